What follows belongs to an exercise in optimizing a design on an open flow for small area, a short achievable clock period and few clock cycles per item; a production flow would make more cautious choices.
RTL that was checked went through simulation tests only; none was proved equivalent to the original.
Order is by start time. A run may have started before the one above it ended, and the first run may already hold edits.
Some runs may be left out. An edit can pass the tests and still lose a function that they never use.
Function not checked in runs 2 to 4: the RTL went through the layout flow alone.
Power and IR drop assume default switching activity.

==> design.v <==
module multiplier(opA, opB, op_en, clk, rst, res, add, sub, done);
    input [31:0] opA, opB;
    input op_en, clk, rst;
    output reg [63:0] res;
    output reg [4:0] add, sub;
    output reg done;
    reg [5:0] index;
    reg signed [63:0] A;
    reg signed [64:0] B;
    always @(posedge clk) begin
        if(rst == 1'b1) begin
            done <= 1'b1;
            index <= 6'd0;
            sub <= 5'd0;
            add <= 5'd0;
            res <= 64'd0;
            A <= 64'd0;
            B <= 65'd0;
        end
        else if(op_en == 1) begin
            done <= 1'b0;
            index <= 6'd1;
            add <= 5'd0;
            sub <= 5'd0;
            res <= 64'd0;
            A <= $signed(opA);
            B[64:1] <= $signed(opB);
            B[0] <= 1'b0;
        end
        else if(done == 1'b0) begin
            if(B[index] != B[index-1]) begin
                if(B[index] == 1'b1) begin
                    res <= res - (A << (index-1));
                    sub <= sub + 5'd1;
                end
                else begin
                    res <= res + (A << (index-1));
                    add <= add + 5'd1;
                end
            end
            if (index == 6'd32 || (B >>> (index)) == 65'sd0 || ~(B >>> (index)) == 65'sd0) begin
                done <= 1'b1;
            end
            index <= index + 5'd1;
        end
    end
endmodule
==> run.sh <==
#!/bin/bash
# synth_recipe.tcl (not shown) runs the flow's synth.tcl, then flattens the netlist and writes it again
# the make line also repeats each setting of config.mk as NAME=value (left out here)
make -C /OpenROAD-flow-scripts/flow DESIGN_CONFIG=/design/flow/config.mk WORK_HOME=/design/flow/orfs CLKGATE_MAP_FILE= SYNTH_SCRIPT=/design/flow/synth_recipe.tcl finish
==> config.mk <==
export PLATFORM = sky130hd
export DESIGN_NAME = multiplier
export DESIGN_NICKNAME = multiplier
export VERILOG_FILES = /design/flow/design.v
export SDC_FILE = /design/flow/constraint.sdc
export NUM_CORES = 4
export LEC_CHECK = 0
export CAP_MARGIN = 20
export CORE_MARGIN = 2
export CORE_UTILIZATION = 40
export PLACE_DENSITY = 0.6
export SLEW_MARGIN = 20
==> constraint.sdc <==
create_clock -name core_clock -period 8.0 [get_ports {clk}]
set_input_delay 1.6000 -clock core_clock [delete_from_list [all_inputs] [get_ports {clk}]]
set_output_delay 1.6000 -clock core_clock [all_outputs]
set_load 0.01 [all_outputs]
==> run_results.csv, run 1 <==
group,metric,value,unit
sta,fin_ws,516,ps
logic_synthesis,synth_fp_nets,2211,
sta,final-hold-violation-count,0,
floorplan,die_h,203,um
floorplan,start_util,40.7,%
routing,finalWirelength,59300,um
sta,grt_setup_unrepaired,"no",
global_route,grt_antenna_before_repair,1,
cells_and_area,final_common_cell,"nand2_1",
critical_path,crit_type,"reg2reg",
floorplan,coreArea,38900,um2
logic_synthesis,ys.flop_type,"dfxtp_1",
power_and_ir_drop,p_total,3.47,mW
cells_and_area,syn_to_final_growth,18.0,%
routing,firstDrtPassIters,6,
cts,root_buffer,"clkbuf_16",
flow_run,drv_cap,0,
floorplan,dieArea,41200,um2
cells_and_area,finish.utilization,48.1,%
cts,cts.sink_count,145,
power_and_ir_drop,vdd_drop_max,0.000153,V
cts,cts_buffer_depth,2,
routing,drtIter0Drc,1573,
cells_and_area,layout-drive-gt1-share,11.5,%
global_route,overflow,0,
logic_synthesis,synth_seq_cells,145,
cells_and_area,insertedDiodeCount,0,
global_route,grt_pass1_wl,91400,um
cts,htreeDepth,4,
logic_synthesis,async_flop_share,0,%
cts,clk_transition_reported_paths,70,ps
global_route,grt_max_degree,69,
sta,drv_slew,0,
placed_design,routabilityCongestion,0.997,
routing,vias_per_cell,6.17,
logic_synthesis,syn_area_per_cell,7.64,um2
global_route,grt_pass1_vias,15400,
routing,drc,0,
cts,cts_tree,"built",
logic_synthesis,synth_edf_count,0,
logic_synthesis,yosysSeqAreaShare,18.3,%
placed_design,pre_cts_ws,397,ps
placed_design,dp_cells,2676,
power_and_ir_drop,leakage,7.30,nW
hold_path,hold_path_class,"reg2reg",
placed_design,hpwlAfterDp,46700,um
floorplan,io-pin-count,142,
floorplan,core.rowCount,72,
sta,relSlewSlack,38.2,%
cts,clk_latency,460,ps
cells_and_area,stdcell_count,2709,
critical_path,rrSetupSlack,520,ps
outcome,status,"finished clean",
critical_path,cp_data_required_time,8390,ps
sta,setup_viol,0,
critical_path,crit_fanout,16,
sta,final.setup_skew,14.8,ps
logic_synthesis,synth_cells,2074,
critical_path,crit_arrival,7870,ps
sta,fin_setup_tns,0,ps
logic_synthesis,yosysWarnings,1,
sta,fin_crit,7480,ps
global_route,track_usage,28.3,%
cts,numCtsBuffers,17,
placed_design,port_buffers,141,
routing,ant_nets,0,
critical_path,cp-start-kind,"flop",
power_and_ir_drop,p_per_area,185,nW/um2
cells_and_area,final_cell_mix,"nand2_1 (271), nor2_1 (221), a21oi_1 (190)",
sta,worst_slew_pin_slew,917,ps
critical_path,cp-end-kind,"flop",
routing,post_drt_wl_per_cell,21.9,um
sta,timing.fmax,134,MHz
cts,cts_setup_buffers,0,
routing,vias,16700,
sta,finalCritPeriodShare,93.6,%
logic_synthesis,yosysUniqueCellTypes,92,
cells_and_area,nets,2315,
logic_synthesis,synth_area,15800,um2
floorplan,dieWidth,203,um
-- power by group --
part           total (mW)  internal (mW)  switching, mW
logic                1.80          0.725           1.07
clock network       0.880          0.481          0.400
registers           0.791          0.749         0.0414
-- cells in the mapped netlist, types with 25 or more instances --
cell type | n | share of area (%)
o21ai_0 | 105 | 3.3
nand2_1 | 271 | 6.4
nand3_1 | 60 | 1.9
xnor2_1 | 78 | 4.3
a211oi_1 | 25 | 1.2
mux4_2 | 62 | 8.8
ha_1 | 69 | 5.4
a31oi_1 | 28 | 1.1
dfxtp_1 | 145 | 18
nor3_1 | 35 | 1.1
a21oi_1 | 190 | 6.0
mux2i_1 | 118 | 7.5
xor2_1 | 44 | 2.4
clkbuf_1 | 92 | 2.2
nor2_1 | 222 | 5.3
a21o_1 | 54 | 2.6
-- layer usage --
metal / track usage (%) / part of all wire (%)
met1: 41.0 / 47
met2: 41.6 / 42
met3: 5.01 / 7.7
met4: 10.8 / 3.3
met5: 0 / 0
-- cell type report --
class,instances,area [um2]
Clock inverter,15,209
Timing Repair Buffer,224,2040
Multi-Input combinational cell,1766,12400
Sequential cell,145,2910
Tap cell,518,648
Fill cell,3870,20200
Clock buffer,17,425
Inverter,24,90.1
-- worst max-delay path, stage by stage, from the launching register on --
cell	delay, ps
dfxtp_1	850
o31a_1	740
nor2_4	220
mux2i_1	340
o22a_1	360
o22ai_1	190
or4_1	480
or4_4	580
nor2_1	170
inv_1	70
o21ai_0	200
xor2_1	110
ha_1	370
and3_1	200
buf_4	120
nand3_1	100
a311oi_1	380
nor3_1	120
buf_4	180
o31ai_1	220
buf_4	180
a21oi_1	130
a211o_1	280
a21oi_1	170
a31oi_1	80
or4_1	400
a21oi_1	140
-- path summary, 6_finish.rpt --
check	from	endpoint	cells past startpoint
worst max-delay path	index[2]$_SDFFE_PP0N_	res[63]$_SDFFE_PP0P_	26
worst min-delay path	res[43]$_SDFFE_PP0P_	res[43]$_SDFFE_PP0P_	2
worst max register to register	index[2]$_SDFFE_PP0N_	res[63]$_SDFFE_PP0P_	26
worst min register to register	res[43]$_SDFFE_PP0P_	res[43]$_SDFFE_PP0P_	2
-- logic make-up (layout without fill, tap and decap cells) --
logic type / after synthesis / count (layout) / share of synthesized area (%)
AND/OR/NAND/NOR: 756 / 756 / 22.0
AO/OA/AOI/OAI: 619 / 619 / 25.4
multiplexers: 199 / 199 / 17.6
buffers and inverters: 163 / 280 / 4.33
flip-flops: 145 / 145 / 18.3
XOR/XNOR: 122 / 122 / 6.74
adder cells (fa/ha/maj): 70 / 70 / 5.57
-- timing repair --
item	CTS	global route
resized for setup	0	7
endpoints found under the setup margin	0	6
hold buffers	0	0
-- sequential cells by signal, summed over array words and instances (netlist names) --
register / flops
add: 5
B: 32
sub: 5
done: 1
res: 64
A: 32
index: 6
-- through the flow --
| stage | cell area [um2] | hold slack (ps) |
|---|---|---|
| 3_3_place_gp | 18000 | 465 |
| 6_report | 18700 | 479 |
| 4_1_cts | 18600 | 482 |
| 2_1_floorplan | 15800 | 479 |
| 3_5_place_dp | 18000 | 473 |
| 5_1_grt | 18700 | 496 |
Testbench counts, summed over its fixed seeds: cycles 30,544, ops 1,600.
==> run 2, diff against run 1 <==
==> design.v (replaced) <==
module multiplier(opA, opB, op_en, clk, rst, res, add, sub, done);
    input [31:0] opA, opB;
    input op_en, clk, rst;
    output reg [63:0] res;
    output reg [4:0] add, sub;
    output reg done;
    localparam K  = 4;                
    localparam R  = K / 2;            
    localparam NG = (32 + K - 1) / K;  
    localparam CW = (NG > 1) ? $clog2(NG) : 1;
    reg [31:0] A, B;
    reg [CW-1:0] cnt;
    reg [R-1:0] neg, one, two;        
    function [NG*K:0] ext;
        input [31:0] x;
        integer i;
        begin
            for (i = 0; i <= NG*K; i = i + 1)
                ext[i] = (i == 0) ? 1'b0 : (i - 1 < 32) ? x[i-1] : x[31];
        end
    endfunction
    function [3*R-1:0] enc;
        input [NG*K:0] e;
        input integer g;
        integer r;
        reg b0, b1, b2;
        begin
            for (r = 0; r < R; r = r + 1) begin
                b0 = e[g*K + 2*r];
                b1 = e[g*K + 2*r + 1];
                b2 = e[g*K + 2*r + 2];
                enc[r]       = b2 & ~(b1 & b0);            
                enc[R + r]   = b1 ^ b0;                    
                enc[2*R + r] = (b2 & ~b1 & ~b0) | (~b2 & b1 & b0);  
            end
        end
    endfunction
    wire [NG*K:0] eB = ext(opB);
    reg  [NG:1] fits;                 
    reg  [CW-1:0] start;
    reg  [3*R-1:0] ctl0;
    integer i;
    always @(*) begin
        for (i = 1; i <= NG; i = i + 1)
            fits[i] = (K*i - 1 >= 31) ? 1'b1 :
                      (&($signed(opB) >>> (K*i - 1))) | ~(|($signed(opB) >>> (K*i - 1)));
        start = {CW{1'b0}};
        ctl0 = enc(eB, 0);
        for (i = 1; i < NG; i = i + 1)
            if (!fits[i]) begin
                start = i;
                ctl0 = enc(eB, i);
            end
    end
    wire [NG*K:0] eBr = ext(B);
    reg [3*R-1:0] ctln;
    integer g;
    always @(*) begin
        ctln = enc(eBr, 0);
        for (g = 0; g < NG; g = g + 1)
            if (cnt == g + 1) ctln = enc(eBr, g);
    end
    reg signed [63:0] acc;
    reg [33:0] mag, pp;
    integer r;
    always @(*) begin
        acc = res << K;
        for (r = 0; r < R; r = r + 1) begin
            mag = two[r] ? {A[31], A, 1'b0} : one[r] ? {{2{A[31]}}, A} : 34'd0;
            pp = neg[r] ? ~mag : mag;
            acc = acc + ({{30{pp[33]}}, pp} << (2*r)) + (neg[r] << (2*r));
        end
    end
    wire [31:0] tr = B ^ {B[30:0], 1'b0};
    reg [5:0] nt;
    integer t;
    always @(*) begin
        nt = 6'd0;
        for (t = 0; t < 32; t = t + 1)
            nt = nt + tr[t];
    end
    always @(posedge clk) begin
        add <= nt[5:1];
        sub <= nt[5:1] + nt[0];
        if (rst) begin
            done <= 1'b1;
        end else if (op_en) begin
            done <= 1'b0;
            A <= opA;
            B <= opB;
            cnt <= start;
            {two, one, neg} <= ctl0;
            res <= 64'd0;
        end else if (!done) begin
            res <= acc;
            {two, one, neg} <= ctln;
            cnt <= cnt - 1'b1;
            if (cnt == 0) done <= 1'b1;
        end
    end
endmodule
--- a/config.mk
+++ b/config.mk
@@ -5,8 +5,10 @@
 export SDC_FILE = /design/flow/constraint.sdc
 export NUM_CORES = 4
 export LEC_CHECK = 0
+export ABC_CLOCK_PERIOD_IN_PS = 2500
 export CAP_MARGIN = 20
 export CORE_MARGIN = 2
 export CORE_UTILIZATION = 40
 export PLACE_DENSITY = 0.6
+export SETUP_SLACK_MARGIN = 5
 export SLEW_MARGIN = 20
==> run 2 against run 1 <==
  * Clock skew increased by 3.7 ps
  * Still clean on timing, DRC and antenna
  * Largest cell class unchanged
  * Fmax increased by 42%
  * Critical path type unchanged
  * Area after synthesis decreased by 6.6%
  * Worst hold slack improved by 220 ps
  * Via count decreased by 19%
  * Register-to-register slack improved by 2200 ps
  * Critical endpoint is now sub[4]$_DFF_P_
  * Setup slack improved by 2200 ps
  * Utilization increased by 15 points
  * Sequential share of layout area increased by 3.4 points
  * Non-clock buffer count increased by 193
==> run_results.csv, run 2 <==
group,metric,value,unit
placed_design,hpwlAfterDp,31600,um
critical_path,crit_fanout,3,
logic_synthesis,yosysUniqueCellTypes,87,
critical_path,crit_arrival,5610,ps
hold_path,hold_start,"cnt[0]$_DFFE_PP_",
cts,numCtsBuffers,17,
cts,cts_buffer_depth,2,
critical_path,cp-end-kind,"flop",
cts,root_buffer,"clkbuf_16",
sta,relSlewSlack,34.9,%
logic_synthesis,synth_edf_count,137,
critical_path,reg2regPathDepth,18,
logic_synthesis,synth_cells,1577,
cts,htreeDepth,4,
logic_synthesis,synth-compound-area-share,18.2,%
floorplan,core.rowCount,70,
sta,setup_viol,0,
logic_synthesis,synth-xor-area-share,7.80,%
sta,timing.fmax,190,MHz
routing,vias,13600,
hold_path,hold_depth,1,
floorplan,dieWidth,196,um
cells_and_area,fill_cells,2814,
cells_and_area,syn_to_final_growth,54.3,%
cells_and_area,insertedDiodeCount,0,
critical_path,reg2reg_to,"sub[4]$_DFF_P_",
cts,cts_hold_buffers,0,
hold_path,min_to,"cnt[0]$_DFFE_PP_",
logic_synthesis,syn_area_per_cell,9.39,um2
critical_path,rrSetupSlack,2740,ps
sta,grt_setup_unrepaired,"yes",
logic_synthesis,yosysSeqAreaShare,29.3,%
global_route,overflow,0,
logic_synthesis,yosysMostFrequentCell,"inv_1",
cells_and_area,reg_top3,"res: 64 flops, A: 32 flops, B: 32 flops",
cells_and_area,largest_register_ffs,64,
cells_and_area,multiInputGateArea,12200,um2
floorplan,dieArea,38600,um2
floorplan,coreArea,36500,um2
sta,drv_slew,0,
critical_path,cp-start-kind,"flop",
floorplan,start_util,40.5,%
logic_synthesis,synth.area.mux_share,2.22,%
hold_path,hold_path_class,"reg2reg",
logic_synthesis,yosysWarnings,1,
sta,fin_crit,5260,ps
floorplan,die_h,196,um
cells_and_area,final_cell_mix,"buf_4 (168), inv_1 (160), edfxtp_1 (137)",
routing,ant_nets,0,
global_route,grt_pass1_vias,13400,
routing,drtIter0Drc,918,
cells_and_area,nets,2241,
logic_synthesis,synth_seq_cells,148,
cells_and_area,seq_area,4340,um2
logic_synthesis,synth_top_family_by_area,"adder cells",
logic_synthesis,yosysTopAreaCell,"edfxtp_1",
critical_path,r2r-start,"B[17]$_DFFE_PP_",
global_route,grt_max_degree,66,
logic_synthesis,ys_top_cells_by_area,"edfxtp_1 (28%), ha_1 (12%), fa_1 (11%)",
cts,cts.sink_count,148,
outcome,status,"finished clean",
critical_path,cp_data_required_time,8350,ps
placed_design,routabilityCongestion,0.911,
critical_path,crit_type,"reg2reg",
cts,clk_latency,460,ps
cells_and_area,layout-drive-gt1-share,37.1,%
placed_design,port_buffers,141,
global_route,grt_antenna_before_repair,0,
logic_synthesis,yosys.area_share.simple,12.1,%
routing,post_drt_wl_per_cell,20.7,um
sta,worst_slew_pin_slew,973,ps
logic_synthesis,async_flop_share,0,%
logic_synthesis,netlist_top_cells_count,"inv_1 (201), ha_1 (147), edfxtp_1 (137)",
sta,fin_setup_tns,0,ps
routing,firstDrtPassIters,5,
logic_synthesis,synth_fp_nets,1873,
cts,cts_tree,"built",
logic_synthesis,ys.flop_type,"edfxtp_1",
flow_run,drv_cap,0,
routing,finalWirelength,50100,um
global_route,track_usage,24.7,%
global_route,grt_pass1_wl,74000,um
routing,vias_per_cell,5.59,
sta,final.setup_skew,18.5,ps
logic_synthesis,synth_area,14800,um2
cells_and_area,final_common_cell,"buf_4",
logic_synthesis,synth_fa_ha_area_share,23.5,%
floorplan,io-pin-count,142,
cts,clk_transition_reported_paths,70,ps
logic_synthesis,netlist.area_leader.share,27.8,%
routing,drc,0,
sta,finalCritPeriodShare,65.7,%
cells_and_area,top_register,"res",
sta,final-hold-violation-count,0,
run 2: changes by cell type after synthesis, moves of 80 or more:
| cell | before | now |
|---|---|---|
| inv_1 | 23 | 201 |
| a21oi_1 | 190 | 110 |
| fa_1 | 1 | 82 |
| nor2_1 | 222 | 115 |
| mux2i_1 | 118 | 13 |
| dfxtp_1 | 145 | 11 |
| edfxtp_1 | 0 | 137 |
| nand2_1 | 271 | 99 |
run 2: worst max-delay path: stages (launching register included):
cell and delay (ps):
edfxtp_1 440, ha_4 300, inv_2 30, fa_1 550, inv_2 40, fa_1 520, inv_1 50, fa_2 530
fa_1 410, inv_1 80, fa_1 420, fa_1 490, inv_1 40, ha_2 190, fa_2 370, a21o_1 170
a21oi_2 170, xnor2_2 110, a31o_2 240
run 2: cell type report:
cell class	count	area share, %
clock buffer	17	1.86
sequential	148	19.0
multi-input combinational	1160	53.2
inverter	201	3.86
clock inverter	15	0.701
timing repair buffer	417	18.9
tap	468	2.56
run 2: kinds of logic (layout without fill, tap and decap cells):
| kind of cell | Yosys count | in the layout |
|---|---|---|
| xor+xnor | 131 | 131 |
| simple gates | 365 | 366 |
| flops | 148 | 148 |
| buf+inv | 270 | 650 |
| fa+ha+maj | 229 | 229 |
| mux | 28 | 28 |
| compound gates | 406 | 406 |
run 2: how the worst max path moves through the flow:
stage	startpoint	end	depth (start not counted)
finish	B[17]$_DFFE_PP_	sub[4]$_DFF_P_	18
global route	B[17]$_DFFE_PP_	sub[4]$_DFF_P_	18
CTS	B[17]$_DFFE_PP_	sub[4]$_DFF_P_	18
detailed placement	B[17]$_DFFE_PP_	sub[4]$_DFF_P_	18
global placement	B[17]$_DFFE_PP_	sub[4]$_DFF_P_	18
floorplan	B[17]$_DFFE_PP_	sub[4]$_DFF_P_	18
run 2: repair_timing:
item                       CTS  global route
pin swaps                  117           137
setup endpoints to repair  267           208
hold endpoints to repair     0             0
gates resized for setup    490           223
setup buffers              151           102
gates cloned                11             1
run 2: routing by layer:
layer | vias to the layer above | global-route usage [%] | wire (um)
li1 | 6289 | - | -
met3 | 110 | 3.08 | 2430
met4 | 0 | 8.56 | 1640
met1 | 6690 | 32.8 | 21400
met2 | 482 | 41.7 | 24700
met5 | - | 0 | 0
run 2: metrics by stage:
| step | hold WS, ps | util (%) | setup WS (ps) | std cells | cell area, um2 |
|---|---|---|---|---|---|
| after floorplan | 610 | - | 2870 | 1577 | 15800 |
| after global placement | 640 | 47.5 | 2730 | 2129 | 17400 |
| after detailed placement | 689 | 47.5 | 2650 | 2129 | 17400 |
| after CTS | 697 | 57.5 | 2760 | 2323 | 21000 |
| after global routing | 757 | 62.6 | 2600 | 2426 | 22900 |
| final | 694 | 62.6 | 2740 | 2426 | 22900 |
Power of run 2 is not shown: the default activity estimate is doubtful for this run.
==> run 3, diff against run 2 <==
==> design.v (replaced) <==
module multiplier(opA, opB, op_en, clk, rst, res, add, sub, done);
    input [31:0] opA, opB;
    input op_en, clk, rst;
    output reg [63:0] res;
    output reg [4:0] add, sub;
    output reg done;
    localparam K  = 4;                 
    localparam R  = K / 2;             
    localparam NG = (32 + K - 1) / K;  
    localparam CW = (NG > 1) ? $clog2(NG) : 1;
    localparam W  = 32 + K;            
    localparam [W-1:0] CLOW = (1 << W) - ((((1 << (2*R)) - 1) / 3) << 33);
    reg [31:0] A, B;
    reg swap;                          
    reg [CW-1:0] cnt;
    reg [R-1:0] neg, one, two;         
    function [K:0] win;
        input [31:0] x;
        input integer g;
        integer i, p;
        begin
            for (i = 0; i <= K; i = i + 1) begin
                p = K*g + i - 1;
                win[i] = (p < 0) ? 1'b0 : (p > 31) ? x[31] : x[p];
            end
        end
    endfunction
    function [3*R-1:0] enc;
        input [K:0] w;
        integer r;
        reg b0, b1, b2;
        begin
            for (r = 0; r < R; r = r + 1) begin
                b0 = w[2*r];
                b1 = w[2*r + 1];
                b2 = w[2*r + 2];
                enc[r]       = b2 & ~(b1 & b0);
                enc[R + r]   = b1 ^ b0;
                enc[2*R + r] = (b2 & ~b1 & ~b0) | (~b2 & b1 & b0);
            end
        end
    endfunction
    function [NG:1] fit;
        input [31:0] x;
        integer i;
        begin
            for (i = 1; i <= NG; i = i + 1)
                fit[i] = (K*i - 1 >= 31) ? 1'b1 :
                         (&($signed(x) >>> (K*i - 1))) | ~(|($signed(x) >>> (K*i - 1)));
        end
    endfunction
    wire [NG:1] fA = fit(opA), fB = fit(opB);
    wire sw = |(fA & ~fB);             
    wire [NG:1] fM = fA | fB;
    reg  [CW-1:0] start;
    reg  [K:0] wA, wB;
    integer i;
    always @(*) begin
        start = {CW{1'b0}};
        wA = win(opA, 0);
        wB = win(opB, 0);
        for (i = 1; i < NG; i = i + 1)
            if (!fM[i]) begin
                start = i;
                wA = win(opA, i);
                wB = win(opB, i);
            end
    end
    reg [K:0] nA, nB;
    integer g;
    always @(*) begin
        nA = win(A, 0);
        nB = win(B, 0);
        for (g = 1; g < NG - 1; g = g + 1)
            if (cnt == g + 1) begin
                nA = win(A, g);
                nB = win(B, g);
            end
    end
    wire [K:0] nY = swap ? nA : nB;
    wire [31:0] X = swap ? B : A;      
    reg [W+1:0] low;                   
    reg [33:0] mag, pp;
    integer r;
    always @(*) begin
        low = {res[31:0], {K{1'b0}}} + CLOW;
        for (r = 0; r < R; r = r + 1) begin
            mag = two[r] ? {X[31], X, 1'b0} : one[r] ? {{2{X[31]}}, X} : 34'd0;
            pp = neg[r] ? ~mag : mag;
            low = low + ({~pp[33], pp[32:0]} << (2*r)) + (neg[r] << (2*r));
        end
    end
    wire [63-W:0] hi  = res[63-K:32];
    wire [63-W:0] hin = (low[W+1:W] == 2'd0) ? hi - 1'b1 :
                        (low[W+1:W] == 2'd1) ? hi : hi + 1'b1;
    wire [31:0] tr = B ^ {B[30:0], 1'b0};
    reg [2:0] c4 [0:7];
    reg [5:0] nt;
    integer t;
    always @(*) begin
        for (t = 0; t < 8; t = t + 1)
            c4[t] = tr[4*t] + tr[4*t+1] + tr[4*t+2] + tr[4*t+3];
        nt = ((c4[0] + c4[1]) + (c4[2] + c4[3])) + ((c4[4] + c4[5]) + (c4[6] + c4[7]));
    end
    always @(posedge clk) begin
        add <= nt[5:1];
        sub <= nt[5:1] + nt[0];
        if (rst) begin
            done <= 1'b1;
        end else if (op_en) begin
            done <= 1'b0;
            A <= opA;
            B <= opB;
            swap <= sw;
            cnt <= start;
            {two, one, neg} <= enc(sw ? wA : wB);
            res <= 64'd0;
        end else if (!done) begin
            res <= {hin, low[W-1:0]};
            {two, one, neg} <= enc(nY);
            cnt <= cnt - 1'b1;
            if (cnt == 0) done <= 1'b1;
        end
    end
endmodule
==> run 3 against run 2 <==
  * Critical path depth did not move
  * Flip-flop and latch count rose by 1
  * Fmax is 0.34% higher
  * Die area decreased by 11%
  * Utilization decreased by 2.8 points
  * Worst hold slack got worse by 40 ps
  * Area after synthesis down 11%
  * Clock-buffer cell count is the same
  * Register-to-register slack improved by 20 ps
  * Non-clock buffer count down 66
  * Critical endpoint unchanged
==> run_results.csv, run 3 <==
group,metric,value,unit
cts,cts_hold_buffers,0,
critical_path,startpoint,"B[20]$_DFFE_PP_",
critical_path,cp-start-kind,"flop",
logic_synthesis,synth_fp_nets,1529,
sta,timing.fmax,191,MHz
routing,vias,11900,
floorplan,dieWidth,185,um
routing,drc,0,
floorplan,dieArea,34400,um2
logic_synthesis,synth_seq_cells,149,
sta,finalCritPeriodShare,65.5,%
sta,setup_viol,0,
cts,cts.sink_count,149,
sta,fin_crit,5240,ps
sta,final.setup_skew,11.9,ps
logic_synthesis,synth_edf_count,138,
logic_synthesis,synth_area,13200,um2
floorplan,die_h,185,um
hold_path,hold_path_class,"reg2reg",
logic_synthesis,ys_top_cells_by_area,"edfxtp_1 (31%), ha_1 (8.8%), fa_1 (8.2%)",
critical_path,reg2reg_to,"sub[4]$_DFF_P_",
critical_path,crit_type,"reg2reg",
logic_synthesis,ys.flop_type,"edfxtp_1",
global_route,overflow,0,
floorplan,start_util,40.6,%
cells_and_area,top_register,"res",
placed_design,hpwlAfterDp,29800,um
cells_and_area,seq_area,4360,um2
critical_path,reg2regPathDepth,18,
cts,cts_buffer_depth,2,
critical_path,cp-end-kind,"flop",
global_route,grt_pass1_vias,12000,
logic_synthesis,yosysSeqAreaShare,33.1,%
sta,drv_slew,0,
logic_synthesis,yosysTopAreaCell,"edfxtp_1",
routing,firstDrtPassIters,5,
logic_synthesis,netlist.area_leader.share,31.5,%
routing,drtIter0Drc,895,
placed_design,routabilityCongestion,0.926,
cells_and_area,reg_top3,"res: 64 flops, A: 32 flops, B: 32 flops",
placed_design,port_buffers,141,
sta,final-hold-violation-count,0,
critical_path,cp_data_required_time,8340,ps
critical_path,critPathMostFrequentCell,"fa_1",
logic_synthesis,yosysMostFrequentCell,"edfxtp_1",
critical_path,crit_path_top_delay_cell,"fa_1",
critical_path,critPathCapture,"sub[4]$_DFF_P_",
cells_and_area,layout-drive-gt1-share,35.5,%
sta,fin_setup_tns,0,ps
cts,root_buffer,"clkbuf_16",
global_route,track_usage,25.4,%
cts,clk_transition_reported_paths,70,ps
logic_synthesis,synth_cells,1315,
global_route,grt_antenna_before_repair,0,
logic_synthesis,yosysWarnings,2,
floorplan,io-pin-count,142,
critical_path,rrSetupSlack,2760,ps
sta,relSlewSlack,36.3,%
logic_synthesis,async_flop_share,0,%
flow_run,drv_cap,0,
global_route,grt_max_degree,76,
critical_path,crit_fanout,2,
cts,cts_tree,"built",
critical_path,r2r-start,"B[20]$_DFFE_PP_",
routing,finalWirelength,43300,um
floorplan,coreArea,32500,um2
hold_path,hold_start,"res[40]$_SDFFCE_PP0P_",
cells_and_area,final_cell_mix,"buf_4 (147), edfxtp_1 (138), nor2_1 (102)",
sta,grt_setup_unrepaired,"yes",
cts,clk_latency,460,ps
cts,htreeDepth,4,
floorplan,core.rowCount,66,
routing,vias_per_cell,5.73,
cells_and_area,final_common_cell,"buf_4",
cells_and_area,fill_cells,2690,
cells_and_area,nets,1833,
cts,numCtsBuffers,17,
critical_path,max_stage_delay,550,ps
global_route,grt_pass1_wl,66900,um
routing,ant_nets,0,
logic_synthesis,syn_area_per_cell,10.0,um2
outcome,status,"finished clean",
cells_and_area,insertedDiodeCount,0,
routing,post_drt_wl_per_cell,20.9,um
critical_path,crit_chain,"xor2_1 > fa_1 > inv_1 > fa_1 > fa_1 > inv_2 > fa_1 > inv_1 > fa_1 > fa_1 > inv_1 > ha_2 > inv_2 > fa_2 > inv_2 > ha_4 > ha_4 > a31o_2",
logic_synthesis,netlist_top_cells_count,"edfxtp_1 (138), xnor2_1 (119), nor2_1 (109)",
cells_and_area,syn_to_final_growth,47.3,%
critical_path,crit_arrival,5580,ps
sta,worst_slew_pin_slew,955,ps
logic_synthesis,yosysUniqueCellTypes,75,
cells_and_area,largest_register_ffs,64,
cells_and_area,multiInputGateArea,10300,um2
run 3: cell types whose count changed after synthesis, moves of 38 or more:
cell | previous run | this run
inv_1 | 201 | 67
xnor2_1 | 50 | 119
a21oi_1 | 110 | 55
ha_1 | 147 | 93
xor2_1 | 80 | 41
nand2_1 | 99 | 61
run 3: what timing repair did:
| item | 4_1_cts | 5_1_grt |
|---|---|---|
| pin swaps | 105 | 90 |
| buffers inserted | 156 | 39 |
| endpoints found under the setup margin | 277 | 158 |
| resized for setup | 345 | 118 |
| cloned | 4 | 1 |
run 3: worst min path at each step:
stage                                 end  cells after the start
floorplan           res[63]$_SDFFCE_PP0P_                      2
global route        res[63]$_SDFFCE_PP0P_                      2
finish              res[44]$_SDFFCE_PP0P_                      2
CTS                 res[63]$_SDFFCE_PP0P_                      2
detailed placement  res[63]$_SDFFCE_PP0P_                      2
global placement    res[63]$_SDFFCE_PP0P_                      2
run 3: area by class of cell:
class	count	share of cell area, %
clock buffers	17	2.19
well taps	442	2.85
multi-input cells	1032	53.3
inverters	68	1.34
clock inverters	15	0.871
flip-flops and latches	149	22.5
repair buffers	351	17.0
run 3: cells by family (layout without fill, tap and decap cells):
| kind of cell | Yosys count | after routing | synth area share (%) |
|---|---|---|---|
| and+or+nand+nor | 348 | 349 | 13.4 |
| xor gates and xnor gates | 160 | 160 | 10.6 |
| AOI/OAI and AO/OA | 311 | 311 | 16.2 |
| muxes | 64 | 65 | 5.58 |
| DFF | 149 | 149 | 33.1 |
| adders and majority gates | 147 | 147 | 17.0 |
| buffers and inverters | 136 | 451 | 4.02 |
run 3: routing by layer:
layer  vias to the layer above  share of wire (%)  wire (um)  track usage [%]
met1                      5861                 42      18300             32.9
met3                        79                5.9       2560             4.21
met5                         -                  0          0                0
li1                       5469                  -          -                -
met4                         0                2.8       1190             7.49
met2                       483                 49      21300             43.7
run 3: critical path: cells and delay by family (launching register included):
kind,cells,cell delay (ps)
XOR/XNOR,1,200
buffers and inverters,6,300
adder cells (fa/ha/maj),10,3990
flip-flops,1,470
AO/OA/AOI/OAI,1,190
run 3: through the flow:
step | area (um2) | cells | util [%] | hold slack, ps | worst slack (ps)
2_1_floorplan | 14100 | 1315 | - | 640 | 2980
3_3_place_gp | 15800 | 1841 | 48.7 | 618 | 1780
3_5_place_dp | 15800 | 1842 | 48.7 | 637 | 1680
4_1_cts | 18600 | 2034 | 57.2 | 661 | 2740
5_1_grt | 19400 | 2074 | 59.8 | 700 | 2590
6_report | 19400 | 2074 | 59.8 | 654 | 2760
Power of run 3 is not shown: the default activity estimate is doubtful for this run.
==> run 4, diff against run 3 <==
--- a/config.mk
+++ b/config.mk
@@ -10,5 +10,5 @@
 export CORE_MARGIN = 2
 export CORE_UTILIZATION = 40
 export PLACE_DENSITY = 0.6
-export SETUP_SLACK_MARGIN = 5
+export SETUP_SLACK_MARGIN = 3
 export SLEW_MARGIN = 20
==> run 4 against run 3 <==
  * Flip-flop and latch count did not move
  * Worst hold slack improved by 1.6 ps
  * Critical path depth rose by 4
  * Die area did not move
  * Cell count fell by 5.3%
  * Synthesized cell count did not move
  * Global-route usage fell by 1.5 points
  * Setup slack got worse by 4.2 ps
  * Non-clock buffer count fell by 110
  * Critical path type unchanged
  * Critical endpoint is now res[41]$_SDFFCE_PP0P_
  * Highest routed layer unchanged
==> run_results.csv, run 4 <==
group,metric,value,unit
logic_synthesis,netlist_top_cells_count,"edfxtp_1 (138), xnor2_1 (119), nor2_1 (109)",
logic_synthesis,synth-compound-area-share,16.2,%
logic_synthesis,ys_top_cells_by_area,"edfxtp_1 (31%), ha_1 (8.8%), fa_1 (8.2%)",
logic_synthesis,synth_edf_count,138,
outcome,status,"finished clean",
cells_and_area,reg_top3,"res: 64 flops, A: 32 flops, B: 32 flops",
cells_and_area,stdcell_count,1965,
sta,setup_viol,0,
sta,fin_setup_tns,0,ps
logic_synthesis,synth_seq_cells,149,
cts,clk_latency,440,ps
cells_and_area,fill_cells,2788,
critical_path,r2r-start,"swap$_DFFE_PP_",
routing,ant_nets,0,
critical_path,startpoint,"swap$_DFFE_PP_",
logic_synthesis,netlist.area_leader.share,31.5,%
cts,cts_hold_buffers,0,
routing,highest_layer,"met4",
global_route,grt_pass1_vias,11200,
global_route,overflow,0,
sta,final-hold-violation-count,0,
cts,htreeDepth,4,
global_route,grt_pass1_wl,63300,um
critical_path,crit_type,"reg2reg",
floorplan,start_util,40.6,%
logic_synthesis,async_flop_share,0,%
logic_synthesis,synth_fa_ha_area_share,17.0,%
hold_path,hold_path_class,"reg2reg",
cts,root_buffer,"clkbuf_16",
logic_synthesis,synth_top_family_by_area,"adder cells",
critical_path,cp_data_required_time,8160,ps
cells_and_area,seq_area,4360,um2
cells_and_area,multiInputGateArea,9730,um2
cts,numCtsBuffers,17,
critical_path,cp-end-kind,"flop",
floorplan,coreArea,32500,um2
sta,timing.fmax,191,MHz
logic_synthesis,synth_cells,1315,
logic_synthesis,syn_area_per_cell,10.0,um2
logic_synthesis,synth_area,13200,um2
routing,drc,0,
floorplan,core.rowCount,66,
logic_synthesis,synth-xor-area-share,10.6,%
logic_synthesis,yosys.area_share.simple,13.4,%
critical_path,max_stage_delay,460,ps
logic_synthesis,synth_fp_nets,1529,
logic_synthesis,yosysMostFrequentCell,"edfxtp_1",
logic_synthesis,yosysTopAreaCell,"edfxtp_1",
logic_synthesis,yosysSeqAreaShare,33.1,%
sta,finalCritPeriodShare,65.5,%
placed_design,port_buffers,141,
sta,worst_slew_pin_slew,941,ps
routing,drtIter0Drc,1161,
cts,clk_transition_reported_paths,70,ps
cells_and_area,insertedDiodeCount,0,
global_route,grt_antenna_before_repair,0,
routing,vias,11400,
cts,cts.sink_count,149,
critical_path,crit_chain,"buf_6 > buf_16 > buf_4 > mux2_2 > a22oi_2 > xnor2_1 > fa_1 > ha_1 > ha_4 > a21o_1 > a21oi_2 > o21bai_2 > a41oi_4 > a21oi_4 > a22o_4 > a21oi_4 > mux2i_4 > buf_6 > buf_4 > o22ai_2 > xnor2_1 > nor2_1",
placed_design,dp_cells,1839,
critical_path,crit_arrival,5400,ps
cells_and_area,largest_register_ffs,64,
floorplan,io-pin-count,142,
cells_and_area,syn_to_final_growth,35.5,%
routing,route.met2.wl,19900,um
critical_path,reg2regPathDepth,22,
sta,holdWs,656,ps
routing,vias_per_cell,5.81,
cells_and_area,final_cell_mix,"edfxtp_1 (138), clkdlybuf4s50_1 (119), nor2_1 (104)",
routing,finalWirelength,41000,um
cts,cts_buffer_depth,2,
critical_path,crit_path_top_delay_cell,"fa_1",
cts,cts_tree,"built",
sta,final.setup_skew,15.1,ps
cells_and_area,final_common_cell,"edfxtp_1",
floorplan,dieWidth,185,um
routing,firstDrtPassIters,5,
sta,fin_crit,5240,ps
hold_path,hold_start,"res[59]$_SDFFCE_PP0P_",
cells_and_area,nets,1724,
placed_design,routabilityCongestion,0.896,
routing,met3_length,2870,um
critical_path,cp-start-kind,"flop",
cells_and_area,layout-drive-gt1-share,24.2,%
logic_synthesis,ys.flop_type,"edfxtp_1",
floorplan,dieArea,34400,um2
global_route,grt_max_degree,67,
critical_path,crit_fanout,6,
routing,post_drt_wl_per_cell,20.9,um
placed_design,hpwlAfterDp,28500,um
logic_synthesis,yosysWarnings,2,
sta,relSlewSlack,37.1,%
routing,met1Wirelength,17500,um
sta,drv_slew,0,
floorplan,die_h,185,um
sta,grt_setup_unrepaired,"yes",
logic_synthesis,synth.area.mux_share,5.58,%
cells_and_area,top_register,"res",
hold_path,hold_depth,2,
cells_and_area,finish.utilization,55.0,%
flow_run,drv_cap,0,
global_route,track_usage,24.0,%
logic_synthesis,yosysUniqueCellTypes,75,
-- run 4: cell count changes in the layout (fill, tap and decap cells not counted), sizes merged, moves of 4 or more --
cell | previous run | this run
buf | 232 | 101
clkbuf | 24 | 18
clkdlybuf4s50 | 42 | 119
clkinv | 7 | 2
dlygate4sd2 | 57 | 5
dlymetal6s2s | 11 | 16
inv | 73 | 77
-- run 4: per-layer routing --
metal	global-route usage [%]	vias to the layer above
met1	32.6	5599
met3	3.09	55
met4	6.25	0
met2	40.2	508
met5	0	-
li1	-	5256
-- run 4: cells by family (layout without fill, tap and decap cells) --
kind of cell / count (synthesis) / after routing
AND/OR/NAND/NOR: 348 / 351
AO/OA/AOI/OAI: 311 / 311
XOR/XNOR: 160 / 160
flip-flops: 149 / 149
adder cells (fa/ha/maj): 147 / 147
buffers and inverters: 136 / 341
multiplexers: 64 / 64
-- run 4: cell type report --
type / count / area share, %
Multi-Input combinational cell: 1033 / 54.6
Sequential cell: 149 / 24.5
Timing Repair Buffer: 241 / 13.2
Tap cell: 442 / 3.10
Clock buffer: 18 / 2.41
Inverter: 68 / 1.43
Clock inverter: 14 / 0.863
-- run 4: what timing repair did --
item                       CTS  global route
pin swaps                   90            64
setup buffers               61            26
setup endpoints to repair   67            46
gates cloned                 7             0
resized for setup          182            84
-- run 4: per-stage QoR --
step / setup slack, ps / instance area [um2]
final: 2760 / 17800
after global routing: 2580 / 17800
after floorplan: 2970 / 13200
after CTS: 2760 / 17200
after global placement: 1510 / 15000
after detailed placement: 1380 / 15000
-- run 4: final timing paths --
path                           endpoint  slack [ps]
setup / recovery  res[41]$_SDFFCE_PP0P_        2760
hold / removal    res[63]$_SDFFCE_PP0P_         660
setup reg to reg  res[41]$_SDFFCE_PP0P_        2760
hold reg to reg   res[63]$_SDFFCE_PP0P_         660
-- run 4: critical path, delay by kind of cell, from the launching register on --
family	cells	cell delay (ps)
AOI/OAI and AO/OA	9	1560
xor gates and xnor gates	2	300
adders and majority gates	3	1070
buffers and inverters	5	770
DFF	1	450
muxes	2	740
and+or+nand+nor	1	50
Power of run 4 is not shown: the default activity estimate is doubtful for this run.
==> run 5, diff against run 4 <==
==> design.v (replaced) <==
module multiplier(opA, opB, op_en, clk, rst, res, add, sub, done);
    input [31:0] opA, opB;
    input op_en, clk, rst;
    output reg [63:0] res;
    output reg [4:0] add, sub;
    output reg done;
    reg [31:0] X, Y;                  
    reg swap;                         
    reg [2:0] cnt;                    
    reg [1:0] neg, one, two;          
    wire fA1 = (&opA[31:3] | ~|opA[31:3]);
    wire fA2 = (&opA[31:7] | ~|opA[31:7]);
    wire fA3 = (&opA[31:11] | ~|opA[31:11]);
    wire fA4 = (&opA[31:15] | ~|opA[31:15]);
    wire fA5 = (&opA[31:19] | ~|opA[31:19]);
    wire fA6 = (&opA[31:23] | ~|opA[31:23]);
    wire fA7 = (&opA[31:27] | ~|opA[31:27]);
    wire fB1 = (&opB[31:3] | ~|opB[31:3]);
    wire fB2 = (&opB[31:7] | ~|opB[31:7]);
    wire fB3 = (&opB[31:11] | ~|opB[31:11]);
    wire fB4 = (&opB[31:15] | ~|opB[31:15]);
    wire fB5 = (&opB[31:19] | ~|opB[31:19]);
    wire fB6 = (&opB[31:23] | ~|opB[31:23]);
    wire fB7 = (&opB[31:27] | ~|opB[31:27]);
    wire sw = (fA1 & ~fB1) | (fA2 & ~fB2) | (fA3 & ~fB3) | (fA4 & ~fB4) | (fA5 & ~fB5) | (fA6 & ~fB6) | (fA7 & ~fB7);
    wire fM1 = fA1 | fB1;
    wire fM2 = fA2 | fB2;
    wire fM3 = fA3 | fB3;
    wire fM4 = fA4 | fB4;
    wire fM5 = fA5 | fB5;
    wire fM6 = fA6 | fB6;
    wire fM7 = fA7 | fB7;
    reg [2:0] start;
    reg [4:0] wA, wB;
    reg [63:0] rinit;
    always @(*) begin
        start = 3'd0;
        rinit = 64'hffffffff60000000;
        wA = {opA[3], opA[2], opA[1], opA[0], 1'b0};
        wB = {opB[3], opB[2], opB[1], opB[0], 1'b0};
        if (!fM1) begin start = 3'd1; rinit = 64'hffffffff56000000; wA = {opA[7], opA[6], opA[5], opA[4], opA[3]}; wB = {opB[7], opB[6], opB[5], opB[4], opB[3]}; end
        if (!fM2) begin start = 3'd2; rinit = 64'hffffffff55600000; wA = {opA[11], opA[10], opA[9], opA[8], opA[7]}; wB = {opB[11], opB[10], opB[9], opB[8], opB[7]}; end
        if (!fM3) begin start = 3'd3; rinit = 64'hffffffff55560000; wA = {opA[15], opA[14], opA[13], opA[12], opA[11]}; wB = {opB[15], opB[14], opB[13], opB[12], opB[11]}; end
        if (!fM4) begin start = 3'd4; rinit = 64'hffffffff55556000; wA = {opA[19], opA[18], opA[17], opA[16], opA[15]}; wB = {opB[19], opB[18], opB[17], opB[16], opB[15]}; end
        if (!fM5) begin start = 3'd5; rinit = 64'hffffffff55555600; wA = {opA[23], opA[22], opA[21], opA[20], opA[19]}; wB = {opB[23], opB[22], opB[21], opB[20], opB[19]}; end
        if (!fM6) begin start = 3'd6; rinit = 64'hffffffff55555560; wA = {opA[27], opA[26], opA[25], opA[24], opA[23]}; wB = {opB[27], opB[26], opB[25], opB[24], opB[23]}; end
        if (!fM7) begin start = 3'd7; rinit = 64'hffffffff55555556; wA = {opA[31], opA[30], opA[29], opA[28], opA[27]}; wB = {opB[31], opB[30], opB[29], opB[28], opB[27]}; end
    end
    function [5:0] enc;
        input [4:0] w;
        integer r;
        reg b0, b1, b2;
        begin
            for (r = 0; r < 2; r = r + 1) begin
                b0 = w[2*r]; b1 = w[2*r+1]; b2 = w[2*r+2];
                enc[r]       = b2 & ~(b1 & b0);
                enc[2 + r]   = b1 ^ b0;
                enc[4 + r] = (b2 & ~b1 & ~b0) | (~b2 & b1 & b0);
            end
        end
    endfunction
    reg [4:0] wn;
    always @(*) begin
        wn = {Y[3], Y[2], Y[1], Y[0], 1'b0};
        case (cnt)
            3'd2: wn = {Y[7], Y[6], Y[5], Y[4], Y[3]};
            3'd3: wn = {Y[11], Y[10], Y[9], Y[8], Y[7]};
            3'd4: wn = {Y[15], Y[14], Y[13], Y[12], Y[11]};
            3'd5: wn = {Y[19], Y[18], Y[17], Y[16], Y[15]};
            3'd6: wn = {Y[23], Y[22], Y[21], Y[20], Y[19]};
            3'd7: wn = {Y[27], Y[26], Y[25], Y[24], Y[23]};
            default: ;
        endcase
    end
    wire [33:0] m0 = two[0] ? {X[31], X, 1'b0} : one[0] ? {{2{X[31]}}, X} : 34'd0;
    wire [33:0] q0 = m0 ^ {34{neg[0]}};
    wire [33:0] u0 = {~q0[33], q0[32:0]};
    wire [33:0] m1 = two[1] ? {X[31], X, 1'b0} : one[1] ? {{2{X[31]}}, X} : 34'd0;
    wire [33:0] q1 = m1 ^ {34{neg[1]}};
    wire [33:0] u1 = {~q1[33], q1[32:0]};
    wire ts1 = neg[1] ^ u0[2];
    wire tc2 = neg[1] & u0[2];
    wire ts3 = u0[3] ^ u1[1];
    wire tc4 = u0[3] & u1[1];
    wire ts5 = res[0] ^ u0[4] ^ u1[2];
    wire tc6 = (res[0] & u0[4]) | (res[0] & u1[2]) | (u0[4] & u1[2]);
    wire ts7 = res[1] ^ u0[5] ^ u1[3];
    wire tc8 = (res[1] & u0[5]) | (res[1] & u1[3]) | (u0[5] & u1[3]);
    wire ts9 = res[2] ^ u0[6] ^ u1[4];
    wire tc10 = (res[2] & u0[6]) | (res[2] & u1[4]) | (u0[6] & u1[4]);
    wire ts11 = res[3] ^ u0[7] ^ u1[5];
    wire tc12 = (res[3] & u0[7]) | (res[3] & u1[5]) | (u0[7] & u1[5]);
    wire ts13 = res[4] ^ u0[8] ^ u1[6];
    wire tc14 = (res[4] & u0[8]) | (res[4] & u1[6]) | (u0[8] & u1[6]);
    wire ts15 = res[5] ^ u0[9] ^ u1[7];
    wire tc16 = (res[5] & u0[9]) | (res[5] & u1[7]) | (u0[9] & u1[7]);
    wire ts17 = res[6] ^ u0[10] ^ u1[8];
    wire tc18 = (res[6] & u0[10]) | (res[6] & u1[8]) | (u0[10] & u1[8]);
    wire ts19 = res[7] ^ u0[11] ^ u1[9];
    wire tc20 = (res[7] & u0[11]) | (res[7] & u1[9]) | (u0[11] & u1[9]);
    wire ts21 = res[8] ^ u0[12] ^ u1[10];
    wire tc22 = (res[8] & u0[12]) | (res[8] & u1[10]) | (u0[12] & u1[10]);
    wire ts23 = res[9] ^ u0[13] ^ u1[11];
    wire tc24 = (res[9] & u0[13]) | (res[9] & u1[11]) | (u0[13] & u1[11]);
    wire ts25 = res[10] ^ u0[14] ^ u1[12];
    wire tc26 = (res[10] & u0[14]) | (res[10] & u1[12]) | (u0[14] & u1[12]);
    wire ts27 = res[11] ^ u0[15] ^ u1[13];
    wire tc28 = (res[11] & u0[15]) | (res[11] & u1[13]) | (u0[15] & u1[13]);
    wire ts29 = res[12] ^ u0[16] ^ u1[14];
    wire tc30 = (res[12] & u0[16]) | (res[12] & u1[14]) | (u0[16] & u1[14]);
    wire ts31 = res[13] ^ u0[17] ^ u1[15];
    wire tc32 = (res[13] & u0[17]) | (res[13] & u1[15]) | (u0[17] & u1[15]);
    wire ts33 = res[14] ^ u0[18] ^ u1[16];
    wire tc34 = (res[14] & u0[18]) | (res[14] & u1[16]) | (u0[18] & u1[16]);
    wire ts35 = res[15] ^ u0[19] ^ u1[17];
    wire tc36 = (res[15] & u0[19]) | (res[15] & u1[17]) | (u0[19] & u1[17]);
    wire ts37 = res[16] ^ u0[20] ^ u1[18];
    wire tc38 = (res[16] & u0[20]) | (res[16] & u1[18]) | (u0[20] & u1[18]);
    wire ts39 = res[17] ^ u0[21] ^ u1[19];
    wire tc40 = (res[17] & u0[21]) | (res[17] & u1[19]) | (u0[21] & u1[19]);
    wire ts41 = res[18] ^ u0[22] ^ u1[20];
    wire tc42 = (res[18] & u0[22]) | (res[18] & u1[20]) | (u0[22] & u1[20]);
    wire ts43 = res[19] ^ u0[23] ^ u1[21];
    wire tc44 = (res[19] & u0[23]) | (res[19] & u1[21]) | (u0[23] & u1[21]);
    wire ts45 = res[20] ^ u0[24] ^ u1[22];
    wire tc46 = (res[20] & u0[24]) | (res[20] & u1[22]) | (u0[24] & u1[22]);
    wire ts47 = res[21] ^ u0[25] ^ u1[23];
    wire tc48 = (res[21] & u0[25]) | (res[21] & u1[23]) | (u0[25] & u1[23]);
    wire ts49 = res[22] ^ u0[26] ^ u1[24];
    wire tc50 = (res[22] & u0[26]) | (res[22] & u1[24]) | (u0[26] & u1[24]);
    wire ts51 = res[23] ^ u0[27] ^ u1[25];
    wire tc52 = (res[23] & u0[27]) | (res[23] & u1[25]) | (u0[27] & u1[25]);
    wire ts53 = res[24] ^ u0[28] ^ u1[26];
    wire tc54 = (res[24] & u0[28]) | (res[24] & u1[26]) | (u0[28] & u1[26]);
    wire ts55 = res[25] ^ u0[29] ^ u1[27];
    wire tc56 = (res[25] & u0[29]) | (res[25] & u1[27]) | (u0[29] & u1[27]);
    wire ts57 = res[26] ^ u0[30] ^ u1[28];
    wire tc58 = (res[26] & u0[30]) | (res[26] & u1[28]) | (u0[30] & u1[28]);
    wire ts59 = res[27] ^ u0[31] ^ u1[29];
    wire tc60 = (res[27] & u0[31]) | (res[27] & u1[29]) | (u0[31] & u1[29]);
    wire ts61 = res[28] ^ u0[32] ^ u1[30];
    wire tc62 = (res[28] & u0[32]) | (res[28] & u1[30]) | (u0[32] & u1[30]);
    wire ts63 = res[29] ^ u0[33] ^ u1[31];
    wire tc64 = (res[29] & u0[33]) | (res[29] & u1[31]) | (u0[33] & u1[31]);
    wire ts65 = res[30] ^ u1[32];
    wire tc66 = res[30] & u1[32];
    wire ts67 = res[31] ^ u1[33];
    wire tc68 = res[31] & u1[33];
    wire [36:0] rs = {tc68, tc66, tc64, tc62, tc60, tc58, tc56, tc54, tc52, tc50, tc48, tc46, tc44, tc42, tc40, tc38, tc36, tc34, tc32, tc30, tc28, tc26, tc24, tc22, tc20, tc18, tc16, tc14, tc12, tc10, tc8, tc6, tc4, tc2, u1[0], u0[1], neg[0]};
    wire [36:0] rc = {1'b0, ts67, ts65, ts63, ts61, ts59, ts57, ts55, ts53, ts51, ts49, ts47, ts45, ts43, ts41, ts39, ts37, ts35, ts33, ts31, ts29, ts27, ts25, ts23, ts21, ts19, ts17, ts15, ts13, ts11, ts9, ts7, ts5, ts3, ts1, 1'b0, u0[0]};
    wire [36:0] low = rs + rc;
    wire [27:0] hi = res[59:32];
    wire [27:0] hin;
    assign hin[0] = hi[0] ^ low[36];
    assign hin[1] = hi[1] ^ (low[36] & (&hi[0:0]));
    assign hin[2] = hi[2] ^ (low[36] & (&hi[1:0]));
    assign hin[3] = hi[3] ^ (low[36] & (&hi[2:0]));
    assign hin[4] = hi[4] ^ (low[36] & (&hi[3:0]));
    assign hin[5] = hi[5] ^ (low[36] & (&hi[4:0]));
    assign hin[6] = hi[6] ^ (low[36] & (&hi[5:0]));
    assign hin[7] = hi[7] ^ (low[36] & (&hi[6:0]));
    assign hin[8] = hi[8] ^ (low[36] & (&hi[7:0]));
    assign hin[9] = hi[9] ^ (low[36] & (&hi[8:0]));
    assign hin[10] = hi[10] ^ (low[36] & (&hi[9:0]));
    assign hin[11] = hi[11] ^ (low[36] & (&hi[10:0]));
    assign hin[12] = hi[12] ^ (low[36] & (&hi[11:0]));
    assign hin[13] = hi[13] ^ (low[36] & (&hi[12:0]));
    assign hin[14] = hi[14] ^ (low[36] & (&hi[13:0]));
    assign hin[15] = hi[15] ^ (low[36] & (&hi[14:0]));
    assign hin[16] = hi[16] ^ (low[36] & (&hi[15:0]));
    assign hin[17] = hi[17] ^ (low[36] & (&hi[16:0]));
    assign hin[18] = hi[18] ^ (low[36] & (&hi[17:0]));
    assign hin[19] = hi[19] ^ (low[36] & (&hi[18:0]));
    assign hin[20] = hi[20] ^ (low[36] & (&hi[19:0]));
    assign hin[21] = hi[21] ^ (low[36] & (&hi[20:0]));
    assign hin[22] = hi[22] ^ (low[36] & (&hi[21:0]));
    assign hin[23] = hi[23] ^ (low[36] & (&hi[22:0]));
    assign hin[24] = hi[24] ^ (low[36] & (&hi[23:0]));
    assign hin[25] = hi[25] ^ (low[36] & (&hi[24:0]));
    assign hin[26] = hi[26] ^ (low[36] & (&hi[25:0]));
    assign hin[27] = hi[27] ^ (low[36] & (&hi[26:0]));
    wire [31:0] B = swap ? X : Y;
    wire [31:0] rise = B & ~{B[30:0], 1'b0};
    wire [15:0] pr;
    genvar j;
    generate for (j = 0; j < 16; j = j + 1) begin : pair
        assign pr[j] = rise[2*j] | rise[2*j+1];
    end endgenerate
    wire ps69 = pr[0] ^ pr[1] ^ pr[2];
    wire pc70 = (pr[0] & pr[1]) | (pr[0] & pr[2]) | (pr[1] & pr[2]);
    wire ps71 = pr[3] ^ pr[4];
    wire pc72 = pr[3] & pr[4];
    wire ps73 = pr[5] ^ pr[6] ^ pr[7];
    wire pc74 = (pr[5] & pr[6]) | (pr[5] & pr[7]) | (pr[6] & pr[7]);
    wire ps75 = pr[8] ^ pr[9] ^ pr[10];
    wire pc76 = (pr[8] & pr[9]) | (pr[8] & pr[10]) | (pr[9] & pr[10]);
    wire ps77 = pr[11] ^ pr[12] ^ pr[13];
    wire pc78 = (pr[11] & pr[12]) | (pr[11] & pr[13]) | (pr[12] & pr[13]);
    wire ps79 = pr[14] ^ pr[15];
    wire pc80 = pr[14] & pr[15];
    wire ps81 = ps69 ^ ps71 ^ ps73;
    wire pc82 = (ps69 & ps71) | (ps69 & ps73) | (ps71 & ps73);
    wire ps83 = pc70 ^ pc72 ^ pc74;
    wire pc84 = (pc70 & pc72) | (pc70 & pc74) | (pc72 & pc74);
    wire ps85 = pc76 ^ pc78;
    wire pc86 = pc76 & pc78;
    wire ps87 = ps75 ^ ps77;
    wire pc88 = ps75 & ps77;
    wire ps89 = pc80 ^ pc82 ^ ps83;
    wire pc90 = (pc80 & pc82) | (pc80 & ps83) | (pc82 & ps83);
    wire ps91 = ps79 ^ ps81;
    wire pc92 = ps79 & ps81;
    wire ps93 = ps85 ^ pc88 ^ ps89;
    wire pc94 = (ps85 & pc88) | (ps85 & ps89) | (pc88 & ps89);
    wire ps95 = pc84 ^ pc86 ^ pc90;
    wire pc96 = (pc84 & pc86) | (pc84 & pc90) | (pc86 & pc90);
    wire [4:0] ps = {1'b0, pc96, pc94, pc92, ps87};
    wire [4:0] pc = {1'b0, 1'b0, ps95, ps93, ps91};
    wire [4:0] m31 = {5{B[31]}};
    wire [4:0] as = ps ^ pc ^ m31;
    wire [4:0] ac = ((ps & pc) | (ps & m31) | (pc & m31)) << 1;
    always @(posedge clk) begin
        sub <= ps + pc;
        add <= as + ac;
        if (rst) begin
            done <= 1'b1;
        end else if (op_en) begin
            done <= 1'b0;
            X <= sw ? opB : opA;
            Y <= sw ? opA : opB;
            swap <= sw;
            cnt <= start;
            {two, one, neg} <= enc(sw ? wA : wB);
            res <= rinit;
        end else if (!done) begin
            res <= {hin, low[35:0]};
            {two, one, neg} <= enc(wn);
            cnt <= cnt - 1'b1;
            if (cnt == 0) done <= 1'b1;
        end
    end
endmodule
--- a/config.mk
+++ b/config.mk
@@ -5,7 +5,6 @@
 export SDC_FILE = /design/flow/constraint.sdc
 export NUM_CORES = 4
 export LEC_CHECK = 0
-export ABC_CLOCK_PERIOD_IN_PS = 2500
 export CAP_MARGIN = 20
 export CORE_MARGIN = 2
 export CORE_UTILIZATION = 40
==> run 5 against run 4 <==
  * Area after synthesis down 2.9%
  * Utilization decreased by 5.5 points
  * Wire length shrank 6.9%
  * Die area shrank 2.8%
  * Highest routed layer unchanged
  * Still clean on timing, DRC and antenna
  * Cell area fell by 13%
  * Sequential share of layout area increased by 3.5 points
  * Largest cell class unchanged
  * Flip-flop and latch count unchanged
  * Via count fell by 3.9%
  * Synthesized cell count increased by 1.4%
==> run_results.csv, run 5 <==
group,metric,value,unit
outcome,status,"finished clean",
critical_path,crit_type,"in2reg",
sta,grt_setup_unrepaired,"no",
power_and_ir_drop,switching_share,43.3,%
floorplan,die_h,183,um
floorplan,coreArea,31600,um2
critical_path,worst-path-buf-inv,3,
cts,cts.sink_count,149,
cells_and_area,final_common_cell,"edfxtp_1",
sta,fin_setup_tns,0,ps
routing,drtIter0Drc,1148,
logic_synthesis,synth_edf_count,138,
routing,drc,0,
routing,firstDrtPassIters,6,
cts,clk_latency,450,ps
sta,fin_crit,4900,ps
global_route,overflow,0,
placed_design,routabilityCongestion,0.976,
logic_synthesis,yosysTopAreaCell,"edfxtp_1",
critical_path,cp-end-kind,"flop",
sta,relSlewSlack,31.1,%
cells_and_area,reg_top3,"res: 64 flops, X: 32 flops, Y: 32 flops",
placed_design,port_buffers,141,
logic_synthesis,yosysSeqAreaShare,34.1,%
cts,clk_transition_reported_paths,60,ps
global_route,grt_max_degree,85,
logic_synthesis,async_flop_share,0,%
critical_path,cp_top_family,"simple AND/OR/NAND/NOR gates",
cts,numCtsBuffers,17,
logic_synthesis,synth_area,12800,um2
power_and_ir_drop,vdd_drop_max,0.000162,V
floorplan,dieArea,33400,um2
routing,finalWirelength,38200,um
logic_synthesis,synth_cells,1333,
logic_synthesis,ys_top_cells_by_area,"edfxtp_1 (32%), fa_1 (6.9%), ha_1 (6.1%)",
global_route,grt_pass1_wl,59200,um
critical_path,max_stage_delay,580,ps
routing,vias_per_cell,5.80,
floorplan,io-pin-count,142,
floorplan,dieWidth,183,um
cts,cts_hold_buffers,0,
critical_path,crit_chain,"clkdlybuf4s50_1 > nand4_1 > or4_1 > or3_4 > o22a_2 > nor2_4 > a2111o_2 > buf_4 > buf_4 > mux2_2",
sta,setup_viol,0,
critical_path,crit_arrival,5090,ps
cells_and_area,nets,1649,
power_and_ir_drop,power_frac_comb,60.6,%
global_route,grt_pass1_vias,10400,
cts,cts_tree,"built",
power_and_ir_drop,power_switching,2.18,mW
logic_synthesis,netlist_top_cells_count,"edfxtp_1 (138), inv_1 (128), nand2_1 (99)",
logic_synthesis,synth_fp_nets,1506,
routing,ant_nets,0,
cells_and_area,largest_register_ffs,64,
cells_and_area,layout-drive-gt1-share,12.0,%
cts,cts_buffer_depth,2,
power_and_ir_drop,p_total,5.03,mW
critical_path,cp-start-kind,"input port",
logic_synthesis,synth_seq_cells,149,
critical_path,cp_data_required_time,8180,ps
critical_path,crit_path_top_delay_cell,"clkdlybuf4s50_1",
logic_synthesis,yosysUniqueCellTypes,78,
floorplan,core.rowCount,65,
logic_synthesis,yosysMostFrequentCell,"edfxtp_1",
sta,final-hold-violation-count,0,
power_and_ir_drop,leakage,6.06,nW
cts,root_buffer,"clkbuf_16",
logic_synthesis,ys.flop_type,"edfxtp_1",
sta,drv_slew,0,
routing,vias,11000,
flow_run,drv_cap,0,
cts,htreeDepth,4,
sta,final.setup_skew,12.5,ps
global_route,grt_antenna_before_repair,0,
floorplan,start_util,40.5,%
cells_and_area,syn_to_final_growth,22.1,%
sta,finalCritPeriodShare,61.3,%
power_and_ir_drop,power.share.clock,16.1,%
cells_and_area,top_register,"res",
critical_path,crit_fanout,38,
placed_design,hpwlAfterDp,29100,um
power_and_ir_drop,seqPwrFrac,23.3,%
sta,worst_slew_pin_slew,1030,ps
cells_and_area,fill_cells,2941,
sta,timing.fmax,204,MHz
logic_synthesis,yosysWarnings,1,
routing,post_drt_wl_per_cell,20.2,um
power_and_ir_drop,p_per_area,323,nW/um2
hold_path,hold_path_class,"reg2reg",
power_and_ir_drop,p_int,2.85,mW
critical_path,critPathMostFrequentCell,"buf_4",
global_route,track_usage,22.8,%
cells_and_area,final_cell_mix,"edfxtp_1 (138), clkdlybuf4s50_1 (134), inv_1 (128)",
logic_synthesis,netlist.area_leader.share,32.4,%
logic_synthesis,syn_area_per_cell,9.59,um2
==> run 5: kinds of logic (layout without fill, tap and decap cells) <==
| group | count (synthesis) | after routing | share of synthesized area (%) |
|---|---|---|---|
| buf+inv | 194 | 348 | 5.90 |
| xor+xnor | 107 | 107 | 7.33 |
| mux | 86 | 86 | 7.37 |
| flops | 149 | 149 | 34.1 |
| compound gates | 346 | 348 | 18.4 |
| fa+ha+maj | 106 | 106 | 13.0 |
| simple gates | 345 | 345 | 13.9 |
| other cells | 0 | 1 | 0 |
==> run 5: metal layers <==
layer	share of wire, %	GRT usage (%)
met5	0	0
met4	2.9	8.22
met3	6.3	3.02
met2	43	33.0
met1	48	34.6
==> run 5: area by class of cell <==
cell class	instances	area, um2	share of cell area [%]
Sequential cell	149	4360	28.0
Timing Repair Buffer	186	1810	11.6
Tap cell	402	503	3.22
Multi-Input combinational cell	992	7860	50.4
Antenna cell	1	2.50	0.0160
Inverter	130	488	3.13
Clock inverter	13	136	0.874
Clock buffer	19	443	2.84
==> run 5: power groups by stage <==
stage          logic, mW  clock network, mW  registers [mW]
2_1_floorplan       2.05                  0            1.20
3_3_place_gp        2.88                  0            1.19
3_5_place_dp        2.91                  0            1.20
4_1_cts             2.98              0.817            1.18
5_1_grt             3.40              0.853            1.19
6_report            3.05              0.811            1.17
==> run 5: stage by stage <==
stage               utilization, %  area [um2]  hold WS, ps  worst slack, ps  std cells
floorplan                        -       12800          610             3010       1333
global placement              46.2       14600          616             1980       1829
detailed placement            46.2       14600          627             1890       1829
CTS                           48.7       15400          645             2990       1875
global route                  49.4       15600          674             3000       1891
finish                        49.5       15600          642             3100       1892
==> run 5: path summary, 6_finish.rpt <==
check                                      startpoint                     to  slack, ps  cells past startpoint
worst max-delay path                          opA[26]        X[12]$_DFFE_PP_       3100                     10
worst min-delay path            res[59]$_SDFFCE_PP1P_  res[63]$_SDFFCE_PP1P_        640                      2
worst max register to register       two[1]$_DFFE_PP_  res[53]$_SDFFCE_PP1P_       3170                     17
worst min register to register  res[59]$_SDFFCE_PP1P_  res[63]$_SDFFCE_PP1P_        640                      2
==> run 5: worst reg2reg max path: cells and delay by family (launching register included) <==
kind | cells | cell delay (ps)
xor+xnor | 1 | 210
compound gates | 2 | 410
fa+ha+maj | 2 | 810
simple gates | 10 | 2260
flops | 1 | 460
buf+inv | 2 | 530
==> run 5: repair_timing <==
item	in CTS	in global routing
setup buffers	12	14
gates resized for setup	16	27
setup endpoints to repair	76	51
pin swaps	7	9
cloned	2	2
Testbench counts for the RTL of run 5, summed over its fixed seeds: cycles 7,138, ops 1,600.
==> run 6, diff against run 5 <==
==> design.v (replaced) <==
module multiplier(opA, opB, op_en, clk, rst, res, add, sub, done);
    input [31:0] opA, opB;
    input op_en, clk, rst;
    output reg [63:0] res;
    output reg [4:0] add, sub;
    output reg done;
    reg [31:0] X, Y;                  
    reg swap;                         
    reg [1:0] cnt;                    
    reg [3:0] neg, one, two;          
    wire fA1 = (&opA[31:7] | ~|opA[31:7]);
    wire fA2 = (&opA[31:15] | ~|opA[31:15]);
    wire fA3 = (&opA[31:23] | ~|opA[31:23]);
    wire fB1 = (&opB[31:7] | ~|opB[31:7]);
    wire fB2 = (&opB[31:15] | ~|opB[31:15]);
    wire fB3 = (&opB[31:23] | ~|opB[31:23]);
    wire sw = (fA1 & ~fB1) | (fA2 & ~fB2) | (fA3 & ~fB3);
    wire fM1 = fA1 | fB1;
    wire fM2 = fA2 | fB2;
    wire fM3 = fA3 | fB3;
    reg [1:0] start;
    reg [8:0] wA, wB;
    reg [63:0] rinit;
    always @(*) begin
        start = 2'd0;
        rinit = 64'hffffffff56000000;
        wA = {opA[7], opA[6], opA[5], opA[4], opA[3], opA[2], opA[1], opA[0], 1'b0};
        wB = {opB[7], opB[6], opB[5], opB[4], opB[3], opB[2], opB[1], opB[0], 1'b0};
        if (!fM1) begin start = 2'd1; rinit = 64'hffffffff55560000; wA = {opA[15], opA[14], opA[13], opA[12], opA[11], opA[10], opA[9], opA[8], opA[7]}; wB = {opB[15], opB[14], opB[13], opB[12], opB[11], opB[10], opB[9], opB[8], opB[7]}; end
        if (!fM2) begin start = 2'd2; rinit = 64'hffffffff55555600; wA = {opA[23], opA[22], opA[21], opA[20], opA[19], opA[18], opA[17], opA[16], opA[15]}; wB = {opB[23], opB[22], opB[21], opB[20], opB[19], opB[18], opB[17], opB[16], opB[15]}; end
        if (!fM3) begin start = 2'd3; rinit = 64'hffffffff55555556; wA = {opA[31], opA[30], opA[29], opA[28], opA[27], opA[26], opA[25], opA[24], opA[23]}; wB = {opB[31], opB[30], opB[29], opB[28], opB[27], opB[26], opB[25], opB[24], opB[23]}; end
    end
    function [11:0] enc;
        input [8:0] w;
        integer r;
        reg b0, b1, b2;
        begin
            for (r = 0; r < 4; r = r + 1) begin
                b0 = w[2*r]; b1 = w[2*r+1]; b2 = w[2*r+2];
                enc[r]       = b2 & ~(b1 & b0);
                enc[4 + r]   = b1 ^ b0;
                enc[8 + r] = (b2 & ~b1 & ~b0) | (~b2 & b1 & b0);
            end
        end
    endfunction
    reg [8:0] wn;
    always @(*) begin
        wn = {Y[7], Y[6], Y[5], Y[4], Y[3], Y[2], Y[1], Y[0], 1'b0};
        case (cnt)
            2'd2: wn = {Y[15], Y[14], Y[13], Y[12], Y[11], Y[10], Y[9], Y[8], Y[7]};
            2'd3: wn = {Y[23], Y[22], Y[21], Y[20], Y[19], Y[18], Y[17], Y[16], Y[15]};
            default: ;
        endcase
    end
    wire [33:0] m0 = two[0] ? {X[31], X, 1'b0} : one[0] ? {{2{X[31]}}, X} : 34'd0;
    wire [33:0] q0 = m0 ^ {34{neg[0]}};
    wire [33:0] u0 = {~q0[33], q0[32:0]};
    wire [33:0] m1 = two[1] ? {X[31], X, 1'b0} : one[1] ? {{2{X[31]}}, X} : 34'd0;
    wire [33:0] q1 = m1 ^ {34{neg[1]}};
    wire [33:0] u1 = {~q1[33], q1[32:0]};
    wire [33:0] m2 = two[2] ? {X[31], X, 1'b0} : one[2] ? {{2{X[31]}}, X} : 34'd0;
    wire [33:0] q2 = m2 ^ {34{neg[2]}};
    wire [33:0] u2 = {~q2[33], q2[32:0]};
    wire [33:0] m3 = two[3] ? {X[31], X, 1'b0} : one[3] ? {{2{X[31]}}, X} : 34'd0;
    wire [33:0] q3 = m3 ^ {34{neg[3]}};
    wire [33:0] u3 = {~q3[33], q3[32:0]};
    wire ts1 = neg[3] ^ u0[6];
    wire tc2 = neg[3] & u0[6];
    wire ts3 = u0[7] ^ u1[5];
    wire tc4 = u0[7] & u1[5];
    wire ts5 = res[0] ^ u0[8] ^ u1[6];
    wire tc6 = (res[0] & u0[8]) | (res[0] & u1[6]) | (u0[8] & u1[6]);
    wire ts7 = res[1] ^ u0[9] ^ u1[7];
    wire tc8 = (res[1] & u0[9]) | (res[1] & u1[7]) | (u0[9] & u1[7]);
    wire ts9 = res[2] ^ u0[10] ^ u1[8];
    wire tc10 = (res[2] & u0[10]) | (res[2] & u1[8]) | (u0[10] & u1[8]);
    wire ts11 = res[3] ^ u0[11] ^ u1[9];
    wire tc12 = (res[3] & u0[11]) | (res[3] & u1[9]) | (u0[11] & u1[9]);
    wire ts13 = res[4] ^ u0[12] ^ u1[10];
    wire tc14 = (res[4] & u0[12]) | (res[4] & u1[10]) | (u0[12] & u1[10]);
    wire ts15 = res[5] ^ u0[13] ^ u1[11];
    wire tc16 = (res[5] & u0[13]) | (res[5] & u1[11]) | (u0[13] & u1[11]);
    wire ts17 = res[6] ^ u0[14] ^ u1[12];
    wire tc18 = (res[6] & u0[14]) | (res[6] & u1[12]) | (u0[14] & u1[12]);
    wire ts19 = res[7] ^ u0[15] ^ u1[13];
    wire tc20 = (res[7] & u0[15]) | (res[7] & u1[13]) | (u0[15] & u1[13]);
    wire ts21 = res[8] ^ u0[16] ^ u1[14];
    wire tc22 = (res[8] & u0[16]) | (res[8] & u1[14]) | (u0[16] & u1[14]);
    wire ts23 = res[9] ^ u0[17] ^ u1[15];
    wire tc24 = (res[9] & u0[17]) | (res[9] & u1[15]) | (u0[17] & u1[15]);
    wire ts25 = res[10] ^ u0[18] ^ u1[16];
    wire tc26 = (res[10] & u0[18]) | (res[10] & u1[16]) | (u0[18] & u1[16]);
    wire ts27 = res[11] ^ u0[19] ^ u1[17];
    wire tc28 = (res[11] & u0[19]) | (res[11] & u1[17]) | (u0[19] & u1[17]);
    wire ts29 = res[12] ^ u0[20] ^ u1[18];
    wire tc30 = (res[12] & u0[20]) | (res[12] & u1[18]) | (u0[20] & u1[18]);
    wire ts31 = res[13] ^ u0[21] ^ u1[19];
    wire tc32 = (res[13] & u0[21]) | (res[13] & u1[19]) | (u0[21] & u1[19]);
    wire ts33 = res[14] ^ u0[22] ^ u1[20];
    wire tc34 = (res[14] & u0[22]) | (res[14] & u1[20]) | (u0[22] & u1[20]);
    wire ts35 = res[15] ^ u0[23] ^ u1[21];
    wire tc36 = (res[15] & u0[23]) | (res[15] & u1[21]) | (u0[23] & u1[21]);
    wire ts37 = res[16] ^ u0[24] ^ u1[22];
    wire tc38 = (res[16] & u0[24]) | (res[16] & u1[22]) | (u0[24] & u1[22]);
    wire ts39 = res[17] ^ u0[25] ^ u1[23];
    wire tc40 = (res[17] & u0[25]) | (res[17] & u1[23]) | (u0[25] & u1[23]);
    wire ts41 = res[18] ^ u0[26] ^ u1[24];
    wire tc42 = (res[18] & u0[26]) | (res[18] & u1[24]) | (u0[26] & u1[24]);
    wire ts43 = res[19] ^ u0[27] ^ u1[25];
    wire tc44 = (res[19] & u0[27]) | (res[19] & u1[25]) | (u0[27] & u1[25]);
    wire ts45 = res[20] ^ u0[28] ^ u1[26];
    wire tc46 = (res[20] & u0[28]) | (res[20] & u1[26]) | (u0[28] & u1[26]);
    wire ts47 = res[21] ^ u0[29] ^ u1[27];
    wire tc48 = (res[21] & u0[29]) | (res[21] & u1[27]) | (u0[29] & u1[27]);
    wire ts49 = res[22] ^ u0[30] ^ u1[28];
    wire tc50 = (res[22] & u0[30]) | (res[22] & u1[28]) | (u0[30] & u1[28]);
    wire ts51 = res[23] ^ u0[31] ^ u1[29];
    wire tc52 = (res[23] & u0[31]) | (res[23] & u1[29]) | (u0[31] & u1[29]);
    wire ts53 = res[24] ^ u0[32] ^ u1[30];
    wire tc54 = (res[24] & u0[32]) | (res[24] & u1[30]) | (u0[32] & u1[30]);
    wire ts55 = res[25] ^ u0[33] ^ u1[31];
    wire tc56 = (res[25] & u0[33]) | (res[25] & u1[31]) | (u0[33] & u1[31]);
    wire ts57 = res[26] ^ u1[32];
    wire tc58 = res[26] & u1[32];
    wire ts59 = res[27] ^ u1[33];
    wire tc60 = res[27] & u1[33];
    wire ts61 = neg[2] ^ u0[4];
    wire tc62 = neg[2] & u0[4];
    wire ts63 = u0[5] ^ u1[3];
    wire tc64 = u0[5] & u1[3];
    wire ts65 = u1[4] ^ u2[2] ^ u3[0];
    wire tc66 = (u1[4] & u2[2]) | (u1[4] & u3[0]) | (u2[2] & u3[0]);
    wire ts67 = u2[3] ^ u3[1] ^ tc2;
    wire tc68 = (u2[3] & u3[1]) | (u2[3] & tc2) | (u3[1] & tc2);
    wire ts69 = u2[4] ^ u3[2] ^ tc4;
    wire tc70 = (u2[4] & u3[2]) | (u2[4] & tc4) | (u3[2] & tc4);
    wire ts71 = u2[5] ^ u3[3] ^ tc6;
    wire tc72 = (u2[5] & u3[3]) | (u2[5] & tc6) | (u3[3] & tc6);
    wire ts73 = u2[6] ^ u3[4] ^ tc8;
    wire tc74 = (u2[6] & u3[4]) | (u2[6] & tc8) | (u3[4] & tc8);
    wire ts75 = u2[7] ^ u3[5] ^ tc10;
    wire tc76 = (u2[7] & u3[5]) | (u2[7] & tc10) | (u3[5] & tc10);
    wire ts77 = u2[8] ^ u3[6] ^ tc12;
    wire tc78 = (u2[8] & u3[6]) | (u2[8] & tc12) | (u3[6] & tc12);
    wire ts79 = u2[9] ^ u3[7] ^ tc14;
    wire tc80 = (u2[9] & u3[7]) | (u2[9] & tc14) | (u3[7] & tc14);
    wire ts81 = u2[10] ^ u3[8] ^ tc16;
    wire tc82 = (u2[10] & u3[8]) | (u2[10] & tc16) | (u3[8] & tc16);
    wire ts83 = u2[11] ^ u3[9] ^ tc18;
    wire tc84 = (u2[11] & u3[9]) | (u2[11] & tc18) | (u3[9] & tc18);
    wire ts85 = u2[12] ^ u3[10] ^ tc20;
    wire tc86 = (u2[12] & u3[10]) | (u2[12] & tc20) | (u3[10] & tc20);
    wire ts87 = u2[13] ^ u3[11] ^ tc22;
    wire tc88 = (u2[13] & u3[11]) | (u2[13] & tc22) | (u3[11] & tc22);
    wire ts89 = u2[14] ^ u3[12] ^ tc24;
    wire tc90 = (u2[14] & u3[12]) | (u2[14] & tc24) | (u3[12] & tc24);
    wire ts91 = u2[15] ^ u3[13] ^ tc26;
    wire tc92 = (u2[15] & u3[13]) | (u2[15] & tc26) | (u3[13] & tc26);
    wire ts93 = u2[16] ^ u3[14] ^ tc28;
    wire tc94 = (u2[16] & u3[14]) | (u2[16] & tc28) | (u3[14] & tc28);
    wire ts95 = u2[17] ^ u3[15] ^ tc30;
    wire tc96 = (u2[17] & u3[15]) | (u2[17] & tc30) | (u3[15] & tc30);
    wire ts97 = u2[18] ^ u3[16] ^ tc32;
    wire tc98 = (u2[18] & u3[16]) | (u2[18] & tc32) | (u3[16] & tc32);
    wire ts99 = u2[19] ^ u3[17] ^ tc34;
    wire tc100 = (u2[19] & u3[17]) | (u2[19] & tc34) | (u3[17] & tc34);
    wire ts101 = u2[20] ^ u3[18] ^ tc36;
    wire tc102 = (u2[20] & u3[18]) | (u2[20] & tc36) | (u3[18] & tc36);
    wire ts103 = u2[21] ^ u3[19] ^ tc38;
    wire tc104 = (u2[21] & u3[19]) | (u2[21] & tc38) | (u3[19] & tc38);
    wire ts105 = u2[22] ^ u3[20] ^ tc40;
    wire tc106 = (u2[22] & u3[20]) | (u2[22] & tc40) | (u3[20] & tc40);
    wire ts107 = u2[23] ^ u3[21] ^ tc42;
    wire tc108 = (u2[23] & u3[21]) | (u2[23] & tc42) | (u3[21] & tc42);
    wire ts109 = u2[24] ^ u3[22] ^ tc44;
    wire tc110 = (u2[24] & u3[22]) | (u2[24] & tc44) | (u3[22] & tc44);
    wire ts111 = u2[25] ^ u3[23] ^ tc46;
    wire tc112 = (u2[25] & u3[23]) | (u2[25] & tc46) | (u3[23] & tc46);
    wire ts113 = u2[26] ^ u3[24] ^ tc48;
    wire tc114 = (u2[26] & u3[24]) | (u2[26] & tc48) | (u3[24] & tc48);
    wire ts115 = u2[27] ^ u3[25] ^ tc50;
    wire tc116 = (u2[27] & u3[25]) | (u2[27] & tc50) | (u3[25] & tc50);
    wire ts117 = u2[28] ^ u3[26] ^ tc52;
    wire tc118 = (u2[28] & u3[26]) | (u2[28] & tc52) | (u3[26] & tc52);
    wire ts119 = u2[29] ^ u3[27] ^ tc54;
    wire tc120 = (u2[29] & u3[27]) | (u2[29] & tc54) | (u3[27] & tc54);
    wire ts121 = u2[30] ^ u3[28] ^ tc56;
    wire tc122 = (u2[30] & u3[28]) | (u2[30] & tc56) | (u3[28] & tc56);
    wire ts123 = u2[31] ^ u3[29] ^ tc58;
    wire tc124 = (u2[31] & u3[29]) | (u2[31] & tc58) | (u3[29] & tc58);
    wire ts125 = res[28] ^ u2[32] ^ u3[30];
    wire tc126 = (res[28] & u2[32]) | (res[28] & u3[30]) | (u2[32] & u3[30]);
    wire ts127 = res[29] ^ u2[33];
    wire tc128 = res[29] & u2[33];
    wire ts129 = neg[1] ^ u0[2];
    wire tc130 = neg[1] & u0[2];
    wire ts131 = u0[3] ^ u1[1];
    wire tc132 = u0[3] & u1[1];
    wire ts133 = u1[2] ^ u2[0] ^ ts61;
    wire tc134 = (u1[2] & u2[0]) | (u1[2] & ts61) | (u2[0] & ts61);
    wire ts135 = u2[1] ^ tc62 ^ ts63;
    wire tc136 = (u2[1] & tc62) | (u2[1] & ts63) | (tc62 & ts63);
    wire ts137 = ts1 ^ tc64 ^ ts65;
    wire tc138 = (ts1 & tc64) | (ts1 & ts65) | (tc64 & ts65);
    wire ts139 = ts3 ^ tc66 ^ ts67;
    wire tc140 = (ts3 & tc66) | (ts3 & ts67) | (tc66 & ts67);
    wire ts141 = ts5 ^ tc68 ^ ts69;
    wire tc142 = (ts5 & tc68) | (ts5 & ts69) | (tc68 & ts69);
    wire ts143 = ts7 ^ tc70 ^ ts71;
    wire tc144 = (ts7 & tc70) | (ts7 & ts71) | (tc70 & ts71);
    wire ts145 = ts9 ^ tc72 ^ ts73;
    wire tc146 = (ts9 & tc72) | (ts9 & ts73) | (tc72 & ts73);
    wire ts147 = ts11 ^ tc74 ^ ts75;
    wire tc148 = (ts11 & tc74) | (ts11 & ts75) | (tc74 & ts75);
    wire ts149 = ts13 ^ tc76 ^ ts77;
    wire tc150 = (ts13 & tc76) | (ts13 & ts77) | (tc76 & ts77);
    wire ts151 = ts15 ^ tc78 ^ ts79;
    wire tc152 = (ts15 & tc78) | (ts15 & ts79) | (tc78 & ts79);
    wire ts153 = ts17 ^ tc80 ^ ts81;
    wire tc154 = (ts17 & tc80) | (ts17 & ts81) | (tc80 & ts81);
    wire ts155 = ts19 ^ tc82 ^ ts83;
    wire tc156 = (ts19 & tc82) | (ts19 & ts83) | (tc82 & ts83);
    wire ts157 = ts21 ^ tc84 ^ ts85;
    wire tc158 = (ts21 & tc84) | (ts21 & ts85) | (tc84 & ts85);
    wire ts159 = ts23 ^ tc86 ^ ts87;
    wire tc160 = (ts23 & tc86) | (ts23 & ts87) | (tc86 & ts87);
    wire ts161 = ts25 ^ tc88 ^ ts89;
    wire tc162 = (ts25 & tc88) | (ts25 & ts89) | (tc88 & ts89);
    wire ts163 = ts27 ^ tc90 ^ ts91;
    wire tc164 = (ts27 & tc90) | (ts27 & ts91) | (tc90 & ts91);
    wire ts165 = ts29 ^ tc92 ^ ts93;
    wire tc166 = (ts29 & tc92) | (ts29 & ts93) | (tc92 & ts93);
    wire ts167 = ts31 ^ tc94 ^ ts95;
    wire tc168 = (ts31 & tc94) | (ts31 & ts95) | (tc94 & ts95);
    wire ts169 = ts33 ^ tc96 ^ ts97;
    wire tc170 = (ts33 & tc96) | (ts33 & ts97) | (tc96 & ts97);
    wire ts171 = ts35 ^ tc98 ^ ts99;
    wire tc172 = (ts35 & tc98) | (ts35 & ts99) | (tc98 & ts99);
    wire ts173 = ts37 ^ tc100 ^ ts101;
    wire tc174 = (ts37 & tc100) | (ts37 & ts101) | (tc100 & ts101);
    wire ts175 = ts39 ^ tc102 ^ ts103;
    wire tc176 = (ts39 & tc102) | (ts39 & ts103) | (tc102 & ts103);
    wire ts177 = ts41 ^ tc104 ^ ts105;
    wire tc178 = (ts41 & tc104) | (ts41 & ts105) | (tc104 & ts105);
    wire ts179 = ts43 ^ tc106 ^ ts107;
    wire tc180 = (ts43 & tc106) | (ts43 & ts107) | (tc106 & ts107);
    wire ts181 = ts45 ^ tc108 ^ ts109;
    wire tc182 = (ts45 & tc108) | (ts45 & ts109) | (tc108 & ts109);
    wire ts183 = ts47 ^ tc110 ^ ts111;
    wire tc184 = (ts47 & tc110) | (ts47 & ts111) | (tc110 & ts111);
    wire ts185 = ts49 ^ tc112 ^ ts113;
    wire tc186 = (ts49 & tc112) | (ts49 & ts113) | (tc112 & ts113);
    wire ts187 = ts51 ^ tc114 ^ ts115;
    wire tc188 = (ts51 & tc114) | (ts51 & ts115) | (tc114 & ts115);
    wire ts189 = ts53 ^ tc116 ^ ts117;
    wire tc190 = (ts53 & tc116) | (ts53 & ts117) | (tc116 & ts117);
    wire ts191 = ts55 ^ tc118 ^ ts119;
    wire tc192 = (ts55 & tc118) | (ts55 & ts119) | (tc118 & ts119);
    wire ts193 = ts57 ^ tc120 ^ ts121;
    wire tc194 = (ts57 & tc120) | (ts57 & ts121) | (tc120 & ts121);
    wire ts195 = ts59 ^ tc122 ^ ts123;
    wire tc196 = (ts59 & tc122) | (ts59 & ts123) | (tc122 & ts123);
    wire ts197 = tc60 ^ tc124 ^ ts125;
    wire tc198 = (tc60 & tc124) | (tc60 & ts125) | (tc124 & ts125);
    wire ts199 = u3[31] ^ tc126 ^ ts127;
    wire tc200 = (u3[31] & tc126) | (u3[31] & ts127) | (tc126 & ts127);
    wire ts201 = res[30] ^ u3[32] ^ tc128;
    wire tc202 = (res[30] & u3[32]) | (res[30] & tc128) | (u3[32] & tc128);
    wire ts203 = res[31] ^ u3[33];
    wire tc204 = res[31] & u3[33];
    wire [40:0] rs = {tc204, tc202, tc200, tc198, tc196, tc194, tc192, tc190, tc188, tc186, tc184, tc182, tc180, tc178, tc176, tc174, tc172, tc170, tc168, tc166, tc164, tc162, tc160, tc158, tc156, tc154, tc152, tc150, tc148, tc146, tc144, tc142, tc140, tc138, tc136, tc134, tc132, tc130, u1[0], u0[1], neg[0]};
    wire [40:0] rc = {1'b0, ts203, ts201, ts199, ts197, ts195, ts193, ts191, ts189, ts187, ts185, ts183, ts181, ts179, ts177, ts175, ts173, ts171, ts169, ts167, ts165, ts163, ts161, ts159, ts157, ts155, ts153, ts151, ts149, ts147, ts145, ts143, ts141, ts139, ts137, ts135, ts133, ts131, ts129, 1'b0, u0[0]};
    wire [40:0] low = rs + rc;
    wire [23:0] hi = res[55:32];
    wire [23:0] hin;
    assign hin[0] = hi[0] ^ low[40];
    assign hin[1] = hi[1] ^ (low[40] & (&hi[0:0]));
    assign hin[2] = hi[2] ^ (low[40] & (&hi[1:0]));
    assign hin[3] = hi[3] ^ (low[40] & (&hi[2:0]));
    assign hin[4] = hi[4] ^ (low[40] & (&hi[3:0]));
    assign hin[5] = hi[5] ^ (low[40] & (&hi[4:0]));
    assign hin[6] = hi[6] ^ (low[40] & (&hi[5:0]));
    assign hin[7] = hi[7] ^ (low[40] & (&hi[6:0]));
    assign hin[8] = hi[8] ^ (low[40] & (&hi[7:0]));
    assign hin[9] = hi[9] ^ (low[40] & (&hi[8:0]));
    assign hin[10] = hi[10] ^ (low[40] & (&hi[9:0]));
    assign hin[11] = hi[11] ^ (low[40] & (&hi[10:0]));
    assign hin[12] = hi[12] ^ (low[40] & (&hi[11:0]));
    assign hin[13] = hi[13] ^ (low[40] & (&hi[12:0]));
    assign hin[14] = hi[14] ^ (low[40] & (&hi[13:0]));
    assign hin[15] = hi[15] ^ (low[40] & (&hi[14:0]));
    assign hin[16] = hi[16] ^ (low[40] & (&hi[15:0]));
    assign hin[17] = hi[17] ^ (low[40] & (&hi[16:0]));
    assign hin[18] = hi[18] ^ (low[40] & (&hi[17:0]));
    assign hin[19] = hi[19] ^ (low[40] & (&hi[18:0]));
    assign hin[20] = hi[20] ^ (low[40] & (&hi[19:0]));
    assign hin[21] = hi[21] ^ (low[40] & (&hi[20:0]));
    assign hin[22] = hi[22] ^ (low[40] & (&hi[21:0]));
    assign hin[23] = hi[23] ^ (low[40] & (&hi[22:0]));
    wire [31:0] B = swap ? X : Y;
    wire [31:0] rise = B & ~{B[30:0], 1'b0};
    wire [15:0] pr;
    genvar j;
    generate for (j = 0; j < 16; j = j + 1) begin : pair
        assign pr[j] = rise[2*j] | rise[2*j+1];
    end endgenerate
    wire ps205 = pr[0] ^ pr[1] ^ pr[2];
    wire pc206 = (pr[0] & pr[1]) | (pr[0] & pr[2]) | (pr[1] & pr[2]);
    wire ps207 = pr[3] ^ pr[4];
    wire pc208 = pr[3] & pr[4];
    wire ps209 = pr[5] ^ pr[6] ^ pr[7];
    wire pc210 = (pr[5] & pr[6]) | (pr[5] & pr[7]) | (pr[6] & pr[7]);
    wire ps211 = pr[8] ^ pr[9] ^ pr[10];
    wire pc212 = (pr[8] & pr[9]) | (pr[8] & pr[10]) | (pr[9] & pr[10]);
    wire ps213 = pr[11] ^ pr[12] ^ pr[13];
    wire pc214 = (pr[11] & pr[12]) | (pr[11] & pr[13]) | (pr[12] & pr[13]);
    wire ps215 = pr[14] ^ pr[15];
    wire pc216 = pr[14] & pr[15];
    wire ps217 = ps205 ^ ps207 ^ ps209;
    wire pc218 = (ps205 & ps207) | (ps205 & ps209) | (ps207 & ps209);
    wire ps219 = pc206 ^ pc208 ^ pc210;
    wire pc220 = (pc206 & pc208) | (pc206 & pc210) | (pc208 & pc210);
    wire ps221 = pc212 ^ pc214;
    wire pc222 = pc212 & pc214;
    wire ps223 = ps211 ^ ps213;
    wire pc224 = ps211 & ps213;
    wire ps225 = pc216 ^ pc218 ^ ps219;
    wire pc226 = (pc216 & pc218) | (pc216 & ps219) | (pc218 & ps219);
    wire ps227 = ps215 ^ ps217;
    wire pc228 = ps215 & ps217;
    wire ps229 = ps221 ^ pc224 ^ ps225;
    wire pc230 = (ps221 & pc224) | (ps221 & ps225) | (pc224 & ps225);
    wire ps231 = pc220 ^ pc222 ^ pc226;
    wire pc232 = (pc220 & pc222) | (pc220 & pc226) | (pc222 & pc226);
    wire [4:0] ps = {1'b0, pc232, pc230, pc228, ps223};
    wire [4:0] pc = {1'b0, 1'b0, ps231, ps229, ps227};
    wire [4:0] m31 = {5{B[31]}};
    wire [4:0] as = ps ^ pc ^ m31;
    wire [4:0] ac = ((ps & pc) | (ps & m31) | (pc & m31)) << 1;
    always @(posedge clk) begin
        sub <= ps + pc;
        add <= as + ac;
        if (rst) begin
            done <= 1'b1;
        end else if (op_en) begin
            done <= 1'b0;
            X <= sw ? opB : opA;
            Y <= sw ? opA : opB;
            swap <= sw;
            cnt <= start;
            {two, one, neg} <= enc(sw ? wA : wB);
            res <= rinit;
        end else if (!done) begin
            res <= {hin, low[39:0]};
            {two, one, neg} <= enc(wn);
            cnt <= cnt - 1'b1;
            if (cnt == 0) done <= 1'b1;
        end
    end
endmodule
==> run 6 against run 5 <==
  * Area after synthesis increased by 22%
  * Still clean
  * First-iteration DRC count increased by 9.9%
  * Critical path type is now reg2reg
  * Utilization increased by 3.9 points
  * Wire length increased by 39%
  * Clock-buffer cell count decreased by 2
  * Sequential share of layout area decreased by 6.1 points
  * Setup slack got worse by 610 ps
==> run_results.csv, run 6 <==
group,metric,value,unit
outcome,status,"finished clean",
cells_and_area,final_cell_mix,"nand2_1 (198), inv_1 (181), edfxtp_1 (143)",
routing,finalWirelength,53000,um
cts,clk_transition_reported_paths,70,ps
critical_path,max_stage_delay,610,ps
cells_and_area,nets,2177,
logic_synthesis,syn_area_per_cell,9.01,um2
cts,clk_latency,470,ps
hold_path,min_to,"cnt[0]$_DFFE_PP_",
logic_synthesis,yosysTopAreaCell,"edfxtp_1",
cts,root_buffer,"clkbuf_16",
sta,timing.fmax,181,MHz
global_route,track_usage,26.0,%
global_route,grt_pass1_vias,13800,
cells_and_area,reg_top3,"res: 64 flops, X: 32 flops, Y: 32 flops",
sta,setup_viol,0,
logic_synthesis,yosysUniqueCellTypes,73,
floorplan,dieArea,40700,um2
critical_path,crit_path_top_delay_cell,"fa_1",
critical_path,rrSetupSlack,2480,ps
sta,drv_slew,0,
logic_synthesis,ys.flop_type,"edfxtp_1",
floorplan,io-pin-count,142,
routing,drc,0,
flow_run,drv_cap,0,
critical_path,critPathMostFrequentCell,"buf_6",
logic_synthesis,synth_fp_nets,1984,
critical_path,reg2regPathDepth,23,
floorplan,core.rowCount,72,
cells_and_area,layout-drive-gt1-share,21.7,%
critical_path,crit_chain,"buf_12 > nor2b_4 > buf_12 > buf_6 > a22oi_2 > xnor2_1 > fa_2 > inv_2 > fa_1 > fa_1 > inv_2 > ha_4 > a21o_1 > a21oi_2 > o21bai_2 > a31oi_4 > a211oi_4 > buf_6 > or4_4 > a21boi_4 > buf_6 > nand4_1 > a21o_1",
logic_synthesis,ys_top_cells_by_area,"edfxtp_1 (27%), fa_1 (14%), ha_1 (5.9%)",
cells_and_area,top_register,"res",
logic_synthesis,netlist_top_cells_count,"nand2_1 (202), inv_1 (201), edfxtp_1 (143)",
logic_synthesis,yosysMostFrequentCell,"nand2_1",
hold_path,hold_depth,1,
logic_synthesis,synth_cells,1737,
logic_synthesis,yosysWarnings,1,
logic_synthesis,synth_area,15600,um2
floorplan,start_util,40.5,%
critical_path,cp_top_family,"adder cells",
sta,fin_crit,5520,ps
critical_path,cp-end-kind,"flop",
cts,cts_tree,"built",
sta,worst_slew_pin_slew,979,ps
placed_design,port_buffers,141,
hold_path,hold_path_class,"reg2reg",
logic_synthesis,netlist.area_leader.share,27.4,%
critical_path,cp-start-kind,"flop",
critical_path,worst-path-buf-inv,7,
global_route,overflow,0,
cells_and_area,fill_cells,3415,
cells_and_area,final_common_cell,"nand2_1",
logic_synthesis,async_flop_share,0,%
floorplan,dieWidth,202,um
cells_and_area,design_area,20600,um2
cts,cts_hold_buffers,0,
placed_design,dpl-instance-area,17600,um2
sta,fin_setup_tns,0,ps
routing,drtIter0Drc,1262,
critical_path,r2r-start,"two[0]$_DFFE_PP_",
floorplan,die_h,202,um
logic_synthesis,synth_seq_cells,154,
critical_path,crit_type,"reg2reg",
cts,numCtsBuffers,17,
cells_and_area,insertedDiodeCount,0,
routing,firstDrtPassIters,6,
critical_path,cp_data_required_time,8220,ps
sta,relSlewSlack,34.7,%
logic_synthesis,yosysSeqAreaShare,28.9,%
placed_design,dp_cells,2304,
cells_and_area,syn_to_final_growth,31.7,%
routing,ant_nets,0,
critical_path,crit_arrival,5730,ps
cts,htreeDepth,4,
global_route,grt_max_degree,82,
placed_design,routabilityCongestion,0.924,
cells_and_area,stdcell_count,2461,
sta,final.setup_skew,13.5,ps
routing,vias,14100,
critical_path,reg2reg_to,"res[50]$_SDFFCE_PP1P_",
sta,grt_setup_unrepaired,"yes",
sta,final-hold-violation-count,0,
cts,cts.sink_count,154,
cts,cts_buffer_depth,2,
floorplan,coreArea,38600,um2
hold_path,hold_start,"cnt[0]$_DFFE_PP_",
global_route,grt_pass1_wl,81500,um
global_route,grt_antenna_before_repair,1,
cells_and_area,largest_register_ffs,64,
critical_path,crit_fanout,8,
routing,vias_per_cell,5.72,
logic_synthesis,synth_edf_count,143,
placed_design,hpwlAfterDp,37500,um
sta,finalCritPeriodShare,68.9,%
cells_and_area,finish.utilization,53.3,%
routing,post_drt_wl_per_cell,21.5,um
run 6: cell count changes after synthesis, moves of 35 or more:
cell,before,now
a22oi_1,68,119
clkbuf_1,52,90
fa_1,44,106
inv_1,128,201
mux2_2,58,7
nand2_1,99,202
xnor2_1,50,85
run 6: cells by family (layout without fill, tap and decap cells):
group                      count (synthesis)  after routing  synth area share (%)
AOI/OAI and AO/OA                        449            450                  19.2
adders and majority gates                180            180                  19.5
muxes                                     26             26                  1.75
buffers and inverters                    317            521                  7.72
xor gates and xnor gates                 161            161                  9.01
DFF                                      154            154                  28.9
and+or+nand+nor                          450            451                  14.0
run 6: final cells by class:
cell class / instances / area (um2) / share of cell area, %
well taps: 518 / 648 / 3.15
flip-flops and latches: 154 / 4510 / 21.9
multi-input cells: 1268 / 11200 / 54.5
repair buffers: 288 / 2890 / 14.0
clock inverters: 15 / 141 / 0.686
inverters: 201 / 754 / 3.66
clock buffers: 17 / 425 / 2.06
run 6: per-layer routing:
layer | global-route usage (%) | wire length [um] | part of all wire [%] | up-vias
li1 | - | - | - | 6492
met1 | 36.3 | 23500 | 44 | 6882
met2 | 42.3 | 24800 | 47 | 607
met3 | 3.37 | 3230 | 6.1 | 90
met4 | 7.93 | 1500 | 2.8 | 0
met5 | 0 | 0 | 0 | -
run 6: per-stage QoR:
stage / worst slack, ps / hold slack (ps)
floorplan: 2900 / 600
global placement: 1570 / 631
detailed placement: 1420 / 637
CTS: 2620 / 646
global route: 2340 / 658
finish: 2480 / 643
run 6: worst max path at each step:
stage	start	to	slack, ps	depth (start not counted)
global placement	two[0]$_DFFE_PP_	res[60]$_SDFFCE_PP1P_	1570	20
global route	two[0]$_DFFE_PP_	res[56]$_SDFFCE_PP1P_	2340	23
finish	two[0]$_DFFE_PP_	res[50]$_SDFFCE_PP1P_	2480	23
CTS	two[0]$_DFFE_PP_	res[60]$_SDFFCE_PP1P_	2620	23
detailed placement	two[0]$_DFFE_PP_	res[60]$_SDFFCE_PP1P_	1420	18
floorplan	two[0]$_DFFE_PP_	res[50]$_SDFFCE_PP1P_	2900	21
run 6: what timing repair did:
action	in CTS	in global routing
setup endpoints to repair	67	57
cloned	8	1
setup buffers	90	26
pin swaps	101	46
hold endpoints to repair	0	0
gates resized for setup	239	64
Testbench counts for the RTL of run 6, summed over its fixed seeds: cycles 4,819, ops 1,600.
Power of run 6 is not shown: the default activity estimate is doubtful for this run.
==> run 7, diff against run 6 <==
--- a/design.v
+++ b/design.v
@@ -1,13 +1,15 @@
 module multiplier(opA, opB, op_en, clk, rst, res, add, sub, done);
     input [31:0] opA, opB;
     input op_en, clk, rst;
-    output reg [63:0] res;
+    output [63:0] res;
     output reg [4:0] add, sub;
     output reg done;
     reg [31:0] X, Y;                  
     reg swap;                         
     reg [1:0] cnt;                    
     reg [3:0] neg, one, two;          
+    reg [63:0] r;                     
+    reg [2:0] cv;                     
     wire fA1 = (&opA[31:7] | ~|opA[31:7]);
     wire fA2 = (&opA[31:15] | ~|opA[31:15]);
     wire fA3 = (&opA[31:23] | ~|opA[31:23]);
@@ -68,62 +70,62 @@
     wire tc2 = neg[3] & u0[6];
     wire ts3 = u0[7] ^ u1[5];
     wire tc4 = u0[7] & u1[5];
-    wire ts5 = res[0] ^ u0[8] ^ u1[6];
-    wire tc6 = (res[0] & u0[8]) | (res[0] & u1[6]) | (u0[8] & u1[6]);
-    wire ts7 = res[1] ^ u0[9] ^ u1[7];
-    wire tc8 = (res[1] & u0[9]) | (res[1] & u1[7]) | (u0[9] & u1[7]);
-    wire ts9 = res[2] ^ u0[10] ^ u1[8];
-    wire tc10 = (res[2] & u0[10]) | (res[2] & u1[8]) | (u0[10] & u1[8]);
-    wire ts11 = res[3] ^ u0[11] ^ u1[9];
-    wire tc12 = (res[3] & u0[11]) | (res[3] & u1[9]) | (u0[11] & u1[9]);
-    wire ts13 = res[4] ^ u0[12] ^ u1[10];
-    wire tc14 = (res[4] & u0[12]) | (res[4] & u1[10]) | (u0[12] & u1[10]);
-    wire ts15 = res[5] ^ u0[13] ^ u1[11];
-    wire tc16 = (res[5] & u0[13]) | (res[5] & u1[11]) | (u0[13] & u1[11]);
-    wire ts17 = res[6] ^ u0[14] ^ u1[12];
-    wire tc18 = (res[6] & u0[14]) | (res[6] & u1[12]) | (u0[14] & u1[12]);
-    wire ts19 = res[7] ^ u0[15] ^ u1[13];
-    wire tc20 = (res[7] & u0[15]) | (res[7] & u1[13]) | (u0[15] & u1[13]);
-    wire ts21 = res[8] ^ u0[16] ^ u1[14];
-    wire tc22 = (res[8] & u0[16]) | (res[8] & u1[14]) | (u0[16] & u1[14]);
-    wire ts23 = res[9] ^ u0[17] ^ u1[15];
-    wire tc24 = (res[9] & u0[17]) | (res[9] & u1[15]) | (u0[17] & u1[15]);
-    wire ts25 = res[10] ^ u0[18] ^ u1[16];
-    wire tc26 = (res[10] & u0[18]) | (res[10] & u1[16]) | (u0[18] & u1[16]);
-    wire ts27 = res[11] ^ u0[19] ^ u1[17];
-    wire tc28 = (res[11] & u0[19]) | (res[11] & u1[17]) | (u0[19] & u1[17]);
-    wire ts29 = res[12] ^ u0[20] ^ u1[18];
-    wire tc30 = (res[12] & u0[20]) | (res[12] & u1[18]) | (u0[20] & u1[18]);
-    wire ts31 = res[13] ^ u0[21] ^ u1[19];
-    wire tc32 = (res[13] & u0[21]) | (res[13] & u1[19]) | (u0[21] & u1[19]);
-    wire ts33 = res[14] ^ u0[22] ^ u1[20];
-    wire tc34 = (res[14] & u0[22]) | (res[14] & u1[20]) | (u0[22] & u1[20]);
-    wire ts35 = res[15] ^ u0[23] ^ u1[21];
-    wire tc36 = (res[15] & u0[23]) | (res[15] & u1[21]) | (u0[23] & u1[21]);
-    wire ts37 = res[16] ^ u0[24] ^ u1[22];
-    wire tc38 = (res[16] & u0[24]) | (res[16] & u1[22]) | (u0[24] & u1[22]);
-    wire ts39 = res[17] ^ u0[25] ^ u1[23];
-    wire tc40 = (res[17] & u0[25]) | (res[17] & u1[23]) | (u0[25] & u1[23]);
-    wire ts41 = res[18] ^ u0[26] ^ u1[24];
-    wire tc42 = (res[18] & u0[26]) | (res[18] & u1[24]) | (u0[26] & u1[24]);
-    wire ts43 = res[19] ^ u0[27] ^ u1[25];
-    wire tc44 = (res[19] & u0[27]) | (res[19] & u1[25]) | (u0[27] & u1[25]);
-    wire ts45 = res[20] ^ u0[28] ^ u1[26];
-    wire tc46 = (res[20] & u0[28]) | (res[20] & u1[26]) | (u0[28] & u1[26]);
-    wire ts47 = res[21] ^ u0[29] ^ u1[27];
-    wire tc48 = (res[21] & u0[29]) | (res[21] & u1[27]) | (u0[29] & u1[27]);
-    wire ts49 = res[22] ^ u0[30] ^ u1[28];
-    wire tc50 = (res[22] & u0[30]) | (res[22] & u1[28]) | (u0[30] & u1[28]);
-    wire ts51 = res[23] ^ u0[31] ^ u1[29];
-    wire tc52 = (res[23] & u0[31]) | (res[23] & u1[29]) | (u0[31] & u1[29]);
-    wire ts53 = res[24] ^ u0[32] ^ u1[30];
-    wire tc54 = (res[24] & u0[32]) | (res[24] & u1[30]) | (u0[32] & u1[30]);
-    wire ts55 = res[25] ^ u0[33] ^ u1[31];
-    wire tc56 = (res[25] & u0[33]) | (res[25] & u1[31]) | (u0[33] & u1[31]);
-    wire ts57 = res[26] ^ u1[32];
-    wire tc58 = res[26] & u1[32];
-    wire ts59 = res[27] ^ u1[33];
-    wire tc60 = res[27] & u1[33];
+    wire ts5 = r[0] ^ u0[8] ^ u1[6];
+    wire tc6 = (r[0] & u0[8]) | (r[0] & u1[6]) | (u0[8] & u1[6]);
+    wire ts7 = r[1] ^ u0[9] ^ u1[7];
+    wire tc8 = (r[1] & u0[9]) | (r[1] & u1[7]) | (u0[9] & u1[7]);
+    wire ts9 = r[2] ^ u0[10] ^ u1[8];
+    wire tc10 = (r[2] & u0[10]) | (r[2] & u1[8]) | (u0[10] & u1[8]);
+    wire ts11 = r[3] ^ u0[11] ^ u1[9];
+    wire tc12 = (r[3] & u0[11]) | (r[3] & u1[9]) | (u0[11] & u1[9]);
+    wire ts13 = r[4] ^ u0[12] ^ u1[10];
+    wire tc14 = (r[4] & u0[12]) | (r[4] & u1[10]) | (u0[12] & u1[10]);
+    wire ts15 = r[5] ^ u0[13] ^ u1[11];
+    wire tc16 = (r[5] & u0[13]) | (r[5] & u1[11]) | (u0[13] & u1[11]);
+    wire ts17 = r[6] ^ u0[14] ^ u1[12];
+    wire tc18 = (r[6] & u0[14]) | (r[6] & u1[12]) | (u0[14] & u1[12]);
+    wire ts19 = r[7] ^ u0[15] ^ u1[13];
+    wire tc20 = (r[7] & u0[15]) | (r[7] & u1[13]) | (u0[15] & u1[13]);
+    wire ts21 = r[8] ^ u0[16] ^ u1[14];
+    wire tc22 = (r[8] & u0[16]) | (r[8] & u1[14]) | (u0[16] & u1[14]);
+    wire ts23 = r[9] ^ u0[17] ^ u1[15];
+    wire tc24 = (r[9] & u0[17]) | (r[9] & u1[15]) | (u0[17] & u1[15]);
+    wire ts25 = r[10] ^ u0[18] ^ u1[16];
+    wire tc26 = (r[10] & u0[18]) | (r[10] & u1[16]) | (u0[18] & u1[16]);
+    wire ts27 = r[11] ^ u0[19] ^ u1[17];
+    wire tc28 = (r[11] & u0[19]) | (r[11] & u1[17]) | (u0[19] & u1[17]);
+    wire ts29 = r[12] ^ u0[20] ^ u1[18];
+    wire tc30 = (r[12] & u0[20]) | (r[12] & u1[18]) | (u0[20] & u1[18]);
+    wire ts31 = r[13] ^ u0[21] ^ u1[19];
+    wire tc32 = (r[13] & u0[21]) | (r[13] & u1[19]) | (u0[21] & u1[19]);
+    wire ts33 = r[14] ^ u0[22] ^ u1[20];
+    wire tc34 = (r[14] & u0[22]) | (r[14] & u1[20]) | (u0[22] & u1[20]);
+    wire ts35 = r[15] ^ u0[23] ^ u1[21];
+    wire tc36 = (r[15] & u0[23]) | (r[15] & u1[21]) | (u0[23] & u1[21]);
+    wire ts37 = r[16] ^ u0[24] ^ u1[22];
+    wire tc38 = (r[16] & u0[24]) | (r[16] & u1[22]) | (u0[24] & u1[22]);
+    wire ts39 = r[17] ^ u0[25] ^ u1[23];
+    wire tc40 = (r[17] & u0[25]) | (r[17] & u1[23]) | (u0[25] & u1[23]);
+    wire ts41 = r[18] ^ u0[26] ^ u1[24];
+    wire tc42 = (r[18] & u0[26]) | (r[18] & u1[24]) | (u0[26] & u1[24]);
+    wire ts43 = r[19] ^ u0[27] ^ u1[25];
+    wire tc44 = (r[19] & u0[27]) | (r[19] & u1[25]) | (u0[27] & u1[25]);
+    wire ts45 = r[20] ^ u0[28] ^ u1[26];
+    wire tc46 = (r[20] & u0[28]) | (r[20] & u1[26]) | (u0[28] & u1[26]);
+    wire ts47 = r[21] ^ u0[29] ^ u1[27];
+    wire tc48 = (r[21] & u0[29]) | (r[21] & u1[27]) | (u0[29] & u1[27]);
+    wire ts49 = r[22] ^ u0[30] ^ u1[28];
+    wire tc50 = (r[22] & u0[30]) | (r[22] & u1[28]) | (u0[30] & u1[28]);
+    wire ts51 = r[23] ^ u0[31] ^ u1[29];
+    wire tc52 = (r[23] & u0[31]) | (r[23] & u1[29]) | (u0[31] & u1[29]);
+    wire ts53 = r[24] ^ u0[32] ^ u1[30];
+    wire tc54 = (r[24] & u0[32]) | (r[24] & u1[30]) | (u0[32] & u1[30]);
+    wire ts55 = r[25] ^ u0[33] ^ u1[31];
+    wire tc56 = (r[25] & u0[33]) | (r[25] & u1[31]) | (u0[33] & u1[31]);
+    wire ts57 = r[26] ^ u1[32];
+    wire tc58 = r[26] & u1[32];
+    wire ts59 = r[27] ^ u1[33];
+    wire tc60 = r[27] & u1[33];
     wire ts61 = neg[2] ^ u0[4];
     wire tc62 = neg[2] & u0[4];
     wire ts63 = u0[5] ^ u1[3];
@@ -188,10 +190,10 @@
     wire tc122 = (u2[30] & u3[28]) | (u2[30] & tc56) | (u3[28] & tc56);
     wire ts123 = u2[31] ^ u3[29] ^ tc58;
     wire tc124 = (u2[31] & u3[29]) | (u2[31] & tc58) | (u3[29] & tc58);
-    wire ts125 = res[28] ^ u2[32] ^ u3[30];
-    wire tc126 = (res[28] & u2[32]) | (res[28] & u3[30]) | (u2[32] & u3[30]);
-    wire ts127 = res[29] ^ u2[33];
-    wire tc128 = res[29] & u2[33];
+    wire ts125 = r[28] ^ u2[32] ^ u3[30];
+    wire tc126 = (r[28] & u2[32]) | (r[28] & u3[30]) | (u2[32] & u3[30]);
+    wire ts127 = r[29] ^ u2[33];
+    wire tc128 = r[29] & u2[33];
     wire ts129 = neg[1] ^ u0[2];
     wire tc130 = neg[1] & u0[2];
     wire ts131 = u0[3] ^ u1[1];
@@ -264,39 +266,39 @@
     wire tc198 = (tc60 & tc124) | (tc60 & ts125) | (tc124 & ts125);
     wire ts199 = u3[31] ^ tc126 ^ ts127;
     wire tc200 = (u3[31] & tc126) | (u3[31] & ts127) | (tc126 & ts127);
-    wire ts201 = res[30] ^ u3[32] ^ tc128;
-    wire tc202 = (res[30] & u3[32]) | (res[30] & tc128) | (u3[32] & tc128);
-    wire ts203 = res[31] ^ u3[33];
-    wire tc204 = res[31] & u3[33];
+    wire ts201 = r[30] ^ u3[32] ^ tc128;
+    wire tc202 = (r[30] & u3[32]) | (r[30] & tc128) | (u3[32] & tc128);
+    wire ts203 = r[31] ^ u3[33];
+    wire tc204 = r[31] & u3[33];
     wire [40:0] rs = {tc204, tc202, tc200, tc198, tc196, tc194, tc192, tc190, tc188, tc186, tc184, tc182, tc180, tc178, tc176, tc174, tc172, tc170, tc168, tc166, tc164, tc162, tc160, tc158, tc156, tc154, tc152, tc150, tc148, tc146, tc144, tc142, tc140, tc138, tc136, tc134, tc132, tc130, u1[0], u0[1], neg[0]};
     wire [40:0] rc = {1'b0, ts203, ts201, ts199, ts197, ts195, ts193, ts191, ts189, ts187, ts185, ts183, ts181, ts179, ts177, ts175, ts173, ts171, ts169, ts167, ts165, ts163, ts161, ts159, ts157, ts155, ts153, ts151, ts149, ts147, ts145, ts143, ts141, ts139, ts137, ts135, ts133, ts131, ts129, 1'b0, u0[0]};
     wire [40:0] low = rs + rc;
-    wire [23:0] hi = res[55:32];
-    wire [23:0] hin;
-    assign hin[0] = hi[0] ^ low[40];
-    assign hin[1] = hi[1] ^ (low[40] & (&hi[0:0]));
-    assign hin[2] = hi[2] ^ (low[40] & (&hi[1:0]));
-    assign hin[3] = hi[3] ^ (low[40] & (&hi[2:0]));
-    assign hin[4] = hi[4] ^ (low[40] & (&hi[3:0]));
-    assign hin[5] = hi[5] ^ (low[40] & (&hi[4:0]));
-    assign hin[6] = hi[6] ^ (low[40] & (&hi[5:0]));
-    assign hin[7] = hi[7] ^ (low[40] & (&hi[6:0]));
-    assign hin[8] = hi[8] ^ (low[40] & (&hi[7:0]));
-    assign hin[9] = hi[9] ^ (low[40] & (&hi[8:0]));
-    assign hin[10] = hi[10] ^ (low[40] & (&hi[9:0]));
-    assign hin[11] = hi[11] ^ (low[40] & (&hi[10:0]));
-    assign hin[12] = hi[12] ^ (low[40] & (&hi[11:0]));
-    assign hin[13] = hi[13] ^ (low[40] & (&hi[12:0]));
-    assign hin[14] = hi[14] ^ (low[40] & (&hi[13:0]));
-    assign hin[15] = hi[15] ^ (low[40] & (&hi[14:0]));
-    assign hin[16] = hi[16] ^ (low[40] & (&hi[15:0]));
-    assign hin[17] = hi[17] ^ (low[40] & (&hi[16:0]));
-    assign hin[18] = hi[18] ^ (low[40] & (&hi[17:0]));
-    assign hin[19] = hi[19] ^ (low[40] & (&hi[18:0]));
-    assign hin[20] = hi[20] ^ (low[40] & (&hi[19:0]));
-    assign hin[21] = hi[21] ^ (low[40] & (&hi[20:0]));
-    assign hin[22] = hi[22] ^ (low[40] & (&hi[21:0]));
-    assign hin[23] = hi[23] ^ (low[40] & (&hi[22:0]));
+    wire [23:0] cvx;
+    assign cvx[0] = cv[0];
+    assign cvx[1] = 1'b0;
+    assign cvx[2] = 1'b0;
+    assign cvx[3] = 1'b0;
+    assign cvx[4] = 1'b0;
+    assign cvx[5] = 1'b0;
+    assign cvx[6] = 1'b0;
+    assign cvx[7] = 1'b0;
+    assign cvx[8] = cv[1];
+    assign cvx[9] = 1'b0;
+    assign cvx[10] = 1'b0;
+    assign cvx[11] = 1'b0;
+    assign cvx[12] = 1'b0;
+    assign cvx[13] = 1'b0;
+    assign cvx[14] = 1'b0;
+    assign cvx[15] = 1'b0;
+    assign cvx[16] = cv[2];
+    assign cvx[17] = 1'b0;
+    assign cvx[18] = 1'b0;
+    assign cvx[19] = 1'b0;
+    assign cvx[20] = 1'b0;
+    assign cvx[21] = 1'b0;
+    assign cvx[22] = 1'b0;
+    assign cvx[23] = 1'b0;
+    assign res = {r[63:40] + cvx, r[39:0]};
     wire [31:0] B = swap ? X : Y;
     wire [31:0] rise = B & ~{B[30:0], 1'b0};
     wire [15:0] pr;
@@ -349,9 +351,11 @@
             swap <= sw;
             cnt <= start;
             {two, one, neg} <= enc(sw ? wA : wB);
-            res <= rinit;
+            r <= rinit;
+            cv <= 0;
         end else if (!done) begin
-            res <= {hin, low[39:0]};
+            r <= {r[55:32], low[39:0]};
+            cv <= {cv, low[40]};
             {two, one, neg} <= enc(wn);
             cnt <= cnt - 1'b1;
             if (cnt == 0) done <= 1'b1;
==> run 7 against run 6 <==
  * Sequential share of layout area grew 1.7 points
  * Clock skew up 2.8 ps
  * Critical path depth down 1
  * Clock-buffer cell count stayed put
  * Critical path type unchanged
  * Still clean
  * Worst hold slack worse by 91 ps
  * Die area is 3.9% higher
  * Global-route usage decreased by 2.0 points
  * First-iteration DRC count fell by 1.7%
  * Synthesized cell count grew 6.9%
==> run_results.csv, run 7 <==
group,metric,value,unit
logic_synthesis,yosysMostFrequentCell,"nand2_1",
cells_and_area,multiInputGateArea,10700,um2
sta,final-hold-violation-count,0,
critical_path,r2r-start,"two[1]$_DFFE_PP_",
routing,vias,13700,
logic_synthesis,synth_edf_count,146,
critical_path,crit_path_top_delay_cell,"fa_1",
cells_and_area,final_common_cell,"nand2_1",
logic_synthesis,ys_top_cells_by_area,"edfxtp_1 (27%), fa_1 (13%), nand2_1 (6.5%)",
cts,clk_transition_reported_paths,80,ps
logic_synthesis,yosysWarnings,1,
sta,drv_slew,0,
floorplan,io-pin-count,142,
outcome,status,"finished clean",
critical_path,rrSetupSlack,2920,ps
sta,timing.fmax,197,MHz
logic_synthesis,synth_cells,1856,
cts,cts_hold_buffers,0,
global_route,track_usage,24.0,%
critical_path,max_stage_delay,530,ps
logic_synthesis,netlist.area_leader.share,27.0,%
logic_synthesis,synth_seq_cells,157,
logic_synthesis,synth_fp_nets,2106,
cts,numCtsBuffers,17,
cells_and_area,fill_cells,3686,
routing,drtIter0Drc,1241,
critical_path,crit_type,"reg2reg",
critical_path,cp_data_required_time,8180,ps
logic_synthesis,syn_area_per_cell,8.76,um2
flow_run,drv_cap,0,
critical_path,crit_arrival,5270,ps
sta,worst_slew_pin_slew,1060,ps
placed_design,hpwlAfterDp,37600,um
cells_and_area,top_register,"r",
cells_and_area,layout-drive-gt1-share,13.2,%
cells_and_area,reg_top3,"r: 64 flops, X: 32 flops, Y: 32 flops",
routing,drc,0,
logic_synthesis,async_flop_share,0,%
global_route,grt_pass1_wl,76800,um
hold_path,hold_start,"r[48]$_SDFFCE_PP1P_",
cells_and_area,insertedDiodeCount,0,
logic_synthesis,ys.flop_type,"edfxtp_1",
logic_synthesis,yosysUniqueCellTypes,71,
placed_design,port_buffers,141,
global_route,overflow,0,
logic_synthesis,yosysSeqAreaShare,28.3,%
cts,cts_tree,"built",
floorplan,start_util,40.8,%
sta,final.setup_skew,16.3,ps
sta,fin_crit,5080,ps
routing,vias_per_cell,5.58,
floorplan,coreArea,39900,um2
global_route,grt_antenna_before_repair,1,
sta,grt_setup_unrepaired,"yes",
floorplan,dieArea,42300,um2
global_route,grt_pass1_vias,13300,
cells_and_area,nets,2172,
hold_path,hold_depth,1,
routing,ant_nets,0,
cells_and_area,seq_area,4600,um2
critical_path,crit_fanout,5,
sta,setup_viol,0,
floorplan,core.rowCount,73,
critical_path,cp_top_family,"adder cells",
sta,finalCritPeriodShare,63.6,%
sta,fin_setup_tns,0,ps
logic_synthesis,synth_area,16300,um2
routing,post_drt_wl_per_cell,20.6,um
cts,cts_buffer_depth,2,
cts,cts.sink_count,157,
routing,finalWirelength,50700,um
cells_and_area,syn_to_final_growth,20.1,%
routing,firstDrtPassIters,6,
hold_path,min_to,"r[56]$_SDFFCE_PP1P_",
critical_path,crit_chain,"buf_12 > nor2b_4 > buf_12 > buf_8 > a22oi_2 > xnor2_2 > fa_2 > inv_2 > fa_1 > fa_1 > inv_2 > ha_4 > buf_6 > a21o_1 > a21o_1 > a21oi_2 > o221a_2 > nand2_4 > a311o_1 > a21oi_4 > mux2i_1 > a311oi_1",
hold_path,hold_path_class,"reg2reg",
cts,clk_latency,470,ps
cts,root_buffer,"clkbuf_16",
logic_synthesis,netlist_top_cells_count,"nand2_1 (283), inv_1 (202), edfxtp_1 (146)",
sta,relSlewSlack,29.5,%
cells_and_area,final_cell_mix,"nand2_1 (282), inv_1 (190), edfxtp_1 (146)",
critical_path,worst-path-buf-inv,6,
critical_path,reg2reg_to,"r[39]$_SDFFCE_PP1P_",
cts,htreeDepth,4,
critical_path,cp-start-kind,"flop",
global_route,grt_max_degree,89,
critical_path,reg2regPathDepth,22,
floorplan,dieWidth,206,um
logic_synthesis,yosysTopAreaCell,"edfxtp_1",
critical_path,cp-end-kind,"flop",
floorplan,die_h,206,um
cells_and_area,largest_register_ffs,64,
placed_design,routabilityCongestion,0.947,
==> run 7: changes by cell type after synthesis, sizes merged, moves of 14 or more <==
| cell | before | now |
|---|---|---|
| clkbuf | 90 | 104 |
| xnor2 | 85 | 111 |
| nand2 | 202 | 283 |
| nor2 | 62 | 76 |
| buf | 26 | 60 |
==> run 7: how the worst max path moves through the flow <==
stage                           startpoint                   to  slack (ps)  cells after the start
after floorplan                      op_en      done$_SDFF_PP1_        3000                      4
after global placement             opA[26]     one[3]$_DFFE_PP_        2040                     12
after detailed placement  two[0]$_DFFE_PP_  cv[0]$_SDFFCE_PP0P_        2040                     20
after CTS                 two[1]$_DFFE_PP_  cv[0]$_SDFFCE_PP0P_        2900                     20
after global routing      two[1]$_DFFE_PP_  r[39]$_SDFFCE_PP1P_        2680                     20
final                     two[1]$_DFFE_PP_  r[39]$_SDFFCE_PP1P_        2920                     22
==> run 7: area by class of cell <==
type	count	share of cell area, %
sequential	157	23.6
inverter	204	3.93
clock inverter	15	0.890
multi-input combinational	1331	54.6
timing repair buffer	211	11.4
clock buffer	17	2.18
tap	525	3.36
==> run 7: repair_timing <==
item | CTS | global route
endpoints found under the hold margin | 0 | 0
resized for setup | 62 | 98
cloned | 7 | 2
setup endpoints to repair | 39 | 29
pin swaps | 17 | 55
setup buffers | 20 | 21
==> run 7: logic make-up (layout without fill, tap and decap cells) <==
logic type               after synthesis  count (layout)  share of synthesized area [%]
AO/OA/AOI/OAI                        411             411                           16.9
XOR/XNOR                             188             188                           10.1
adder cells (fa/ha/maj)              183             183                           19.0
buffers and inverters                368             447                           9.44
flip-flops                           157             157                           28.3
multiplexers                          17              17                           1.17
AND/OR/NAND/NOR                      532             532                           15.1
==> run 7: per-layer routing <==
metal | vias to the layer above | share of wire, % | GRT usage, %
met1 | 6573 | 43 | 31.5
met5 | - | 0 | 0
li1 | 6447 | - | -
met4 | 0 | 3.6 | 9.46
met3 | 117 | 6.3 | 3.99
met2 | 599 | 47 | 39.5
==> run 7: metrics by stage <==
stage	area [um2]	hold WS (ps)	cells	util, %	setup WS [ps]
floorplan	16300	509	1856	-	3000
CTS	19000	556	2437	47.5	2900
detailed placement	17700	534	2378	44.5	2040
global route	19500	577	2460	48.9	2680
finish	19500	552	2460	48.9	2920
global placement	17700	533	2378	44.5	2040
Testbench counts for the RTL of run 7, summed over its fixed seeds: cycles 4,819, ops 1,600.
Power of run 7 is not shown: the default activity estimate is doubtful for this run.
==> run 8, diff against run 7 <==
==> design.v (replaced) <==
module multiplier(opA, opB, op_en, clk, rst, res, add, sub, done);
    input [31:0] opA, opB;
    input op_en, clk, rst;
    output [63:0] res;
    output reg [4:0] add, sub;
    output reg done;
    reg [31:0] X, Y;                  
    reg [1:0] cnt;                    
    reg [3:0] neg, one, two;          
    reg [63:0] r;                     
    reg [2:0] cv;                     
    wire fA1 = (&opA[31:7] | ~|opA[31:7]);
    wire fA2 = (&opA[31:15] | ~|opA[31:15]);
    wire fA3 = (&opA[31:23] | ~|opA[31:23]);
    wire fB1 = (&opB[31:7] | ~|opB[31:7]);
    wire fB2 = (&opB[31:15] | ~|opB[31:15]);
    wire fB3 = (&opB[31:23] | ~|opB[31:23]);
    wire sw = (fA1 & ~fB1) | (fA2 & ~fB2) | (fA3 & ~fB3);
    wire fM1 = fA1 | fB1;
    wire fM2 = fA2 | fB2;
    wire fM3 = fA3 | fB3;
    reg [1:0] start;
    reg [8:0] wA, wB;
    reg [63:0] rinit;
    always @(*) begin
        start = 2'd0;
        rinit = 64'hffffffff56000000;
        wA = {opA[7], opA[6], opA[5], opA[4], opA[3], opA[2], opA[1], opA[0], 1'b0};
        wB = {opB[7], opB[6], opB[5], opB[4], opB[3], opB[2], opB[1], opB[0], 1'b0};
        if (!fM1) begin start = 2'd1; rinit = 64'hffffffff55560000; wA = {opA[15], opA[14], opA[13], opA[12], opA[11], opA[10], opA[9], opA[8], opA[7]}; wB = {opB[15], opB[14], opB[13], opB[12], opB[11], opB[10], opB[9], opB[8], opB[7]}; end
        if (!fM2) begin start = 2'd2; rinit = 64'hffffffff55555600; wA = {opA[23], opA[22], opA[21], opA[20], opA[19], opA[18], opA[17], opA[16], opA[15]}; wB = {opB[23], opB[22], opB[21], opB[20], opB[19], opB[18], opB[17], opB[16], opB[15]}; end
        if (!fM3) begin start = 2'd3; rinit = 64'hffffffff55555556; wA = {opA[31], opA[30], opA[29], opA[28], opA[27], opA[26], opA[25], opA[24], opA[23]}; wB = {opB[31], opB[30], opB[29], opB[28], opB[27], opB[26], opB[25], opB[24], opB[23]}; end
    end
    function [11:0] enc;
        input [8:0] w;
        integer r;
        reg b0, b1, b2;
        begin
            for (r = 0; r < 4; r = r + 1) begin
                b0 = w[2*r]; b1 = w[2*r+1]; b2 = w[2*r+2];
                enc[r]       = b2 & ~(b1 & b0);
                enc[4 + r]   = b1 ^ b0;
                enc[8 + r] = (b2 & ~b1 & ~b0) | (~b2 & b1 & b0);
            end
        end
    endfunction
    reg [8:0] wn;
    always @(*) begin
        wn = {Y[7], Y[6], Y[5], Y[4], Y[3], Y[2], Y[1], Y[0], 1'b0};
        case (cnt)
            2'd2: wn = {Y[15], Y[14], Y[13], Y[12], Y[11], Y[10], Y[9], Y[8], Y[7]};
            2'd3: wn = {Y[23], Y[22], Y[21], Y[20], Y[19], Y[18], Y[17], Y[16], Y[15]};
            default: ;
        endcase
    end
    wire [33:0] m0 = two[0] ? {X[31], X, 1'b0} : one[0] ? {{2{X[31]}}, X} : 34'd0;
    wire [33:0] q0 = m0 ^ {34{neg[0]}};
    wire [33:0] u0 = {~q0[33], q0[32:0]};
    wire [33:0] m1 = two[1] ? {X[31], X, 1'b0} : one[1] ? {{2{X[31]}}, X} : 34'd0;
    wire [33:0] q1 = m1 ^ {34{neg[1]}};
    wire [33:0] u1 = {~q1[33], q1[32:0]};
    wire [33:0] m2 = two[2] ? {X[31], X, 1'b0} : one[2] ? {{2{X[31]}}, X} : 34'd0;
    wire [33:0] q2 = m2 ^ {34{neg[2]}};
    wire [33:0] u2 = {~q2[33], q2[32:0]};
    wire [33:0] m3 = two[3] ? {X[31], X, 1'b0} : one[3] ? {{2{X[31]}}, X} : 34'd0;
    wire [33:0] q3 = m3 ^ {34{neg[3]}};
    wire [33:0] u3 = {~q3[33], q3[32:0]};
    wire ts1, tc2; assign {tc2, ts1} = neg[3] + u0[6];
    wire ts3, tc4; assign {tc4, ts3} = u0[7] + u1[5];
    wire ts5, tc6; assign {tc6, ts5} = r[0] + u0[8] + u1[6];
    wire ts7, tc8; assign {tc8, ts7} = r[1] + u0[9] + u1[7];
    wire ts9, tc10; assign {tc10, ts9} = r[2] + u0[10] + u1[8];
    wire ts11, tc12; assign {tc12, ts11} = r[3] + u0[11] + u1[9];
    wire ts13, tc14; assign {tc14, ts13} = r[4] + u0[12] + u1[10];
    wire ts15, tc16; assign {tc16, ts15} = r[5] + u0[13] + u1[11];
    wire ts17, tc18; assign {tc18, ts17} = r[6] + u0[14] + u1[12];
    wire ts19, tc20; assign {tc20, ts19} = r[7] + u0[15] + u1[13];
    wire ts21, tc22; assign {tc22, ts21} = r[8] + u0[16] + u1[14];
    wire ts23, tc24; assign {tc24, ts23} = r[9] + u0[17] + u1[15];
    wire ts25, tc26; assign {tc26, ts25} = r[10] + u0[18] + u1[16];
    wire ts27, tc28; assign {tc28, ts27} = r[11] + u0[19] + u1[17];
    wire ts29, tc30; assign {tc30, ts29} = r[12] + u0[20] + u1[18];
    wire ts31, tc32; assign {tc32, ts31} = r[13] + u0[21] + u1[19];
    wire ts33, tc34; assign {tc34, ts33} = r[14] + u0[22] + u1[20];
    wire ts35, tc36; assign {tc36, ts35} = r[15] + u0[23] + u1[21];
    wire ts37, tc38; assign {tc38, ts37} = r[16] + u0[24] + u1[22];
    wire ts39, tc40; assign {tc40, ts39} = r[17] + u0[25] + u1[23];
    wire ts41, tc42; assign {tc42, ts41} = r[18] + u0[26] + u1[24];
    wire ts43, tc44; assign {tc44, ts43} = r[19] + u0[27] + u1[25];
    wire ts45, tc46; assign {tc46, ts45} = r[20] + u0[28] + u1[26];
    wire ts47, tc48; assign {tc48, ts47} = r[21] + u0[29] + u1[27];
    wire ts49, tc50; assign {tc50, ts49} = r[22] + u0[30] + u1[28];
    wire ts51, tc52; assign {tc52, ts51} = r[23] + u0[31] + u1[29];
    wire ts53, tc54; assign {tc54, ts53} = r[24] + u0[32] + u1[30];
    wire ts55, tc56; assign {tc56, ts55} = r[25] + u0[33] + u1[31];
    wire ts57, tc58; assign {tc58, ts57} = r[26] + u1[32];
    wire ts59, tc60; assign {tc60, ts59} = r[27] + u1[33];
    wire ts61, tc62; assign {tc62, ts61} = neg[2] + u0[4];
    wire ts63, tc64; assign {tc64, ts63} = u0[5] + u1[3];
    wire ts65, tc66; assign {tc66, ts65} = u1[4] + u2[2] + u3[0];
    wire ts67, tc68; assign {tc68, ts67} = u2[3] + u3[1] + tc2;
    wire ts69, tc70; assign {tc70, ts69} = u2[4] + u3[2] + tc4;
    wire ts71, tc72; assign {tc72, ts71} = u2[5] + u3[3] + tc6;
    wire ts73, tc74; assign {tc74, ts73} = u2[6] + u3[4] + tc8;
    wire ts75, tc76; assign {tc76, ts75} = u2[7] + u3[5] + tc10;
    wire ts77, tc78; assign {tc78, ts77} = u2[8] + u3[6] + tc12;
    wire ts79, tc80; assign {tc80, ts79} = u2[9] + u3[7] + tc14;
    wire ts81, tc82; assign {tc82, ts81} = u2[10] + u3[8] + tc16;
    wire ts83, tc84; assign {tc84, ts83} = u2[11] + u3[9] + tc18;
    wire ts85, tc86; assign {tc86, ts85} = u2[12] + u3[10] + tc20;
    wire ts87, tc88; assign {tc88, ts87} = u2[13] + u3[11] + tc22;
    wire ts89, tc90; assign {tc90, ts89} = u2[14] + u3[12] + tc24;
    wire ts91, tc92; assign {tc92, ts91} = u2[15] + u3[13] + tc26;
    wire ts93, tc94; assign {tc94, ts93} = u2[16] + u3[14] + tc28;
    wire ts95, tc96; assign {tc96, ts95} = u2[17] + u3[15] + tc30;
    wire ts97, tc98; assign {tc98, ts97} = u2[18] + u3[16] + tc32;
    wire ts99, tc100; assign {tc100, ts99} = u2[19] + u3[17] + tc34;
    wire ts101, tc102; assign {tc102, ts101} = u2[20] + u3[18] + tc36;
    wire ts103, tc104; assign {tc104, ts103} = u2[21] + u3[19] + tc38;
    wire ts105, tc106; assign {tc106, ts105} = u2[22] + u3[20] + tc40;
    wire ts107, tc108; assign {tc108, ts107} = u2[23] + u3[21] + tc42;
    wire ts109, tc110; assign {tc110, ts109} = u2[24] + u3[22] + tc44;
    wire ts111, tc112; assign {tc112, ts111} = u2[25] + u3[23] + tc46;
    wire ts113, tc114; assign {tc114, ts113} = u2[26] + u3[24] + tc48;
    wire ts115, tc116; assign {tc116, ts115} = u2[27] + u3[25] + tc50;
    wire ts117, tc118; assign {tc118, ts117} = u2[28] + u3[26] + tc52;
    wire ts119, tc120; assign {tc120, ts119} = u2[29] + u3[27] + tc54;
    wire ts121, tc122; assign {tc122, ts121} = u2[30] + u3[28] + tc56;
    wire ts123, tc124; assign {tc124, ts123} = u2[31] + u3[29] + tc58;
    wire ts125, tc126; assign {tc126, ts125} = r[28] + u2[32] + u3[30];
    wire ts127, tc128; assign {tc128, ts127} = r[29] + u2[33];
    wire ts129, tc130; assign {tc130, ts129} = neg[1] + u0[2];
    wire ts131, tc132; assign {tc132, ts131} = u0[3] + u1[1];
    wire ts133, tc134; assign {tc134, ts133} = u1[2] + u2[0] + ts61;
    wire ts135, tc136; assign {tc136, ts135} = u2[1] + tc62 + ts63;
    wire ts137, tc138; assign {tc138, ts137} = ts1 + tc64 + ts65;
    wire ts139, tc140; assign {tc140, ts139} = ts3 + tc66 + ts67;
    wire ts141, tc142; assign {tc142, ts141} = ts5 + tc68 + ts69;
    wire ts143, tc144; assign {tc144, ts143} = ts7 + tc70 + ts71;
    wire ts145, tc146; assign {tc146, ts145} = ts9 + tc72 + ts73;
    wire ts147, tc148; assign {tc148, ts147} = ts11 + tc74 + ts75;
    wire ts149, tc150; assign {tc150, ts149} = ts13 + tc76 + ts77;
    wire ts151, tc152; assign {tc152, ts151} = ts15 + tc78 + ts79;
    wire ts153, tc154; assign {tc154, ts153} = ts17 + tc80 + ts81;
    wire ts155, tc156; assign {tc156, ts155} = ts19 + tc82 + ts83;
    wire ts157, tc158; assign {tc158, ts157} = ts21 + tc84 + ts85;
    wire ts159, tc160; assign {tc160, ts159} = ts23 + tc86 + ts87;
    wire ts161, tc162; assign {tc162, ts161} = ts25 + tc88 + ts89;
    wire ts163, tc164; assign {tc164, ts163} = ts27 + tc90 + ts91;
    wire ts165, tc166; assign {tc166, ts165} = ts29 + tc92 + ts93;
    wire ts167, tc168; assign {tc168, ts167} = ts31 + tc94 + ts95;
    wire ts169, tc170; assign {tc170, ts169} = ts33 + tc96 + ts97;
    wire ts171, tc172; assign {tc172, ts171} = ts35 + tc98 + ts99;
    wire ts173, tc174; assign {tc174, ts173} = ts37 + tc100 + ts101;
    wire ts175, tc176; assign {tc176, ts175} = ts39 + tc102 + ts103;
    wire ts177, tc178; assign {tc178, ts177} = ts41 + tc104 + ts105;
    wire ts179, tc180; assign {tc180, ts179} = ts43 + tc106 + ts107;
    wire ts181, tc182; assign {tc182, ts181} = ts45 + tc108 + ts109;
    wire ts183, tc184; assign {tc184, ts183} = ts47 + tc110 + ts111;
    wire ts185, tc186; assign {tc186, ts185} = ts49 + tc112 + ts113;
    wire ts187, tc188; assign {tc188, ts187} = ts51 + tc114 + ts115;
    wire ts189, tc190; assign {tc190, ts189} = ts53 + tc116 + ts117;
    wire ts191, tc192; assign {tc192, ts191} = ts55 + tc118 + ts119;
    wire ts193, tc194; assign {tc194, ts193} = ts57 + tc120 + ts121;
    wire ts195, tc196; assign {tc196, ts195} = ts59 + tc122 + ts123;
    wire ts197, tc198; assign {tc198, ts197} = tc60 + tc124 + ts125;
    wire ts199, tc200; assign {tc200, ts199} = u3[31] + tc126 + ts127;
    wire ts201, tc202; assign {tc202, ts201} = r[30] + u3[32] + tc128;
    wire ts203, tc204; assign {tc204, ts203} = r[31] + u3[33];
    wire [40:0] rs = {tc204, tc202, tc200, tc198, tc196, tc194, tc192, tc190, tc188, tc186, tc184, tc182, tc180, tc178, tc176, tc174, tc172, tc170, tc168, tc166, tc164, tc162, tc160, tc158, tc156, tc154, tc152, tc150, tc148, tc146, tc144, tc142, tc140, tc138, tc136, tc134, tc132, tc130, u1[0], u0[1], neg[0]};
    wire [40:0] rc = {1'b0, ts203, ts201, ts199, ts197, ts195, ts193, ts191, ts189, ts187, ts185, ts183, ts181, ts179, ts177, ts175, ts173, ts171, ts169, ts167, ts165, ts163, ts161, ts159, ts157, ts155, ts153, ts151, ts149, ts147, ts145, ts143, ts141, ts139, ts137, ts135, ts133, ts131, ts129, 1'b0, u0[0]};
    wire [40:0] low = rs + rc;
    wire [23:0] cvx;
    assign cvx[0] = cv[0];
    assign cvx[1] = 1'b0;
    assign cvx[2] = 1'b0;
    assign cvx[3] = 1'b0;
    assign cvx[4] = 1'b0;
    assign cvx[5] = 1'b0;
    assign cvx[6] = 1'b0;
    assign cvx[7] = 1'b0;
    assign cvx[8] = cv[1];
    assign cvx[9] = 1'b0;
    assign cvx[10] = 1'b0;
    assign cvx[11] = 1'b0;
    assign cvx[12] = 1'b0;
    assign cvx[13] = 1'b0;
    assign cvx[14] = 1'b0;
    assign cvx[15] = 1'b0;
    assign cvx[16] = cv[2];
    assign cvx[17] = 1'b0;
    assign cvx[18] = 1'b0;
    assign cvx[19] = 1'b0;
    assign cvx[20] = 1'b0;
    assign cvx[21] = 1'b0;
    assign cvx[22] = 1'b0;
    assign cvx[23] = 1'b0;
    assign res = {r[63:40] + cvx, r[39:0]};
    wire [31:0] B = opB;
    wire [31:0] rise = B & ~{B[30:0], 1'b0};
    wire [15:0] pr;
    genvar j;
    generate for (j = 0; j < 16; j = j + 1) begin : pair
        assign pr[j] = rise[2*j] | rise[2*j+1];
    end endgenerate
    wire ps205, pc206; assign {pc206, ps205} = pr[0] + pr[1] + pr[2];
    wire ps207, pc208; assign {pc208, ps207} = pr[3] + pr[4];
    wire ps209, pc210; assign {pc210, ps209} = pr[5] + pr[6] + pr[7];
    wire ps211, pc212; assign {pc212, ps211} = pr[8] + pr[9] + pr[10];
    wire ps213, pc214; assign {pc214, ps213} = pr[11] + pr[12] + pr[13];
    wire ps215, pc216; assign {pc216, ps215} = pr[14] + pr[15];
    wire ps217, pc218; assign {pc218, ps217} = ps205 + ps207 + ps209;
    wire ps219, pc220; assign {pc220, ps219} = pc206 + pc208 + pc210;
    wire ps221, pc222; assign {pc222, ps221} = pc212 + pc214;
    wire ps223, pc224; assign {pc224, ps223} = ps211 + ps213;
    wire ps225, pc226; assign {pc226, ps225} = pc216 + pc218 + ps219;
    wire ps227, pc228; assign {pc228, ps227} = ps215 + ps217;
    wire ps229, pc230; assign {pc230, ps229} = ps221 + pc224 + ps225;
    wire ps231, pc232; assign {pc232, ps231} = pc220 + pc222 + pc226;
    wire [4:0] ps = {1'b0, pc232, pc230, pc228, ps223};
    wire [4:0] pc = {1'b0, 1'b0, ps231, ps229, ps227};
    wire [4:0] m31 = {5{B[31]}};
    wire [4:0] as = ps ^ pc ^ m31;
    wire [4:0] ac = ((ps & pc) | (ps & m31) | (pc & m31)) << 1;
    always @(posedge clk) begin
        if (op_en) begin
            sub <= ps + pc;
            add <= as + ac;
        end
        if (op_en) {two, one, neg} <= enc(sw ? wA : wB);
        else {two, one, neg} <= enc(wn);
        if (op_en) cnt <= start;
        else cnt <= cnt - 1'b1;
        if (rst) begin
            done <= 1'b1;
        end else if (op_en) begin
            done <= 1'b0;
            X <= sw ? opB : opA;
            Y <= sw ? opA : opB;
            r <= rinit;
            cv <= 0;
        end else if (!done) begin
            r <= {r[55:32], low[39:0]};
            cv <= {cv, low[40]};
            if (cnt == 0) done <= 1'b1;
        end
    end
endmodule
==> run 8 against run 7 <==
  * Die area shrank 5.9%
  * Flip-flop and latch count down 9
  * Clock-buffer cell count is 2 higher
  * Cell area down 5.0%
  * Clock skew about the same
  * Setup slack improved by 56 ps
==> run_results.csv, run 8 <==
group,metric,value,unit
cells_and_area,layout-drive-gt1-share,16.2,%
cells_and_area,final_cell_mix,"nand2_1 (195), inv_1 (175), edfxtp_1 (133)",
routing,ant_nets,0,
cells_and_area,largest_register_ffs,64,
cts,cts.sink_count,148,
logic_synthesis,synth_fp_nets,1929,
cts,cts_buffer_depth,2,
logic_synthesis,synth_cells,1679,
critical_path,cp-end-kind,"flop",
logic_synthesis,netlist.area_leader.share,26.1,%
sta,finalCritPeriodShare,62.9,%
logic_synthesis,yosysSeqAreaShare,28.1,%
floorplan,core.rowCount,71,
sta,final-hold-violation-count,0,
critical_path,crit_type,"reg2reg",
floorplan,die_h,200,um
critical_path,worst-path-buf-inv,4,
sta,relSlewSlack,35.4,%
global_route,grt_antenna_before_repair,0,
logic_synthesis,yosysMostFrequentCell,"nand2_1",
routing,drtIter0Drc,1329,
cells_and_area,fill_cells,3587,
floorplan,coreArea,37700,um2
logic_synthesis,yosysUniqueCellTypes,70,
global_route,grt_max_degree,89,
floorplan,dieWidth,200,um
outcome,status,"finished clean",
floorplan,dieArea,39800,um2
global_route,grt_pass1_wl,73700,um
critical_path,max_stage_delay,570,ps
sta,final.setup_skew,16.7,ps
logic_synthesis,async_flop_share,0,%
placed_design,routabilityCongestion,0.967,
cells_and_area,reg_top3,"r: 64 flops, X: 32 flops, Y: 24 flops",
critical_path,crit_chain,"buf_12 > nor2b_4 > buf_6 > a22oi_2 > xnor2_2 > fa_2 > inv_2 > fa_1 > fa_1 > inv_2 > ha_4 > a21oi_4 > o21ai_2 > a211oi_2 > o21ai_2 > a221oi_4 > o21ai_4 > a31oi_4 > o31ai_4 > a41oi_2 > mux2_4",
global_route,grt_pass1_vias,12500,
critical_path,cp_top_family,"compound AO/OA/AOI/OAI gates",
cells_and_area,nets,2012,
global_route,overflow,0,
cells_and_area,top_register,"r",
cells_and_area,stdcell_count,2285,
hold_path,hold_path_class,"reg2reg",
floorplan,start_util,40.6,%
cells_and_area,insertedDiodeCount,0,
cts,clk_transition_reported_paths,70,ps
placed_design,port_buffers,141,
cts,cts_hold_buffers,0,
cts,htreeDepth,4,
cts,cts_tree,"built",
routing,vias_per_cell,5.54,
routing,post_drt_wl_per_cell,21.3,um
logic_synthesis,yosysWarnings,1,
critical_path,crit_arrival,5230,ps
floorplan,io-pin-count,142,
sta,drv_slew,0,
routing,vias,12700,
logic_synthesis,ys.flop_type,"edfxtp_1",
cells_and_area,syn_to_final_growth,21.4,%
cells_and_area,final_common_cell,"nand2_1",
placed_design,hpwlAfterDp,36600,um
routing,finalWirelength,48600,um
logic_synthesis,netlist_top_cells_count,"nand2_1 (196), inv_1 (185), edfxtp_1 (133)",
logic_synthesis,syn_area_per_cell,9.11,um2
placed_design,dp_cells,2193,
logic_synthesis,synth_area,15300,um2
logic_synthesis,ys_top_cells_by_area,"edfxtp_1 (26%), fa_1 (14%), ha_1 (6.3%)",
critical_path,cp_data_required_time,8200,ps
routing,firstDrtPassIters,6,
routing,drc,0,
global_route,track_usage,24.8,%
sta,fin_crit,5030,ps
critical_path,crit_path_top_delay_cell,"fa_1",
cts,clk_latency,460,ps
sta,setup_viol,0,
cts,numCtsBuffers,17,
sta,worst_slew_pin_slew,969,ps
critical_path,cp-start-kind,"flop",
sta,fin_setup_tns,0,ps
critical_path,crit_fanout,6,
logic_synthesis,synth_edf_count,133,
sta,timing.fmax,199,MHz
cts,root_buffer,"clkbuf_16",
critical_path,rrSetupSlack,2970,ps
logic_synthesis,yosysTopAreaCell,"edfxtp_1",
logic_synthesis,synth_seq_cells,148,
flow_run,drv_cap,0,
sta,grt_setup_unrepaired,"yes",
[run 8: cell types whose count changed after synthesis, moves of 9 or more]
cell      change
xor2_1        +9
a21oi_1      -11
o21bai_1     +10
o21ai_0      -25
nor2_1       -13
o211ai_1     -12
edfxtp_1     -13
a22oi_1      +11
inv_1        -17
clkbuf_1     -14
nand2_1      -87
[run 8: logic make-up (layout without fill, tap and decap cells)]
| family | count (synthesis) | after routing | synth area share [%] |
|---|---|---|---|
| buffers and inverters | 343 | 437 | 9.49 |
| multiplexers | 27 | 27 | 1.88 |
| flip-flops | 148 | 148 | 28.1 |
| XOR/XNOR | 191 | 191 | 10.9 |
| AND/OR/NAND/NOR | 414 | 415 | 12.8 |
| adder cells (fa/ha/maj) | 183 | 183 | 20.2 |
| AO/OA/AOI/OAI | 373 | 373 | 16.6 |
[run 8: final timing paths]
| kind | to | from | cells after the start |
|---|---|---|---|
| worst min-delay path | cnt[0]$_DFF_P_ | cnt[0]$_DFF_P_ | 1 |
| worst max-delay path | cv[0]$_SDFFCE_PP0P_ | two[0]$_DFF_P_ | 21 |
| worst max register to register | cv[0]$_SDFFCE_PP0P_ | two[0]$_DFF_P_ | 21 |
| worst min register to register | cnt[0]$_DFF_P_ | cnt[0]$_DFF_P_ | 1 |
[run 8: final cells by class]
class                           instances  area, um2  area share, %
Clock buffer                           19        433           2.33
Clock inverter                         12        125          0.674
Inverter                              186        701           3.77
Multi-Input combinational cell       1189      10200           55.0
Sequential cell                       148       4310           23.2
Tap cell                              511        639           3.44
Timing Repair Buffer                  220       2150           11.6
[run 8: routing by layer]
| metal | GRT usage [%] | vias up | wire, um | part of all wire [%] |
|---|---|---|---|---|
| li1 | - | 5880 | - | - |
| met1 | 33.8 | 6138 | 21400 | 44 |
| met2 | 38.9 | 565 | 22300 | 46 |
| met3 | 4.51 | 72 | 3320 | 6.8 |
| met4 | 9.63 | 0 | 1600 | 3.3 |
| met5 | 0 | - | 0 | 0 |
[run 8: through the flow]
| step | hold WS, ps | util, % | setup WS (ps) | instance area, um2 |
|---|---|---|---|---|
| floorplan | 462 | - | 2680 | 15300 |
| global placement | 497 | 44.6 | 1720 | 16800 |
| detailed placement | 509 | 44.6 | 1580 | 16800 |
| CTS | 522 | 47.4 | 2870 | 17900 |
| global route | 541 | 49.3 | 2800 | 18600 |
| finish | 512 | 49.3 | 2970 | 18600 |
[run 8: repair_timing]
item                                   4_1_cts  5_1_grt
endpoints found under the hold margin        0        0
pin swaps                                   31       57
gates cloned                                 3        1
setup endpoints to repair                   44       27
setup buffers                               27       30
gates resized for setup                    131      125
Testbench counts for the RTL of run 8, summed over its fixed seeds: cycles 4,819, ops 1,600.
Power of run 8 is left out: the tool's default activity adds up to more than one toggle a clock period on the data nets, which glitch-free logic cannot reach.
==> run 9, diff against run 8 <==
--- a/design.v
+++ b/design.v
@@ -53,16 +53,16 @@
             default: ;
         endcase
     end
-    wire [33:0] m0 = two[0] ? {X[31], X, 1'b0} : one[0] ? {{2{X[31]}}, X} : 34'd0;
+    wire [33:0] m0 = ({34{two[0]}} & {X[31], X, 1'b0}) | ({34{one[0]}} & {{2{X[31]}}, X});
     wire [33:0] q0 = m0 ^ {34{neg[0]}};
     wire [33:0] u0 = {~q0[33], q0[32:0]};
-    wire [33:0] m1 = two[1] ? {X[31], X, 1'b0} : one[1] ? {{2{X[31]}}, X} : 34'd0;
+    wire [33:0] m1 = ({34{two[1]}} & {X[31], X, 1'b0}) | ({34{one[1]}} & {{2{X[31]}}, X});
     wire [33:0] q1 = m1 ^ {34{neg[1]}};
     wire [33:0] u1 = {~q1[33], q1[32:0]};
-    wire [33:0] m2 = two[2] ? {X[31], X, 1'b0} : one[2] ? {{2{X[31]}}, X} : 34'd0;
+    wire [33:0] m2 = ({34{two[2]}} & {X[31], X, 1'b0}) | ({34{one[2]}} & {{2{X[31]}}, X});
     wire [33:0] q2 = m2 ^ {34{neg[2]}};
     wire [33:0] u2 = {~q2[33], q2[32:0]};
-    wire [33:0] m3 = two[3] ? {X[31], X, 1'b0} : one[3] ? {{2{X[31]}}, X} : 34'd0;
+    wire [33:0] m3 = ({34{two[3]}} & {X[31], X, 1'b0}) | ({34{one[3]}} & {{2{X[31]}}, X});
     wire [33:0] q3 = m3 ^ {34{neg[3]}};
     wire [33:0] u3 = {~q3[33], q3[32:0]};
     wire ts1, tc2; assign {tc2, ts1} = neg[3] + u0[6];
@@ -170,32 +170,10 @@
     wire [40:0] rs = {tc204, tc202, tc200, tc198, tc196, tc194, tc192, tc190, tc188, tc186, tc184, tc182, tc180, tc178, tc176, tc174, tc172, tc170, tc168, tc166, tc164, tc162, tc160, tc158, tc156, tc154, tc152, tc150, tc148, tc146, tc144, tc142, tc140, tc138, tc136, tc134, tc132, tc130, u1[0], u0[1], neg[0]};
     wire [40:0] rc = {1'b0, ts203, ts201, ts199, ts197, ts195, ts193, ts191, ts189, ts187, ts185, ts183, ts181, ts179, ts177, ts175, ts173, ts171, ts169, ts167, ts165, ts163, ts161, ts159, ts157, ts155, ts153, ts151, ts149, ts147, ts145, ts143, ts141, ts139, ts137, ts135, ts133, ts131, ts129, 1'b0, u0[0]};
     wire [40:0] low = rs + rc;
-    wire [23:0] cvx;
-    assign cvx[0] = cv[0];
-    assign cvx[1] = 1'b0;
-    assign cvx[2] = 1'b0;
-    assign cvx[3] = 1'b0;
-    assign cvx[4] = 1'b0;
-    assign cvx[5] = 1'b0;
-    assign cvx[6] = 1'b0;
-    assign cvx[7] = 1'b0;
-    assign cvx[8] = cv[1];
-    assign cvx[9] = 1'b0;
-    assign cvx[10] = 1'b0;
-    assign cvx[11] = 1'b0;
-    assign cvx[12] = 1'b0;
-    assign cvx[13] = 1'b0;
-    assign cvx[14] = 1'b0;
-    assign cvx[15] = 1'b0;
-    assign cvx[16] = cv[2];
-    assign cvx[17] = 1'b0;
-    assign cvx[18] = 1'b0;
-    assign cvx[19] = 1'b0;
-    assign cvx[20] = 1'b0;
-    assign cvx[21] = 1'b0;
-    assign cvx[22] = 1'b0;
-    assign cvx[23] = 1'b0;
-    assign res = {r[63:40] + cvx, r[39:0]};
+    wire [8:0] o0 = r[47:40] + cv[0] + 1'b0;
+    wire [8:0] o1 = r[55:48] + cv[1] + o0[8];
+    wire [8:0] o2 = r[63:56] + cv[2] + o1[8];
+    assign res = {o2[7:0], o1[7:0], o0[7:0], r[39:0]};
     wire [31:0] B = opB;
     wire [31:0] rise = B & ~{B[30:0], 1'b0};
     wire [15:0] pr;
--- a/config.mk
+++ b/config.mk
@@ -7,7 +7,8 @@
 export LEC_CHECK = 0
 export CAP_MARGIN = 20
 export CORE_MARGIN = 2
-export CORE_UTILIZATION = 40
-export PLACE_DENSITY = 0.6
-export SETUP_SLACK_MARGIN = 3
+export CORE_UTILIZATION = 50
+export PLACE_DENSITY = 0.65
+export SETUP_SLACK_MARGIN = 5
 export SLEW_MARGIN = 20
+export TNS_END_PERCENT = 0
==> run 9 against run 8 <==
  * Area after synthesis is 1.6% lower
  * Highest routed layer unchanged
  * Global-route usage is 1.7 points higher
  * Still clean on timing, DRC and antenna
  * Largest cell class unchanged
  * Via count is 7.9% lower
  * Cell area is 5.6% lower
  * First-iteration DRC count is 27% lower
==> run_results.csv, run 9 <==
group,metric,value,unit
outcome,status,"finished clean",
cells_and_area,fill_cells,2539,
placed_design,hpwlAfterDp,30300,um
routing,drtIter0Drc,971,
cells_and_area,top_register,"r",
cts,clk_transition_reported_paths,70,ps
routing,route.met2.wl,18700,um
critical_path,startpoint,"opA[27]",
routing,met1Wirelength,18300,um
hold_path,hold_path_class,"reg2reg",
sta,fin_crit,5100,ps
cts,root_buffer,"clkbuf_16",
cells_and_area,syn_to_final_growth,16.5,%
cells_and_area,layout-drive-gt1-share,15.3,%
logic_synthesis,netlist_top_cells_count,"inv_1 (204), edfxtp_1 (133), a22oi_1 (132)",
sta,setup_viol,0,
cells_and_area,reg_top3,"r: 64 flops, X: 32 flops, Y: 24 flops",
routing,finalWirelength,40500,um
sta,worst_slew_pin_slew,959,ps
logic_synthesis,yosysTopAreaCell,"edfxtp_1",
cells_and_area,multiInputGateArea,9580,um2
cts,cts_tree,"built",
critical_path,r2r-start,"X[7]$_DFFE_PP_",
logic_synthesis,synth_cells,1548,
logic_synthesis,yosysMostFrequentCell,"inv_1",
cells_and_area,largest_register_ffs,64,
routing,highest_layer,"met4",
global_route,grt_pass1_wl,64000,um
flow_run,drv_cap,0,
global_route,grt_max_degree,92,
sta,relSlewSlack,36.1,%
critical_path,cp-start-kind,"input port",
sta,final.setup_skew,18.1,ps
logic_synthesis,yosysWarnings,1,
routing,vias,11700,
sta,drv_slew,0,
routing,ant_nets,0,
logic_synthesis,ys.flop_type,"edfxtp_1",
cells_and_area,seq_area,4310,um2
floorplan,start_util,50.8,%
floorplan,dieArea,31500,um2
cts,cts_hold_buffers,0,
global_route,overflow,0,
global_route,grt_antenna_before_repair,1,
logic_synthesis,synth_edf_count,133,
floorplan,dieWidth,177,um
critical_path,reg2regPathDepth,18,
critical_path,crit_arrival,5420,ps
sta,timing.fmax,196,MHz
logic_synthesis,yosysSeqAreaShare,28.5,%
cts,clk_latency,440,ps
sta,finalCritPeriodShare,63.7,%
global_route,track_usage,26.5,%
routing,post_drt_wl_per_cell,20.1,um
sta,fin_setup_tns,0,ps
critical_path,crit_fanout,25,
placed_design,port_buffers,141,
floorplan,die_h,177,um
cts,cts.sink_count,148,
cells_and_area,final_cell_mix,"inv_1 (197), edfxtp_1 (133), a22oi_1 (131)",
cts,cts_buffer_depth,2,
sta,grt_setup_unrepaired,"yes",
critical_path,crit_type,"in2reg",
critical_path,critPathCapture,"one[3]$_DFF_P_",
critical_path,cp-end-kind,"flop",
cts,htreeDepth,4,
routing,vias_per_cell,5.78,
logic_synthesis,synth_seq_cells,148,
floorplan,core.rowCount,63,
routing,drc,0,
critical_path,reg2reg_to,"r[35]$_SDFFCE_PP1P_",
routing,met3_length,2610,um
logic_synthesis,yosysUniqueCellTypes,72,
cells_and_area,nets,1865,
placed_design,routabilityCongestion,0.927,
cells_and_area,final_common_cell,"inv_1",
logic_synthesis,netlist.area_leader.share,26.5,%
floorplan,io-pin-count,142,
floorplan,coreArea,29600,um2
logic_synthesis,ys_top_cells_by_area,"edfxtp_1 (27%), fa_1 (14%), a22oi_1 (6.6%)",
cts,numCtsBuffers,17,
critical_path,cp_data_required_time,8320,ps
logic_synthesis,syn_area_per_cell,9.72,um2
global_route,grt_pass1_vias,11400,
cells_and_area,insertedDiodeCount,0,
logic_synthesis,synth_fp_nets,1800,
critical_path,rrSetupSlack,2930,ps
sta,final-hold-violation-count,0,
logic_synthesis,synth_area,15000,um2
logic_synthesis,async_flop_share,0,%
routing,firstDrtPassIters,5,
-- run 9: layout make-up --
cell class / instances / share of cell area (%)
well taps: 390 / 2.78
clock buffers: 19 / 2.47
repair buffers: 188 / 10.5
inverters: 204 / 4.37
clock inverters: 13 / 0.628
flip-flops and latches: 148 / 24.6
multi-input cells: 1054 / 54.7
-- run 9: cells by family after synthesis --
group / count (synthesis) / synth area share, %
buf+inv: 347 / 9.95
compound gates: 337 / 15.8
simple gates: 277 / 9.15
xor+xnor: 188 / 10.9
fa+ha+maj: 185 / 20.8
flops: 148 / 28.5
mux: 66 / 4.85
-- run 9: stage by stage --
| step | cells | util [%] | cell area, um2 | setup WS (ps) | hold slack, ps |
|---|---|---|---|---|---|
| 6_report | 2016 | 59.1 | 17500 | 2900 | 519 |
| 5_1_grt | 2016 | 59.1 | 17500 | 2750 | 549 |
| 3_3_place_gp | 1952 | 55.3 | 16400 | 1810 | 486 |
| 3_5_place_dp | 1952 | 55.3 | 16400 | 1760 | 522 |
| 2_1_floorplan | 1548 | - | 15100 | 2770 | 462 |
| 4_1_cts | 2008 | 58.6 | 17400 | 2920 | 528 |
-- run 9: timing repair --
action | in CTS | in global routing
endpoints found under the hold margin | 0 | 0
gates resized for setup | 139 | 13
pin swaps | 20 | 6
endpoints found under the setup margin | 295 | 297
gates cloned | 2 | 2
setup buffers | 22 | 6
-- run 9: worst max-delay path: stages --
cell and delay [ps]:
clkdlybuf4s50_1 490, or4_4 560, nor4_4 290, nand3_2 180, o22a_4 340, o221ai_4 230, buf_12 220, mux2_2 370
a221oi_1 300, o21ai_0 250, ha_1 330, mux2_2 250
-- run 9: layer usage --
metal  global-route usage [%]  up-vias
li1                         -     5444
met1                     38.3     5703
met2                     41.2      455
met3                     4.43       49
met4                     6.90        0
met5                        0        -
-- run 9: how the worst min path moves through the flow --
stage	slack, ps	from	to	cells past startpoint
finish	520	cnt[0]$_DFF_P_	cnt[0]$_DFF_P_	1
global placement	490	cnt[0]$_DFF_P_	cnt[0]$_DFF_P_	1
floorplan	460	cnt[0]$_DFF_P_	cnt[0]$_DFF_P_	1
global route	550	cnt[0]$_DFF_P_	cnt[0]$_DFF_P_	1
CTS	530	cnt[0]$_DFF_P_	cnt[0]$_DFF_P_	1
detailed placement	520	cnt[0]$_DFF_P_	cnt[0]$_DFF_P_	1
Testbench counts for the RTL of run 9, summed over its fixed seeds: cycles 4,819, ops 1,600.
Power of run 9 is left out for the same reason.
==> run 10, diff against run 9 <==
--- a/config.mk
+++ b/config.mk
@@ -7,8 +7,7 @@
 export LEC_CHECK = 0
 export CAP_MARGIN = 20
 export CORE_MARGIN = 2
-export CORE_UTILIZATION = 50
-export PLACE_DENSITY = 0.65
-export SETUP_SLACK_MARGIN = 5
+export CORE_UTILIZATION = 40
+export PLACE_DENSITY = 0.6
+export SETUP_SLACK_MARGIN = 3
 export SLEW_MARGIN = 20
-export TNS_END_PERCENT = 0
==> run 10 against run 9 <==
  * Largest cell class unchanged
  * Flip-flop and latch count unchanged
  * Critical endpoint is now add[2]$_DFFE_PP_
  * Cell count up 8.4%
  * Still clean on timing, DRC and antenna
  * Critical path depth up 1
  * Register-to-register slack better by 90 ps
  * Utilization down 10 points
==> run_results.csv, run 10 <==
group,metric,value,unit
logic_synthesis,netlist_top_cells_count,"inv_1 (204), edfxtp_1 (133), a22oi_1 (132)",
critical_path,crit_chain,"buf_6 > or2_4 > fa_2 > inv_2 > fa_2 > fa_2 > fa_2 > inv_2 > fa_1 > ha_2 > inv_2 > fa_2 > inv_1",
sta,worst_slew_pin_slew,975,ps
routing,post_drt_wl_per_cell,19.6,um
critical_path,critPathMostFrequentCell,"fa_2",
logic_synthesis,syn_area_per_cell,9.72,um2
critical_path,reg2regPathDepth,19,
cts,cts_hold_buffers,0,
logic_synthesis,ys_top_cells_by_area,"edfxtp_1 (27%), fa_1 (14%), a22oi_1 (6.6%)",
global_route,grt_max_degree,91,
global_route,grt_antenna_before_repair,1,
cts,htreeDepth,4,
critical_path,crit_arrival,5210,ps
placed_design,routabilityCongestion,0.890,
floorplan,io-pin-count,142,
logic_synthesis,synth_area,15000,um2
logic_synthesis,async_flop_share,0,%
floorplan,dieWidth,198,um
cells_and_area,layout-drive-gt1-share,21.1,%
global_route,track_usage,22.1,%
cells_and_area,final_common_cell,"inv_1",
sta,final-hold-violation-count,0,
logic_synthesis,netlist.area_leader.share,26.5,%
logic_synthesis,yosysSeqAreaShare,28.5,%
cells_and_area,syn_to_final_growth,22.2,%
cells_and_area,top_register,"r",
logic_synthesis,synth_fp_nets,1800,
sta,relSlewSlack,35.0,%
sta,grt_setup_unrepaired,"yes",
outcome,status,"finished clean",
hold_path,hold_depth,1,
logic_synthesis,synth_cells,1548,
sta,final.setup_skew,19.8,ps
routing,drc,0,
sta,setup_viol,0,
logic_synthesis,yosysUniqueCellTypes,72,
logic_synthesis,synth_seq_cells,148,
cts,cts.sink_count,148,
logic_synthesis,yosysTopAreaCell,"edfxtp_1",
critical_path,r2r-start,"X[7]$_DFFE_PP_",
cells_and_area,largest_register_ffs,64,
hold_path,hold_start,"cnt[0]$_DFF_P_",
cts,clk_transition_reported_paths,70,ps
cells_and_area,stdcell_count,2186,
placed_design,dpl-instance-area,16500,um2
cts,cts_buffer_depth,2,
floorplan,coreArea,37400,um2
cts,clk_latency,450,ps
placed_design,port_buffers,141,
cells_and_area,seq_area,4320,um2
critical_path,crit_path_top_delay_cell,"fa_2",
floorplan,die_h,198,um
floorplan,core.rowCount,71,
sta,finalCritPeriodShare,62.6,%
cells_and_area,reg_top3,"r: 64 flops, X: 32 flops, Y: 24 flops",
routing,ant_nets,0,
cells_and_area,fill_cells,3443,
placed_design,hpwlAfterDp,31700,um
sta,drv_slew,0,
logic_synthesis,ys.flop_type,"edfxtp_1",
logic_synthesis,yosysWarnings,1,
critical_path,cp-end-kind,"flop",
critical_path,crit_fanout,3,
critical_path,cp-start-kind,"input port",
logic_synthesis,yosysMostFrequentCell,"inv_1",
flow_run,drv_cap,0,
placed_design,dp_cells,2073,
sta,fin_crit,5010,ps
cts,numCtsBuffers,17,
cells_and_area,design_area,18400,um2
cells_and_area,finish.utilization,49.2,%
sta,timing.fmax,200,MHz
cts,cts_tree,"built",
floorplan,dieArea,39200,um2
floorplan,start_util,40.2,%
global_route,grt_pass1_wl,66000,um
routing,finalWirelength,42900,um
critical_path,reg2reg_to,"r[35]$_SDFFCE_PP1P_",
critical_path,cp_data_required_time,8200,ps
hold_path,min_to,"cnt[0]$_DFF_P_",
critical_path,rrSetupSlack,3020,ps
critical_path,crit_type,"in2reg",
routing,drtIter0Drc,1062,
global_route,overflow,0,
global_route,grt_pass1_vias,11500,
hold_path,hold_path_class,"reg2reg",
logic_synthesis,synth_edf_count,133,
routing,vias,11900,
cells_and_area,multiInputGateArea,9870,um2
critical_path,max_stage_delay,560,ps
routing,firstDrtPassIters,6,
cells_and_area,insertedDiodeCount,0,
cells_and_area,final_cell_mix,"inv_1 (194), edfxtp_1 (133), a22oi_1 (120)",
routing,vias_per_cell,5.44,
sta,fin_setup_tns,0,ps
cells_and_area,nets,1914,
cts,root_buffer,"clkbuf_16",
## run 10: cell types whose count changed in the layout (fill, tap and decap cells not counted), moves of 6 or more
| cell | delta |
|---|---|
| a21oi_2 | +7 |
| a21oi_1 | -9 |
| fa_1 | -7 |
| fa_2 | +7 |
| a22oi_1 | -11 |
| ha_1 | -6 |
| buf_6 | +7 |
| buf_4 | +50 |
| a22oi_2 | +11 |
## run 10: what timing repair did
item | in CTS | in global routing
cloned | 1 | 2
pin swaps | 27 | 44
gates resized for setup | 172 | 80
setup endpoints to repair | 47 | 39
setup buffers | 37 | 41
## run 10: through the flow
| step | setup WS [ps] | hold slack (ps) |
|---|---|---|
| 3_3_place_gp | 1870 | 484 |
| 5_1_grt | 2750 | 518 |
| 3_5_place_dp | 1850 | 490 |
| 2_1_floorplan | 2730 | 462 |
| 6_report | 2990 | 500 |
| 4_1_cts | 2940 | 498 |
## run 10: final cells by class
type / instances / share of cell area [%]
timing repair buffer: 238 / 12.0
clock buffer: 17 / 2.31
sequential: 148 / 23.5
clock inverter: 15 / 0.918
inverter: 204 / 4.16
multi-input combinational: 1053 / 53.6
tap: 511 / 3.48
## run 10: logic make-up after synthesis
| group | after synthesis | share of synthesized area (%) |
|---|---|---|
| compound gates | 337 | 15.8 |
| simple gates | 277 | 9.15 |
| buf+inv | 347 | 9.95 |
| flops | 148 | 28.5 |
| mux | 66 | 4.85 |
| fa+ha+maj | 185 | 20.8 |
| xor+xnor | 188 | 10.9 |
## run 10: how the worst max path moves through the flow
stage	cells after the start	slack (ps)	from	end
after CTS	18	2940	cv[0]$_SDFFCE_PP0P_	res[62]
after detailed placement	12	1850	opB[10]	add[2]$_DFFE_PP_
final	13	2990	opB[0]	add[2]$_DFFE_PP_
after global routing	18	2750	r[40]$_SDFFCE_PP1P_	res[62]
after floorplan	12	2730	opB[1]	add[2]$_DFFE_PP_
after global placement	12	1870	opB[10]	add[2]$_DFFE_PP_
## run 10: critical path, delay by kind of cell
kind          cells  cell delay [ps]
simple gates      1              240
buf+inv           5              250
fa+ha+maj         7             3110
## run 10: per-layer routing
metal | wire (um) | track usage [%]
met5 | 0 | 0
met4 | 1010 | 6.99
met3 | 2860 | 3.65
met2 | 19100 | 33.4
met1 | 19900 | 32.1
Power of run 10 is left out for the same reason.
==> run 11, diff against run 10 <==
--- a/config.mk
+++ b/config.mk
@@ -7,7 +7,10 @@
 export LEC_CHECK = 0
 export CAP_MARGIN = 20
 export CORE_MARGIN = 2
-export CORE_UTILIZATION = 40
-export PLACE_DENSITY = 0.6
-export SETUP_SLACK_MARGIN = 3
+export CORE_UTILIZATION = 60
+export CTS_BUF_LIST = sky130_fd_sc_hd__clkbuf_4 sky130_fd_sc_hd__clkbuf_8
+export CTS_CLUSTER_SIZE = 30
+export PLACE_DENSITY = 0.7
+export SETUP_SLACK_MARGIN = 5
 export SLEW_MARGIN = 20
+export TNS_END_PERCENT = 0
==> run 11 against run 10 <==
  * Global-route usage increased by 8.4 points
  * Flip-flop and latch count unchanged
  * Cell count fell by 11%
  * Via count fell by 1.4%
  * Non-clock buffer count shrank 45
  * Utilization up 21 points
  * Setup slack got worse by 130 ps
  * Sequential share of layout area increased by 1.6 points
  * Highest routed layer unchanged
  * Critical endpoint is now one[1]$_DFF_P_
  * Fmax fell by 2.5%
  * Critical path depth decreased by 2
==> run_results.csv, run 11 <==
group,metric,value,unit
outcome,status,"finished clean",
sta,grt_setup_unrepaired,"yes",
logic_synthesis,netlist.area_leader.share,26.5,%
critical_path,crit_arrival,5470,ps
cells_and_area,fill_cells,1865,
sta,fin_ws,2860,ps
floorplan,io-pin-count,142,
routing,post_drt_wl_per_cell,20.1,um
cells_and_area,final_cell_mix,"inv_1 (198), edfxtp_1 (133), a22oi_1 (130)",
critical_path,cp-end-kind,"flop",
floorplan,dieArea,26400,um2
floorplan,die_h,162,um
cells_and_area,layout-drive-gt1-share,15.6,%
critical_path,crit_fanout,8,
logic_synthesis,yosysMostFrequentCell,"inv_1",
routing,ant_nets,0,
logic_synthesis,ys_top_cells_by_area,"edfxtp_1 (27%), fa_1 (14%), a22oi_1 (6.6%)",
logic_synthesis,yosysSeqAreaShare,28.5,%
sta,fin_crit,5140,ps
cells_and_area,largest_register_ffs,64,
sta,worst_slew_pin_slew,962,ps
cts,cts_tree,"built",
routing,firstDrtPassIters,8,
floorplan,coreArea,24500,um2
cts,root_buffer,"clkbuf_8",
cts,cts_buffer_depth,2,
cts,numCtsBuffers,17,
cells_and_area,final_common_cell,"inv_1",
cells_and_area,nets,1870,
logic_synthesis,syn_area_per_cell,9.72,um2
flow_run,drv_cap,0,
hold_path,hold_path_class,"reg2reg",
cells_and_area,insertedDiodeCount,0,
cells_and_area,syn_to_final_growth,14.3,%
placed_design,routabilityCongestion,0.992,
global_route,grt_pass1_wl,61700,um
sta,holdWs,512,ps
cells_and_area,top_register,"r",
logic_synthesis,synth_seq_cells,148,
logic_synthesis,netlist_top_cells_count,"inv_1 (204), edfxtp_1 (133), a22oi_1 (132)",
logic_synthesis,synth_area,15000,um2
cts,cts.sink_count,148,
critical_path,worst-path-buf-inv,2,
logic_synthesis,synth_fp_nets,1800,
critical_path,cp_data_required_time,8330,ps
logic_synthesis,ys.flop_type,"edfxtp_1",
floorplan,start_util,61.5,%
routing,vias_per_cell,5.99,
floorplan,core.rowCount,57,
critical_path,rrSetupSlack,2910,ps
sta,relSlewSlack,35.9,%
global_route,grt_antenna_before_repair,1,
sta,finalCritPeriodShare,64.2,%
logic_synthesis,async_flop_share,0,%
cells_and_area,reg_top3,"r: 64 flops, X: 32 flops, Y: 24 flops",
global_route,track_usage,30.4,%
routing,drtIter0Drc,1138,
routing,finalWirelength,39300,um
critical_path,crit_chain,"clkdlybuf4s50_1 > or4_4 > nor4_4 > nand3_2 > o22ai_1 > nor2_1 > o221a_2 > o221ai_1 > inv_1 > ha_1 > mux2_2",
logic_synthesis,yosysUniqueCellTypes,72,
global_route,grt_max_degree,91,
sta,setup_viol,0,
cts,htreeDepth,4,
cts,clk_transition_reported_paths,100,ps
critical_path,crit_type,"in2reg",
critical_path,startpoint,"opA[27]",
logic_synthesis,yosysTopAreaCell,"edfxtp_1",
critical_path,cp-start-kind,"input port",
critical_path,cp_top_family,"compound AO/OA/AOI/OAI gates",
placed_design,hpwlAfterDp,29800,um
sta,final.setup_skew,34.5,ps
cts,clk_latency,470,ps
logic_synthesis,synth_edf_count,133,
critical_path,max_stage_delay,780,ps
sta,fin_setup_tns,0,ps
placed_design,port_buffers,141,
critical_path,r2r-start,"X[7]$_DFFE_PP_",
floorplan,dieWidth,162,um
critical_path,crit_path_top_delay_cell,"o22ai_1",
placed_design,pre_cts_ws,1650,ps
routing,vias,11700,
sta,drv_slew,0,
logic_synthesis,synth_cells,1548,
hold_path,hold_start,"cnt[0]$_DFF_P_",
global_route,overflow,0,
routing,drc,0,
logic_synthesis,yosysWarnings,1,
global_route,grt_pass1_vias,11300,
sta,final-hold-violation-count,0,
sta,timing.fmax,195,MHz
run 11: cell counts after synthesis:
No cell type changed its count.
run 11: cells by family after synthesis:
logic type | after synthesis | share of synthesized area (%)
buf+inv | 347 | 9.95
compound gates | 337 | 15.8
simple gates | 277 | 9.15
xor+xnor | 188 | 10.9
fa+ha+maj | 185 | 20.8
flops | 148 | 28.5
mux | 66 | 4.85
run 11: path summary, 6_finish.rpt:
kind	end	cells after the start
worst max register to register	r[35]$_SDFFCE_PP1P_	18
worst min-delay path	cnt[0]$_DFF_P_	1
worst max-delay path	one[1]$_DFF_P_	11
worst min register to register	cnt[0]$_DFF_P_	1
run 11: per-stage QoR:
step	std cells	area [um2]	util, %
finish	1955	17200	70.3
global route	1955	17200	70.3
CTS	1954	17200	70.2
detailed placement	1888	16300	66.6
global placement	1888	16300	66.6
floorplan	1548	15100	-
run 11: layer usage:
metal  vias up  GRT usage [%]  part of all wire, %
met3        53           4.56                  7.7
li1       5456              -                    -
met2       529           48.1                   46
met1      5682           43.9                   44
met5         -              0                    0
met4         0           8.53                  2.4
run 11: area by class of cell:
cell class	count	area [um2]	area share, %
Multi-Input combinational cell	1054	9560	55.6
Sequential cell	148	4310	25.1
Timing Repair Buffer	193	1750	10.2
Inverter	204	766	4.45
Tap cell	324	405	2.36
Clock buffer	18	248	1.44
Clock inverter	14	164	0.953
run 11: timing repair:
action                     in CTS  in global routing
gates resized for setup       149                  3
setup endpoints to repair     174                209
cloned                          1                  0
setup buffers                  33                  1
hold buffers                    0                  0
pin swaps                      26                  4
run 11: worst register-to-register path, stage by stage, from the launching register on:
cell and delay (ps):
edfxtp_1 450, buf_4 200, a22oi_1 180, xnor2_1 130, fa_1 420, inv_1 90
fa_1 440, fa_1 520, inv_1 50, ha_1 370, a21oi_1 220, o221ai_1 180
o21a_1 250, o31ai_4 300, o21ai_4 140, a221oi_4 370, o21ai_2 140, xor2_1 150
or2_2 270
Power of run 11 is left out for the same reason.
==> run 12, diff against run 11 <==
--- a/design.v
+++ b/design.v
@@ -8,7 +8,8 @@
     reg [1:0] cnt;                    
     reg [3:0] neg, one, two;          
     reg [63:0] r;                     
-    reg [2:0] cv;                     
+    reg first;                        
+    reg cp;                           
     wire fA1 = (&opA[31:7] | ~|opA[31:7]);
     wire fA2 = (&opA[31:15] | ~|opA[31:15]);
     wire fA3 = (&opA[31:23] | ~|opA[31:23]);
@@ -21,15 +22,13 @@
     wire fM3 = fA3 | fB3;
     reg [1:0] start;
     reg [8:0] wA, wB;
-    reg [63:0] rinit;
     always @(*) begin
         start = 2'd0;
-        rinit = 64'hffffffff56000000;
         wA = {opA[7], opA[6], opA[5], opA[4], opA[3], opA[2], opA[1], opA[0], 1'b0};
         wB = {opB[7], opB[6], opB[5], opB[4], opB[3], opB[2], opB[1], opB[0], 1'b0};
-        if (!fM1) begin start = 2'd1; rinit = 64'hffffffff55560000; wA = {opA[15], opA[14], opA[13], opA[12], opA[11], opA[10], opA[9], opA[8], opA[7]}; wB = {opB[15], opB[14], opB[13], opB[12], opB[11], opB[10], opB[9], opB[8], opB[7]}; end
-        if (!fM2) begin start = 2'd2; rinit = 64'hffffffff55555600; wA = {opA[23], opA[22], opA[21], opA[20], opA[19], opA[18], opA[17], opA[16], opA[15]}; wB = {opB[23], opB[22], opB[21], opB[20], opB[19], opB[18], opB[17], opB[16], opB[15]}; end
-        if (!fM3) begin start = 2'd3; rinit = 64'hffffffff55555556; wA = {opA[31], opA[30], opA[29], opA[28], opA[27], opA[26], opA[25], opA[24], opA[23]}; wB = {opB[31], opB[30], opB[29], opB[28], opB[27], opB[26], opB[25], opB[24], opB[23]}; end
+        if (!fM1) begin start = 2'd1; wA = {opA[15], opA[14], opA[13], opA[12], opA[11], opA[10], opA[9], opA[8], opA[7]}; wB = {opB[15], opB[14], opB[13], opB[12], opB[11], opB[10], opB[9], opB[8], opB[7]}; end
+        if (!fM2) begin start = 2'd2; wA = {opA[23], opA[22], opA[21], opA[20], opA[19], opA[18], opA[17], opA[16], opA[15]}; wB = {opB[23], opB[22], opB[21], opB[20], opB[19], opB[18], opB[17], opB[16], opB[15]}; end
+        if (!fM3) begin start = 2'd3; wA = {opA[31], opA[30], opA[29], opA[28], opA[27], opA[26], opA[25], opA[24], opA[23]}; wB = {opB[31], opB[30], opB[29], opB[28], opB[27], opB[26], opB[25], opB[24], opB[23]}; end
     end
     function [11:0] enc;
         input [8:0] w;
@@ -65,36 +64,49 @@
     wire [33:0] m3 = ({34{two[3]}} & {X[31], X, 1'b0}) | ({34{one[3]}} & {{2{X[31]}}, X});
     wire [33:0] q3 = m3 ^ {34{neg[3]}};
     wire [33:0] u3 = {~q3[33], q3[32:0]};
+    reg [63:0] ra;
+    always @(*) begin
+        ra = r;
+        if (first) begin
+            case (cnt)
+                2'd0: ra = 64'hffffffff56000000;
+                2'd1: ra = 64'hffffffff55560000;
+                2'd2: ra = 64'hffffffff55555600;
+                2'd3: ra = 64'hffffffff55555556;
+                default: ra = 64'hffffffff56000000;
+            endcase
+        end
+    end
     wire ts1, tc2; assign {tc2, ts1} = neg[3] + u0[6];
     wire ts3, tc4; assign {tc4, ts3} = u0[7] + u1[5];
-    wire ts5, tc6; assign {tc6, ts5} = r[0] + u0[8] + u1[6];
-    wire ts7, tc8; assign {tc8, ts7} = r[1] + u0[9] + u1[7];
-    wire ts9, tc10; assign {tc10, ts9} = r[2] + u0[10] + u1[8];
-    wire ts11, tc12; assign {tc12, ts11} = r[3] + u0[11] + u1[9];
-    wire ts13, tc14; assign {tc14, ts13} = r[4] + u0[12] + u1[10];
-    wire ts15, tc16; assign {tc16, ts15} = r[5] + u0[13] + u1[11];
-    wire ts17, tc18; assign {tc18, ts17} = r[6] + u0[14] + u1[12];
-    wire ts19, tc20; assign {tc20, ts19} = r[7] + u0[15] + u1[13];
-    wire ts21, tc22; assign {tc22, ts21} = r[8] + u0[16] + u1[14];
-    wire ts23, tc24; assign {tc24, ts23} = r[9] + u0[17] + u1[15];
-    wire ts25, tc26; assign {tc26, ts25} = r[10] + u0[18] + u1[16];
-    wire ts27, tc28; assign {tc28, ts27} = r[11] + u0[19] + u1[17];
-    wire ts29, tc30; assign {tc30, ts29} = r[12] + u0[20] + u1[18];
-    wire ts31, tc32; assign {tc32, ts31} = r[13] + u0[21] + u1[19];
-    wire ts33, tc34; assign {tc34, ts33} = r[14] + u0[22] + u1[20];
-    wire ts35, tc36; assign {tc36, ts35} = r[15] + u0[23] + u1[21];
-    wire ts37, tc38; assign {tc38, ts37} = r[16] + u0[24] + u1[22];
-    wire ts39, tc40; assign {tc40, ts39} = r[17] + u0[25] + u1[23];
-    wire ts41, tc42; assign {tc42, ts41} = r[18] + u0[26] + u1[24];
-    wire ts43, tc44; assign {tc44, ts43} = r[19] + u0[27] + u1[25];
-    wire ts45, tc46; assign {tc46, ts45} = r[20] + u0[28] + u1[26];
-    wire ts47, tc48; assign {tc48, ts47} = r[21] + u0[29] + u1[27];
-    wire ts49, tc50; assign {tc50, ts49} = r[22] + u0[30] + u1[28];
-    wire ts51, tc52; assign {tc52, ts51} = r[23] + u0[31] + u1[29];
-    wire ts53, tc54; assign {tc54, ts53} = r[24] + u0[32] + u1[30];
-    wire ts55, tc56; assign {tc56, ts55} = r[25] + u0[33] + u1[31];
-    wire ts57, tc58; assign {tc58, ts57} = r[26] + u1[32];
-    wire ts59, tc60; assign {tc60, ts59} = r[27] + u1[33];
+    wire ts5, tc6; assign {tc6, ts5} = ra[0] + u0[8] + u1[6];
+    wire ts7, tc8; assign {tc8, ts7} = ra[1] + u0[9] + u1[7];
+    wire ts9, tc10; assign {tc10, ts9} = ra[2] + u0[10] + u1[8];
+    wire ts11, tc12; assign {tc12, ts11} = ra[3] + u0[11] + u1[9];
+    wire ts13, tc14; assign {tc14, ts13} = ra[4] + u0[12] + u1[10];
+    wire ts15, tc16; assign {tc16, ts15} = ra[5] + u0[13] + u1[11];
+    wire ts17, tc18; assign {tc18, ts17} = ra[6] + u0[14] + u1[12];
+    wire ts19, tc20; assign {tc20, ts19} = ra[7] + u0[15] + u1[13];
+    wire ts21, tc22; assign {tc22, ts21} = ra[8] + u0[16] + u1[14];
+    wire ts23, tc24; assign {tc24, ts23} = ra[9] + u0[17] + u1[15];
+    wire ts25, tc26; assign {tc26, ts25} = ra[10] + u0[18] + u1[16];
+    wire ts27, tc28; assign {tc28, ts27} = ra[11] + u0[19] + u1[17];
+    wire ts29, tc30; assign {tc30, ts29} = ra[12] + u0[20] + u1[18];
+    wire ts31, tc32; assign {tc32, ts31} = ra[13] + u0[21] + u1[19];
+    wire ts33, tc34; assign {tc34, ts33} = ra[14] + u0[22] + u1[20];
+    wire ts35, tc36; assign {tc36, ts35} = ra[15] + u0[23] + u1[21];
+    wire ts37, tc38; assign {tc38, ts37} = ra[16] + u0[24] + u1[22];
+    wire ts39, tc40; assign {tc40, ts39} = ra[17] + u0[25] + u1[23];
+    wire ts41, tc42; assign {tc42, ts41} = ra[18] + u0[26] + u1[24];
+    wire ts43, tc44; assign {tc44, ts43} = ra[19] + u0[27] + u1[25];
+    wire ts45, tc46; assign {tc46, ts45} = ra[20] + u0[28] + u1[26];
+    wire ts47, tc48; assign {tc48, ts47} = ra[21] + u0[29] + u1[27];
+    wire ts49, tc50; assign {tc50, ts49} = ra[22] + u0[30] + u1[28];
+    wire ts51, tc52; assign {tc52, ts51} = ra[23] + u0[31] + u1[29];
+    wire ts53, tc54; assign {tc54, ts53} = ra[24] + u0[32] + u1[30];
+    wire ts55, tc56; assign {tc56, ts55} = ra[25] + u0[33] + u1[31];
+    wire ts57, tc58; assign {tc58, ts57} = ra[26] + u1[32];
+    wire ts59, tc60; assign {tc60, ts59} = ra[27] + u1[33];
     wire ts61, tc62; assign {tc62, ts61} = neg[2] + u0[4];
     wire ts63, tc64; assign {tc64, ts63} = u0[5] + u1[3];
     wire ts65, tc66; assign {tc66, ts65} = u1[4] + u2[2] + u3[0];
@@ -127,8 +139,8 @@
     wire ts119, tc120; assign {tc120, ts119} = u2[29] + u3[27] + tc54;
     wire ts121, tc122; assign {tc122, ts121} = u2[30] + u3[28] + tc56;
     wire ts123, tc124; assign {tc124, ts123} = u2[31] + u3[29] + tc58;
-    wire ts125, tc126; assign {tc126, ts125} = r[28] + u2[32] + u3[30];
-    wire ts127, tc128; assign {tc128, ts127} = r[29] + u2[33];
+    wire ts125, tc126; assign {tc126, ts125} = ra[28] + u2[32] + u3[30];
+    wire ts127, tc128; assign {tc128, ts127} = ra[29] + u2[33];
     wire ts129, tc130; assign {tc130, ts129} = neg[1] + u0[2];
     wire ts131, tc132; assign {tc132, ts131} = u0[3] + u1[1];
     wire ts133, tc134; assign {tc134, ts133} = u1[2] + u2[0] + ts61;
@@ -165,15 +177,13 @@
     wire ts195, tc196; assign {tc196, ts195} = ts59 + tc122 + ts123;
     wire ts197, tc198; assign {tc198, ts197} = tc60 + tc124 + ts125;
     wire ts199, tc200; assign {tc200, ts199} = u3[31] + tc126 + ts127;
-    wire ts201, tc202; assign {tc202, ts201} = r[30] + u3[32] + tc128;
-    wire ts203, tc204; assign {tc204, ts203} = r[31] + u3[33];
+    wire ts201, tc202; assign {tc202, ts201} = ra[30] + u3[32] + tc128;
+    wire ts203, tc204; assign {tc204, ts203} = ra[31] + u3[33];
     wire [40:0] rs = {tc204, tc202, tc200, tc198, tc196, tc194, tc192, tc190, tc188, tc186, tc184, tc182, tc180, tc178, tc176, tc174, tc172, tc170, tc168, tc166, tc164, tc162, tc160, tc158, tc156, tc154, tc152, tc150, tc148, tc146, tc144, tc142, tc140, tc138, tc136, tc134, tc132, tc130, u1[0], u0[1], neg[0]};
     wire [40:0] rc = {1'b0, ts203, ts201, ts199, ts197, ts195, ts193, ts191, ts189, ts187, ts185, ts183, ts181, ts179, ts177, ts175, ts173, ts171, ts169, ts167, ts165, ts163, ts161, ts159, ts157, ts155, ts153, ts151, ts149, ts147, ts145, ts143, ts141, ts139, ts137, ts135, ts133, ts131, ts129, 1'b0, u0[0]};
     wire [40:0] low = rs + rc;
-    wire [8:0] o0 = r[47:40] + cv[0] + 1'b0;
-    wire [8:0] o1 = r[55:48] + cv[1] + o0[8];
-    wire [8:0] o2 = r[63:56] + cv[2] + o1[8];
-    assign res = {o2[7:0], o1[7:0], o0[7:0], r[39:0]};
+    wire [23:0] hin = {ra[55:40] + cp, ra[39:32]};
+    assign res = {r[63:40] + cp, r[39:0]};
     wire [31:0] B = opB;
     wire [31:0] rise = B & ~{B[30:0], 1'b0};
     wire [15:0] pr;
@@ -215,11 +225,12 @@
             done <= 1'b0;
             X <= sw ? opB : opA;
             Y <= sw ? opA : opB;
-            r <= rinit;
-            cv <= 0;
+            first <= 1'b1;
+            cp <= 1'b0;
         end else if (!done) begin
-            r <= {r[55:32], low[39:0]};
-            cv <= {cv, low[40]};
+            r <= {hin, low[39:0]};
+            first <= 1'b0;
+            cp <= low[40];
             if (cnt == 0) done <= 1'b1;
         end
     end
==> config.mk (replaced) <==
export PLATFORM = sky130hd
export DESIGN_NAME = multiplier
export DESIGN_NICKNAME = multiplier
export VERILOG_FILES = /design/flow/design.v
export SDC_FILE = /design/flow/constraint.sdc
export NUM_CORES = 4
export LEC_CHECK = 0
export CAP_MARGIN = 20
export CORE_MARGIN = 2
export CORE_UTILIZATION = 50
export PLACE_DENSITY = 0.65
export SETUP_SLACK_MARGIN = 5
export SLEW_MARGIN = 20
export TNS_END_PERCENT = 0
==> run 12 against run 11 <==
  * Still clean on timing, DRC and antenna
  * Critical path depth unchanged
  * Sequential share of layout area down 0.79 points
  * Cell area up 2.7%
  * First-iteration DRC count up 7.1%
  * Fmax up 2.5%
  * Global-route usage down 3.7 points
  * Utilization down 11 points
  * Critical path type unchanged
  * Highest routed layer unchanged
==> run_results.csv, run 12 <==
group,metric,value,unit
routing,ant_nets,0,
global_route,grt_pass1_vias,11600,
placed_design,port_buffers,141,
logic_synthesis,async_flop_share,0,%
critical_path,cp-start-kind,"input port",
logic_synthesis,ys.flop_type,"edfxtp_1",
cells_and_area,top_register,"r",
logic_synthesis,netlist_top_cells_count,"xor2_1 (139), inv_1 (136), edfxtp_1 (132)",
critical_path,crit_arrival,5330,ps
sta,worst_slew_pin_slew,852,ps
sta,final-hold-violation-count,0,
logic_synthesis,synth_cells,1555,
sta,finalCritPeriodShare,62.6,%
sta,relSlewSlack,43.2,%
critical_path,crit_type,"in2reg",
logic_synthesis,yosysMostFrequentCell,"xor2_1",
sta,drv_slew,0,
floorplan,dieWidth,177,um
cells_and_area,syn_to_final_growth,17.8,%
logic_synthesis,yosysSeqAreaShare,28.4,%
flow_run,drv_cap,0,
logic_synthesis,syn_area_per_cell,9.65,um2
cts,cts.sink_count,147,
critical_path,startpoint,"opA[27]",
logic_synthesis,synth_edf_count,132,
cts,clk_latency,430,ps
logic_synthesis,yosysUniqueCellTypes,66,
floorplan,dieArea,31400,um2
logic_synthesis,ys_top_cells_by_area,"edfxtp_1 (26%), fa_1 (14%), xor2_1 (8.1%)",
cells_and_area,final_common_cell,"xor2_1",
cts,root_buffer,"clkbuf_16",
routing,drc,0,
hold_path,hold_path_class,"reg2reg",
sta,timing.fmax,200,MHz
routing,drtIter0Drc,1219,
floorplan,start_util,50.8,%
floorplan,coreArea,29600,um2
global_route,grt_max_degree,65,
critical_path,cp-end-kind,"flop",
cts,clk_transition_reported_paths,60,ps
logic_synthesis,netlist.area_leader.share,26.4,%
floorplan,io-pin-count,142,
placed_design,pre_cts_ws,2000,ps
cells_and_area,multiInputGateArea,9870,um2
outcome,status,"finished clean",
sta,grt_setup_unrepaired,"yes",
cts,cts_tree,"built",
routing,firstDrtPassIters,5,
placed_design,routabilityCongestion,0.962,
cells_and_area,seq_area,4290,um2
logic_synthesis,synth_area,15000,um2
sta,fin_crit,5010,ps
cells_and_area,final_cell_mix,"xor2_1 (139), edfxtp_1 (132), inv_1 (130)",
global_route,grt_pass1_wl,64900,um
routing,post_drt_wl_per_cell,20.5,um
logic_synthesis,synth_seq_cells,147,
logic_synthesis,synth_fp_nets,1806,
sta,fin_setup_tns,0,ps
placed_design,hpwlAfterDp,31500,um
cts,htreeDepth,4,
routing,finalWirelength,41600,um
cells_and_area,fill_cells,2549,
cells_and_area,layout-drive-gt1-share,14.9,%
global_route,overflow,0,
critical_path,r2r-start,"first$_SDFFCE_PP1P_",
cells_and_area,insertedDiodeCount,0,
cells_and_area,reg_top3,"r: 64 flops, X: 32 flops, Y: 24 flops",
logic_synthesis,yosysWarnings,1,
routing,vias,11900,
cts,cts_hold_buffers,0,
routing,vias_per_cell,5.88,
sta,fin_ws,2990,ps
floorplan,core.rowCount,63,
logic_synthesis,yosysTopAreaCell,"edfxtp_1",
global_route,track_usage,26.7,%
critical_path,reg2regPathDepth,17,
sta,setup_viol,0,
global_route,grt_antenna_before_repair,0,
cells_and_area,nets,1879,
cts,numCtsBuffers,17,
critical_path,cp_data_required_time,8320,ps
critical_path,crit_fanout,11,
hold_path,hold_depth,1,
hold_path,hold_start,"cnt[0]$_DFF_P_",
cells_and_area,largest_register_ffs,64,
cts,cts_buffer_depth,2,
floorplan,die_h,177,um
sta,final.setup_skew,7.49,ps
## run 12: cell types whose count changed after synthesis, moves of 11 or more
cell     delta
xor2_1     +50
xnor2_1    -39
nand3_1    +14
mux2_2     -17
nor3_1     +11
a21oi_1    +25
inv_1      -68
## run 12: timing repair
action	in CTS	in global routing
gates cloned	3	3
pin swaps	20	20
buffers inserted	11	28
setup endpoints to repair	280	288
gates resized for setup	107	75
## run 12: routing by layer
layer  track usage (%)  routed length [um]  vias to the layer above
li1                  -                   -                     5581
met1              39.0               19000                     5796
met2              40.0               18600                      506
met3              4.64                2770                       65
met4              9.37                1270                        0
met5                 0                   0                        -
## run 12: cells by family (layout without fill, tap and decap cells)
| family | Yosys count | in the layout | share of synthesized area (%) |
|---|---|---|---|
| buf+inv | 287 | 370 | 8.47 |
| xor+xnor | 199 | 199 | 11.6 |
| compound gates | 374 | 374 | 16.6 |
| mux | 55 | 55 | 4.04 |
| flops | 147 | 147 | 28.4 |
| simple gates | 309 | 312 | 10.2 |
| fa+ha+maj | 184 | 184 | 20.7 |
## run 12: worst paths after layout
path,end,slack [ps]
worst min register to register,cnt[0]$_DFF_P_,520
worst max-delay path,one[1]$_DFF_P_,2990
worst min-delay path,cnt[0]$_DFF_P_,520
worst max register to register,r[33]$_DFFE_PP_,3070
## run 12: area by class of cell
class | count | area share [%]
Multi-Input combinational cell | 1124 | 55.9
Sequential cell | 147 | 24.3
Timing Repair Buffer | 199 | 10.6
Inverter | 137 | 2.93
Tap cell | 390 | 2.76
Clock buffer | 19 | 2.45
Clock inverter | 13 | 1.04
Timing Repair inverter | 2 | 0.0850
## run 12: per-stage QoR
stage	cells	hold slack [ps]	instance area, um2	utilization [%]
2_1_floorplan	1555	454	15000	-
3_3_place_gp	1954	467	16300	55.2
3_5_place_dp	1954	480	16300	55.2
4_1_cts	2000	527	17200	58.1
5_1_grt	2031	557	17700	59.8
6_report	2031	521	17700	59.8
## run 12: critical path, stage by stage
cell	delay [ps]
clkdlybuf4s50_1	440
or4_4	560
or4_4	580
a2bb2oi_2	210
o32a_4	470
nand2_8	140
mux2_2	390
o22ai_1	220
o22ai_2	140
ha_1	310
mux2_2	260
Testbench counts for the RTL of run 12, summed over its fixed seeds: cycles 4,819, ops 1,600.
Power of run 12 is left out for the same reason.
==> run 13, diff against run 12 <==
--- a/config.mk
+++ b/config.mk
@@ -7,8 +7,9 @@
 export LEC_CHECK = 0
 export CAP_MARGIN = 20
 export CORE_MARGIN = 2
-export CORE_UTILIZATION = 50
-export PLACE_DENSITY = 0.65
+export CORE_UTILIZATION = 60
+export CTS_CLUSTER_SIZE = 30
+export PLACE_DENSITY = 0.7
 export SETUP_SLACK_MARGIN = 5
 export SLEW_MARGIN = 20
 export TNS_END_PERCENT = 0
==> run 13 against run 12 <==
  * Still clean
  * Cell count fell by 3.3%
  * Sequential share of layout area grew 0.34 points
  * Cell area down 1.3%
  * Flip-flop and latch count unchanged
  * Global-route usage up 5.6 points
  * Setup slack better by 12 ps
  * Die area fell by 16%
  * Synthesized cell count unchanged
  * Critical path depth up 3
  * Highest routed layer unchanged
==> run_results.csv, run 13 <==
group,metric,value,unit
outcome,status,"finished clean",
cells_and_area,insertedDiodeCount,0,
routing,vias,12100,
critical_path,crit_path_top_delay_cell,"fa_2",
critical_path,cp-start-kind,"input port",
floorplan,io-pin-count,142,
hold_path,hold_start,"cnt[0]$_DFF_P_",
cells_and_area,finish.utilization,71.3,%
critical_path,rrSetupSlack,3050,ps
critical_path,crit_arrival,5200,ps
logic_synthesis,netlist.area_leader.share,26.4,%
global_route,grt_pass1_wl,65500,um
cells_and_area,final_common_cell,"xor2_1",
critical_path,critPathCapture,"add[2]$_DFFE_PP_",
floorplan,dieWidth,162,um
cts,cts.sink_count,147,
floorplan,die_h,162,um
logic_synthesis,synth_fp_nets,1806,
cts,htreeDepth,4,
cts,cts_hold_buffers,0,
global_route,overflow,0,
sta,relSlewSlack,42.3,%
cells_and_area,design_area,17400,um2
logic_synthesis,synth_cells,1555,
logic_synthesis,yosysSeqAreaShare,28.4,%
sta,final.setup_skew,11.3,ps
critical_path,cp_data_required_time,8200,ps
cts,numCtsBuffers,17,
sta,grt_setup_unrepaired,"yes",
critical_path,cp.depth,14,
floorplan,dieArea,26300,um2
critical_path,reg2regPathDepth,17,
logic_synthesis,async_flop_share,0,%
floorplan,coreArea,24500,um2
logic_synthesis,yosysMostFrequentCell,"xor2_1",
global_route,grt_antenna_before_repair,0,
cts,root_buffer,"clkbuf_16",
cells_and_area,largest_register_ffs,64,
logic_synthesis,ys.flop_type,"edfxtp_1",
logic_synthesis,synth_edf_count,132,
hold_path,hold_path_class,"reg2reg",
sta,final-hold-violation-count,0,
logic_synthesis,synth_area,15000,um2
sta,drv_slew,0,
floorplan,start_util,61.3,%
cells_and_area,final_cell_mix,"xor2_1 (139), edfxtp_1 (132), inv_1 (129)",
critical_path,worst-path-buf-inv,6,
critical_path,crit_fanout,6,
critical_path,cp_top_family,"adder cells",
global_route,track_usage,32.4,%
cells_and_area,top_register,"r",
cts,clk_latency,440,ps
placed_design,port_buffers,141,
global_route,grt_pass1_vias,12000,
logic_synthesis,syn_area_per_cell,9.65,um2
logic_synthesis,yosysUniqueCellTypes,66,
critical_path,startpoint,"opB[15]",
sta,finalCritPeriodShare,62.5,%
critical_path,cp-end-kind,"flop",
cells_and_area,reg_top3,"r: 64 flops, X: 32 flops, Y: 24 flops",
cells_and_area,nets,1877,
logic_synthesis,yosysTopAreaCell,"edfxtp_1",
sta,timing.fmax,200,MHz
routing,drc,0,
cts,clk_transition_reported_paths,70,ps
floorplan,core.rowCount,57,
routing,finalWirelength,42100,um
logic_synthesis,netlist_top_cells_count,"xor2_1 (139), inv_1 (136), edfxtp_1 (132)",
logic_synthesis,ys_top_cells_by_area,"edfxtp_1 (26%), fa_1 (14%), xor2_1 (8.1%)",
routing,vias_per_cell,6.16,
routing,ant_nets,0,
cells_and_area,syn_to_final_growth,16.3,%
critical_path,crit_chain,"clkdlybuf4s15_2 > o21ai_2 > fa_2 > fa_2 > fa_1 > inv_2 > fa_2 > inv_2 > fa_1 > inv_2 > ha_4 > inv_2 > fa_2 > inv_1",
logic_synthesis,synth_seq_cells,147,
logic_synthesis,yosysWarnings,1,
critical_path,crit_type,"in2reg",
sta,worst_slew_pin_slew,865,ps
routing,drtIter0Drc,1381,
critical_path,max_stage_delay,530,ps
sta,setup_viol,0,
placed_design,hpwlAfterDp,31900,um
placed_design,routabilityCongestion,0.943,
flow_run,drv_cap,0,
cts,cts_buffer_depth,2,
critical_path,reg2reg_to,"r[33]$_DFFE_PP_",
routing,post_drt_wl_per_cell,21.5,um
global_route,grt_max_degree,65,
critical_path,r2r-start,"X[8]$_DFFE_PP_",
sta,fin_crit,5000,ps
placed_design,dpl-instance-area,16200,um2
cells_and_area,layout-drive-gt1-share,14.0,%
sta,fin_setup_tns,0,ps
cts,cts_tree,"built",
routing,firstDrtPassIters,6,
run 13: cell counts after synthesis:
No cell type changed its count.
run 13: per-stage QoR:
step | instances | setup WS (ps) | hold WS (ps)
floorplan | 1555 | 2760 | 454
global placement | 1886 | 2040 | 467
detailed placement | 1886 | 2020 | 488
CTS | 1940 | 2960 | 521
global route | 1963 | 2800 | 562
finish | 1963 | 3000 | 535
run 13: cell type report:
type | instances | area (um2)
clock buffer | 17 | 425
fill | 1894 | 7020
sequential | 147 | 4290
multi-input combinational | 1123 | 9750
timing repair buffer | 198 | 1900
inverter | 137 | 518
tap | 324 | 405
clock inverter | 15 | 133
timing repair inverter | 2 | 15.0
run 13: repair_timing:
| action | CTS | global route |
|---|---|---|
| gates resized for setup | 110 | 50 |
| pin swaps | 21 | 10 |
| gates cloned | 4 | 2 |
| setup buffers | 18 | 21 |
| endpoints found under the setup margin | 277 | 282 |
run 13: logic make-up (layout without fill, tap and decap cells):
kind of cell / count (synthesis) / in the layout / share of synthesized area, %
compound gates: 374 / 374 / 16.6
simple gates: 309 / 311 / 10.2
buf+inv: 287 / 369 / 8.47
xor+xnor: 199 / 199 / 11.6
fa+ha+maj: 184 / 184 / 20.7
flops: 147 / 147 / 28.4
mux: 55 / 55 / 4.04
run 13: worst min-delay path by stage:
stage,end,cells past startpoint
CTS,cnt[0]$_DFF_P_,1
detailed placement,cnt[0]$_DFF_P_,1
global placement,cnt[0]$_DFF_P_,1
finish,cnt[0]$_DFF_P_,1
floorplan,cnt[0]$_DFF_P_,1
global route,r[43]$_SDFFCE_PP1P_,1
run 13: layer usage:
metal	GRT usage, %	routed length (um)
met3	4.39	2600
met4	15.4	2070
met5	0	0
met2	52.0	19700
met1	43.6	17800
run 13: worst register-to-register path: cells and delay by family (launching register included):
kind | cells | cell delay (ps)
compound gates | 8 | 1810
simple gates | 1 | 160
flops | 1 | 500
xor+xnor | 2 | 260
fa+ha+maj | 4 | 1720
buf+inv | 2 | 250
Power of run 13 is left out for the same reason.
==> run 14, diff against run 13 <==
==> design.v (replaced) <==
module multiplier(opA, opB, op_en, clk, rst, res, add, sub, done);
    input [31:0] opA, opB;
    input op_en, clk, rst;
    output [63:0] res;
    output reg [4:0] add, sub;
    output reg done;
    reg [31:0] X, Y;                  
    reg [1:0] cnt;                    
    reg [4:0] neg, one, two;          
    reg [63:0] r;                     
    reg first;                        
    reg cp;                           
    wire fA1 = (&opA[31:9] | ~|opA[31:9]);
    wire fA2 = (&opA[31:19] | ~|opA[31:19]);
    wire fA3 = (&opA[31:29] | ~|opA[31:29]);
    wire fB1 = (&opB[31:9] | ~|opB[31:9]);
    wire fB2 = (&opB[31:19] | ~|opB[31:19]);
    wire fB3 = (&opB[31:29] | ~|opB[31:29]);
    wire sw = (fA1 & ~fB1) | (fA2 & ~fB2) | (fA3 & ~fB3);
    wire fM1 = fA1 | fB1;
    wire fM2 = fA2 | fB2;
    wire fM3 = fA3 | fB3;
    reg [1:0] start;
    reg [10:0] wA, wB;
    always @(*) begin
        start = 2'd0;
        wA = {opA[9], opA[8], opA[7], opA[6], opA[5], opA[4], opA[3], opA[2], opA[1], opA[0], 1'b0};
        wB = {opB[9], opB[8], opB[7], opB[6], opB[5], opB[4], opB[3], opB[2], opB[1], opB[0], 1'b0};
        if (!fM1) begin start = 2'd1; wA = {opA[19], opA[18], opA[17], opA[16], opA[15], opA[14], opA[13], opA[12], opA[11], opA[10], opA[9]}; wB = {opB[19], opB[18], opB[17], opB[16], opB[15], opB[14], opB[13], opB[12], opB[11], opB[10], opB[9]}; end
        if (!fM2) begin start = 2'd2; wA = {opA[29], opA[28], opA[27], opA[26], opA[25], opA[24], opA[23], opA[22], opA[21], opA[20], opA[19]}; wB = {opB[29], opB[28], opB[27], opB[26], opB[25], opB[24], opB[23], opB[22], opB[21], opB[20], opB[19]}; end
        if (!fM3) begin start = 2'd3; wA = {opA[31], opA[31], opA[31], opA[31], opA[31], opA[31], opA[31], opA[31], opA[31], opA[30], opA[29]}; wB = {opB[31], opB[31], opB[31], opB[31], opB[31], opB[31], opB[31], opB[31], opB[31], opB[30], opB[29]}; end
    end
    function [14:0] enc;
        input [10:0] w;
        integer r;
        reg b0, b1, b2;
        begin
            for (r = 0; r < 5; r = r + 1) begin
                b0 = w[2*r]; b1 = w[2*r+1]; b2 = w[2*r+2];
                enc[r]       = b2 & ~(b1 & b0);
                enc[5 + r]   = b1 ^ b0;
                enc[10 + r] = (b2 & ~b1 & ~b0) | (~b2 & b1 & b0);
            end
        end
    endfunction
    reg [10:0] wn;
    always @(*) begin
        wn = {Y[9], Y[8], Y[7], Y[6], Y[5], Y[4], Y[3], Y[2], Y[1], Y[0], 1'b0};
        case (cnt)
            2'd2: wn = {Y[19], Y[18], Y[17], Y[16], Y[15], Y[14], Y[13], Y[12], Y[11], Y[10], Y[9]};
            2'd3: wn = {Y[29], Y[28], Y[27], Y[26], Y[25], Y[24], Y[23], Y[22], Y[21], Y[20], Y[19]};
            default: ;
        endcase
    end
    wire [33:0] m0 = ({34{two[0]}} & {X[31], X, 1'b0}) | ({34{one[0]}} & {{2{X[31]}}, X});
    wire [33:0] q0 = m0 ^ {34{neg[0]}};
    wire [33:0] u0 = {~q0[33], q0[32:0]};
    wire [33:0] m1 = ({34{two[1]}} & {X[31], X, 1'b0}) | ({34{one[1]}} & {{2{X[31]}}, X});
    wire [33:0] q1 = m1 ^ {34{neg[1]}};
    wire [33:0] u1 = {~q1[33], q1[32:0]};
    wire [33:0] m2 = ({34{two[2]}} & {X[31], X, 1'b0}) | ({34{one[2]}} & {{2{X[31]}}, X});
    wire [33:0] q2 = m2 ^ {34{neg[2]}};
    wire [33:0] u2 = {~q2[33], q2[32:0]};
    wire [33:0] m3 = ({34{two[3]}} & {X[31], X, 1'b0}) | ({34{one[3]}} & {{2{X[31]}}, X});
    wire [33:0] q3 = m3 ^ {34{neg[3]}};
    wire [33:0] u3 = {~q3[33], q3[32:0]};
    wire [33:0] m4 = ({34{two[4]}} & {X[31], X, 1'b0}) | ({34{one[4]}} & {{2{X[31]}}, X});
    wire [33:0] q4 = m4 ^ {34{neg[4]}};
    wire [33:0] u4 = {~q4[33], q4[32:0]};
    reg [63:0] ra;
    always @(*) begin
        ra = r;
        if (first) begin
            case (cnt)
                2'd0: ra = 64'hffffffff40000000;
                2'd1: ra = 64'hffffffff3fd00000;
                2'd2: ra = 64'hffffffff3fcff400;
                2'd3: ra = 64'hffffffff3fcff3fd;
                default: ra = 64'hffffffff40000000;
            endcase
        end
    end
    wire ts1, tc2; assign {tc2, ts1} = ra[23] + u0[33];
    wire ts3, tc4; assign {tc4, ts3} = ra[24] + u1[32];
    wire ts5, tc6; assign {tc6, ts5} = neg[3] + u0[6];
    wire ts7, tc8; assign {tc8, ts7} = u0[7] + u1[5];
    wire ts9, tc10; assign {tc10, ts9} = neg[4] + u0[8] + u1[6];
    wire ts11, tc12; assign {tc12, ts11} = u2[4] + u3[2];
    wire ts13, tc14; assign {tc14, ts13} = u0[9] + u1[7] + u2[5];
    wire ts15, tc16; assign {tc16, ts15} = u3[3] + u4[1];
    wire ts17, tc18; assign {tc18, ts17} = ra[0] + u0[10] + u1[8];
    wire ts19, tc20; assign {tc20, ts19} = u2[6] + u3[4] + u4[2];
    wire ts21, tc22; assign {tc22, ts21} = ra[1] + u0[11] + u1[9];
    wire ts23, tc24; assign {tc24, ts23} = u2[7] + u3[5] + u4[3];
    wire ts25, tc26; assign {tc26, ts25} = ra[2] + u0[12] + u1[10];
    wire ts27, tc28; assign {tc28, ts27} = u2[8] + u3[6] + u4[4];
    wire ts29, tc30; assign {tc30, ts29} = ra[3] + u0[13] + u1[11];
    wire ts31, tc32; assign {tc32, ts31} = u2[9] + u3[7] + u4[5];
    wire ts33, tc34; assign {tc34, ts33} = ra[4] + u0[14] + u1[12];
    wire ts35, tc36; assign {tc36, ts35} = u2[10] + u3[8] + u4[6];
    wire ts37, tc38; assign {tc38, ts37} = ra[5] + u0[15] + u1[13];
    wire ts39, tc40; assign {tc40, ts39} = u2[11] + u3[9] + u4[7];
    wire ts41, tc42; assign {tc42, ts41} = ra[6] + u0[16] + u1[14];
    wire ts43, tc44; assign {tc44, ts43} = u2[12] + u3[10] + u4[8];
    wire ts45, tc46; assign {tc46, ts45} = ra[7] + u0[17] + u1[15];
    wire ts47, tc48; assign {tc48, ts47} = u2[13] + u3[11] + u4[9];
    wire ts49, tc50; assign {tc50, ts49} = ra[8] + u0[18] + u1[16];
    wire ts51, tc52; assign {tc52, ts51} = u2[14] + u3[12] + u4[10];
    wire ts53, tc54; assign {tc54, ts53} = ra[9] + u0[19] + u1[17];
    wire ts55, tc56; assign {tc56, ts55} = u2[15] + u3[13] + u4[11];
    wire ts57, tc58; assign {tc58, ts57} = ra[10] + u0[20] + u1[18];
    wire ts59, tc60; assign {tc60, ts59} = u2[16] + u3[14] + u4[12];
    wire ts61, tc62; assign {tc62, ts61} = ra[11] + u0[21] + u1[19];
    wire ts63, tc64; assign {tc64, ts63} = u2[17] + u3[15] + u4[13];
    wire ts65, tc66; assign {tc66, ts65} = ra[12] + u0[22] + u1[20];
    wire ts67, tc68; assign {tc68, ts67} = u2[18] + u3[16] + u4[14];
    wire ts69, tc70; assign {tc70, ts69} = ra[13] + u0[23] + u1[21];
    wire ts71, tc72; assign {tc72, ts71} = u2[19] + u3[17] + u4[15];
    wire ts73, tc74; assign {tc74, ts73} = ra[14] + u0[24] + u1[22];
    wire ts75, tc76; assign {tc76, ts75} = u2[20] + u3[18] + u4[16];
    wire ts77, tc78; assign {tc78, ts77} = ra[15] + u0[25] + u1[23];
    wire ts79, tc80; assign {tc80, ts79} = u2[21] + u3[19] + u4[17];
    wire ts81, tc82; assign {tc82, ts81} = ra[16] + u0[26] + u1[24];
    wire ts83, tc84; assign {tc84, ts83} = u2[22] + u3[20] + u4[18];
    wire ts85, tc86; assign {tc86, ts85} = ra[17] + u0[27] + u1[25];
    wire ts87, tc88; assign {tc88, ts87} = u2[23] + u3[21] + u4[19];
    wire ts89, tc90; assign {tc90, ts89} = ra[18] + u0[28] + u1[26];
    wire ts91, tc92; assign {tc92, ts91} = u2[24] + u3[22] + u4[20];
    wire ts93, tc94; assign {tc94, ts93} = ra[19] + u0[29] + u1[27];
    wire ts95, tc96; assign {tc96, ts95} = u2[25] + u3[23] + u4[21];
    wire ts97, tc98; assign {tc98, ts97} = ra[20] + u0[30] + u1[28];
    wire ts99, tc100; assign {tc100, ts99} = u2[26] + u3[24] + u4[22];
    wire ts101, tc102; assign {tc102, ts101} = ra[21] + u0[31] + u1[29];
    wire ts103, tc104; assign {tc104, ts103} = u2[27] + u3[25] + u4[23];
    wire ts105, tc106; assign {tc106, ts105} = ra[22] + u0[32] + u1[30];
    wire ts107, tc108; assign {tc108, ts107} = u2[28] + u3[26] + u4[24];
    wire ts109, tc110; assign {tc110, ts109} = u1[31] + u2[29] + u3[27];
    wire ts111, tc112; assign {tc112, ts111} = u4[25] + 1'b1 + ts1;
    wire ts113, tc114; assign {tc114, ts113} = u2[30] + u3[28] + u4[26];
    wire ts115, tc116; assign {tc116, ts115} = 1'b1 + tc2 + ts3;
    wire ts117, tc118; assign {tc118, ts117} = ra[25] + u1[33] + u2[31];
    wire ts119, tc120; assign {tc120, ts119} = u3[29] + u4[27] + tc4;
    wire ts121, tc122; assign {tc122, ts121} = ra[26] + u2[32] + u3[30];
    wire ts123, tc124; assign {tc124, ts123} = u4[28] + 1'b1;
    wire ts125, tc126; assign {tc126, ts125} = ra[27] + u2[33] + u3[31];
    wire ts127, tc128; assign {tc128, ts127} = ra[28] + u3[32];
    wire ts129, tc130; assign {tc130, ts129} = neg[2] + u0[4];
    wire ts131, tc132; assign {tc132, ts131} = u0[5] + u1[3];
    wire ts133, tc134; assign {tc134, ts133} = u1[4] + u2[2] + u3[0];
    wire ts135, tc136; assign {tc136, ts135} = u2[3] + u3[1] + tc6;
    wire ts137, tc138; assign {tc138, ts137} = u4[0] + tc8 + ts9;
    wire ts139, tc140; assign {tc140, ts139} = tc10 + tc12 + ts13;
    wire ts141, tc142; assign {tc142, ts141} = tc14 + tc16 + ts17;
    wire ts143, tc144; assign {tc144, ts143} = tc18 + tc20 + ts21;
    wire ts145, tc146; assign {tc146, ts145} = tc22 + tc24 + ts25;
    wire ts147, tc148; assign {tc148, ts147} = tc26 + tc28 + ts29;
    wire ts149, tc150; assign {tc150, ts149} = tc30 + tc32 + ts33;
    wire ts151, tc152; assign {tc152, ts151} = tc34 + tc36 + ts37;
    wire ts153, tc154; assign {tc154, ts153} = tc38 + tc40 + ts41;
    wire ts155, tc156; assign {tc156, ts155} = tc42 + tc44 + ts45;
    wire ts157, tc158; assign {tc158, ts157} = tc46 + tc48 + ts49;
    wire ts159, tc160; assign {tc160, ts159} = tc50 + tc52 + ts53;
    wire ts161, tc162; assign {tc162, ts161} = tc54 + tc56 + ts57;
    wire ts163, tc164; assign {tc164, ts163} = tc58 + tc60 + ts61;
    wire ts165, tc166; assign {tc166, ts165} = tc62 + tc64 + ts65;
    wire ts167, tc168; assign {tc168, ts167} = tc66 + tc68 + ts69;
    wire ts169, tc170; assign {tc170, ts169} = tc70 + tc72 + ts73;
    wire ts171, tc172; assign {tc172, ts171} = tc74 + tc76 + ts77;
    wire ts173, tc174; assign {tc174, ts173} = tc78 + tc80 + ts81;
    wire ts175, tc176; assign {tc176, ts175} = tc82 + tc84 + ts85;
    wire ts177, tc178; assign {tc178, ts177} = tc86 + tc88 + ts89;
    wire ts179, tc180; assign {tc180, ts179} = tc90 + tc92 + ts93;
    wire ts181, tc182; assign {tc182, ts181} = tc94 + tc96 + ts97;
    wire ts183, tc184; assign {tc184, ts183} = tc98 + tc100 + ts101;
    wire ts185, tc186; assign {tc186, ts185} = tc102 + tc104 + ts105;
    wire ts187, tc188; assign {tc188, ts187} = tc106 + tc108 + ts109;
    wire ts189, tc190; assign {tc190, ts189} = tc110 + tc112 + ts113;
    wire ts191, tc192; assign {tc192, ts191} = tc114 + tc116 + ts117;
    wire ts193, tc194; assign {tc194, ts193} = tc118 + tc120 + ts121;
    wire ts195, tc196; assign {tc196, ts195} = u4[29] + tc122 + tc124;
    wire ts197, tc198; assign {tc198, ts197} = u4[30] + 1'b1 + tc126;
    wire ts199, tc200; assign {tc200, ts199} = ra[29] + u3[33] + u4[31];
    wire ts201, tc202; assign {tc202, ts201} = neg[1] + u0[2];
    wire ts203, tc204; assign {tc204, ts203} = u0[3] + u1[1];
    wire ts205, tc206; assign {tc206, ts205} = u1[2] + u2[0] + ts129;
    wire ts207, tc208; assign {tc208, ts207} = u2[1] + tc130 + ts131;
    wire ts209, tc210; assign {tc210, ts209} = ts5 + tc132 + ts133;
    wire ts211, tc212; assign {tc212, ts211} = ts7 + tc134 + ts135;
    wire ts213, tc214; assign {tc214, ts213} = ts11 + tc136 + ts137;
    wire ts215, tc216; assign {tc216, ts215} = ts15 + tc138 + ts139;
    wire ts217, tc218; assign {tc218, ts217} = ts19 + tc140 + ts141;
    wire ts219, tc220; assign {tc220, ts219} = ts23 + tc142 + ts143;
    wire ts221, tc222; assign {tc222, ts221} = ts27 + tc144 + ts145;
    wire ts223, tc224; assign {tc224, ts223} = ts31 + tc146 + ts147;
    wire ts225, tc226; assign {tc226, ts225} = ts35 + tc148 + ts149;
    wire ts227, tc228; assign {tc228, ts227} = ts39 + tc150 + ts151;
    wire ts229, tc230; assign {tc230, ts229} = ts43 + tc152 + ts153;
    wire ts231, tc232; assign {tc232, ts231} = ts47 + tc154 + ts155;
    wire ts233, tc234; assign {tc234, ts233} = ts51 + tc156 + ts157;
    wire ts235, tc236; assign {tc236, ts235} = ts55 + tc158 + ts159;
    wire ts237, tc238; assign {tc238, ts237} = ts59 + tc160 + ts161;
    wire ts239, tc240; assign {tc240, ts239} = ts63 + tc162 + ts163;
    wire ts241, tc242; assign {tc242, ts241} = ts67 + tc164 + ts165;
    wire ts243, tc244; assign {tc244, ts243} = ts71 + tc166 + ts167;
    wire ts245, tc246; assign {tc246, ts245} = ts75 + tc168 + ts169;
    wire ts247, tc248; assign {tc248, ts247} = ts79 + tc170 + ts171;
    wire ts249, tc250; assign {tc250, ts249} = ts83 + tc172 + ts173;
    wire ts251, tc252; assign {tc252, ts251} = ts87 + tc174 + ts175;
    wire ts253, tc254; assign {tc254, ts253} = ts91 + tc176 + ts177;
    wire ts255, tc256; assign {tc256, ts255} = ts95 + tc178 + ts179;
    wire ts257, tc258; assign {tc258, ts257} = ts99 + tc180 + ts181;
    wire ts259, tc260; assign {tc260, ts259} = ts103 + tc182 + ts183;
    wire ts261, tc262; assign {tc262, ts261} = ts107 + tc184 + ts185;
    wire ts263, tc264; assign {tc264, ts263} = ts111 + tc186 + ts187;
    wire ts265, tc266; assign {tc266, ts265} = ts115 + tc188 + ts189;
    wire ts267, tc268; assign {tc268, ts267} = ts119 + tc190 + ts191;
    wire ts269, tc270; assign {tc270, ts269} = ts123 + tc192 + ts193;
    wire ts271, tc272; assign {tc272, ts271} = ts125 + tc194 + ts195;
    wire ts273, tc274; assign {tc274, ts273} = ts127 + tc196 + ts197;
    wire ts275, tc276; assign {tc276, ts275} = tc128 + tc198 + ts199;
    wire ts277, tc278; assign {tc278, ts277} = ra[30] + u4[32] + tc200;
    wire ts279, tc280; assign {tc280, ts279} = ra[31] + u4[33];
    wire [42:0] rs = {tc280, tc278, tc276, tc274, tc272, tc270, tc268, tc266, tc264, tc262, tc260, tc258, tc256, tc254, tc252, tc250, tc248, tc246, tc244, tc242, tc240, tc238, tc236, tc234, tc232, tc230, tc228, tc226, tc224, tc222, tc220, tc218, tc216, tc214, tc212, tc210, tc208, tc206, tc204, tc202, u1[0], u0[1], neg[0]};
    wire [42:0] rc = {1'b0, ts279, ts277, ts275, ts273, ts271, ts269, ts267, ts265, ts263, ts261, ts259, ts257, ts255, ts253, ts251, ts249, ts247, ts245, ts243, ts241, ts239, ts237, ts235, ts233, ts231, ts229, ts227, ts225, ts223, ts221, ts219, ts217, ts215, ts213, ts211, ts209, ts207, ts205, ts203, ts201, 1'b0, u0[0]};
    wire [42:0] low = rs + rc;
    wire [21:0] hin = {ra[53:42] + cp, ra[41:32]};
    assign res = {r[63:42] + cp, r[41:0]};
    wire [31:0] B = opB;
    wire [31:0] rise = B & ~{B[30:0], 1'b0};
    wire [15:0] pr;
    genvar j;
    generate for (j = 0; j < 16; j = j + 1) begin : pair
        assign pr[j] = rise[2*j] | rise[2*j+1];
    end endgenerate
    wire ps281, pc282; assign {pc282, ps281} = pr[0] + pr[1] + pr[2];
    wire ps283, pc284; assign {pc284, ps283} = pr[3] + pr[4];
    wire ps285, pc286; assign {pc286, ps285} = pr[5] + pr[6] + pr[7];
    wire ps287, pc288; assign {pc288, ps287} = pr[8] + pr[9] + pr[10];
    wire ps289, pc290; assign {pc290, ps289} = pr[11] + pr[12] + pr[13];
    wire ps291, pc292; assign {pc292, ps291} = pr[14] + pr[15];
    wire ps293, pc294; assign {pc294, ps293} = ps281 + ps283 + ps285;
    wire ps295, pc296; assign {pc296, ps295} = pc282 + pc284 + pc286;
    wire ps297, pc298; assign {pc298, ps297} = pc288 + pc290;
    wire ps299, pc300; assign {pc300, ps299} = ps287 + ps289;
    wire ps301, pc302; assign {pc302, ps301} = pc292 + pc294 + ps295;
    wire ps303, pc304; assign {pc304, ps303} = ps291 + ps293;
    wire ps305, pc306; assign {pc306, ps305} = ps297 + pc300 + ps301;
    wire ps307, pc308; assign {pc308, ps307} = pc296 + pc298 + pc302;
    wire [4:0] ps = {1'b0, pc308, pc306, pc304, ps299};
    wire [4:0] pc = {1'b0, 1'b0, ps307, ps305, ps303};
    wire [4:0] m31 = {5{B[31]}};
    wire [4:0] as = ps ^ pc ^ m31;
    wire [4:0] ac = ((ps & pc) | (ps & m31) | (pc & m31)) << 1;
    always @(posedge clk) begin
        if (op_en) begin
            sub <= ps + pc;
            add <= as + ac;
        end
        if (op_en) {two, one, neg} <= enc(sw ? wA : wB);
        else {two, one, neg} <= enc(wn);
        if (op_en) cnt <= start;
        else cnt <= cnt - 1'b1;
        if (rst) begin
            done <= 1'b1;
        end else if (op_en) begin
            done <= 1'b0;
            X <= sw ? opB : opA;
            Y <= sw ? opA : opB;
            first <= 1'b1;
            cp <= 1'b0;
        end else if (!done) begin
            r <= {hin, low[41:0]};
            first <= 1'b0;
            cp <= low[42];
            if (cnt == 0) done <= 1'b1;
        end
    end
endmodule
==> run 14 against run 13 <==
  * Clock-buffer cell count unchanged
  * Clock skew is 10 ps higher
  * Flip-flop and latch count increased by 9
  * Setup slack worse by 60 ps
  * Cell area rose by 20%
  * Cell count rose by 21%
  * Critical path type is now reg2reg
  * Critical endpoint is now r[33]$_DFFE_PP_
  * Largest cell class unchanged
==> run_results.csv, run 14 <==
group,metric,value,unit
outcome,status,"finished clean",
routing,ant_nets,0,
routing,finalWirelength,56000,um
cells_and_area,syn_to_final_growth,20.4,%
logic_synthesis,synth_cells,1873,
logic_synthesis,synth_seq_cells,156,
global_route,grt_max_degree,65,
critical_path,reg2reg_to,"r[33]$_DFFE_PP_",
hold_path,hold_depth,1,
cells_and_area,final_common_cell,"nand2_1",
placed_design,dpl-instance-area,18600,um2
logic_synthesis,synth_area,17300,um2
critical_path,max_stage_delay,500,ps
cells_and_area,design_area,20900,um2
hold_path,hold_path_class,"reg2reg",
critical_path,crit_arrival,5260,ps
critical_path,crit_type,"reg2reg",
cts,clk_latency,460,ps
logic_synthesis,netlist.area_leader.share,23.9,%
logic_synthesis,yosysTopAreaCell,"edfxtp_1",
critical_path,crit_path_top_delay_cell,"fa_1",
global_route,track_usage,34.7,%
global_route,grt_pass1_wl,80600,um
cells_and_area,reg_top3,"r: 64 flops, X: 32 flops, Y: 30 flops",
sta,drv_slew,0,
cts,cts_buffer_depth,2,
cells_and_area,nets,2276,
critical_path,rrSetupSlack,2940,ps
hold_path,hold_start,"cnt[0]$_DFF_P_",
hold_path,min_to,"cnt[0]$_DFF_P_",
floorplan,dieWidth,174,um
placed_design,hpwlAfterDp,39100,um
critical_path,cp-start-kind,"flop",
cts,root_buffer,"clkbuf_16",
routing,drtIter0Drc,2114,
floorplan,dieArea,30300,um2
logic_synthesis,yosysWarnings,1,
global_route,grt_antenna_before_repair,1,
sta,finalCritPeriodShare,63.2,%
sta,relSlewSlack,40.2,%
placed_design,pre_cts_ws,1810,ps
sta,setup_viol,0,
flow_run,drv_cap,0,
floorplan,start_util,60.6,%
critical_path,cp.depth,17,
logic_synthesis,synth_fp_nets,2166,
floorplan,io-pin-count,142,
critical_path,cp_top_family,"compound AO/OA/AOI/OAI gates",
sta,final.setup_skew,21.5,ps
cts,cts_tree,"built",
cells_and_area,final_cell_mix,"nand2_1 (228), xor2_1 (164), a22oi_1 (155)",
sta,final-hold-violation-count,0,
logic_synthesis,yosysMostFrequentCell,"nand2_1",
routing,firstDrtPassIters,7,
critical_path,worst-path-buf-inv,3,
cells_and_area,top_register,"r",
critical_path,reg2regPathDepth,17,
cts,cts.sink_count,156,
routing,post_drt_wl_per_cell,23.5,um
logic_synthesis,ys.flop_type,"edfxtp_1",
cts,clk_transition_reported_paths,60,ps
logic_synthesis,yosysSeqAreaShare,26.0,%
routing,vias_per_cell,6.47,
cts,htreeDepth,4,
critical_path,cp_data_required_time,8200,ps
global_route,overflow,0,
routing,drc,0,
cts,numCtsBuffers,17,
placed_design,port_buffers,141,
sta,fin_crit,5060,ps
critical_path,crit_chain,"clkinvlp_4 > buf_6 > a21oi_2 > fa_1 > fa_1 > fa_1 > inv_1 > ha_4 > a21o_1 > a21o_1 > a21oi_2 > o2111ai_2 > a311o_1 > o211ai_1 > nand2b_1 > a31oi_2 > xnor2_1",
routing,vias,15400,
logic_synthesis,ys_top_cells_by_area,"edfxtp_1 (24%), fa_1 (16%), xor2_1 (8.3%)",
sta,timing.fmax,198,MHz
sta,fin_setup_tns,0,ps
global_route,grt_pass1_vias,14500,
critical_path,crit_fanout,6,
logic_synthesis,netlist_top_cells_count,"nand2_1 (229), a22oi_1 (164), xor2_1 (164)",
sta,fin_ws,2940,ps
logic_synthesis,async_flop_share,0,%
placed_design,routabilityCongestion,0.979,
critical_path,critPathMostFrequentCell,"fa_1",
floorplan,coreArea,28600,um2
logic_synthesis,yosysUniqueCellTypes,77,
floorplan,die_h,174,um
logic_synthesis,syn_area_per_cell,9.26,um2
cells_and_area,layout-drive-gt1-share,17.5,%
floorplan,core.rowCount,62,
logic_synthesis,synth_edf_count,138,
sta,grt_setup_unrepaired,"yes",
sta,worst_slew_pin_slew,897,ps
cells_and_area,fill_cells,1946,
cts,cts_hold_buffers,0,
critical_path,r2r-start,"first$_SDFFCE_PP1P_",
cells_and_area,largest_register_ffs,64,
critical_path,cp-end-kind,"flop",
-- run 14: worst reg2reg max path, delay by kind of cell (launching register included) --
family	cells	cell delay [ps]
AOI/OAI and AO/OA	8	1730
xor gates and xnor gates	1	90
adders and majority gates	4	1720
buffers and inverters	3	640
DFF	1	480
and+or+nand+nor	1	130
-- run 14: timing repair --
action	in CTS	in global routing
endpoints found under the setup margin	243	311
pin swaps	18	76
gates cloned	3	4
resized for setup	149	152
setup buffers	31	67
-- run 14: cell families (layout without fill, tap and decap cells) --
kind of cell,after synthesis,in the layout,synth area share (%)
xor gates and xnor gates,228,228,11.5
buffers and inverters,340,462,8.37
muxes,33,33,2.03
other,0,1,0
adders and majority gates,226,226,22.3
AOI/OAI and AO/OA,439,439,17.6
and+or+nand+nor,451,452,12.3
DFF,156,156,26.0
-- run 14: how the worst max path moves through the flow --
stage,slack [ps],end,from
after global routing,2790,r[33]$_DFFE_PP_,first$_SDFFCE_PP1P_
after floorplan,2680,add[2]$_DFFE_PP_,opB[13]
after CTS,2880,add[2]$_DFFE_PP_,opB[0]
final,2940,r[33]$_DFFE_PP_,first$_SDFFCE_PP1P_
after global placement,1800,r[40]$_DFFE_PP_,cnt[0]$_DFF_P_
after detailed placement,1810,add[2]$_DFFE_PP_,opB[14]
-- run 14: area by class of cell --
class	instances	area, um2	area share, %
Clock buffer	17	425	2.04
Timing Repair Buffer	266	2610	12.5
Multi-Input combinational cell	1378	12100	57.8
Tap cell	384	480	2.30
Clock inverter	15	139	0.665
Sequential cell	156	4540	21.8
Inverter	163	621	2.97
Timing Repair inverter	1	7.51	0.0359
Antenna cell	1	2.50	0.0120
-- run 14: stage by stage --
step | std cells | utilization [%] | hold slack, ps
6_report | 2381 | 73.0 | 498
5_1_grt | 2380 | 73.0 | 520
4_1_cts | 2309 | 68.8 | 491
3_5_place_dp | 2243 | 65.0 | 498
3_3_place_gp | 2243 | 65.0 | 468
2_1_floorplan | 1873 | - | 454
-- run 14: per-layer routing --
layer  track usage, %  share of wire [%]  vias to the layer above
met5                0                  0                        -
met1             44.4                 38                     7441
met4             13.4                4.4                        0
li1                 -                  -                     6709
met2             57.8                 48                     1052
met3             7.72                 10                      198
Testbench counts for the RTL of run 14, summed over its fixed seeds: cycles 4,370, ops 1,600.
Power of run 14 is left out for the same reason.
==> run 15, diff against run 14 <==
==> design.v: back to that of run 12 <==
--- a/config.mk
+++ b/config.mk
@@ -7,9 +7,9 @@
 export LEC_CHECK = 0
 export CAP_MARGIN = 20
 export CORE_MARGIN = 2
-export CORE_UTILIZATION = 60
+export CORE_UTILIZATION = 70
 export CTS_CLUSTER_SIZE = 30
-export PLACE_DENSITY = 0.7
+export PLACE_DENSITY = 0.8
 export SETUP_SLACK_MARGIN = 5
 export SLEW_MARGIN = 20
 export TNS_END_PERCENT = 0
==> run 15 against run 14 <==
  * Clock skew shrank 9.8 ps
  * Wire length down 11%
  * Critical path depth unchanged
  * Die area down 25%
  * Critical path type unchanged
  * Highest routed layer unchanged
==> run_results.csv, run 15 <==
group,metric,value,unit
critical_path,cp_data_required_time,8180,ps
global_route,grtUsageMet1,52.4,%
logic_synthesis,yosysMostFrequentCell,"xor2_1",
cts,htreeDepth,4,
critical_path,startpoint,"one[2]$_DFF_P_",
cts,numCtsBuffers,17,
routing,finalWirelength,49700,um
routing,vias_per_cell,7.06,
floorplan,dieWidth,150,um
cts,root_buffer,"clkbuf_16",
global_route,busiest_layer,"met2",
sta,setup_viol,0,
sta,final-hold-violation-count,0,
floorplan,core.rowCount,53,
floorplan,die_h,150,um
routing,post_drt_wl_per_cell,25.9,um
critical_path,cp-end-kind,"flop",
global_route,met3_usage,8.52,%
cts,clk_transition_reported_paths,60,ps
cells_and_area,final_cell_mix,"xor2_1 (139), edfxtp_1 (132), inv_1 (131)",
critical_path,cp_top_family,"compound AO/OA/AOI/OAI gates",
global_route,overflow,0,
critical_path,max_stage_delay,540,ps
routing,drtIter0Drc,2251,
critical_path,cp.depth,17,
hold_path,hold_depth,1,
sta,relSlewSlack,40.0,%
critical_path,crit_type,"reg2reg",
cts,cts.sink_count,147,
cells_and_area,insertedDiodeCount,0,
routing,vias,13600,
logic_synthesis,yosysWarnings,1,
cells_and_area,final_common_cell,"xor2_1",
critical_path,cp-start-kind,"flop",
global_route,grt_pass1_vias,12500,
sta,finalCritPeriodShare,65.2,%
placed_design,routabilityCongestion,1.01,
global_route,grt_antenna_before_repair,1,
sta,final.setup_skew,11.7,ps
cts,cts_tree,"built",
placed_design,port_buffers,141,
cells_and_area,largest_register_ffs,64,
cts,cts_hold_buffers,0,
logic_synthesis,synth_fp_nets,1806,
logic_synthesis,async_flop_share,0,%
hold_path,hold_start,"r[36]$_DFFE_PP_",
placed_design,hpwlAfterDp,31800,um
floorplan,io-pin-count,142,
critical_path,crit_arrival,5400,ps
logic_synthesis,netlist.area_leader.share,26.4,%
logic_synthesis,ys.flop_type,"edfxtp_1",
global_route,grt_max_degree,65,
cells_and_area,reg_top3,"r: 64 flops, X: 32 flops, Y: 24 flops",
logic_synthesis,yosysUniqueCellTypes,66,
critical_path,reg2regPathDepth,17,
routing,drc,0,
sta,drv_slew,0,
logic_synthesis,netlist_top_cells_count,"xor2_1 (139), inv_1 (136), edfxtp_1 (132)",
critical_path,crit_path_top_delay_cell,"fa_1",
cells_and_area,layout-drive-gt1-share,15.2,%
floorplan,start_util,71.4,%
flow_run,drv_cap,0,
routing,firstDrtPassIters,10,
outcome,status,"finished clean",
global_route,grt.met2_usage,64.2,%
sta,fin_crit,5220,ps
critical_path,crit_chain,"buf_4 > a22oi_1 > xor2_1 > fa_1 > fa_1 > inv_1 > ha_1 > a21o_1 > a311o_1 > nand2_1 > o21ai_4 > a211oi_4 > o31ai_4 > a221oi_2 > buf_4 > o21ai_1 > xnor2_1",
cts,clk_latency,440,ps
sta,worst_slew_pin_slew,900,ps
cells_and_area,nets,1883,
sta,timing.fmax,192,MHz
cells_and_area,syn_to_final_growth,17.1,%
logic_synthesis,yosysSeqAreaShare,28.4,%
global_route,grt_pass1_wl,68500,um
logic_synthesis,synth_seq_cells,147,
cts,cts_buffer_depth,2,
cells_and_area,seq_area,4300,um2
logic_synthesis,ys_top_cells_by_area,"edfxtp_1 (26%), fa_1 (14%), xor2_1 (8.1%)",
logic_synthesis,synth_edf_count,132,
floorplan,dieArea,22600,um2
critical_path,crit_fanout,24,
sta,grt_setup_unrepaired,"yes",
cells_and_area,fill_cells,1026,
logic_synthesis,synth_cells,1555,
critical_path,r2r-start,"one[2]$_DFF_P_",
sta,fin_setup_tns,0,ps
cells_and_area,top_register,"r",
floorplan,coreArea,21000,um2
hold_path,hold_path_class,"reg2reg",
logic_synthesis,yosysTopAreaCell,"edfxtp_1",
cells_and_area,multiInputGateArea,9850,um2
critical_path,worst-path-buf-inv,3,
routing,ant_nets,0,
global_route,track_usage,40.0,%
logic_synthesis,syn_area_per_cell,9.65,um2
logic_synthesis,synth_area,15000,um2
==> run 15: cell types whose count changed in the layout (fill, tap and decap cells not counted), sizes merged, moves of 7 or more <==
cell   delta
nor4      -8
fa       -32
o21ai    +13
mux2i    -11
nand2   -137
or4       +7
xor2     -25
a21oi    -14
mux2     +33
inv      -30
ha       -10
buf      -61
a22oi    -38
==> run 15: cells by family (layout without fill, tap and decap cells) <==
group                      count (synthesis)  after routing  synth area share (%)
adders and majority gates                184            184                  20.7
AOI/OAI and AO/OA                        374            374                  16.6
buffers and inverters                    287            375                  8.47
xor gates and xnor gates                 199            199                  11.6
muxes                                     55             55                  4.04
and+or+nand+nor                          309            311                  10.2
DFF                                      147            147                  28.4
==> run 15: layer usage <==
metal | up-vias | wire length, um
met2 | 1318 | 22700
met5 | - | 0
met1 | 6320 | 17200
met4 | 0 | 3380
li1 | 5601 | -
met3 | 313 | 6440
==> run 15: final timing paths <==
check                        end  slack, ps
max reg2reg      r[33]$_DFFE_PP_       2780
min reg2reg  r[44]$_SDFFCE_PP1P_        530
max              r[33]$_DFFE_PP_       2780
min          r[44]$_SDFFCE_PP1P_        530
==> run 15: timing repair <==
action,in CTS,in global routing
resized for setup,118,55
setup buffers,15,32
gates cloned,3,2
pin swaps,19,17
setup endpoints to repair,271,284
==> run 15: layout make-up <==
class | instances | area share [%]
clock buffer | 20 | 2.54
clock inverter | 12 | 1.16
inverter | 137 | 2.95
multi-input combinational | 1123 | 56.1
sequential | 147 | 24.4
tap | 275 | 1.96
timing repair buffer | 204 | 10.8
timing repair inverter | 2 | 0.0855
==> run 15: through the flow <==
stage,utilization (%),cells,setup slack [ps],instance area (um2),hold slack [ps]
3_5_place_dp,76.8,1836,1990,16100,483
6_report,83.6,1920,2780,17600,530
2_1_floorplan,-,1555,2760,15000,454
5_1_grt,83.6,1920,2510,17600,555
4_1_cts,81.5,1886,2960,17100,529
3_3_place_gp,76.8,1836,2040,16100,463
Testbench counts for the RTL of run 15, summed over its fixed seeds: cycles 4,819, ops 1,600.
Power of run 15 is left out for the same reason.
==> run 16, diff against run 15 <==
--- a/config.mk
+++ b/config.mk
@@ -7,9 +7,9 @@
 export LEC_CHECK = 0
 export CAP_MARGIN = 20
 export CORE_MARGIN = 2
-export CORE_UTILIZATION = 70
+export CORE_UTILIZATION = 55
 export CTS_CLUSTER_SIZE = 30
-export PLACE_DENSITY = 0.8
-export SETUP_SLACK_MARGIN = 5
+export PLACE_DENSITY = 0.7
+export SETUP_SLACK_MARGIN = 4.5
 export SLEW_MARGIN = 20
 export TNS_END_PERCENT = 0
==> run 16 against run 15 <==
  * Utilization fell by 19 points
  * Fmax increased by 3.6%
  * Cell area shrank 0.71%
  * Wire length shrank 16%
  * Setup slack improved by 180 ps
  * Global-route usage is 11 points lower
  * Area after synthesis stayed put
  * Non-clock buffer count fell by 16
  * Critical path depth down 6
  * Die area grew 27%
==> run_results.csv, run 16 <==
group,metric,value,unit
outcome,status,"finished clean",
logic_synthesis,synth_edf_count,132,
floorplan,dieArea,28600,um2
logic_synthesis,async_flop_share,0,%
placed_design,pre_cts_ws,2040,ps
routing,drc,0,
sta,relSlewSlack,42.5,%
logic_synthesis,synth_cells,1555,
logic_synthesis,synth_seq_cells,147,
global_route,grt_pass1_vias,11500,
routing,vias,12100,
global_route,track_usage,29.1,%
placed_design,hpwlAfterDp,31200,um
sta,fin_crit,5040,ps
cts,cts_tree,"built",
placed_design,port_buffers,141,
floorplan,die_h,169,um
hold_path,hold_depth,1,
cts,clk_latency,440,ps
critical_path,cp_data_required_time,8330,ps
global_route,busiest_layer,"met2",
cts,root_buffer,"clkbuf_16",
logic_synthesis,yosysUniqueCellTypes,66,
sta,timing.fmax,199,MHz
logic_synthesis,synth_area,15000,um2
flow_run,drv_cap,0,
sta,worst_slew_pin_slew,863,ps
routing,ant_nets,0,
critical_path,critPathMostFrequentCell,"or4_4",
cts,cts.sink_count,147,
logic_synthesis,syn_area_per_cell,9.65,um2
sta,finalCritPeriodShare,62.9,%
cts,numCtsBuffers,17,
hold_path,min_to,"cnt[0]$_DFF_P_",
sta,drv_slew,0,
sta,holdWs,521,ps
floorplan,start_util,55.8,%
critical_path,reg2reg_to,"cp$_SDFFCE_PP0P_",
global_route,grt_max_degree,65,
critical_path,crit_arrival,5360,ps
cells_and_area,final_common_cell,"xor2_1",
critical_path,crit_fanout,6,
hold_path,hold_path_class,"reg2reg",
global_route,grt_pass1_wl,64300,um
routing,post_drt_wl_per_cell,21.2,um
critical_path,crit_chain,"clkdlybuf4s50_1 > or4_4 > or4_4 > a2bb2oi_2 > o32a_4 > nand2_4 > mux2_1 > o22ai_1 > o31ai_2 > ha_1 > mux2_2",
sta,fin_ws,2960,ps
logic_synthesis,synth_fp_nets,1806,
cts,cts_hold_buffers,0,
cts,clk_transition_reported_paths,70,ps
floorplan,core.rowCount,60,
global_route,overflow,0,
global_route,grt.met2_usage,44.4,%
critical_path,cp-end-kind,"flop",
logic_synthesis,ys.flop_type,"edfxtp_1",
critical_path,rrSetupSlack,3080,ps
routing,firstDrtPassIters,6,
sta,final.setup_skew,16.5,ps
sta,fin_setup_tns,0,ps
logic_synthesis,yosysSeqAreaShare,28.4,%
critical_path,crit_path_top_delay_cell,"or4_4",
global_route,grtUsageMet1,42.1,%
global_route,grt_antenna_before_repair,0,
critical_path,cp-start-kind,"input port",
cells_and_area,reg_top3,"r: 64 flops, X: 32 flops, Y: 24 flops",
hold_path,hold_start,"cnt[0]$_DFF_P_",
floorplan,io-pin-count,142,
logic_synthesis,netlist_top_cells_count,"xor2_1 (139), inv_1 (136), edfxtp_1 (132)",
routing,drtIter0Drc,1433,
cells_and_area,syn_to_final_growth,16.3,%
cells_and_area,largest_register_ffs,64,
cells_and_area,top_register,"r",
floorplan,coreArea,26900,um2
cells_and_area,layout-drive-gt1-share,14.3,%
logic_synthesis,yosysTopAreaCell,"edfxtp_1",
routing,vias_per_cell,6.14,
critical_path,reg2regPathDepth,19,
critical_path,crit_type,"in2reg",
sta,setup_viol,0,
logic_synthesis,yosysMostFrequentCell,"xor2_1",
sta,grt_setup_unrepaired,"yes",
logic_synthesis,yosysWarnings,1,
cts,htreeDepth,4,
cells_and_area,nets,1868,
global_route,met3_usage,4.62,%
placed_design,routabilityCongestion,0.949,
cells_and_area,fill_cells,2199,
sta,final-hold-violation-count,0,
cts,cts_buffer_depth,2,
critical_path,max_stage_delay,570,ps
cells_and_area,final_cell_mix,"xor2_1 (139), edfxtp_1 (132), inv_1 (131)",
cells_and_area,insertedDiodeCount,0,
logic_synthesis,netlist.area_leader.share,26.4,%
floorplan,dieWidth,169,um
critical_path,r2r-start,"first$_SDFFCE_PP1P_",
logic_synthesis,ys_top_cells_by_area,"edfxtp_1 (26%), fa_1 (14%), xor2_1 (8.1%)",
routing,finalWirelength,41900,um
[run 16: worst max-delay path, delay by kind of cell]
kind,cells,cell delay (ps)
simple gates,3,1280
compound gates,4,1040
mux,2,690
buf+inv,1,440
fa+ha+maj,1,310
[run 16: per-layer routing]
metal | share of wire (%) | up-vias
met5 | 0 | -
met4 | 3.3 | 0
met3 | 8.0 | 74
met2 | 45 | 598
met1 | 44 | 5868
li1 | - | 5561
[run 16: worst max-delay path by stage]
stage	start	end	slack, ps	depth (start not counted)
2_1_floorplan	opB[1]	add[2]$_DFFE_PP_	2760	14
3_3_place_gp	opB[15]	add[2]$_DFFE_PP_	2070	14
3_5_place_dp	opB[15]	add[3]$_DFFE_PP_	2040	14
4_1_cts	opB[0]	add[2]$_DFFE_PP_	2970	15
5_1_grt	X[6]$_DFFE_PP_	cp$_SDFFCE_PP0P_	2850	18
6_report	opA[27]	one[2]$_DFF_P_	2960	11
[run 16: timing repair]
action / 4_1_cts / 5_1_grt
cloned: 3 / 3
buffers inserted: 13 / 15
resized for setup: 113 / 62
pin swaps: 21 / 17
setup endpoints to repair: 194 / 194
[run 16: cell families (layout without fill, tap and decap cells)]
kind of cell	after synthesis	in the layout	share of synthesized area, %
xor+xnor	199	199	11.6
compound gates	374	374	16.6
buf+inv	287	359	8.47
flops	147	147	28.4
fa+ha+maj	184	184	20.7
mux	55	55	4.04
simple gates	309	312	10.2
[run 16: cell type report]
type | instances | area (um2) | area share (%)
multi-input cells | 1124 | 9840 | 56.4
flip-flops and latches | 147 | 4290 | 24.6
repair buffers | 188 | 1760 | 10.1
clock buffers | 24 | 536 | 3.07
inverters | 137 | 518 | 2.97
well taps | 341 | 427 | 2.45
clock inverters | 8 | 61.3 | 0.351
repair inverters | 2 | 15.0 | 0.0861
[run 16: stage by stage]
stage / cell area (um2) / cells / util [%]
2_1_floorplan: 15000 / 1555 / -
4_1_cts: 17200 / 1953 / 63.8
3_5_place_dp: 16300 / 1905 / 60.5
6_report: 17400 / 1971 / 64.9
3_3_place_gp: 16300 / 1905 / 60.5
5_1_grt: 17400 / 1971 / 64.9
Power of run 16 is left out for the same reason.
==> run 17, diff against run 16 <==
--- a/config.mk
+++ b/config.mk
@@ -7,9 +7,9 @@
 export LEC_CHECK = 0
 export CAP_MARGIN = 20
 export CORE_MARGIN = 2
-export CORE_UTILIZATION = 55
+export CORE_UTILIZATION = 60
 export CTS_CLUSTER_SIZE = 30
 export PLACE_DENSITY = 0.7
-export SETUP_SLACK_MARGIN = 4.5
+export SETUP_SLACK_MARGIN = 3.5
 export SLEW_MARGIN = 20
 export TNS_END_PERCENT = 0
==> run 17 against run 16 <==
  * Cell area is essentially flat
  * Largest cell class unchanged
  * Cell count shrank 0.41%
  * Via count is essentially flat
  * Register-to-register slack lost 30 ps
  * Non-clock buffer count grew 10
==> run_results.csv, run 17 <==
group,metric,value,unit
outcome,status,"finished clean",
logic_synthesis,yosys.area_share.simple,10.2,%
routing,firstDrtPassIters,6,
cts,cts_tree,"built",
sta,fin_crit,5000,ps
logic_synthesis,netlist.area_leader.share,26.4,%
cts,root_buffer,"clkbuf_16",
cells_and_area,final_cell_mix,"xor2_1 (139), edfxtp_1 (132), inv_1 (129)",
critical_path,crit_path_top_delay_cell,"fa_2",
logic_synthesis,synth-xor-area-share,11.6,%
routing,vias,12100,
logic_synthesis,synth_fp_nets,1806,
logic_synthesis,ys.flop_type,"edfxtp_1",
critical_path,crit_arrival,5200,ps
critical_path,cp.depth,14,
placed_design,port_buffers,141,
logic_synthesis,yosysUniqueCellTypes,66,
logic_synthesis,synth_area,15000,um2
global_route,met3_usage,4.39,%
hold_path,hold_depth,1,
floorplan,dieWidth,162,um
sta,finalCritPeriodShare,62.5,%
logic_synthesis,async_flop_share,0,%
routing,ant_nets,0,
cells_and_area,reg_top3,"r: 64 flops, X: 32 flops, Y: 24 flops",
floorplan,coreArea,24500,um2
global_route,grtUsageMet1,43.6,%
sta,setup_viol,0,
routing,post_drt_wl_per_cell,21.5,um
critical_path,worst-path-buf-inv,6,
floorplan,die_h,162,um
sta,final.setup_skew,11.3,ps
cells_and_area,final_common_cell,"xor2_1",
routing,vias_per_cell,6.16,
global_route,track_usage,32.4,%
sta,drv_slew,0,
cells_and_area,layout-drive-gt1-share,14.0,%
global_route,grt_antenna_before_repair,0,
logic_synthesis,synth_fa_ha_area_share,20.7,%
global_route,grt.met2_usage,52.0,%
logic_synthesis,synth_cells,1555,
sta,relSlewSlack,42.3,%
sta,timing.fmax,200,MHz
cells_and_area,top_register,"r",
global_route,overflow,0,
cells_and_area,nets,1877,
routing,finalWirelength,42100,um
logic_synthesis,ys_top_cells_by_area,"edfxtp_1 (26%), fa_1 (14%), xor2_1 (8.1%)",
logic_synthesis,yosysMostFrequentCell,"xor2_1",
critical_path,crit_type,"in2reg",
floorplan,start_util,61.3,%
cts,cts_hold_buffers,0,
cells_and_area,insertedDiodeCount,0,
logic_synthesis,syn_area_per_cell,9.65,um2
cts,htreeDepth,4,
sta,worst_slew_pin_slew,865,ps
routing,drtIter0Drc,1381,
critical_path,crit_chain,"clkdlybuf4s15_2 > o21ai_2 > fa_2 > fa_2 > fa_1 > inv_2 > fa_2 > inv_2 > fa_1 > inv_2 > ha_4 > inv_2 > fa_2 > inv_1",
global_route,grt_max_degree,65,
cells_and_area,largest_register_ffs,64,
critical_path,reg2regPathDepth,17,
placed_design,routabilityCongestion,0.943,
logic_synthesis,synth_top_family_by_area,"adder cells",
critical_path,rrSetupSlack,3050,ps
logic_synthesis,yosysWarnings,1,
cts,clk_transition_reported_paths,70,ps
logic_synthesis,yosysTopAreaCell,"edfxtp_1",
flow_run,drv_cap,0,
cts,numCtsBuffers,17,
cells_and_area,syn_to_final_growth,16.3,%
placed_design,hpwlAfterDp,31900,um
global_route,busiest_layer,"met2",
critical_path,cp_data_required_time,8200,ps
floorplan,io-pin-count,142,
cts,cts.sink_count,147,
hold_path,hold_path_class,"reg2reg",
logic_synthesis,synth_edf_count,132,
sta,grt_setup_unrepaired,"yes",
logic_synthesis,netlist_top_cells_count,"xor2_1 (139), inv_1 (136), edfxtp_1 (132)",
critical_path,max_stage_delay,530,ps
critical_path,cp-start-kind,"input port",
critical_path,cp_top_family,"adder cells",
logic_synthesis,yosysSeqAreaShare,28.4,%
floorplan,core.rowCount,57,
logic_synthesis,synth-compound-area-share,16.6,%
logic_synthesis,synth.area.mux_share,4.04,%
logic_synthesis,synth_seq_cells,147,
global_route,grt_pass1_vias,12000,
cts,cts_buffer_depth,2,
global_route,grt_pass1_wl,65500,um
critical_path,crit_fanout,6,
sta,final-hold-violation-count,0,
sta,fin_setup_tns,0,ps
routing,drc,0,
cts,clk_latency,440,ps
floorplan,dieArea,26300,um2
critical_path,cp-end-kind,"flop",
run 17: cell counts after synthesis:
Identical to the previous run, type by type.
run 17: worst paths after layout:
path / from / end
setup / recovery: opB[15] / add[2]$_DFFE_PP_
hold / removal: cnt[0]$_DFF_P_ / cnt[0]$_DFF_P_
setup reg to reg: X[8]$_DFFE_PP_ / r[33]$_DFFE_PP_
hold reg to reg: cnt[0]$_DFF_P_ / cnt[0]$_DFF_P_
run 17: logic make-up (layout without fill, tap and decap cells):
kind of cell	after synthesis	after routing
AO/OA/AOI/OAI	374	374
AND/OR/NAND/NOR	309	311
buffers and inverters	287	369
XOR/XNOR	199	199
adder cells (fa/ha/maj)	184	184
flip-flops	147	147
multiplexers	55	55
run 17: timing repair:
item,4_1_cts,5_1_grt
setup endpoints to repair,88,57
buffers inserted,18,21
pin swaps,21,10
gates cloned,4,2
gates resized for setup,110,50
run 17: stage by stage:
step	setup slack [ps]	hold WS (ps)	cell area [um2]	util, %	cells
finish	3000	535	17400	71.3	1963
global route	2800	562	17400	71.3	1963
CTS	2960	521	17100	69.9	1940
detailed placement	2020	488	16200	66.3	1886
global placement	2040	467	16200	66.3	1886
floorplan	2760	454	15000	-	1555
run 17: final cells by class:
cell class / count / area, um2
multi-input cells: 1123 / 9750
clock buffers: 17 / 425
well taps: 324 / 405
fillers: 1894 / 7020
clock inverters: 15 / 133
flip-flops and latches: 147 / 4290
repair inverters: 2 / 15.0
repair buffers: 198 / 1900
inverters: 137 / 518
run 17: worst register-to-register path: stages, from the launching register on:
cell and delay (ps):
edfxtp_1 500, buf_4 200, a22oi_1 190, xor2_1 130
fa_1 460, fa_1 500, fa_1 530, inv_1 50
ha_1 230, a211oi_2 290, nand2_1 160, o31ai_2 230
o21ai_2 140, a211oi_4 330, o31ai_4 130, a221oi_2 380
o21ai_1 120, xnor2_1 130
run 17: metal layers:
metal / part of all wire, % / wire length [um] / up-vias
li1: - / - / 5586
met1: 42 / 17800 / 5851
met2: 47 / 19700 / 559
met3: 6.2 / 2600 / 95
met4: 4.9 / 2070 / 0
met5: 0 / 0 / -
Power of run 17 is left out for the same reason.

port drivers added, routing unchanged:
Ports are ideal in the flow. The routed layouts listed here were re-timed in OpenROAD. Step 1 sets driving cells, clkbuf_16 on the clock port and buf_2 on the other inputs (assumed; they add their load-dependent delay and slew). Step 2 moves the port delays by t, midway between the first and last clock arrival at a register: inputs arrive t later, outputs are due t later. That takes back most of the time a late clock gives input paths. Three values: ideal ports, drivers, drivers and shift; two values: the first two.
run | shift t [ns] | slack for setup (ns) | hold WS [ns] | clock arrival spread, ns | slew at the worst register clock pin (ns)
run 1 | 0.514 | 0.516 / 0.516 / 0.516 | 0.479 / 0.479 / 0.479 | 0.014 / 0.015 | 0.08 / 0.08
run 2 | 0.506 | 2.745 / 2.745 / 2.745 | 0.694 / 0.694 / 0.694 | 0.019 / 0.019 | 0.08 / 0.08
run 3 | 0.507 | 2.763 / 2.763 / 2.763 | 0.654 / 0.654 / 0.654 | 0.012 / 0.012 | 0.07 / 0.07
run 4 | 0.484 | 2.758 / 2.758 / 2.555 | 0.656 / 0.656 / 0.656 | 0.015 / 0.016 | 0.08 / 0.08
run 5 | 0.486 | 3.096 / 3.114 / 2.628 | 0.642 / 0.642 / 0.642 | 0.015 / 0.015 | 0.07 / 0.07
run 6 | 0.515 | 2.484 / 2.484 / 2.484 | 0.643 / 0.643 / 0.643 | 0.016 / 0.016 | 0.07 / 0.07
run 7 | 0.518 | 2.916 / 2.916 / 2.616 | 0.552 / 0.552 / 0.552 | 0.016 / 0.017 | 0.08 / 0.08
run 8 | 0.504 | 2.972 / 2.972 / 2.509 | 0.512 / 0.512 / 0.512 | 0.017 / 0.017 | 0.08 / 0.08
run 9 | 0.485 | 2.901 / 2.898 / 2.447 | 0.519 / 0.519 / 0.519 | 0.019 / 0.019 | 0.07 / 0.07
run 10 | 0.494 | 2.991 / 2.953 / 2.516 | 0.500 / 0.500 / 0.500 | 0.020 / 0.020 | 0.08 / 0.08
run 11 | 0.502 | 2.861 / 2.886 / 2.384 | 0.512 / 0.512 / 0.512 | 0.035 / 0.034 | 0.12 / 0.12
run 12 | 0.483 | 2.988 / 3.010 / 2.526 | 0.521 / 0.521 / 0.521 | 0.008 / 0.009 | 0.07 / 0.07
run 13 | 0.482 | 3.000 / 3.024 / 2.542 | 0.535 / 0.535 / 0.535 | 0.012 / 0.011 | 0.07 / 0.07
run 14 | 0.504 | 2.941 / 2.941 / 2.491 | 0.498 / 0.498 / 0.498 | 0.021 / 0.022 | 0.08 / 0.08
run 15 | 0.483 | 2.782 / 2.782 / 2.489 | 0.530 / 0.530 / 0.530 | 0.012 / 0.012 | 0.07 / 0.07
run 16 | 0.477 | 2.965 / 2.983 / 2.505 | 0.521 / 0.521 / 0.521 | 0.017 / 0.017 | 0.07 / 0.07
run 17 | 0.482 | 3.000 / 3.024 / 2.542 | 0.535 / 0.535 / 0.535 | 0.012 / 0.011 | 0.07 / 0.07
After both steps every run listed still meets setup and hold. The setup slack of run 11, which loses most, moves by +0.025 ns with the drivers and by -0.477 ns with both steps.
